From an optimization exercise on the open Yosys and OpenROAD flow, aimed at small area; shortcuts taken in it are not production practice. At most, simulation tests tie the RTL to the original design; equivalence was not proved. The runs stand in the order in which they began. Some may have run side by side, so a run need not build on the results above it, and the first need not be the original design. Not every run is shown, and edits may drop behaviour that the tests do not exercise. Only the layout flow was run in runs 2, 3 and 21; the RTL was not checked for function there. The clock cells of runs 17 to 27 and 29 to 31 come from the design's own scripts or RTL, not from TritonCTS. The clock input has no modelled driver; a real chip could not lean on it and would need a root buffer or a full tree.

--- flow/design.v ---
module poly_fir_stage1 #(
    parameter int DECIMATION_FACTOR = 9,
    parameter int TAP_LEN          = 63,    
    parameter int DATA_WIDTH       = 16,
    parameter int COEF_WIDTH       = 16,
    parameter int BUF_LEN          = 64    
    )(
    input  logic                          clk,
    input  logic                          rst,
    input  logic                          din_valid,
    output logic                          dout_valid,
    input  logic signed [DATA_WIDTH-1:0]  din,
    output logic signed [DATA_WIDTH-1:0]  dout
    );
    function automatic logic signed [COEF_WIDTH-1:0] fir_coef(input logic [6:0] idx);
        case (idx)
            7'd0: fir_coef = 16'd2;
            7'd1: fir_coef = 16'd4;
            7'd2: fir_coef = 16'd8;
            7'd3: fir_coef = 16'd13;
            7'd4: fir_coef = 16'd21;
            7'd5: fir_coef = 16'd31;
            7'd6: fir_coef = 16'd44;
            7'd7: fir_coef = 16'd61;
            7'd8: fir_coef = 16'd82;
            7'd9: fir_coef = 16'd108;
            7'd10: fir_coef = 16'd139;
            7'd11: fir_coef = 16'd176;
            7'd12: fir_coef = 16'd218;
            7'd13: fir_coef = 16'd266;
            7'd14: fir_coef = 16'd320;
            7'd15: fir_coef = 16'd379;
            7'd16: fir_coef = 16'd444;
            7'd17: fir_coef = 16'd513;
            7'd18: fir_coef = 16'd585;
            7'd19: fir_coef = 16'd661;
            7'd20: fir_coef = 16'd738;
            7'd21: fir_coef = 16'd815;
            7'd22: fir_coef = 16'd891;
            7'd23: fir_coef = 16'd964;
            7'd24: fir_coef = 16'd1033;
            7'd25: fir_coef = 16'd1096;
            7'd26: fir_coef = 16'd1153;
            7'd27: fir_coef = 16'd1201;
            7'd28: fir_coef = 16'd1239;
            7'd29: fir_coef = 16'd1268;
            7'd30: fir_coef = 16'd1285;
            7'd31: fir_coef = 16'd1291;
            7'd32: fir_coef = 16'd1285;
            7'd33: fir_coef = 16'd1268;
            7'd34: fir_coef = 16'd1239;
            7'd35: fir_coef = 16'd1201;
            7'd36: fir_coef = 16'd1153;
            7'd37: fir_coef = 16'd1096;
            7'd38: fir_coef = 16'd1033;
            7'd39: fir_coef = 16'd964;
            7'd40: fir_coef = 16'd891;
            7'd41: fir_coef = 16'd815;
            7'd42: fir_coef = 16'd738;
            7'd43: fir_coef = 16'd661;
            7'd44: fir_coef = 16'd585;
            7'd45: fir_coef = 16'd513;
            7'd46: fir_coef = 16'd444;
            7'd47: fir_coef = 16'd379;
            7'd48: fir_coef = 16'd320;
            7'd49: fir_coef = 16'd266;
            7'd50: fir_coef = 16'd218;
            7'd51: fir_coef = 16'd176;
            7'd52: fir_coef = 16'd139;
            7'd53: fir_coef = 16'd108;
            7'd54: fir_coef = 16'd82;
            7'd55: fir_coef = 16'd61;
            7'd56: fir_coef = 16'd44;
            7'd57: fir_coef = 16'd31;
            7'd58: fir_coef = 16'd21;
            7'd59: fir_coef = 16'd13;
            7'd60: fir_coef = 16'd8;
            7'd61: fir_coef = 16'd4;
            7'd62: fir_coef = 16'd2;
            default: fir_coef = '0;
        endcase
    endfunction
    localparam int AW = $clog2(BUF_LEN);
    localparam int acc_width = (DATA_WIDTH + COEF_WIDTH) + $clog2(TAP_LEN);
    localparam signed [DATA_WIDTH-1:0] MAX_VAL = (1 <<< (DATA_WIDTH-1)) - 1;
    localparam signed [DATA_WIDTH-1:0] MIN_VAL = -(1 <<< (DATA_WIDTH-1));
    (* ramstyle = "M9K, no_rw_check" *)
    logic signed [DATA_WIDTH-1:0] sram [0:BUF_LEN-1];
    logic [AW-1:0] wr_ptr;   
    always_ff @(posedge clk) begin : WR_PORT
        if (rst) begin
            wr_ptr <= '0;
        end else if (din_valid) begin
            sram[wr_ptr] <= din;
            wr_ptr <= (wr_ptr == BUF_LEN-1) ? '0 : (wr_ptr + 1);
        end
    end
    logic [$clog2(DECIMATION_FACTOR)-1:0] phase_cnt;
    always_ff @(posedge clk) begin
        if (rst) phase_cnt <= '0;
        else if (din_valid) phase_cnt <= (phase_cnt == DECIMATION_FACTOR-1) ? '0 : (phase_cnt + 1);
    end
    wire base_trigger = (din_valid && (phase_cnt == DECIMATION_FACTOR-1));
    typedef enum logic [1:0] {IDLE, BUSY, DONE} st_t;
    st_t st;
    logic [AW-1:0] rd_addr;
    logic signed [DATA_WIDTH-1:0] sample_q;
    always_ff @(posedge clk) begin
        sample_q <= sram[rd_addr];  
    end
    logic [6:0]    tap_idx;            
    logic [6:0]    tap_done;           
    logic          have_prev;          
    logic signed [acc_width-1:0] acc_total;
    logic signed [DATA_WIDTH-1:0] dout_reg;
    assign dout = dout_reg;
    always_ff @(posedge clk) begin
        if (rst) begin
            st          <= IDLE;
            dout_valid  <= 1'b0;
            dout_reg    <= '0;
            rd_addr     <= '0;
            tap_idx     <= '0;
            tap_done    <= '0;
            have_prev   <= 1'b0;
            acc_total   <= '0;
        end else begin
            dout_valid <= 1'b0;  
            unique case (st)
                IDLE: begin
                    if (base_trigger) begin
                        rd_addr   <= wr_ptr;
                        tap_idx   <= 7'd0;    
                        tap_done  <= 7'd0;
                        have_prev <= 1'b0;    
                        acc_total <= '0;
                        st <= BUSY;
                    end
                end
                BUSY: begin
                    if (have_prev) begin
                        acc_total <= acc_total+(sample_q*(* multstyle = "dsp" *)fir_coef(tap_idx));
                        tap_idx  <= tap_idx + 1;
                        tap_done <= tap_done + 1;
                    end
                    rd_addr   <= (rd_addr == 0) ? (BUF_LEN-1) : (rd_addr - 1);
                    have_prev <= 1'b1;
                    if (have_prev && (tap_done == TAP_LEN-1)) begin
                        st       <= DONE;
                        have_prev<= 1'b0;  
                    end
                end
                DONE: begin
                    logic signed [acc_width-1:0] scaled;
                    logic signed [DATA_WIDTH-1:0] saturated;
                    scaled = acc_total >>> 15;
                    if      (scaled >  MAX_VAL) saturated = MAX_VAL;
                    else if (scaled <  MIN_VAL) saturated = MIN_VAL;
                    else                        saturated = scaled[DATA_WIDTH-1:0];
                    dout_reg   <= saturated;
                    dout_valid <= 1'b1;
                    st         <= IDLE;
                end
                default: st <= IDLE;
            endcase
        end
    end
endmodule
--- flow/run.sh ---
#!/bin/bash
# synth_recipe.tcl (not shown) runs the flow's synth.tcl, then flattens the netlist and writes it again
# the make line also repeats each setting of config.mk as NAME=value (left out here)
make -C /OpenROAD-flow-scripts/flow DESIGN_CONFIG=/design/flow/config.mk WORK_HOME=/design/flow/orfs CLKGATE_MAP_FILE= SYNTH_SCRIPT=/design/flow/synth_recipe.tcl finish
--- flow/config.mk ---
export PLATFORM = sky130hd
export DESIGN_NAME = poly_fir_stage1
export DESIGN_NICKNAME = poly_fir_stage1
export VERILOG_FILES = /design/flow/design.v
export SDC_FILE = /design/flow/constraint.sdc
export NUM_CORES = 8
export LEC_CHECK = 0
export CAP_MARGIN = 20
export CORE_MARGIN = 2
export CORE_UTILIZATION = 40
export SLEW_MARGIN = 20
--- flow/constraint.sdc ---
create_clock -name core_clock -period 10.0 [get_ports {clk}]
set_input_delay 2.0000 -clock core_clock [delete_from_list [all_inputs] [get_ports {clk}]]
set_output_delay 2.0000 -clock core_clock [all_outputs]
set_load 0.01 [all_outputs]
==> notes.md, run 1 <==
min-delay worst type=register to register; Area Overhead vs Synth=12.0%; Iteration-0 DRC Markers=~2,600; Worst path top cell family by delay=adder cells; crit-path max cell delay=840 ps; overall routing resource usage=18.6%; clock buffer depth=3; total negative slack=0 ps; CTS Buf Count=between 100 and 150; row count=roughly 140; Yosys top cell by area=edfxtp_1; top-area cell type share of the netlist area=approximately 57%; CP max FO=16; relative slew slack=roughly 25%; Worst Path Required=between 10,000 and 15,000 ps; die area=139,000 um2; Initial Util=40.2%; clock root buffer=clkbuf_16; main flop type after synthesis=edfxtp_1; CP Launch Type=register; synth top area cells=edfxtp_1 57%, mux4_2 12%, fa_1 8.3%; max-cap violation count=0; post-synthesis async set-or-reset flop share=0%; CTS clk-pin slew, worst paths=approximately 60 ps; top post-synthesis cells by count=1,024 x edfxtp_1, 394 x inv_1, 294 x mux4_2; Initial DRT Pass Iterations=6; WP buf/inv=5; largest net degree at the start of global routing=between 100 and 150; Yosys cell types=79; clock latency (worst-skew pair)=roughly 750 ps; post-synthesis register bit count=1,139; WL final=between 100,000 and 150,000 um; fmax=between 100 and 150 MHz; CTS tree=yes; cells resized by post-CTS repair=0; Worst EP arrival=approximately 8500 ps; Die Span X=372 um; Residual DRC=0; skew final=79.8 ps; Worst path slowest cell=nor2b_1; Top-Level Pins=36; GPL Wtd Cong=roughly 0.83; Regs by FF count=sram: 1024 flops, acc_total: 38 flops; first-pass GRT wire length=191,000 um; ordered cell list for the critical path=nor2b_1 > nand2_1 > fa_1 > inv_1 > fa_1 > inv_1 > fa_1 > inv_1 > ha_1 > inv_1 > fa_1 > fa_1 > inv_1 > ha_1 > a21oi_1 > nand2_1 > o21bai_1 > or4_1 > o21ai_1 > o311ai_1 > xnor2_1 > o21ai_1; Net Count, Synth=~3,800; Post-synth EDFFs=roughly 1,000; vias=between 20,000 and 30,000; Syn. warnings=1; grt ovf=0; top-count cell post-synth=edfxtp_1; H-tree depth=3; Avg Inst Size Synth=about 16 um2; Tcrit/Tclk final=79.1%; Slew @ Worst Pin=1130 ps; # hold bufs at CTS=0; final max-slew violation count=0; Top reg by flops=sram; initial antenna violation count=6; Tmin final=between 7000 and 8000 ps; Layout fillers=approximately 12,000; RSZ-0062 raised after global routing=no; post-CTS setup buffer count=0; # setup viols final=0; R2R Setup Slk=2090 ps; post-synthesis sequential area ratio=61.0%; drt wl/cell=around 24 um; DR vias/cell=roughly 5.4; vias in the first global route=29,200; Core ar.=135,000 um2; n_diodes=0; Detail Placement HPWL=around 79,000 um; final hold vios=0; mapped cell area=~54,000 um2; Die Ht=372 um; Synth Instances=between 3,000 and 4,000; Clock Sinks=1,139; max FFs per register=about 1,000; Antenna Violating Nets Remaining=0; IO buf count=35; status=finished clean; share of cells above drive strength 1=between 15 and 20%; CP Capture Type=register; crit path kind=register to register; Final nets=roughly 3,800
==> worst reg2reg max path, delay by kind of cell (launching register included) <==
family	cells	cell delay [ps]
AND/OR/NAND/NOR	4	1720
XOR/XNOR	1	170
AO/OA/AOI/OAI	5	980
flip-flops	1	460
adder cells (fa/ha/maj)	7	3910
buffers and inverters	5	560
==> metrics by stage <==
stage / utilization (%) / hold WS, ps / cells / instance area (um2) / worst slack, ps
after floorplan: - / 425 / 3413 / 54200 / 3210
after global placement: 42.0 / 439 / 5136 / 56700 / 2350
after detailed placement: 42.0 / 444 / 5136 / 56700 / 2100
after CTS: 45.0 / 453 / 5353 / 60700 / 2090
after global routing: 45.0 / 468 / 5355 / 60700 / 1400
final: 45.0 / 449 / 5355 / 60700 / 2090
==> layout by cell type, fill, tap and decap left out, types with 112 or more instances in the layout <==
cell,Yosys,layout
edfxtp_1,1024,1024
nand2_1,160,160
clkbuf_16,0,119
ha_1,117,117
inv_1,394,394
and2_1,123,123
a21oi_1,117,117
nor2_1,149,112
fa_1,224,224
mux4_2,294,294
==> layout make-up <==
| cell class | instances | area [um2] | share of cell area [%] |
|---|---|---|---|
| Tap cell | 1781 | 2230 | 3.67 |
| Multi-Input combinational cell | 1702 | 19000 | 31.4 |
| Clock inverter | 81 | 922 | 1.52 |
| Clock buffer | 136 | 3070 | 5.05 |
| Timing Repair Buffer | 117 | 918 | 1.51 |
| Sequential cell | 1139 | 33100 | 54.4 |
| Inverter | 399 | 1500 | 2.47 |
==> kinds of logic after synthesis <==
family,share of synthesized area [%]
flip-flops,61.0
multiplexers,13.4
AND/OR/NAND/NOR,5.32
buffers and inverters,4.15
adder cells (fa/ha/maj),11.0
AO/OA/AOI/OAI,4.28
XOR/XNOR,0.888
==> final timing paths <==
check                                  start            end  cells past startpoint
worst min-delay path            acc_total[3]   acc_total[3]                      2
worst max-delay path              tap_idx[6]  acc_total[35]                     22
worst min register to register  acc_total[3]   acc_total[3]                      2
worst max register to register    tap_idx[6]  acc_total[35]                     22
==> layer usage <==
layer / up-vias / GRT usage [%] / wire, um
li1: 12700 / - / -
met1: 15000 / 25.5 / 54800
met2: 732 / 30.6 / 61700
met3: 210 / 2.91 / 6210
met4: 10 / 5.62 / 3750
met5: - / 0 / 57
Power of run 1 is not shown: the default activity estimate is doubtful for this run.
==> run 2: changes to the inputs <==
==> flow/design.v (replaced) <==
module poly_fir_stage1 #(
    parameter int DECIMATION_FACTOR = 9,
    parameter int TAP_LEN          = 63,
    parameter int DATA_WIDTH       = 16,
    parameter int COEF_WIDTH       = 16,
    parameter int BUF_LEN          = 64
    )(
    input  logic                          clk,
    input  logic                          rst,
    input  logic                          din_valid,
    output logic                          dout_valid,
    input  logic signed [DATA_WIDTH-1:0]  din,
    output logic signed [DATA_WIDTH-1:0]  dout
    );
    localparam int W = 32;
    wire accept = din_valid & ~rst;
    logic [3:0] preg;
    always_ff @(posedge clk) begin
        if (rst) preg <= 4'd0;
        else if (accept) preg <= (preg == 4'd8) ? 4'd0 : preg + 4'd1;
    end
    logic       busy;
    logic [2:0] j;
    logic [1:0] r;
    wire last = busy & (j == 3'd6) & (r == 2'd3);
    always_ff @(posedge clk) begin
        if (rst) begin
            busy <= 1'b0;
        end else if (accept) begin
            busy <= 1'b1;
        end else if (last) begin
            busy <= 1'b0;
        end
        if (accept) begin
            j <= 3'd0;
            r <= 2'd0;
        end else if (j == 3'd6) begin
            j <= 3'd0;
            r <= r + 2'd1;
        end else begin
            j <= j + 3'd1;
        end
    end
    wire blk_end = last & (preg == 4'd0);
    logic [2:0] kc;
    always_ff @(posedge clk) begin
        if (rst) kc <= 3'd0;
        else if (!blk_end) kc <= (kc == 3'd6) ? 3'd0 : kc + 3'd1;
    end
    logic signed [15:0] x;
    always_ff @(posedge clk) begin
        if (accept) x <= din;
        else if (last) x <= '0;
    end
    wire signed [17:0] x3 = {{2{x[15]}}, x} + {x[15], x, 1'b0};
    logic [5:0] tc;
    always_comb begin
        case ({preg, kc, r})
            9'd0: tc = {1'b0, 4'd0, 1'b0};
            9'd1: tc = {1'b0, 4'd0, 1'b0};
            9'd2: tc = {1'b0, 4'd0, 1'b0};
            9'd3: tc = {1'b0, 4'd0, 1'b1};
            9'd4: tc = {1'b0, 4'd2, 1'b0};
            9'd5: tc = {1'b0, 4'd3, 1'b0};
            9'd6: tc = {1'b1, 4'd4, 1'b0};
            9'd7: tc = {1'b1, 4'd4, 1'b0};
            9'd8: tc = {1'b0, 4'd0, 1'b0};
            9'd9: tc = {1'b0, 4'd3, 1'b0};
            9'd10: tc = {1'b1, 4'd6, 1'b0};
            9'd11: tc = {1'b1, 4'd7, 1'b0};
            9'd12: tc = {1'b0, 4'd0, 1'b0};
            9'd13: tc = {1'b1, 4'd4, 1'b0};
            9'd14: tc = {1'b1, 4'd7, 1'b0};
            9'd15: tc = {1'b1, 4'd8, 1'b0};
            9'd16: tc = {1'b0, 4'd0, 1'b0};
            9'd17: tc = {1'b1, 4'd7, 1'b0};
            9'd18: tc = {1'b1, 4'd7, 1'b0};
            9'd19: tc = {1'b1, 4'd7, 1'b0};
            9'd20: tc = {1'b0, 4'd0, 1'b0};
            9'd21: tc = {1'b0, 4'd6, 1'b0};
            9'd22: tc = {1'b0, 4'd6, 1'b0};
            9'd23: tc = {1'b1, 4'd7, 1'b0};
            9'd24: tc = {1'b0, 4'd1, 1'b0};
            9'd25: tc = {1'b0, 4'd4, 1'b0};
            9'd26: tc = {1'b0, 4'd4, 1'b0};
            9'd27: tc = {1'b1, 4'd4, 1'b0};
            9'd32: tc = {1'b0, 4'd1, 1'b0};
            9'd33: tc = {1'b0, 4'd4, 1'b0};
            9'd34: tc = {1'b0, 4'd4, 1'b0};
            9'd35: tc = {1'b1, 4'd4, 1'b0};
            9'd36: tc = {1'b0, 4'd0, 1'b0};
            9'd37: tc = {1'b0, 4'd6, 1'b0};
            9'd38: tc = {1'b0, 4'd6, 1'b0};
            9'd39: tc = {1'b1, 4'd7, 1'b0};
            9'd40: tc = {1'b0, 4'd0, 1'b0};
            9'd41: tc = {1'b1, 4'd7, 1'b0};
            9'd42: tc = {1'b1, 4'd7, 1'b0};
            9'd43: tc = {1'b1, 4'd7, 1'b0};
            9'd44: tc = {1'b0, 4'd0, 1'b0};
            9'd45: tc = {1'b1, 4'd4, 1'b0};
            9'd46: tc = {1'b1, 4'd7, 1'b0};
            9'd47: tc = {1'b1, 4'd8, 1'b0};
            9'd48: tc = {1'b0, 4'd0, 1'b0};
            9'd49: tc = {1'b0, 4'd3, 1'b0};
            9'd50: tc = {1'b1, 4'd6, 1'b0};
            9'd51: tc = {1'b1, 4'd7, 1'b0};
            9'd52: tc = {1'b0, 4'd2, 1'b0};
            9'd53: tc = {1'b0, 4'd3, 1'b0};
            9'd54: tc = {1'b1, 4'd4, 1'b0};
            9'd55: tc = {1'b1, 4'd4, 1'b0};
            9'd56: tc = {1'b0, 4'd0, 1'b0};
            9'd57: tc = {1'b0, 4'd0, 1'b0};
            9'd58: tc = {1'b0, 4'd0, 1'b0};
            9'd59: tc = {1'b0, 4'd0, 1'b1};
            9'd64: tc = {1'b0, 4'd0, 1'b0};
            9'd65: tc = {1'b1, 4'd2, 1'b0};
            9'd66: tc = {1'b1, 4'd3, 1'b0};
            9'd67: tc = {1'b1, 4'd3, 1'b0};
            9'd68: tc = {1'b0, 4'd2, 1'b1};
            9'd69: tc = {1'b0, 4'd6, 1'b0};
            9'd70: tc = {1'b1, 4'd6, 1'b0};
            9'd71: tc = {1'b1, 4'd6, 1'b0};
            9'd72: tc = {1'b0, 4'd3, 1'b0};
            9'd73: tc = {1'b0, 4'd6, 1'b0};
            9'd74: tc = {1'b0, 4'd8, 1'b0};
            9'd75: tc = {1'b1, 4'd8, 1'b0};
            9'd76: tc = {1'b0, 4'd0, 1'b1};
            9'd77: tc = {1'b1, 4'd3, 1'b0};
            9'd78: tc = {1'b1, 4'd6, 1'b0};
            9'd79: tc = {1'b0, 4'd10, 1'b0};
            9'd80: tc = {1'b1, 4'd0, 1'b1};
            9'd81: tc = {1'b1, 4'd3, 1'b0};
            9'd82: tc = {1'b1, 4'd7, 1'b0};
            9'd83: tc = {1'b0, 4'd8, 1'b0};
            9'd84: tc = {1'b1, 4'd0, 1'b0};
            9'd85: tc = {1'b0, 4'd3, 1'b0};
            9'd86: tc = {1'b0, 4'd5, 1'b0};
            9'd87: tc = {1'b1, 4'd5, 1'b0};
            9'd88: tc = {1'b0, 4'd0, 1'b0};
            9'd89: tc = {1'b0, 4'd0, 1'b0};
            9'd90: tc = {1'b0, 4'd0, 1'b0};
            9'd91: tc = {1'b0, 4'd0, 1'b0};
            9'd96: tc = {1'b0, 4'd2, 1'b0};
            9'd97: tc = {1'b0, 4'd3, 1'b0};
            9'd98: tc = {1'b0, 4'd3, 1'b0};
            9'd99: tc = {1'b1, 4'd3, 1'b0};
            9'd100: tc = {1'b0, 4'd0, 1'b1};
            9'd101: tc = {1'b0, 4'd2, 1'b1};
            9'd102: tc = {1'b1, 4'd6, 1'b0};
            9'd103: tc = {1'b1, 4'd6, 1'b0};
            9'd104: tc = {1'b0, 4'd0, 1'b0};
            9'd105: tc = {1'b0, 4'd3, 1'b0};
            9'd106: tc = {1'b0, 4'd8, 1'b0};
            9'd107: tc = {1'b1, 4'd8, 1'b0};
            9'd108: tc = {1'b1, 4'd2, 1'b1};
            9'd109: tc = {1'b0, 4'd8, 1'b0};
            9'd110: tc = {1'b0, 4'd8, 1'b0};
            9'd111: tc = {1'b1, 4'd8, 1'b0};
            9'd112: tc = {1'b0, 4'd1, 1'b0};
            9'd113: tc = {1'b0, 4'd5, 1'b1};
            9'd114: tc = {1'b1, 4'd7, 1'b0};
            9'd115: tc = {1'b1, 4'd7, 1'b0};
            9'd116: tc = {1'b0, 4'd4, 1'b0};
            9'd117: tc = {1'b0, 4'd5, 1'b0};
            9'd118: tc = {1'b0, 4'd5, 1'b0};
            9'd119: tc = {1'b1, 4'd5, 1'b0};
            9'd120: tc = {1'b0, 4'd0, 1'b0};
            9'd121: tc = {1'b0, 4'd0, 1'b0};
            9'd122: tc = {1'b1, 4'd0, 1'b0};
            9'd123: tc = {1'b1, 4'd0, 1'b0};
            9'd128: tc = {1'b0, 4'd0, 1'b0};
            9'd129: tc = {1'b1, 4'd1, 1'b0};
            9'd130: tc = {1'b1, 4'd2, 1'b0};
            9'd131: tc = {1'b1, 4'd2, 1'b0};
            9'd132: tc = {1'b0, 4'd5, 1'b0};
            9'd133: tc = {1'b1, 4'd5, 1'b0};
            9'd134: tc = {1'b1, 4'd5, 1'b0};
            9'd135: tc = {1'b1, 4'd5, 1'b0};
            9'd136: tc = {1'b0, 4'd2, 1'b0};
            9'd137: tc = {1'b1, 4'd6, 1'b0};
            9'd138: tc = {1'b1, 4'd7, 1'b0};
            9'd139: tc = {1'b1, 4'd7, 1'b0};
            9'd140: tc = {1'b0, 4'd0, 1'b0};
            9'd141: tc = {1'b0, 4'd2, 1'b0};
            9'd142: tc = {1'b1, 4'd8, 1'b0};
            9'd143: tc = {1'b0, 4'd9, 1'b0};
            9'd144: tc = {1'b0, 4'd0, 1'b1};
            9'd145: tc = {1'b1, 4'd4, 1'b0};
            9'd146: tc = {1'b1, 4'd7, 1'b0};
            9'd147: tc = {1'b1, 4'd7, 1'b0};
            9'd148: tc = {1'b0, 4'd1, 1'b0};
            9'd149: tc = {1'b1, 4'd3, 1'b0};
            9'd150: tc = {1'b1, 4'd5, 1'b0};
            9'd151: tc = {1'b1, 4'd5, 1'b0};
            9'd152: tc = {1'b1, 4'd0, 1'b0};
            9'd153: tc = {1'b0, 4'd1, 1'b0};
            9'd154: tc = {1'b0, 4'd1, 1'b0};
            9'd155: tc = {1'b1, 4'd1, 1'b0};
            9'd160: tc = {1'b1, 4'd0, 1'b0};
            9'd161: tc = {1'b1, 4'd1, 1'b0};
            9'd162: tc = {1'b1, 4'd1, 1'b0};
            9'd163: tc = {1'b1, 4'd1, 1'b0};
            9'd164: tc = {1'b0, 4'd1, 1'b0};
            9'd165: tc = {1'b0, 4'd3, 1'b0};
            9'd166: tc = {1'b0, 4'd6, 1'b0};
            9'd167: tc = {1'b1, 4'd6, 1'b0};
            9'd168: tc = {1'b0, 4'd0, 1'b1};
            9'd169: tc = {1'b0, 4'd2, 1'b1};
            9'd170: tc = {1'b0, 4'd7, 1'b0};
            9'd171: tc = {1'b1, 4'd8, 1'b0};
            9'd172: tc = {1'b1, 4'd0, 1'b0};
            9'd173: tc = {1'b0, 4'd3, 1'b0};
            9'd174: tc = {1'b1, 4'd8, 1'b0};
            9'd175: tc = {1'b0, 4'd9, 1'b0};
            9'd176: tc = {1'b0, 4'd0, 1'b1};
            9'd177: tc = {1'b0, 4'd2, 1'b1};
            9'd178: tc = {1'b0, 4'd7, 1'b0};
            9'd179: tc = {1'b1, 4'd8, 1'b0};
            9'd180: tc = {1'b0, 4'd1, 1'b0};
            9'd181: tc = {1'b0, 4'd3, 1'b0};
            9'd182: tc = {1'b0, 4'd6, 1'b0};
            9'd183: tc = {1'b1, 4'd6, 1'b0};
            9'd184: tc = {1'b1, 4'd0, 1'b0};
            9'd185: tc = {1'b1, 4'd1, 1'b0};
            9'd186: tc = {1'b1, 4'd1, 1'b0};
            9'd187: tc = {1'b1, 4'd1, 1'b0};
            9'd192: tc = {1'b1, 4'd0, 1'b0};
            9'd193: tc = {1'b0, 4'd1, 1'b0};
            9'd194: tc = {1'b0, 4'd1, 1'b0};
            9'd195: tc = {1'b1, 4'd1, 1'b0};
            9'd196: tc = {1'b0, 4'd1, 1'b0};
            9'd197: tc = {1'b1, 4'd3, 1'b0};
            9'd198: tc = {1'b1, 4'd5, 1'b0};
            9'd199: tc = {1'b1, 4'd5, 1'b0};
            9'd200: tc = {1'b0, 4'd0, 1'b1};
            9'd201: tc = {1'b1, 4'd4, 1'b0};
            9'd202: tc = {1'b1, 4'd7, 1'b0};
            9'd203: tc = {1'b1, 4'd7, 1'b0};
            9'd204: tc = {1'b0, 4'd0, 1'b0};
            9'd205: tc = {1'b0, 4'd2, 1'b0};
            9'd206: tc = {1'b1, 4'd8, 1'b0};
            9'd207: tc = {1'b0, 4'd9, 1'b0};
            9'd208: tc = {1'b0, 4'd2, 1'b0};
            9'd209: tc = {1'b1, 4'd6, 1'b0};
            9'd210: tc = {1'b1, 4'd7, 1'b0};
            9'd211: tc = {1'b1, 4'd7, 1'b0};
            9'd212: tc = {1'b0, 4'd5, 1'b0};
            9'd213: tc = {1'b1, 4'd5, 1'b0};
            9'd214: tc = {1'b1, 4'd5, 1'b0};
            9'd215: tc = {1'b1, 4'd5, 1'b0};
            9'd216: tc = {1'b0, 4'd0, 1'b0};
            9'd217: tc = {1'b1, 4'd1, 1'b0};
            9'd218: tc = {1'b1, 4'd2, 1'b0};
            9'd219: tc = {1'b1, 4'd2, 1'b0};
            9'd224: tc = {1'b0, 4'd0, 1'b0};
            9'd225: tc = {1'b0, 4'd0, 1'b0};
            9'd226: tc = {1'b1, 4'd0, 1'b0};
            9'd227: tc = {1'b1, 4'd0, 1'b0};
            9'd228: tc = {1'b0, 4'd4, 1'b0};
            9'd229: tc = {1'b0, 4'd5, 1'b0};
            9'd230: tc = {1'b0, 4'd5, 1'b0};
            9'd231: tc = {1'b1, 4'd5, 1'b0};
            9'd232: tc = {1'b0, 4'd1, 1'b0};
            9'd233: tc = {1'b0, 4'd5, 1'b1};
            9'd234: tc = {1'b1, 4'd7, 1'b0};
            9'd235: tc = {1'b1, 4'd7, 1'b0};
            9'd236: tc = {1'b1, 4'd2, 1'b1};
            9'd237: tc = {1'b0, 4'd8, 1'b0};
            9'd238: tc = {1'b0, 4'd8, 1'b0};
            9'd239: tc = {1'b1, 4'd8, 1'b0};
            9'd240: tc = {1'b0, 4'd0, 1'b0};
            9'd241: tc = {1'b0, 4'd3, 1'b0};
            9'd242: tc = {1'b0, 4'd8, 1'b0};
            9'd243: tc = {1'b1, 4'd8, 1'b0};
            9'd244: tc = {1'b0, 4'd0, 1'b1};
            9'd245: tc = {1'b0, 4'd2, 1'b1};
            9'd246: tc = {1'b1, 4'd6, 1'b0};
            9'd247: tc = {1'b1, 4'd6, 1'b0};
            9'd248: tc = {1'b0, 4'd2, 1'b0};
            9'd249: tc = {1'b0, 4'd3, 1'b0};
            9'd250: tc = {1'b0, 4'd3, 1'b0};
            9'd251: tc = {1'b1, 4'd3, 1'b0};
            9'd256: tc = {1'b0, 4'd0, 1'b0};
            9'd257: tc = {1'b0, 4'd0, 1'b0};
            9'd258: tc = {1'b0, 4'd0, 1'b0};
            9'd259: tc = {1'b0, 4'd0, 1'b0};
            9'd260: tc = {1'b1, 4'd0, 1'b0};
            9'd261: tc = {1'b0, 4'd3, 1'b0};
            9'd262: tc = {1'b0, 4'd5, 1'b0};
            9'd263: tc = {1'b1, 4'd5, 1'b0};
            9'd264: tc = {1'b1, 4'd0, 1'b1};
            9'd265: tc = {1'b1, 4'd3, 1'b0};
            9'd266: tc = {1'b1, 4'd7, 1'b0};
            9'd267: tc = {1'b0, 4'd8, 1'b0};
            9'd268: tc = {1'b0, 4'd0, 1'b1};
            9'd269: tc = {1'b1, 4'd3, 1'b0};
            9'd270: tc = {1'b1, 4'd6, 1'b0};
            9'd271: tc = {1'b0, 4'd10, 1'b0};
            9'd272: tc = {1'b0, 4'd3, 1'b0};
            9'd273: tc = {1'b0, 4'd6, 1'b0};
            9'd274: tc = {1'b0, 4'd8, 1'b0};
            9'd275: tc = {1'b1, 4'd8, 1'b0};
            9'd276: tc = {1'b0, 4'd2, 1'b1};
            9'd277: tc = {1'b0, 4'd6, 1'b0};
            9'd278: tc = {1'b1, 4'd6, 1'b0};
            9'd279: tc = {1'b1, 4'd6, 1'b0};
            9'd280: tc = {1'b0, 4'd0, 1'b0};
            9'd281: tc = {1'b1, 4'd2, 1'b0};
            9'd282: tc = {1'b1, 4'd3, 1'b0};
            9'd283: tc = {1'b1, 4'd3, 1'b0};
            default: tc = 6'd0;
        endcase
    end
    wire        t_m3  = tc[5];
    wire [3:0]  t_sh  = tc[4:1];
    wire        t_neg = tc[0];
    wire signed [17:0] mx = t_m3 ? x3 : {{2{x[15]}}, x};
    wire signed [W-1:0] mxe = W'(mx);
    wire signed [W-1:0] term = (mxe <<< t_sh) ^ {W{t_neg}};
    logic signed [W-1:0] ring [0:6];
    wire clr = busy & (preg == 4'd1) & (r == 2'd0) & (kc == 3'd6);
    wire fin = busy & (preg == 4'd0) & (r == 2'd3) & (kc == 3'd0);
    wire signed [W-1:0] a = clr ? '0 : ring[6];
    wire signed [W-1:0] sum = a + term + W'(t_neg);
    always_ff @(posedge clk) begin
        ring[0] <= sum;
        for (int i = 1; i < 7; i++) ring[i] <= ring[i-1];
    end
    always_ff @(posedge clk) begin
        if (rst) dout_valid <= 1'b0;
        else dout_valid <= fin;
    end
    wire [1:0] top = ring[0][31:30];
    assign dout = (top == 2'b01) ? 16'sh7fff :
                  (top == 2'b10) ? 16'sh8000 : ring[0][30:15];
endmodule
==> run 2 against run 1 <==
Still clean on timing, DRC and antenna. Clock-buffer cell count shrank 106. Synthesized cell count shrank 64%. Critical path depth grew 2. Critical endpoint is now ring[0][30].
==> notes.md, run 2 <==
status=finished clean; Regs by FF count=ring: 224 flops, x: 16 flops, preg: 4 flops; overall routing resource usage=17.2% (-1.4 points); min-delay worst type=register to register; Final nets=1,292 (-66%); Slew @ Worst Pin=890 ps (-238 ps); Final Core Density=45.3% (+0.31 points); # setup viols final=0 (unchanged); CP Capture Type=register; Die Ht=177 um (-52%); clock root buffer=clkbuf_16; CTS tree=yes; mapped cell area=12,000 um2 (-78%); CP max FO=19 (+3); Syn. warnings=2 (+1); Residual DRC=0 (unchanged); max-cap violation count=0 (unchanged); Detail Placement HPWL=19,300 um (-75%); Top-Level Pins=36 (unchanged); WL final=27,000 um (-79%); fmax=130 MHz (+3.0%); Synth Instances=1,212 (-64%); largest net degree at the start of global routing=59 (-58%); commonest non-fill, non-tap cell in the layout=dfxtp_1; cells resized by post-CTS repair=0 (unchanged); H-tree depth=1 (-2); CTS Buf Count=24 (-79%); main flop type after synthesis=dfxtp_1; post-CTS setup buffer count=0 (unchanged); Met1 Wirelength=13,300 um (-76%); Tmin final=7680 ps (-231 ps); Die Span X=177 um (-52%); Yosys cell types=95 (+20%); CP Launch Type=register; IO buf count=35 (unchanged); n_diodes=0 (unchanged); RSZ-0062 raised after global routing=no; Worst Path Required=10,460 ps (-130 ps); Net Count, Synth=1,291 (-66%); Area Overhead vs Synth=11.7%; CTS clk-pin slew, worst paths=70 ps (about the same); clock buffer depth=3 (unchanged); relative slew slack=40.7% (+16 points); die area=31,500 um2 (-77%); commonest non-fill, non-tap cells in the layout=236 x dfxtp_1, 70 x a21oi_1, 66 x nor2_1; Avg Inst Size Synth=9.92 um2 (-38%); crit path kind=register to register; vias in the first global route=8,253 (-72%); Antenna Violating Nets Remaining=0 (unchanged); Yosys top cell by area=dfxtp_1; Core ar.=29,600 um2 (-78%); wire length on met2=11,600 um (-81%); first-pass GRT wire length=43,900 um (-77%); top-area cell type share of the netlist area=39.6% (-17 points); post-synthesis register bit count=254 (-78%); top post-synthesis cells by count=238 x dfxtp_1, 70 x a21oi_1, 66 x nor2_1; Top reg by flops=ring; initial antenna violation count=0 (-6); final hold vios=0 (unchanged); post-synthesis sequential area ratio=43.6% (-17 points); post-synthesis async set-or-reset flop share=0% (unchanged); Initial DRT Pass Iterations=5 (-1); GPL Wtd Cong=0.920 (+10%); met3 WL post-DR=1310 um (-79%); drt wl/cell=16.6 um (-30%); highest layer used for signal routing=met4; synth top area cells=dfxtp_1 40%, ha_1 6.0%, mux2i_1 4.3%; Iteration-0 DRC Markers=654 (-75%); vias=8,761 (-69%); top-count cell post-synth=dfxtp_1; Worst EP arrival=8140 ps (-360 ps); DR vias/cell=5.41 (+0.94%); final max-slew violation count=0 (unchanged); Clock Sinks=254 (-78%); share of cells above drive strength 1=8.86% (-9.4 points); row count=63 (-53%); # hold bufs at CTS=0 (unchanged); Initial Util=40.6% (+0.41 points); max FFs per register=224 (-78%); total negative slack=0 ps (unchanged); Post-synth EDFFs=16 (-98%); clock latency (worst-skew pair)=530 ps (-220 ps); grt ovf=0 (unchanged); skew final=18.0 ps (-61.8 ps); Tcrit/Tclk final=76.8% (-2.3 points)
[run 2: cell types whose count changed after synthesis, sizes merged, moves of 59 or more]
cell    change
edfxtp   -1008
inv       -363
mux4      -293
fa        -222
dfxtp     +123
and2      -102
nand2      -93
nor2       -83
clkbuf     -69
ha         -59
[run 2: worst max-delay path: stages (launching register included)]
cell,delay (ps)
dfxtp_1,620
inv_1,240
ha_1,510
nor2b_1,330
a211o_1,330
o21ai_1,230
a311oi_4,150
o31ai_4,740
mux2i_1,290
mux2_2,320
mux2i_1,320
nand2_1,100
a21oi_1,190
xnor2_1,90
ha_1,380
a2111oi_0,410
o21a_1,220
o31ai_1,120
o41a_1,400
a221o_1,360
o41ai_1,580
o211ai_1,230
o21a_1,210
nor2_1,110
xnor2_1,130
[run 2: worst paths after layout]
kind	from	to	slack, ps	depth (start not counted)
setup reg to reg	r[0]	ring[0][30]	2320	24
hold / removal	ring[4][26]	ring[5][26]	320	0
setup / recovery	r[0]	ring[0][30]	2320	24
hold reg to reg	ring[4][26]	ring[5][26]	320	0
[run 2: cell families (layout without fill, tap and decap cells)]
kind of cell,count (synthesis),count (layout),synth area share (%)
AOI/OAI and AO/OA,307,307,18.5
xor gates and xnor gates,67,67,4.88
adders and majority gates,75,75,7.61
buffers and inverters,107,125,4.44
DFF,254,254,43.6
muxes,75,75,6.71
and+or+nand+nor,327,327,14.3
[run 2: layout make-up]
| cell class | instances | area [um2] |
|---|---|---|
| Clock inverter | 13 | 170 |
| Clock buffer | 30 | 696 |
| Sequential cell | 254 | 5250 |
| Multi-Input combinational cell | 851 | 6260 |
| Inverter | 36 | 135 |
| Timing Repair Buffer | 46 | 433 |
| Fill cell | 2830 | 16200 |
| Tap cell | 390 | 488 |
[run 2: per-stage QoR]
step                hold slack, ps  instance area, um2  setup WS [ps]  cells
floorplan                      310               12000           3970   1212
global route                   329               13400           1710   1620
finish                         318               13400           2320   1620
CTS                            323               13400           2380   1620
global placement               310               12600           2700   1577
detailed placement             312               12600           2420   1577
[run 2: routing by layer]
layer,up-vias,track usage (%)
met5,-,0
met4,0,6.01
met3,51,2.55
met2,236,25.9
met1,4122,24.8
li1,4352,-
Power of run 2 is not shown: the default activity estimate is doubtful for this run.
==> run 3: changes to the inputs <==
==> flow/design.v (replaced) <==
module poly_fir_stage1 #(
    parameter int DECIMATION_FACTOR = 9,
    parameter int TAP_LEN          = 63,
    parameter int DATA_WIDTH       = 16,
    parameter int COEF_WIDTH       = 16,
    parameter int BUF_LEN          = 64
    )(
    input  logic                          clk,
    input  logic                          rst,
    input  logic                          din_valid,
    output logic                          dout_valid,
    input  logic signed [DATA_WIDTH-1:0]  din,
    output logic signed [DATA_WIDTH-1:0]  dout
    );
    localparam int W = 32;
    wire accept = din_valid & ~rst;
    logic       qs;
    logic [2:0] qm;
    always_ff @(posedge clk) begin
        if (rst) begin
            qs <= 1'b0;
            qm <= 3'd4;
        end else if (accept) begin
            if (qs) begin
                if (qm == 3'd1) begin
                    qs <= 1'b0;
                    qm <= 3'd0;
                end else begin
                    qm <= qm - 3'd1;
                end
            end else begin
                if (qm == 3'd4) qs <= 1'b1;
                else qm <= qm + 3'd1;
            end
        end
    end
    logic       busy;
    logic [1:0] r;
    logic [2:0] j;
    wire last = busy & (j == 3'd6) & (r == 2'd3);
    always_ff @(posedge clk) begin
        if (rst) busy <= 1'b0;
        else if (accept) busy <= 1'b1;
        else if (last) busy <= 1'b0;
        if (accept) begin
            r <= 2'd0;
            j <= 3'd0;
        end else if (j == 3'd6) begin
            r <= r + 2'd1;
            j <= 3'd0;
        end else begin
            j <= j + 3'd1;
        end
    end
    wire blk_end = last & ~qs & (qm == 3'd4);
    logic       ks;
    logic [1:0] km;
    always_ff @(posedge clk) begin
        if (!blk_end) begin
            if (ks) begin
                if (km == 2'd1) begin
                    ks <= 1'b0;
                    km <= 2'd0;
                end else begin
                    km <= km - 2'd1;
                end
            end else begin
                if (km == 2'd3) ks <= 1'b1;
                else km <= km + 2'd1;
            end
        end
    end
    logic [4:0] dg;
    always_comb begin
        case ({qm, ks ^ qs, km, r})
            8'd0: dg = 5'b00100;
            8'd1: dg = 5'b00001;
            8'd2: dg = 5'b11000;
            8'd3: dg = 5'b00100;
            8'd4: dg = 5'b00100;
            8'd5: dg = 5'b10001;
            8'd6: dg = 5'b10010;
            8'd7: dg = 5'b00010;
            8'd8: dg = 5'b00010;
            8'd9: dg = 5'b00001;
            8'd10: dg = 5'b11000;
            8'd11: dg = 5'b00001;
            8'd12: dg = 5'b10100;
            8'd13: dg = 5'b00100;
            8'd14: dg = 5'b00000;
            8'd15: dg = 5'b00000;
            8'd16: dg = 5'b00100;
            8'd17: dg = 5'b00001;
            8'd18: dg = 5'b11000;
            8'd19: dg = 5'b00100;
            8'd20: dg = 5'b00100;
            8'd21: dg = 5'b10001;
            8'd22: dg = 5'b10010;
            8'd23: dg = 5'b00010;
            8'd24: dg = 5'b00010;
            8'd25: dg = 5'b00001;
            8'd26: dg = 5'b11000;
            8'd27: dg = 5'b00001;
            8'd28: dg = 5'b10100;
            8'd29: dg = 5'b00100;
            8'd30: dg = 5'b00000;
            8'd31: dg = 5'b00000;
            8'd32: dg = 5'b10100;
            8'd33: dg = 5'b00001;
            8'd34: dg = 5'b11000;
            8'd35: dg = 5'b00100;
            8'd36: dg = 5'b11000;
            8'd37: dg = 5'b00001;
            8'd38: dg = 5'b10001;
            8'd39: dg = 5'b00010;
            8'd40: dg = 5'b00000;
            8'd41: dg = 5'b00000;
            8'd42: dg = 5'b10100;
            8'd43: dg = 5'b00001;
            8'd44: dg = 5'b10001;
            8'd45: dg = 5'b01000;
            8'd46: dg = 5'b00000;
            8'd47: dg = 5'b00000;
            8'd48: dg = 5'b10100;
            8'd49: dg = 5'b00001;
            8'd50: dg = 5'b11000;
            8'd51: dg = 5'b00100;
            8'd52: dg = 5'b10001;
            8'd53: dg = 5'b10010;
            8'd54: dg = 5'b10100;
            8'd55: dg = 5'b00010;
            8'd56: dg = 5'b00010;
            8'd57: dg = 5'b00100;
            8'd58: dg = 5'b00100;
            8'd59: dg = 5'b00000;
            8'd60: dg = 5'b10100;
            8'd61: dg = 5'b00010;
            8'd62: dg = 5'b00000;
            8'd63: dg = 5'b00000;
            8'd64: dg = 5'b11000;
            8'd65: dg = 5'b10001;
            8'd66: dg = 5'b01000;
            8'd67: dg = 5'b00010;
            8'd68: dg = 5'b00001;
            8'd69: dg = 5'b00001;
            8'd70: dg = 5'b00000;
            8'd71: dg = 5'b00010;
            8'd72: dg = 5'b00100;
            8'd73: dg = 5'b10001;
            8'd74: dg = 5'b10010;
            8'd75: dg = 5'b00001;
            8'd76: dg = 5'b11000;
            8'd77: dg = 5'b10010;
            8'd78: dg = 5'b00001;
            8'd79: dg = 5'b00000;
            8'd80: dg = 5'b11000;
            8'd81: dg = 5'b10001;
            8'd82: dg = 5'b01000;
            8'd83: dg = 5'b00010;
            8'd84: dg = 5'b00010;
            8'd85: dg = 5'b11000;
            8'd86: dg = 5'b01000;
            8'd87: dg = 5'b00001;
            8'd88: dg = 5'b00000;
            8'd89: dg = 5'b10010;
            8'd90: dg = 5'b00100;
            8'd91: dg = 5'b00000;
            8'd92: dg = 5'b00000;
            8'd93: dg = 5'b00001;
            8'd94: dg = 5'b00000;
            8'd95: dg = 5'b00000;
            8'd96: dg = 5'b10001;
            8'd97: dg = 5'b00100;
            8'd98: dg = 5'b00100;
            8'd99: dg = 5'b00010;
            8'd100: dg = 5'b00000;
            8'd101: dg = 5'b00001;
            8'd102: dg = 5'b00001;
            8'd103: dg = 5'b00010;
            8'd104: dg = 5'b11000;
            8'd105: dg = 5'b00000;
            8'd106: dg = 5'b10001;
            8'd107: dg = 5'b00001;
            8'd108: dg = 5'b10100;
            8'd109: dg = 5'b00000;
            8'd110: dg = 5'b00001;
            8'd111: dg = 5'b00000;
            8'd112: dg = 5'b10001;
            8'd113: dg = 5'b00100;
            8'd114: dg = 5'b00100;
            8'd115: dg = 5'b00010;
            8'd116: dg = 5'b10100;
            8'd117: dg = 5'b00100;
            8'd118: dg = 5'b00010;
            8'd119: dg = 5'b00001;
            8'd120: dg = 5'b00100;
            8'd121: dg = 5'b00001;
            8'd122: dg = 5'b00010;
            8'd123: dg = 5'b00000;
            8'd124: dg = 5'b11000;
            8'd125: dg = 5'b00001;
            8'd126: dg = 5'b00000;
            8'd127: dg = 5'b00000;
            8'd128: dg = 5'b00001;
            8'd129: dg = 5'b10010;
            8'd130: dg = 5'b00100;
            8'd131: dg = 5'b00010;
            8'd132: dg = 5'b00001;
            8'd133: dg = 5'b00000;
            8'd134: dg = 5'b00010;
            8'd135: dg = 5'b00010;
            8'd136: dg = 5'b00001;
            8'd137: dg = 5'b00000;
            8'd138: dg = 5'b00000;
            8'd139: dg = 5'b00001;
            8'd140: dg = 5'b00010;
            8'd141: dg = 5'b00010;
            8'd142: dg = 5'b00001;
            8'd143: dg = 5'b00000;
            8'd144: dg = 5'b00001;
            8'd145: dg = 5'b10010;
            8'd146: dg = 5'b00100;
            8'd147: dg = 5'b00010;
            8'd148: dg = 5'b00001;
            8'd149: dg = 5'b00001;
            8'd150: dg = 5'b00001;
            8'd151: dg = 5'b00001;
            8'd152: dg = 5'b11000;
            8'd153: dg = 5'b10010;
            8'd154: dg = 5'b00010;
            8'd155: dg = 5'b00000;
            8'd156: dg = 5'b00010;
            8'd157: dg = 5'b00000;
            8'd158: dg = 5'b00000;
            8'd159: dg = 5'b00000;
            default: dg = 5'd0;
        endcase
    end
    wire       neg = dg[4];
    wire [3:0] sel = dg[3:0] & {4{busy}};
    logic signed [15:0] x;
    always_ff @(posedge clk) begin
        if (accept) x <= din;
    end
    logic [17:0] x3;
    logic [16:0] c3;
    assign x3[0] = x[0];
    assign c3[0] = 1'b0;
    genvar gi;
    generate
        for (gi = 1; gi < 17; gi++) begin : g_x3
            wire aa = (gi < 16) ? x[gi] : x[15];
            wire bb = x[gi-1];
            assign x3[gi] = aa ^ bb ^ c3[gi-1];
            assign c3[gi] = (aa & bb) | (aa & c3[gi-1]) | (bb & c3[gi-1]);
        end
    endgenerate
    assign x3[17] = x[15] ^ x[15] ^ c3[16];
    wire [18:0] xe = {{3{x[15]}}, x};
    wire [18:0] mx = ({19{sel[0]}} & xe)
                   | ({19{sel[1]}} & {xe[17:0], 1'b0})
                   | ({19{sel[2]}} & {x3[17], x3})
                   | ({19{sel[3]}} & {xe[16:0], 2'b00});
    wire [18:0] mn = mx ^ {19{neg}};
    logic [W-1:0] term;
    always_comb begin
        case (r)
            2'd0: term = {{13{mn[18]}}, mn};
            2'd1: term = {{10{mn[18]}}, mn, {3{neg}}};
            2'd2: term = {{7{mn[18]}}, mn, {6{neg}}};
            default: term = {{4{mn[18]}}, mn, {9{neg}}};
        endcase
    end
    logic [W-1:0] ring [0:6];
    wire clr = busy & qs & (qm == 3'd4) & ~ks & (km == 2'd3) & (r == 2'd0);
    wire fin = busy & ~qs & (qm == 3'd4) & ks & (km == 2'd3) & (r == 2'd3);
    wire [W-1:0] a = ring[6] & {W{~clr}};
    logic [W-1:0] sum;
    logic [W:0] c;
    assign c[0] = neg;
    generate
        for (gi = 0; gi < W; gi++) begin : g_add
            assign sum[gi] = a[gi] ^ term[gi] ^ c[gi];
            assign c[gi+1] = (a[gi] & term[gi]) | (a[gi] & c[gi]) | (term[gi] & c[gi]);
        end
    endgenerate
    always_ff @(posedge clk) begin
        ring[0] <= sum;
        for (int i = 1; i < 7; i++) ring[i] <= ring[i-1];
    end
    always_ff @(posedge clk) begin
        if (rst) dout_valid <= 1'b0;
        else dout_valid <= fin;
    end
    wire [1:0] top = ring[0][31:30];
    assign dout = (top == 2'b01) ? 16'sh7fff :
                  (top == 2'b10) ? 16'sh8000 : ring[0][30:15];
endmodule
==> run 3 against run 2 <==
Via count is 29% lower. First-iteration DRC count decreased by 48%. Clock-buffer cell count grew 1. Sequential cell count did not move. Wire length decreased by 30%. Register-to-register slack got worse by 5800 ps. Core utilization increased by 6.3 points. The layout now fails its checks (setup timing). Highest routed layer unchanged. Sequential share of layout area rose by 4.8 points.
==> notes.md, run 3 <==
status=failed layout checks; Failed Checks=setup timing; Die Span X=158 um (-11%); Tcrit/Tclk final=135% (+58 points); reg2reg path depth=42 (+75%); Setup crit end=ring[0][31]; Tmin final=13,490 ps (+5810 ps); Post-synth EDFFs=19 (+3); Worst Path Required=10,370 ps (-90 ps); R2R Setup Slk=-3490 ps (-5810 ps); CP Capture Type=register; WL final=18,900 um (-30%); crit path kind=register to register; mapped cell area=9450 um2 (-21%); Core ar.=23,300 um2 (-21%); # hold bufs at CTS=0 (unchanged); Final Core Density=51.6% (+6.3 points); clock root buffer=clkbuf_16; drt wl/cell=14.4 um (-14%); worst reg2reg endpoint=ring[0][31]; Yosys cell types=69 (-27%); Initial Util=40.5% (-0.088 points); Detail Placement HPWL=13,900 um (-28%); CTS clk-pin slew, worst paths=70 ps (about the same); Initial DRT Pass Iterations=5 (unchanged); clock latency (worst-skew pair)=510 ps (-20 ps); overall routing resource usage=15.7% (-1.4 points); row count=56 (-11%); Yosys top cell by area=dfxtp_1; Top-Level Pins=36 (unchanged); vias in the first global route=6,032 (-27%); CP Launch Type=register; n_diodes=0 (unchanged); CTS Buf Count=24 (unchanged); commonest non-fill, non-tap cell in the layout=dfxtp_1; Synth Instances=820 (-32%); relative slew slack=36.2% (-4.5 points); CP Launch Point=r[0]; DR vias/cell=4.71 (-13%); Net Count, Synth=901 (-30%); initial antenna violation count=0 (unchanged); critical path's most frequent cell=fa_2; grt ovf=0 (unchanged); Reg-to-Reg Start=r[0]; top-count cell post-synth=dfxtp_1; share of cells above drive strength 1=26.6% (+18 points); Slew @ Worst Pin=955 ps (+65.7 ps); Avg Inst Size Synth=11.5 um2 (+16%); fmax=74.1 MHz (-43%); top post-synthesis cells by count=235 x dfxtp_1, 74 x nand2_1, 63 x inv_1; commonest non-fill, non-tap cells in the layout=233 x dfxtp_1, 150 x buf_4, 74 x nand2_1; post-synthesis async set-or-reset flop share=0% (unchanged); Worst EP arrival=13,860 ps (+5720 ps); final setup margin=-3490 ps (-5810 ps); Top reg by flops=ring; max FFs per register=224 (unchanged); Clock Sinks=254 (unchanged); IO buf count=35 (unchanged); main flop type after synthesis=dfxtp_1; post-synthesis sequential area ratio=55.8% (+12 points); crit-path max cell delay=450 ps (-290 ps); Final nets=1,065 (-18%); Area Overhead vs Synth=27.4%; Residual DRC=0 (unchanged); CTS tree=yes; top-area cell type share of the netlist area=49.8% (+10 points); H-tree depth=1 (unchanged); vias=6,206 (-29%); largest net degree at the start of global routing=32 (-46%); max-cap violation count=0 (unchanged); CP max FO=4 (-15); final hold vios=0 (unchanged); die area=24,900 um2 (-21%); Antenna Violating Nets Remaining=0 (unchanged); min-delay worst type=register to register; # setup viols final=11 (+11); clock buffer depth=3 (unchanged); Iteration-0 DRC Markers=342 (-48%); Regs by FF count=ring: 224 flops, x: 16 flops; synth top area cells=dfxtp_1 50%, fa_1 9.1%, edfxtp_1 6.0%; Die Ht=158 um (-11%); GPL Wtd Cong=0.857 (-6.8%); RSZ-0062 raised after global routing=yes; post-synthesis register bit count=254 (unchanged); skew final=20.3 ps (+2.25 ps); final max-slew violation count=0 (unchanged); first-pass GRT wire length=31,300 um (-29%); Worst path slowest cell=mux4_2; Syn. warnings=2 (unchanged)
[run 3: cell types whose count changed in the layout (fill, tap and decap cells not counted), moves of 33 or more]
cell     previous run  this run
mux2i_1            52        12
xor2_1             34         1
ha_1               58        17
nor2b_1            55         6
a21oi_1            70        25
buf_4              11       150
[run 3: cell type report]
| type | instances | area [um2] |
|---|---|---|
| Inverter | 65 | 251 |
| Sequential cell | 254 | 5280 |
| Multi-Input combinational cell | 452 | 3820 |
| Clock inverter | 11 | 128 |
| Timing Repair Buffer | 187 | 1520 |
| Fill cell | 2072 | 11300 |
| Tap cell | 319 | 399 |
| Clock buffer | 31 | 637 |
[run 3: how the worst min path moves through the flow]
stage                      startpoint           to  slack [ps]  cells past startpoint
after floorplan            ring[0][0]   ring[1][0]         310                      0
after CTS                 ring[4][23]  ring[5][23]         310                      0
final                     ring[4][23]  ring[5][23]         310                      0
after detailed placement   ring[1][0]   ring[2][0]         310                      0
after global placement    ring[4][10]  ring[5][10]         310                      0
after global routing      ring[4][23]  ring[5][23]         310                      0
[run 3: routing by layer]
metal | global-route usage, % | vias to the layer above | share of wire, %
met3 | 2.35 | 25 | 3.9
met5 | 0 | - | 0
met4 | 3.12 | 0 | 1.6
li1 | - | 3136 | -
met2 | 23.0 | 125 | 42
met1 | 24.6 | 2920 | 52
[run 3: cells by family after synthesis]
family / Yosys count / share of synthesized area [%]
mux: 20 / 2.46
simple gates: 169 / 7.89
compound gates: 174 / 14.3
buf+inv: 114 / 5.20
xor+xnor: 27 / 2.66
fa+ha+maj: 62 / 11.6
flops: 254 / 55.8
[run 3: per-stage QoR]
stage	cell area [um2]	TNS, ps	cells	setup WS, ps	hold WS, ps
4_1_cts	12000	-22060	1318	-3510	309
2_1_floorplan	9610	-22630	820	-3500	310
6_report	12000	-21870	1319	-3490	309
3_5_place_dp	11200	-21650	1274	-3470	312
3_3_place_gp	11200	-20660	1274	-3350	309
5_1_grt	12000	-25570	1319	-3840	310
[run 3: timing repair]
action	4_1_cts	5_1_grt
setup endpoints to repair	11	12
resized for setup	0	12
setup buffers	2	1
gates cloned	0	0
pin swaps	1	3
[run 3: critical path, delay by kind of cell (launching register included)]
family	cells	cell delay, ps
adder cells (fa/ha/maj)	31	10610
AO/OA/AOI/OAI	4	870
multiplexers	2	720
AND/OR/NAND/NOR	2	450
flip-flops	1	360
XOR/XNOR	2	270
buffers and inverters	1	40
Power of run 3 is not shown: the default activity estimate is doubtful for this run.
==> run 4: changes to the inputs <==
==> flow/design.v (replaced) <==
module poly_fir_stage1 #(
    parameter int DECIMATION_FACTOR = 9,
    parameter int TAP_LEN          = 63,
    parameter int DATA_WIDTH       = 16,
    parameter int COEF_WIDTH       = 16,
    parameter int BUF_LEN          = 64
    )(
    input  logic                          clk,
    input  logic                          rst,
    input  logic                          din_valid,
    output logic                          dout_valid,
    input  logic signed [DATA_WIDTH-1:0]  din,
    output logic signed [DATA_WIDTH-1:0]  dout
    );
    localparam int LW = 20;           
    localparam int HW = 32 - LW;      
    wire accept = din_valid & ~rst;
    logic       qs;
    logic [2:0] qm;
    always_ff @(posedge clk) begin
        if (rst) begin
            qs <= 1'b0;
            qm <= 3'd4;
        end else if (accept) begin
            if (qs) begin
                if (qm == 3'd1) begin
                    qs <= 1'b0;
                    qm <= 3'd0;
                end else begin
                    qm <= qm - 3'd1;
                end
            end else begin
                if (qm == 3'd4) qs <= 1'b1;
                else qm <= qm + 3'd1;
            end
        end
    end
    logic       go;
    logic       busy;
    logic [1:0] r;
    logic [2:0] j;
    wire last = busy & (j == 3'd6) & (r == 2'd3);
    wire       busy_n = rst ? 1'b0 : (go | (busy & ~last));
    wire [2:0] j_n = (go | (j == 3'd6)) ? 3'd0 : j + 3'd1;
    wire [1:0] r_n = go ? 2'd0 : ((j == 3'd6) ? r + 2'd1 : r);
    always_ff @(posedge clk) begin
        go   <= accept;
        busy <= busy_n;
        j    <= j_n;
        r    <= r_n;
    end
    wire blk_end = last & ~qs & (qm == 3'd4);
    logic       ks, ks_n;
    logic [1:0] km, km_n;
    always_comb begin
        ks_n = ks;
        km_n = km;
        if (!blk_end) begin
            if (ks) begin
                if (km == 2'd1) begin
                    ks_n = 1'b0;
                    km_n = 2'd0;
                end else begin
                    km_n = km - 2'd1;
                end
            end else begin
                if (km == 2'd3) ks_n = 1'b1;
                else km_n = km + 2'd1;
            end
        end
    end
    always_ff @(posedge clk) begin
        ks <= ks_n;
        km <= km_n;
    end
    logic [4:0] rom;
    always_comb begin
        case ({qm, ks_n ^ qs, km_n, r_n})
            8'd0: rom = 5'b00100;
            8'd1: rom = 5'b00001;
            8'd2: rom = 5'b11000;
            8'd3: rom = 5'b00100;
            8'd4: rom = 5'b00100;
            8'd5: rom = 5'b10001;
            8'd6: rom = 5'b10010;
            8'd7: rom = 5'b00010;
            8'd8: rom = 5'b00010;
            8'd9: rom = 5'b00001;
            8'd10: rom = 5'b11000;
            8'd11: rom = 5'b00001;
            8'd12: rom = 5'b10100;
            8'd13: rom = 5'b00100;
            8'd14: rom = 5'b00000;
            8'd15: rom = 5'b00000;
            8'd16: rom = 5'b00100;
            8'd17: rom = 5'b00001;
            8'd18: rom = 5'b11000;
            8'd19: rom = 5'b00100;
            8'd20: rom = 5'b00100;
            8'd21: rom = 5'b10001;
            8'd22: rom = 5'b10010;
            8'd23: rom = 5'b00010;
            8'd24: rom = 5'b00010;
            8'd25: rom = 5'b00001;
            8'd26: rom = 5'b11000;
            8'd27: rom = 5'b00001;
            8'd28: rom = 5'b10100;
            8'd29: rom = 5'b00100;
            8'd30: rom = 5'b00000;
            8'd31: rom = 5'b00000;
            8'd32: rom = 5'b10100;
            8'd33: rom = 5'b00001;
            8'd34: rom = 5'b11000;
            8'd35: rom = 5'b00100;
            8'd36: rom = 5'b11000;
            8'd37: rom = 5'b00001;
            8'd38: rom = 5'b10001;
            8'd39: rom = 5'b00010;
            8'd40: rom = 5'b00000;
            8'd41: rom = 5'b00000;
            8'd42: rom = 5'b10100;
            8'd43: rom = 5'b00001;
            8'd44: rom = 5'b10001;
            8'd45: rom = 5'b01000;
            8'd46: rom = 5'b00000;
            8'd47: rom = 5'b00000;
            8'd48: rom = 5'b10100;
            8'd49: rom = 5'b00001;
            8'd50: rom = 5'b11000;
            8'd51: rom = 5'b00100;
            8'd52: rom = 5'b10001;
            8'd53: rom = 5'b10010;
            8'd54: rom = 5'b10100;
            8'd55: rom = 5'b00010;
            8'd56: rom = 5'b00010;
            8'd57: rom = 5'b00100;
            8'd58: rom = 5'b00100;
            8'd59: rom = 5'b00000;
            8'd60: rom = 5'b10100;
            8'd61: rom = 5'b00010;
            8'd62: rom = 5'b00000;
            8'd63: rom = 5'b00000;
            8'd64: rom = 5'b11000;
            8'd65: rom = 5'b10001;
            8'd66: rom = 5'b01000;
            8'd67: rom = 5'b00010;
            8'd68: rom = 5'b00001;
            8'd69: rom = 5'b00001;
            8'd70: rom = 5'b00000;
            8'd71: rom = 5'b00010;
            8'd72: rom = 5'b00100;
            8'd73: rom = 5'b10001;
            8'd74: rom = 5'b10010;
            8'd75: rom = 5'b00001;
            8'd76: rom = 5'b11000;
            8'd77: rom = 5'b10010;
            8'd78: rom = 5'b00001;
            8'd79: rom = 5'b00000;
            8'd80: rom = 5'b11000;
            8'd81: rom = 5'b10001;
            8'd82: rom = 5'b01000;
            8'd83: rom = 5'b00010;
            8'd84: rom = 5'b00010;
            8'd85: rom = 5'b11000;
            8'd86: rom = 5'b01000;
            8'd87: rom = 5'b00001;
            8'd88: rom = 5'b00000;
            8'd89: rom = 5'b10010;
            8'd90: rom = 5'b00100;
            8'd91: rom = 5'b00000;
            8'd92: rom = 5'b00000;
            8'd93: rom = 5'b00001;
            8'd94: rom = 5'b00000;
            8'd95: rom = 5'b00000;
            8'd96: rom = 5'b10001;
            8'd97: rom = 5'b00100;
            8'd98: rom = 5'b00100;
            8'd99: rom = 5'b00010;
            8'd100: rom = 5'b00000;
            8'd101: rom = 5'b00001;
            8'd102: rom = 5'b00001;
            8'd103: rom = 5'b00010;
            8'd104: rom = 5'b11000;
            8'd105: rom = 5'b00000;
            8'd106: rom = 5'b10001;
            8'd107: rom = 5'b00001;
            8'd108: rom = 5'b10100;
            8'd109: rom = 5'b00000;
            8'd110: rom = 5'b00001;
            8'd111: rom = 5'b00000;
            8'd112: rom = 5'b10001;
            8'd113: rom = 5'b00100;
            8'd114: rom = 5'b00100;
            8'd115: rom = 5'b00010;
            8'd116: rom = 5'b10100;
            8'd117: rom = 5'b00100;
            8'd118: rom = 5'b00010;
            8'd119: rom = 5'b00001;
            8'd120: rom = 5'b00100;
            8'd121: rom = 5'b00001;
            8'd122: rom = 5'b00010;
            8'd123: rom = 5'b00000;
            8'd124: rom = 5'b11000;
            8'd125: rom = 5'b00001;
            8'd126: rom = 5'b00000;
            8'd127: rom = 5'b00000;
            8'd128: rom = 5'b00001;
            8'd129: rom = 5'b10010;
            8'd130: rom = 5'b00100;
            8'd131: rom = 5'b00010;
            8'd132: rom = 5'b00001;
            8'd133: rom = 5'b00000;
            8'd134: rom = 5'b00010;
            8'd135: rom = 5'b00010;
            8'd136: rom = 5'b00001;
            8'd137: rom = 5'b00000;
            8'd138: rom = 5'b00000;
            8'd139: rom = 5'b00001;
            8'd140: rom = 5'b00010;
            8'd141: rom = 5'b00010;
            8'd142: rom = 5'b00001;
            8'd143: rom = 5'b00000;
            8'd144: rom = 5'b00001;
            8'd145: rom = 5'b10010;
            8'd146: rom = 5'b00100;
            8'd147: rom = 5'b00010;
            8'd148: rom = 5'b00001;
            8'd149: rom = 5'b00001;
            8'd150: rom = 5'b00001;
            8'd151: rom = 5'b00001;
            8'd152: rom = 5'b11000;
            8'd153: rom = 5'b10010;
            8'd154: rom = 5'b00010;
            8'd155: rom = 5'b00000;
            8'd156: rom = 5'b00010;
            8'd157: rom = 5'b00000;
            8'd158: rom = 5'b00000;
            8'd159: rom = 5'b00000;
            default: rom = 5'd0;
        endcase
    end
    logic [4:0] dg;
    always_ff @(posedge clk) begin
        dg <= rom & {5{busy_n}};
    end
    wire       neg = dg[4];
    wire [3:0] sel = dg[3:0];
    logic signed [15:0] x;
    always_ff @(posedge clk) begin
        if (accept) x <= din;
    end
    logic [17:0] x3;
    logic [17:0] c3;
    logic        c9;
    assign x3[0] = x[0];
    assign c3[1] = 1'b0;
    genvar gi;
    generate
        for (gi = 1; gi < 17; gi++) begin : g_x3
            wire aa = (gi < 16) ? x[gi] : x[15];
            wire bb = x[gi-1];
            wire ci = (gi == 9) ? c9 : c3[gi];
            assign x3[gi] = aa ^ bb ^ ci;
            assign c3[gi+1] = (aa & bb) | (aa & ci) | (bb & ci);
        end
    endgenerate
    assign x3[17] = x[15];
    always_ff @(posedge clk) begin
        c9 <= c3[9];
    end
    wire [18:0] xe = {{3{x[15]}}, x};
    wire [18:0] mx = ({19{sel[0]}} & xe)
                   | ({19{sel[1]}} & {xe[17:0], 1'b0})
                   | ({19{sel[2]}} & {x3[17], x3})
                   | ({19{sel[3]}} & {xe[16:0], 2'b00});
    wire [18:0] mn = mx ^ {19{neg}};
    logic [31:0] term;
    always_comb begin
        case (r)
            2'd0: term = {{13{mn[18]}}, mn};
            2'd1: term = {{10{mn[18]}}, mn, {3{neg}}};
            2'd2: term = {{7{mn[18]}}, mn, {6{neg}}};
            default: term = {{4{mn[18]}}, mn, {9{neg}}};
        endcase
    end
    logic [32:0] ring [0:6];
    wire clr = busy & qs & (qm == 3'd4) & ~ks & (km == 2'd3) & (r == 2'd0);
    wire fin = busy & ~qs & (qm == 3'd4) & ks & (km == 2'd3) & (r == 2'd1);
    wire [32:0] a = ring[6] & {33{~clr}};
    logic [LW-1:0] lsum;
    logic [LW:0]   lc;
    logic [HW-1:0] hsum;
    logic [HW:0]   hc;
    assign lc[0] = neg;
    assign hc[0] = a[LW];
    generate
        for (gi = 0; gi < LW; gi++) begin : g_lo
            assign lsum[gi] = a[gi] ^ term[gi] ^ lc[gi];
            assign lc[gi+1] = (a[gi] & term[gi]) | (a[gi] & lc[gi]) | (term[gi] & lc[gi]);
        end
        for (gi = 0; gi < HW; gi++) begin : g_hi
            wire aa = a[LW+1+gi];
            wire tt = term[LW+gi];
            assign hsum[gi] = aa ^ tt ^ hc[gi];
            assign hc[gi+1] = (aa & tt) | (aa & hc[gi]) | (tt & hc[gi]);
        end
    endgenerate
    always_ff @(posedge clk) begin
        ring[0] <= {hsum, lc[LW], lsum};
        for (int i = 1; i < 7; i++) ring[i] <= ring[i-1];
    end
    always_ff @(posedge clk) begin
        if (rst) dout_valid <= 1'b0;
        else dout_valid <= fin;
    end
    wire [31:0] acc = {ring[0][32:LW+1], ring[0][LW-1:0]};
    wire [1:0] top = acc[31:30];
    assign dout = (top == 2'b01) ? 16'sh7fff :
                  (top == 2'b10) ? 16'sh8000 : acc[30:15];
endmodule
==> run 4 against run 3 <==
Now clean on timing, DRC and antenna. Synthesized area increased by 1.8%. Die area increased by 1.8%. Synthesized cell count increased by 3.9%. Global-route usage decreased by 1.5 points. Wire length decreased by 4.7%. Register-to-register slack improved by 4100 ps. Core utilization decreased by 4.3 points. Critical path depth decreased by 14. Clock skew decreased by 13 ps. Non-clock buffer count decreased by 135. Critical endpoint is now ring[0][19]. Largest cell class unchanged.
==> notes.md, run 4 <==
status=finished clean; Top reg by flops=ring; initial antenna violation count=0 (unchanged); GPL Wtd Cong=0.868 (+1.2%); Top-Level Pins=36 (unchanged); Slew @ Worst Pin=846 ps (-110 ps); final hold vios=0 (unchanged); Initial Util=40.9% (+0.38 points); CTS tree=yes; Layout fillers=2,210 (+6.7%); Yosys cell types=76 (+10%); commonest non-fill, non-tap cell in the layout=dfxtp_1; Worst path slowest cell=fa_1; overall routing resource usage=14.2% (-1.5 points); Detail Placement HPWL=12,400 um (-11%); post-CTS setup buffer count=0 (-2); total negative slack=0 ps (+21,870 ps); CTS Buf Count=26 (+8.3%); Avg Inst Size Synth=11.3 um2 (-2.0%); fmax=106 MHz (+44%); # setup viols final=0 (-11); row count=56 (unchanged); max-cap violation count=0 (unchanged); Tmin final=9400 ps (-4090 ps); Antenna Violating Nets Remaining=0 (unchanged); first-pass GRT wire length=29,700 um (-5.2%); Syn. warnings=2 (unchanged); RSZ-0062 raised after global routing=no; vias in the first global route=5,600 (-7.2%); Core ar.=23,500 um2 (+0.90%); commonest non-fill, non-tap cells in the layout=252 x dfxtp_1, 90 x nand2_1, 64 x inv_1; grt ovf=0 (unchanged); main flop type after synthesis=dfxtp_1; min-delay worst type=register to register; max FFs per register=231 (+3.1%); Die Span X=159 um (+0.89%); Die Ht=159 um (+0.89%); CP max FO=9 (+5); synth top area cells=dfxtp_1 52%, fa_1 8.9%, edfxtp_1 5.0%; Iteration-0 DRC Markers=510 (+49%); footprint of the multi-input gates=3620 um2 (-5.4%); Initial DRT Pass Iterations=5 (unchanged); Residual DRC=0 (unchanged); post-synthesis register bit count=268 (+5.5%); WL final=18,100 um (-4.7%); Post-synth EDFFs=16 (-3); Reg area=5530 um2 (+4.6%); clock latency (worst-skew pair)=530 ps (+20 ps); mapped cell area=9620 um2 (+1.8%); Net Count, Synth=937 (+4.0%); clock root buffer=clkbuf_16; Worst EP arrival=9800 ps (-4060 ps); Synth Instances=852 (+3.9%); Clock Sinks=268 (+5.5%); IO buf count=35 (unchanged); Tcrit/Tclk final=94.0% (-41 points); final max-slew violation count=0 (unchanged); # hold bufs at CTS=0 (unchanged); H-tree depth=1 (unchanged); n_diodes=0 (unchanged); Area Overhead vs Synth=15.7%; crit-path max cell delay=430 ps (-20 ps); largest net degree at the start of global routing=32 (unchanged); critical path's most frequent cell=fa_1; cells resized by post-CTS repair=0 (unchanged); share of cells above drive strength 1=8.74% (-18 points); Final nets=971 (-8.8%); clock buffer depth=3 (unchanged); top post-synthesis cells by count=252 x dfxtp_1, 90 x nand2_1, 64 x inv_1; relative slew slack=43.6% (+7.4 points); vias=6,009 (-3.2%); CP Launch Type=register; CTS clk-pin slew, worst paths=70 ps (about the same); top-area cell type share of the netlist area=52.4% (+2.6 points); skew final=7.50 ps (-12.8 ps); drt wl/cell=14.8 um (+2.8%); top-count cell post-synth=dfxtp_1; die area=25,300 um2 (+1.8%); post-synthesis async set-or-reset flop share=0% (unchanged); Worst Path Required=10,400 ps (+30 ps); post-synthesis sequential area ratio=57.4% (+1.6 points); CP Capture Type=register; DR vias/cell=4.91 (+4.4%); Regs by FF count=ring: 231 flops, x: 16 flops, dg: 5 flops; crit path kind=register to register; Yosys top cell by area=dfxtp_1
==> run 4: worst max-delay path: cells and delay by family (launching register included) <==
family                   cells  cell delay, ps
AO/OA/AOI/OAI                2             380
adder cells (fa/ha/maj)     21            8080
buffers and inverters        4             320
flip-flops                   1             420
AND/OR/NAND/NOR              1              60
==> run 4: area by class of cell <==
| class | instances | area share (%) |
|---|---|---|
| Sequential cell | 268 | 49.6 |
| Multi-Input combinational cell | 470 | 32.5 |
| Clock buffer | 35 | 6.51 |
| Timing Repair Buffer | 52 | 4.29 |
| Tap cell | 319 | 3.59 |
| Inverter | 68 | 2.29 |
| Clock inverter | 11 | 1.21 |
==> run 4: worst paths after layout <==
check,startpoint,endpoint,slack (ps),cells past startpoint
worst min register to register,ring[3][2],ring[4][2],320,0
worst min-delay path,ring[3][2],ring[4][2],320,0
worst max register to register,r[0],ring[0][19],600,28
worst max-delay path,r[0],ring[0][19],600,28
==> run 4: through the flow <==
stage          utilization [%]  hold WS (ps)  worst slack [ps]  cells  instance area (um2)
6_report                  47.3           321               602   1223                11100
4_1_cts                   47.3           322               616   1223                11100
3_3_place_gp              43.6           310               733   1177                10300
3_5_place_dp              43.6           312               674   1177                10300
5_1_grt                   47.3           328               204   1223                11100
2_1_floorplan                -           310               562    852                 9620
==> run 4: cells by family after synthesis <==
group	count (synthesis)	synth area share [%]
AO/OA/AOI/OAI	167	12.5
XOR/XNOR	25	2.28
adder cells (fa/ha/maj)	66	11.9
buffers and inverters	114	5.03
flip-flops	268	57.4
multiplexers	9	1.11
AND/OR/NAND/NOR	203	9.78
==> run 4: metal layers <==
layer  track usage, %  up-vias  wire length [um]
met4             3.43        0               412
met1             22.0     2835              9180
met2             20.3      190              7460
li1                 -     2946                 -
met5                0        -                 0
met3             2.76       38              1000
Power of run 4 is not shown: the default activity estimate is doubtful for this run.
==> run 5: changes to the inputs <==
--- a/flow/config.mk
+++ b/flow/config.mk
@@ -7,5 +7,6 @@
 export LEC_CHECK = 0
 export CAP_MARGIN = 20
 export CORE_MARGIN = 2
-export CORE_UTILIZATION = 40
+export CORE_UTILIZATION = 60
+export CTS_BUF_LIST = sky130_fd_sc_hd__clkbuf_4
 export SLEW_MARGIN = 20
==> run 5 against run 4 <==
Fmax shrank 1.8%. Critical path depth up 1. Wire length up 7.7%. Die area down 33%. Synthesized cell count unchanged. Cell count down 4.1%. Core utilization is 22 points higher. Register-to-register slack worse by 170 ps. Sequential share of layout area increased by 1.3 points. Global-route usage rose by 9.1 points. Largest cell class unchanged.
==> notes.md, run 5 <==
commonest non-fill, non-tap cell in the layout=dfxtp_1; Net Count, Synth=937 (unchanged); clock latency (worst-skew pair)=650 ps (+120 ps); CP Launch Point=qm[0]; commonest non-fill, non-tap cells in the layout=251 x dfxtp_1, 91 x clkbuf_4, 90 x nand2_1; Die Ht=131 um (-18%); Worst path slowest cell=fa_1; mapped cell area=9620 um2 (unchanged); CP Capture Type=register; Die Span X=131 um (-18%); Top-Level Pins=36 (unchanged); Synth Instances=852 (unchanged); CTS Buf Count=61 (+130%); WL final=19,400 um (+7.7%); crit path kind=register to register; total negative slack=0 ps (unchanged); CTS clk-pin slew, worst paths=70 ps (about the same); Area Overhead vs Synth=12.8%; vias=6,394 (+6.4%); post-CTS setup buffer count=0 (unchanged); Final Core Density=68.8% (+22 points); Slew @ Worst Pin=1070 ps (+229 ps); Top reg by flops=ring; CTS tree=yes; grt ovf=0 (unchanged); Residual DRC=0 (unchanged); top post-synthesis cells by count=252 x dfxtp_1, 90 x nand2_1, 64 x inv_1; fmax=105 MHz (-1.8%); footprint of the multi-input gates=3610 um2 (about the same); Antenna Violating Nets Remaining=0 (unchanged); skew final=33.8 ps (+26.3 ps); Yosys cell types=76 (unchanged); min-delay worst type=register to register; crit-path max cell delay=440 ps (about the same); top-area cell type share of the netlist area=52.4% (unchanged); Initial Util=61.0% (+20 points); Reg-to-Reg Start=qm[0]; CP Launch Type=register; Detail Placement HPWL=13,500 um (+8.4%); Post-synth EDFFs=16 (unchanged); Worst EP arrival=10,070 ps (+270 ps); main flop type after synthesis=dfxtp_1; row count=46 (-18%); post-synthesis register bit count=268 (unchanged); R2R Setup Slk=430 ps (-170 ps); max FFs per register=231 (unchanged); # hold bufs at CTS=0 (unchanged); relative slew slack=28.2% (-15 points); largest net degree at the start of global routing=33 (+3.1%); Initial DRT Pass Iterations=8 (+3); synth top area cells=dfxtp_1 52%, fa_1 8.9%, edfxtp_1 5.0%; Hold Path Origin=ring[5][20]; WP buf/inv=4 (unchanged); # setup viols final=0 (unchanged); post-synthesis sequential area ratio=57.4% (unchanged); die area=17,100 um2 (-33%); vias in the first global route=6,363 (+14%); clock buffer depth=3 (unchanged); Core ar.=15,800 um2 (-33%); max-cap violation count=0 (unchanged); Final nets=999 (+2.9%); DR vias/cell=5.45 (+11%); CP max FO=10 (+1); drt wl/cell=16.6 um (+12%); final hold vios=0 (unchanged); Clock Sinks=268 (unchanged); Worst Path Required=10,510 ps (+110 ps); RSZ-0062 raised after global routing=no; Syn. warnings=2 (unchanged); worst reg2reg endpoint=ring[0][19]; overall routing resource usage=23.3% (+9.1 points); Tmin final=9570 ps (+168 ps); Tcrit/Tclk final=95.7% (+1.7 points); status=finished clean; reg2reg path depth=29 (+3.6%); Layout fillers=1,194 (-46%); initial antenna violation count=1 (+1); final max-slew violation count=0 (unchanged); Regs by FF count=ring: 231 flops, x: 16 flops, dg: 5 flops; Iteration-0 DRC Markers=426 (-16%); Yosys top cell by area=dfxtp_1; Worst path top cell family by delay=adder cells; post-synthesis async set-or-reset flop share=0% (unchanged); critical path's most frequent cell=fa_1; clock root buffer=clkbuf_4; Reg area=5530 um2 (about the same); GPL Wtd Cong=0.904 (+4.1%); first-pass GRT wire length=31,000 um (+4.3%); Hold Path Cell Cnt=0 (unchanged); Worst Hold Path EP=ring[6][20]; H-tree depth=2 (+1); IO buf count=35 (unchanged); share of cells above drive strength 1=13.5% (+4.8 points); top-count cell post-synth=dfxtp_1; Avg Inst Size Synth=11.3 um2 (unchanged)
-- run 5: cell counts after synthesis --
No cell type changed its count.
-- run 5: layout make-up --
type | count | area share (%)
flip-flops and latches | 268 | 50.9
multi-input cells | 470 | 33.3
clock buffers | 91 | 6.30
repair buffers | 45 | 3.95
well taps | 216 | 2.49
inverters | 68 | 2.39
clock inverters | 14 | 0.623
diodes | 1 | 0.0231
-- run 5: logic make-up (layout without fill, tap and decap cells) --
logic type	after synthesis	count (layout)	synth area share, %
buffers and inverters	114	218	5.03
XOR/XNOR	25	25	2.28
adder cells (fa/ha/maj)	66	66	11.9
AO/OA/AOI/OAI	167	167	12.5
other	0	1	0
AND/OR/NAND/NOR	203	203	9.78
flip-flops	268	268	57.4
multiplexers	9	9	1.11
-- run 5: metal layers --
metal  track usage, %  vias up  wire length [um]
met3             5.21       36              1260
met1             30.6     3055              8550
met4             10.3        0               526
li1                 -     3032                 -
met2             37.4      271              9110
met5                0        -                 0
-- run 5: stage by stage --
step                std cells  hold WS [ps]  setup WS (ps)  cell area, um2
floorplan                 852           310            562            9620
global placement         1067           310            548           10100
detailed placement       1067           312            427           10100
CTS                      1172           303            349           10800
global route             1173           301           71.8           10900
finish                   1173           298            434           10900
-- run 5: how the worst max path moves through the flow --
| stage | end | cells after the start |
|---|---|---|
| after global routing | ring[0][19] | 29 |
| after detailed placement | ring[0][19] | 28 |
| after CTS | ring[0][19] | 28 |
| after global placement | ring[0][19] | 28 |
| after floorplan | ring[0][19] | 30 |
| final | ring[0][19] | 29 |
-- run 5: timing repair --
action,in CTS,in global routing
setup endpoints to repair,0,1
hold endpoints to repair,0,0
gates resized for setup,0,3
Power of run 5 is not shown: the default activity estimate is doubtful for this run.
==> run 6: changes to the inputs <==
==> flow/flow/run.sh (new file) <==
#!/bin/bash
set -euo pipefail
export BUFFER_PORTS_ARGS="-buffer_cell sky130_fd_sc_hd__buf_1"
export CTS_ARGS="-sink_clustering_enable -repair_clock_nets -sink_clustering_size ${CTS_SIZE:-24} -sink_clustering_max_diameter ${CTS_DIAM:-60} -buf_list sky130_fd_sc_hd__clkbuf_16 -dont_use_dummy_load"
bash standard.sh finish > make_flow.log 2>&1
==> flow/standard.sh (new file) <==
#!/bin/bash
# synth_recipe.tcl (not shown) runs the flow's synth.tcl, then flattens the netlist and writes it again
# the make line also repeats each setting of config.mk as NAME=value (left out here)
make -C /OpenROAD-flow-scripts/flow DESIGN_CONFIG=/design/flow/config.mk WORK_HOME=/design/flow/orfs CLKGATE_MAP_FILE= SYNTH_SCRIPT=/design/flow/synth_recipe.tcl "${@:-finish}"
--- a/flow/config.mk
+++ b/flow/config.mk
@@ -8,5 +8,4 @@
 export CAP_MARGIN = 20
 export CORE_MARGIN = 2
 export CORE_UTILIZATION = 60
-export CTS_BUF_LIST = sky130_fd_sc_hd__clkbuf_4
 export SLEW_MARGIN = 20
removed: flow/run.sh
==> run 6 against run 5 <==
Register-to-register slack got worse by 70 ps. Via count is 5.9% lower. Largest cell class unchanged. Core utilization fell by 3.6 points. Sequential share of layout area up 2.8 points. Wire length fell by 5.8%. First-iteration DRC count grew 18%. Highest routed layer unchanged.
==> notes.md, run 6 <==
grt ovf=0 (unchanged); Clock Sinks=268 (unchanged); Reg-to-Reg Start=dg[0]; WL final=18,300 um (-5.8%); Top reg by flops=ring; clock root buffer=clkbuf_16; skew final=57.5 ps (+23.7 ps); fmax=104 MHz (-0.69%); Final Cell Area=10,300 um2 (-5.2%); top post-synthesis cells by count=252 x dfxtp_1, 90 x nand2_1, 64 x inv_1; Core ar.=15,800 um2 (unchanged); H-tree depth=1 (-1); drt wl/cell=16.9 um (+2.1%); post-synthesis register bit count=268 (unchanged); n_diodes=0 (-1); Residual DRC=0 (unchanged); vias=6,015 (-5.9%); Hold Path Origin=ring[4][32]; top-count cell post-synth=dfxtp_1; post-synthesis sequential area ratio=57.4% (unchanged); share of cells above drive strength 1=5.42% (-8.1 points); Syn. warnings=2 (unchanged); Iteration-0 DRC Markers=503 (+18%); crit path kind=register to register; CTS clk-pin slew, worst paths=90 ps (+20 ps); Die Ht=131 um (unchanged); top-area cell type share of the netlist area=52.4% (unchanged); Tcrit/Tclk final=96.3% (+0.67 points); # hold bufs at CTS=0 (unchanged); Synth Instances=852 (unchanged); GPL Wtd Cong=0.953 (+5.4%); Worst Hold Path EP=ring[5][32]; Final Core Density=65.2% (-3.6 points); Area Overhead vs Synth=6.93%; mapped cell area=9620 um2 (unchanged); die area=17,100 um2 (unchanged); status=finished clean; vias in the first global route=5,946 (-6.6%); # setup viols final=0 (unchanged); CP max FO=18 (+8); Detail Placement HPWL=12,800 um (-4.6%); Worst EP arrival=10,020 ps (-50 ps); Slew @ Worst Pin=1090 ps (+14.8 ps); max-cap violation count=0 (unchanged); first-pass GRT wire length=30,100 um (-2.9%); Finished Layout Cells=1,083 (-7.7%); CTS tree=yes; CTS Buf Count=17 (-72%); dpl cells=1,066 (-0.094%); Yosys top cell by area=dfxtp_1; relative slew slack=27.2% (-0.99 points); Hold Path Cell Cnt=0 (unchanged); worst reg2reg endpoint=ring[0][19]; row count=46 (unchanged); largest net degree at the start of global routing=32 (-3.0%); cells resized by post-CTS repair=0 (unchanged); Net Count, Synth=937 (unchanged); clock latency (worst-skew pair)=500 ps (-150 ps); commonest non-fill, non-tap cell in the layout=dfxtp_1; Initial Util=61.0% (unchanged); synth top area cells=dfxtp_1 52%, fa_1 8.9%, edfxtp_1 5.0%; Final nets=954 (-4.5%); commonest non-fill, non-tap cells in the layout=251 x dfxtp_1, 90 x nand2_1, 64 x inv_1; Post-synth EDFFs=16 (unchanged); Initial DRT Pass Iterations=7 (-1); final max-slew violation count=0 (unchanged); R2R Setup Slk=370 ps (-70 ps); Regs by FF count=ring: 231 flops, x: 16 flops, dg: 5 flops; Area after DPL=9860 um2 (-2.2%); Yosys cell types=76 (unchanged); Tmin final=9630 ps (+66.6 ps); CP Capture Type=register; DR vias/cell=5.55 (+1.9%); Layout fillers=1,272 (+6.5%); CP Launch Type=register; Antenna Violating Nets Remaining=0 (unchanged); max FFs per register=231 (unchanged); post-synthesis async set-or-reset flop share=0% (unchanged); CP Launch Point=dg[0]; initial antenna violation count=0 (-1); reg2reg path depth=27 (-6.9%); Top-Level Pins=36 (unchanged); post-CTS setup buffer count=0 (unchanged); main flop type after synthesis=dfxtp_1; min-delay worst type=register to register; Avg Inst Size Synth=11.3 um2 (unchanged); clock buffer depth=3 (unchanged); overall routing resource usage=22.1% (-1.2 points); IO buf count=35 (unchanged); Die Span X=131 um (unchanged); final hold vios=0 (unchanged); Worst Path Required=10,380 ps (-130 ps)
## run 6: cell counts after synthesis
No cell type changed its count.
## run 6: logic make-up after synthesis
kind of cell	synth area share, %
flip-flops	57.4
AND/OR/NAND/NOR	9.78
multiplexers	1.11
adder cells (fa/ha/maj)	11.9
buffers and inverters	5.03
XOR/XNOR	2.28
AO/OA/AOI/OAI	12.5
## run 6: through the flow
stage	setup WS, ps	TNS (ps)	hold slack, ps
floorplan	562	0	310
global placement	540	0	310
detailed placement	378	0	312
CTS	365	0	290
global route	-7.60	-7.60	301
finish	367	0	289
## run 6: worst max-delay path by stage
stage                              to  depth (start not counted)
final                     ring[0][19]                         27
after global routing      ring[0][19]                         29
after CTS                 ring[0][19]                         29
after detailed placement  ring[0][19]                         29
after global placement    ring[0][19]                         29
after floorplan           ring[0][19]                         30
## run 6: critical path, cell delays in order (launching register included)
cell	delay, ps
dfxtp_1	660
o21ai_0	230
xnor2_1	370
a221o_1	210
nand2_1	70
fa_1	380
inv_1	80
fa_1	170
inv_1	60
fa_1	390
fa_1	410
fa_1	430
fa_1	410
fa_1	410
fa_1	400
fa_1	390
fa_1	390
fa_1	400
fa_1	400
fa_1	390
fa_1	390
fa_1	390
fa_1	390
fa_1	400
fa_1	430
fa_1	420
inv_1	80
fa_1	390
## run 6: cell type report
class | count | area [um2] | share of cell area, %
inverters | 68 | 255 | 2.48
repair buffers | 44 | 199 | 1.93
clock buffers | 17 | 425 | 4.13
flip-flops and latches | 268 | 5530 | 53.7
multi-input cells | 470 | 3610 | 35.1
well taps | 216 | 270 | 2.63
## run 6: per-layer routing
metal	GRT usage (%)	vias up	part of all wire [%]
li1	-	2897	-
met1	31.4	2859	46
met2	35.5	226	46
met3	3.62	33	6.3
met4	5.94	0	2.0
met5	0	-	0
Power of run 6 is not shown: the default activity estimate is doubtful for this run.
==> run 7: changes to the inputs <==
==> flow/flow/run.sh (replaced) <==
#!/bin/bash
set -euo pipefail
export BUFFER_PORTS_ARGS="-buffer_cell sky130_fd_sc_hd__buf_1"
export CTS_ARGS="-sink_clustering_enable -repair_clock_nets -sink_clustering_size ${CTS_SIZE:-28} -sink_clustering_max_diameter ${CTS_DIAM:-100} -buf_list sky130_fd_sc_hd__clkbuf_16 -dont_use_dummy_load"
bash standard.sh finish > make_flow.log 2>&1
--- a/flow/config.mk
+++ b/flow/config.mk
@@ -7,5 +7,6 @@
 export LEC_CHECK = 0
 export CAP_MARGIN = 20
 export CORE_MARGIN = 2
-export CORE_UTILIZATION = 60
+export CORE_UTILIZATION = 75
+export PLACE_DENSITY = 0.85
 export SLEW_MARGIN = 20
==> run 7 against run 6 <==
Cell count down 4.1%. Synthesized cell count unchanged. Clock skew down 23 ps. Fmax down 1.2%. Sequential cell count unchanged. Die area down 19%. Critical path type unchanged. Critical endpoint unchanged.
==> notes.md, run 7 <==
relative slew slack=43.2% (+16 points); max-cap violation count=0 (unchanged); min-delay worst type=register to register; max FFs per register=231 (unchanged); row count=41 (-11%); synth top area cells=dfxtp_1 52%, fa_1 8.9%, edfxtp_1 5.0%; top-count cell post-synth=dfxtp_1; RSZ-0062 raised after global routing=no; dpl cells=1,024 (-3.9%); Antenna Violating Nets Remaining=0 (unchanged); Post-synth EDFFs=16 (unchanged); vias in the first global route=6,563 (+10%); XOR/XNOR Fraction of Synth Area=2.28% (unchanged); Final nets=954 (unchanged); critical path's most frequent cell=fa_1; Post-Synth Simple-Gate Area=9.78% (unchanged); CP max FO=10 (-8); Worst Hold Path EP=ring[6][27]; R2R Setup Slk=250 ps (-120 ps); WL final=21,500 um (+17%); largest family of logic cells by synthesized area=compound AO/OA/AOI/OAI gates; worst reg2reg endpoint=ring[0][19]; Iteration-0 DRC Markers=722 (+44%); Hold Path Cell Cnt=0 (unchanged); Reg-to-Reg Start=qm[1]; mapped cell area=9620 um2 (unchanged); Yosys top cell by area=dfxtp_1; Hold Path Origin=ring[5][27]; Adder-Cell Fraction of Synth Area=11.9% (unchanged); clock latency (worst-skew pair)=470 ps (-30 ps); crit path kind=register to register; Initial Util=76.6% (+16 points); IO buf count=35 (unchanged); Die Span X=117 um (-10%); skew final=34.7 ps (-22.8 ps); Synth Instances=852 (unchanged); first-pass GRT wire length=34,200 um (+14%); Finished Layout Cells=1,039 (-4.1%); Area Overhead vs Synth=5.89%; n_diodes=0 (unchanged); CTS Buf Count=13 (-4); final max-slew violation count=0 (unchanged); grt ovf=0 (unchanged); CP Launch Point=qm[1]; Residual DRC=0 (unchanged); CP Capture Type=register; commonest non-fill, non-tap cell in the layout=dfxtp_1; H-tree depth=1 (unchanged); top-area cell type share of the netlist area=52.4% (unchanged); Net Count, Synth=937 (unchanged); DR vias/cell=6.21 (+12%); Regs by FF count=ring: 231 flops, x: 16 flops, dg: 5 flops; Tcrit/Tclk final=97.5% (+1.2 points); final hold vios=0 (unchanged); post-synthesis async set-or-reset flop share=0% (unchanged); total negative slack=0 ps (unchanged); overall routing resource usage=32.5% (+10 points); CTS clk-pin slew, worst paths=100 ps (about the same); drt wl/cell=20.7 um (+22%); Layout fillers=661 (-48%); top post-synthesis cells by count=252 x dfxtp_1, 90 x nand2_1, 64 x inv_1; clock buffer depth=3 (unchanged); clock root buffer=clkbuf_16; Synth Area in Compound Gates=12.5% (unchanged); status=finished clean; Yosys cell types=76 (unchanged); Core ar.=12,600 um2 (-20%); Worst Path Required=10,350 ps (-30 ps); post-synthesis register bit count=268 (unchanged); largest net degree at the start of global routing=33 (+3.1%); Worst EP arrival=10,100 ps (+80 ps); Clock Sinks=268 (unchanged); initial antenna violation count=0 (unchanged); Top reg by flops=ring; mux contribution to synthesized area=1.11% (unchanged); commonest non-fill, non-tap cells in the layout=251 x dfxtp_1, 90 x nand2_1, 64 x inv_1; Tmin final=9750 ps (+122 ps); Initial DRT Pass Iterations=7 (unchanged); die area=13,800 um2 (-19%); Top-Level Pins=36 (unchanged); GPL Wtd Cong=0.924 (-3.0%); # hold bufs at CTS=0 (unchanged); CTS tree=yes; main flop type after synthesis=dfxtp_1; Detail Placement HPWL=14,200 um (+10%); Syn. warnings=2 (unchanged); reg2reg path depth=29 (+7.4%); Die Ht=117 um (-10%); # setup viols final=0 (unchanged); Avg Inst Size Synth=11.3 um2 (unchanged); share of cells above drive strength 1=6.11% (+0.69 points); Worst path slowest cell=fa_1; post-synthesis sequential area ratio=57.4% (unchanged); vias=6,448 (+7.2%); CP Launch Type=register; Hold Slack=292 ps (+3.21 ps); Slew @ Worst Pin=853 ps (-237 ps); fmax=103 MHz (-1.2%); crit-path max cell delay=460 ps (-200 ps)
==> run 7: cell counts after synthesis <==
Identical to the previous run, type by type.
==> run 7: stage by stage <==
stage	setup slack [ps]	area (um2)	util, %
after global placement	701	9820	78.2
after floorplan	562	9620	-
after global routing	24.3	10200	81.1
final	246	10200	81.1
after CTS	149	10100	80.7
after detailed placement	372	9820	78.2
==> run 7: cells by family after synthesis <==
kind of cell | count (synthesis)
AO/OA/AOI/OAI | 167
XOR/XNOR | 25
adder cells (fa/ha/maj) | 66
buffers and inverters | 114
flip-flops | 268
multiplexers | 9
AND/OR/NAND/NOR | 203
==> run 7: metal layers <==
metal | routed length (um) | up-vias | GRT usage, %
li1 | - | 2891 | -
met1 | 8280 | 3055 | 41.6
met2 | 10700 | 392 | 55.8
met3 | 1470 | 110 | 4.38
met4 | 1050 | 0 | 13.7
met5 | 0 | - | 0
==> run 7: worst max path at each step <==
stage | end | slack [ps] | cells after the start
after global placement | ring[0][19] | 700 | 29
after global routing | ring[0][19] | 20 | 29
after detailed placement | ring[0][19] | 370 | 28
final | ring[0][19] | 250 | 29
after CTS | ring[0][19] | 150 | 28
after floorplan | ring[0][19] | 560 | 30
==> run 7: repair_timing <==
item | in CTS | in global routing
endpoints found under the setup margin | 0 | 1
gates resized for setup | 0 | 7
buffers inserted | 0 | 2
==> run 7: layout make-up <==
cell class / count / area [um2] / area share [%]
clock buffer: 13 / 325 / 3.19
sequential: 268 / 5530 / 54.2
timing repair buffer: 48 / 233 / 2.28
inverter: 68 / 259 / 2.54
multi-input combinational: 470 / 3630 / 35.6
tap: 172 / 215 / 2.11
==> run 7: worst max-delay path: cells and delay by family (launching register included) <==
family	cells	cell delay, ps
adders and majority gates	21	8210
and+or+nand+nor	4	550
DFF	1	440
buffers and inverters	4	420
Power of run 7 is not shown: the default activity estimate is doubtful for this run.
==> run 8: changes to the inputs <==
==> flow/flow/run.sh (replaced) <==
#!/bin/bash
# Own layout flow: the standard flow (standard.sh) with changes that only affect how the
# layout is built:
#  - synthesis: flow/synth.tcl (the standard flow's synthesis script with an area-oriented ABC mapping;
#    same registers, names and cell types),
#  - port buffers use the smallest buffer cell,
#  - clock tree synthesis builds one level of large clock buffers without dummy loads,
set -euo pipefail
here=$(pwd)
export OWN_ABC_SCRIPT="$here/flow/area.abc"
export BUFFER_PORTS_ARGS="-buffer_cell sky130_fd_sc_hd__buf_1"
export CTS_ARGS="-sink_clustering_enable -repair_clock_nets -sink_clustering_size 24 -sink_clustering_max_diameter 60 -buf_list sky130_fd_sc_hd__clkbuf_16 -dont_use_dummy_load"
sed "s#SYNTH_SCRIPT=[^ ]*#SYNTH_SCRIPT=$here/flow/synth.tcl#" standard.sh > own_standard.sh
bash own_standard.sh finish > make_flow.log 2>&1
==> flow/flow/area.abc (new file) <==
strash
 &get -n
 &fraig -x
 &put
 scorr
 dc2
 strash
 &get -n
 &dch -f
 &nf -a
 &put
==> flow/flow/synth.tcl (new file) <==
# The standard synthesis (synth_recipe.tcl) with two changes to the combinational mapping only:
# Yosys's synth runs without its internal quick ABC pass (so full adders are extracted from the
# RTL's own adder structure), and the final ABC mapping uses flow/area.abc. Register inference,
# flip-flop mapping, flattening and renaming are unchanged.
proc synth {args} { yosys synth -nofsm -noshare -noabc {*}$args }
proc abc {args} {
  set i [lsearch -exact $args -script]
  if {$i >= 0} { lset args [expr {$i+1}] $::env(OWN_ABC_SCRIPT) }
  yosys abc {*}$args
}
source $::env(SCRIPTS_DIR)/synth.tcl
# left out here: clear keep_hierarchy, flatten, clean up, hide names made inside functions, write 1_2_yosys.v
--- a/flow/config.mk
+++ b/flow/config.mk
@@ -7,6 +7,5 @@
 export LEC_CHECK = 0
 export CAP_MARGIN = 20
 export CORE_MARGIN = 2
-export CORE_UTILIZATION = 75
-export PLACE_DENSITY = 0.85
+export CORE_UTILIZATION = 60
 export SLEW_MARGIN = 20
==> run 8 against run 7 <==
Critical path type unchanged. Global-route usage shrank 11 points. Wire length shrank 22%. Register-to-register slack gained 320 ps. Worst setup slack gained 320 ps. Still clean. Synthesized area shrank 7.6%. Non-clock buffer count shrank 2. Critical path depth shrank 4. Die area grew 15%. Design area shrank 4.6%. Highest routed layer unchanged. Worst hold slack is essentially flat.
==> notes.md, run 8 <==
Regs by FF count=ring: 231 flops, x: 16 flops, dg: 5 flops; cells resized by post-CTS repair=0 (unchanged); Yosys top cell by area=dfxtp_1; final hold vios=0 (unchanged); max-cap violation count=0 (unchanged); skew final=40.4 ps (+5.70 ps); die area=15,800 um2 (+15%); CP max FO=13 (+3); CP Capture Type=register; post-synthesis register bit count=268 (unchanged); top-area cell type share of the netlist area=56.7% (+4.3 points); Detail Placement HPWL=11,400 um (-19%); row count=44 (+7.3%); worst reg2reg endpoint=ring[0][19]; Synth Instances=715 (-16%); Worst EP arrival=9790 ps (-310 ps); clock buffer depth=3 (unchanged); Reg-to-Reg Start=qm[1]; synth top area cells=dfxtp_1 57%, fa_1 10%, edfxtp_1 5.4%; Post-synth EDFFs=16 (unchanged); XOR/XNOR Fraction of Synth Area=2.56% (+0.28 points); Syn. warnings=2 (unchanged); mux contribution to synthesized area=0.338% (-0.77 points); Iteration-0 DRC Markers=518 (-28%); Top reg by flops=ring; Slew @ Worst Pin=664 ps (-188 ps); main flop type after synthesis=dfxtp_1; status=finished clean; Die Span X=126 um (+7.2%); CP Launch Point=qm[1]; Adder-Cell Fraction of Synth Area=12.0% (+0.019 points); IO buf count=35 (unchanged); Layout fillers=1,090 (+65%); commonest non-fill, non-tap cells in the layout=252 x dfxtp_1, 87 x nand2_1, 45 x fa_1; CP Launch Type=register; Reg area=5530 um2 (about the same); CTS clk-pin slew, worst paths=80 ps (-20 ps); relative slew slack=55.4% (+12 points); H-tree depth=1 (unchanged); reg2reg path depth=25 (-14%); Worst Path Required=10,360 ps (about the same); drt wl/cell=17.5 um (-15%); CTS tree=yes; clock latency (worst-skew pair)=470 ps (about the same); clock root buffer=clkbuf_16; Tmin final=9430 ps (-325 ps); Residual DRC=0 (unchanged); post-synthesis async set-or-reset flop share=0% (unchanged); RSZ-0062 raised after global routing=no; post-CTS setup buffer count=0 (unchanged); Post-Synth Simple-Gate Area=10.5% (+0.74 points); CTS Buf Count=15 (+2); footprint of the multi-input gates=3310 um2 (-8.9%); min-delay worst type=register to register; top post-synthesis cells by count=252 x dfxtp_1, 87 x nand2_1, 45 x fa_1; grt ovf=0 (unchanged); post-synthesis sequential area ratio=62.1% (+4.7 points); # setup viols final=0 (unchanged); vias in the first global route=5,395 (-18%); DR vias/cell=5.70 (-8.1%); top-count cell post-synth=dfxtp_1; Synth Area in Compound Gates=11.7% (-0.78 points); Initial DRT Pass Iterations=7 (unchanged); initial antenna violation count=0 (unchanged); max FFs per register=231 (unchanged); R2R Setup Slk=570 ps (+320 ps); mapped cell area=8900 um2 (-7.6%); Area Overhead vs Synth=9.30%; Core ar.=14,500 um2 (+16%); share of cells above drive strength 1=3.48% (-2.6 points); n_diodes=0 (unchanged); first-pass GRT wire length=28,000 um (-18%); Die Ht=126 um (+7.2%); Net Count, Synth=792 (-15%); Avg Inst Size Synth=12.4 um2 (+10%); Final nets=854 (-10%); commonest non-fill, non-tap cell in the layout=dfxtp_1; final max-slew violation count=0 (unchanged); total negative slack=0 ps (unchanged); Antenna Violating Nets Remaining=0 (unchanged); overall routing resource usage=22.0% (-11 points); Yosys cell types=46 (-39%); crit path kind=register to register; # hold bufs at CTS=0 (unchanged); WL final=16,800 um (-22%); vias=5,471 (-15%); Top-Level Pins=36 (unchanged); Initial Util=61.2% (-15 points); fmax=106 MHz (+3.4%); GPL Wtd Cong=0.852 (-7.8%); largest net degree at the start of global routing=37 (+12%); Clock Sinks=268 (unchanged); Tcrit/Tclk final=94.3% (-3.2 points); largest family of logic cells by synthesized area=adder cells; Setup crit end=ring[0][19]
[run 8: per-stage QoR]
stage                     std cells  worst slack (ps)  instance area, um2  utilization (%)  hold slack [ps]
after floorplan                 715              18.1                8900                -              310
after global placement          944               678                9350             64.3              310
after detailed placement        944               525                9350             64.3              312
after CTS                       959               577                9720             66.9              289
after global routing            959               152                9720             66.9              303
final                           959               570                9720             66.9              293
[run 8: kinds of logic (layout without fill, tap and decap cells)]
group	after synthesis	in the layout
and+or+nand+nor	195	195
AOI/OAI and AO/OA	145	145
muxes	3	3
DFF	268	268
buffers and inverters	20	80
xor gates and xnor gates	26	26
adders and majority gates	58	58
[run 8: cell type report]
class                           instances  area share, %
Timing Repair Buffer                   46           2.20
Tap cell                              184           2.37
Inverter                               19          0.733
Multi-Input combinational cell        427           34.0
Sequential cell                       268           56.8
Clock buffer                           15           3.86
[run 8: worst max-delay path, cell delays in order (launching register included)]
cell and delay, ps:
dfxtp_1 450, clkinv_1 260, ha_1 250, nand2_1 130, nor3_4 260, nor2b_1 90
fa_1 450, fa_1 390, fa_1 390, fa_1 390, fa_1 390, fa_1 390
fa_1 390, fa_1 400, fa_1 390, fa_1 390, fa_1 390, fa_1 390
fa_1 380, fa_1 390, fa_1 390, fa_1 390, fa_1 380, fa_1 380
fa_1 380, fa_1 430
[run 8: metal layers]
layer	vias up	GRT usage, %	share of wire [%]
met1	2613	32.7	47
met3	25	2.89	4.8
li1	2643	-	-
met2	190	35.3	47
met5	-	0	0
met4	0	4.14	1.7
[run 8: how the worst min path moves through the flow]
stage / cells after the start / startpoint / slack, ps / end
floorplan: 0 / ring[0][0] / 310 / ring[1][0]
global placement: 0 / ring[3][17] / 310 / ring[4][17]
detailed placement: 0 / ring[2][17] / 310 / ring[3][17]
CTS: 0 / ring[3][19] / 290 / ring[4][19]
global route: 0 / ring[3][19] / 300 / ring[4][19]
finish: 0 / ring[3][19] / 290 / ring[4][19]
Power of run 8 is not shown: the default activity estimate is doubtful for this run.
==> run 9: changes to the inputs <==
--- a/flow/design.v
+++ b/flow/design.v
@@ -283,14 +283,19 @@
             default: term = {{4{mn[18]}}, mn, {9{neg}}};
         endcase
     end
-    logic [32:0] ring [0:6];
-    wire clr = busy & qs & (qm == 3'd4) & ~ks & (km == 2'd3) & (r == 2'd0);
-    wire fin = busy & ~qs & (qm == 3'd4) & ks & (km == 2'd3) & (r == 2'd1);
-    wire [32:0] a = ring[6] & {33{~clr}};
+    localparam int UW = HW - 1;       
+    logic [LW+UW:0] ring [0:6];
+    wire clr  = busy & qs & (qm == 3'd4) & ~ks & (km == 2'd3) & (r == 2'd0);
+    wire fin  = busy & ~qs & (qm == 3'd4) & ks & (km == 2'd3) & (r == 2'd1);
+    wire role0 = ks & (km == 2'd3);
+    wire [LW+UW:0] a = ring[6] & {(LW+UW+1){~clr}};
+    logic e31, e31v;
+    wire  a31 = e31v ? e31 : a[LW+UW];
     logic [LW-1:0] lsum;
     logic [LW:0]   lc;
     logic [HW-1:0] hsum;
     logic [HW:0]   hc;
+    wire  [HW-1:0] ah = {a31, a[LW+UW:LW+1]};
     assign lc[0] = neg;
     assign hc[0] = a[LW];
     generate
@@ -299,22 +304,23 @@
             assign lc[gi+1] = (a[gi] & term[gi]) | (a[gi] & lc[gi]) | (term[gi] & lc[gi]);
         end
         for (gi = 0; gi < HW; gi++) begin : g_hi
-            wire aa = a[LW+1+gi];
-            wire tt = term[LW+gi];
-            assign hsum[gi] = aa ^ tt ^ hc[gi];
-            assign hc[gi+1] = (aa & tt) | (aa & hc[gi]) | (tt & hc[gi]);
+            assign hsum[gi] = ah[gi] ^ term[LW+gi] ^ hc[gi];
+            assign hc[gi+1] = (ah[gi] & term[LW+gi]) | (ah[gi] & hc[gi]) | (term[LW+gi] & hc[gi]);
         end
     endgenerate
     always_ff @(posedge clk) begin
-        ring[0] <= {hsum, lc[LW], lsum};
+        ring[0] <= {hsum[UW-1:0], lc[LW], lsum};
         for (int i = 1; i < 7; i++) ring[i] <= ring[i-1];
+        if (role0) e31 <= hsum[HW-1];
+        if (blk_end) e31v <= 1'b0;
+        else if (role0) e31v <= 1'b1;
     end
     always_ff @(posedge clk) begin
         if (rst) dout_valid <= 1'b0;
         else dout_valid <= fin;
     end
-    wire [31:0] acc = {ring[0][32:LW+1], ring[0][LW-1:0]};
-    wire [1:0] top = acc[31:30];
+    wire [30:0] acc = {ring[0][LW+UW:LW+1], ring[0][LW-1:0]};
+    wire [1:0] top = {e31, acc[30]};
     assign dout = (top == 2'b01) ? 16'sh7fff :
                   (top == 2'b10) ? 16'sh8000 : acc[30:15];
 endmodule
==> run 9 against run 8 <==
Sequential cell count down 5. First-iteration DRC count up 11%. Non-clock buffer count up 4. Wire length up 2.7%. Worst hold slack worse by 12 ps. Sequential share of layout area down 0.81 points. Highest routed layer unchanged.
==> notes.md, run 9 <==
synth top area cells=dfxtp_1 56%, fa_1 10%, edfxtp_1 5.8%; CP Capture Type=register; Core ar.=14,400 um2 (-0.76%); share of cells above drive strength 1=4.38% (+0.90 points); Tcrit/Tclk final=94.4% (+0.11 points); Final nets=855 (+0.12%); die area=15,600 um2 (-1.2%); first-pass GRT wire length=28,500 um (+1.7%); skew final=63.9 ps (+23.5 ps); Worst Path Required=10,380 ps (+20 ps); status=finished clean; CP max FO=5 (-8); Hold Slack=281 ps (-11.8 ps); dpl cells=943 (-0.11%); Finished Layout Cells=960 (+0.10%); post-CTS setup buffer count=0 (unchanged); Slew @ Worst Pin=1010 ps (+349 ps); worst reg2reg endpoint=ring[0][19]; Syn. warnings=2 (unchanged); Setup crit end=ring[0][19]; Regs by FF count=ring: 224 flops, x: 16 flops, dg: 5 flops; CTS Buf Count=17 (+2); grt ovf=0 (unchanged); DR vias/cell=5.87 (+2.9%); CTS tree=yes; R2R Setup Slk=560 ps (about the same); row count=44 (unchanged); post-synthesis async set-or-reset flop share=0% (unchanged); Synth Instances=710 (-0.70%); Clock Sinks=263 (-1.9%); GPL Wtd Cong=0.882 (+3.4%); Initial DRT Pass Iterations=8 (+1); Die Ht=125 um (-0.59%); top-count cell post-synth=dfxtp_1; Worst EP arrival=9820 ps (+30 ps); Antenna Violating Nets Remaining=0 (unchanged); # hold bufs at CTS=0 (unchanged); largest net degree at the start of global routing=41 (+11%); max FFs per register=224 (-3.0%); IO buf count=35 (unchanged); main flop type after synthesis=dfxtp_1; post-synthesis register bit count=263 (-1.9%); top-area cell type share of the netlist area=56.0% (-0.67 points); Net Count, Synth=787 (-0.63%); mapped cell area=8790 um2 (-1.2%); relative slew slack=32.1% (-23 points); vias in the first global route=5,591 (+3.6%); Yosys top cell by area=dfxtp_1; drt wl/cell=18.0 um (+2.6%); clock latency (worst-skew pair)=500 ps (+30 ps); commonest non-fill, non-tap cells in the layout=246 x dfxtp_1, 91 x nand2_1, 45 x fa_1; Avg Inst Size Synth=12.4 um2 (-0.51%); Layout fillers=1,085 (-0.46%); initial antenna violation count=0 (unchanged); CTS clk-pin slew, worst paths=90 ps (about the same); final max-slew violation count=0 (unchanged); Reg-to-Reg Start=x[1]; Initial Util=60.9% (-0.28 points); n_diodes=0 (unchanged); H-tree depth=1 (unchanged); reg2reg path depth=25 (unchanged); Residual DRC=0 (unchanged); top post-synthesis cells by count=246 x dfxtp_1, 91 x nand2_1, 45 x fa_1; Die Span X=125 um (-0.59%); clock root buffer=clkbuf_16; Post-synth EDFFs=17 (+1); Tmin final=9440 ps (+11.0 ps); commonest non-fill, non-tap cell in the layout=dfxtp_1; crit path kind=register to register; cells resized by post-CTS repair=0 (unchanged); CP Launch Point=x[1]; Top-Level Pins=36 (unchanged); post-synthesis sequential area ratio=61.8% (-0.26 points); clock buffer depth=3 (unchanged); max-cap violation count=0 (unchanged); total negative slack=0 ps (unchanged); Iteration-0 DRC Markers=576 (+11%); fmax=106 MHz (-0.12%); # setup viols final=0 (unchanged); vias=5,636 (+3.0%); final hold vios=0 (unchanged); overall routing resource usage=22.5% (+0.52 points); Area Overhead vs Synth=10.4%; Top reg by flops=ring; WL final=17,300 um (+2.7%); RSZ-0062 raised after global routing=no; Detail Placement HPWL=12,100 um (+5.6%); CP Launch Type=register; Yosys cell types=50 (+8.7%); min-delay worst type=register to register
run 9: cell type report:
| cell class | count | area (um2) | share of cell area [%] |
|---|---|---|---|
| sequential | 263 | 5440 | 56.0 |
| clock buffer | 17 | 425 | 4.38 |
| inverter | 20 | 75.1 | 0.774 |
| tap | 184 | 230 | 2.37 |
| timing repair buffer | 50 | 244 | 2.51 |
| multi-input combinational | 426 | 3290 | 33.9 |
run 9: cells by family (layout without fill, tap and decap cells):
group | count (synthesis) | after routing | share of synthesized area [%]
flip-flops | 263 | 263 | 61.8
AND/OR/NAND/NOR | 195 | 195 | 10.5
AO/OA/AOI/OAI | 147 | 147 | 12.0
adder cells (fa/ha/maj) | 58 | 58 | 12.1
XOR/XNOR | 23 | 23 | 2.29
buffers and inverters | 21 | 87 | 0.897
multiplexers | 3 | 3 | 0.342
run 9: critical path, stage by stage (launching register included):
cell and delay, ps:
edfxtp_1 480, ha_1 270, fa_1 390, fa_1 400, fa_1 390, fa_1 390
fa_1 400, fa_1 400, fa_1 450, nand2_1 80, nand2_1 60, xor2_1 210
a222oi_1 360, o21ai_0 180, fa_1 500, fa_1 410, fa_1 400, fa_1 390
fa_1 400, fa_1 400, fa_1 390, fa_1 400, fa_1 410, fa_1 390
fa_1 380, fa_1 440
run 9: how the worst min path moves through the flow:
stage	slack, ps	from	to	cells after the start
6_report	280	ring[1][8]	ring[2][8]	0
5_1_grt	290	ring[1][8]	ring[2][8]	0
4_1_cts	290	ring[1][8]	ring[2][8]	0
3_5_place_dp	310	ring[0][11]	ring[1][11]	0
3_3_place_gp	310	ring[4][28]	ring[5][28]	0
2_1_floorplan	310	ring[0][0]	ring[1][0]	0
run 9: through the flow:
stage               setup WS [ps]  util, %  instance area (um2)
floorplan                    38.6        -                 8790
global placement              815     64.3                 9280
detailed placement            613     64.3                 9280
CTS                           584     67.3                 9700
global route                  223     67.3                 9700
finish                        559     67.3                 9700
run 9: per-layer routing:
metal	track usage, %	part of all wire, %
met1	32.5	45
met3	5.09	7.2
met2	35.2	46
met5	0	0
met4	5.03	2.2
Power of run 9 is not shown: the default activity estimate is doubtful for this run.
==> run 10: changes to the inputs <==
--- a/flow/flow/run.sh
+++ b/flow/flow/run.sh
@@ -9,6 +9,6 @@
 here=$(pwd)
 export OWN_ABC_SCRIPT="$here/flow/area.abc"
 export BUFFER_PORTS_ARGS="-buffer_cell sky130_fd_sc_hd__buf_1"
-export CTS_ARGS="-sink_clustering_enable -repair_clock_nets -sink_clustering_size 24 -sink_clustering_max_diameter 60 -buf_list sky130_fd_sc_hd__clkbuf_16 -dont_use_dummy_load"
+export CTS_ARGS="-sink_clustering_enable -repair_clock_nets -sink_clustering_size 32 -sink_clustering_max_diameter 100 -buf_list sky130_fd_sc_hd__clkbuf_16 -dont_use_dummy_load"
 sed "s#SYNTH_SCRIPT=[^ ]*#SYNTH_SCRIPT=$here/flow/synth.tcl#" standard.sh > own_standard.sh
 bash own_standard.sh finish > make_flow.log 2>&1
--- a/flow/config.mk
+++ b/flow/config.mk
@@ -7,5 +7,5 @@
 export LEC_CHECK = 0
 export CAP_MARGIN = 20
 export CORE_MARGIN = 2
-export CORE_UTILIZATION = 60
+export CORE_UTILIZATION = 65
 export SLEW_MARGIN = 20
==> run 10 against run 9 <==
Core utilization grew 4.8 points. Clock skew decreased by 11 ps. Cell count shrank 1.8%. Register-to-register slack got worse by 280 ps. Still clean. Highest routed layer unchanged.
==> notes.md, run 10 <==
mapped cell area=8790 um2 (unchanged); post-synthesis sequential area ratio=61.8% (unchanged); Tmin final=9720 ps (+279 ps); Layout fillers=838 (-23%); Tcrit/Tclk final=97.2% (+2.8 points); worst reg2reg endpoint=ring[0][19]; Area Overhead vs Synth=8.57%; crit path kind=register to register; synth top area cells=dfxtp_1 56%, fa_1 10%, edfxtp_1 5.8%; CP Capture Type=register; RSZ-0062 raised after global routing=no; Residual DRC=0 (unchanged); Iteration-0 DRC Markers=672 (+17%); Net Count, Synth=787 (unchanged); grt ovf=0 (unchanged); main flop type after synthesis=dfxtp_1; CTS tree=yes; Synth Instances=710 (unchanged); largest net degree at the start of global routing=41 (unchanged); relative slew slack=31.6% (-0.53 points); CP max FO=31 (+26); top-count cell post-synth=dfxtp_1; post-synthesis async set-or-reset flop share=0% (unchanged); DR vias/cell=6.13 (+4.4%); CTS Buf Count=12 (-5); Detail Placement HPWL=12,800 um (+6.0%); clock root buffer=clkbuf_16; Avg Inst Size Synth=12.4 um2 (unchanged); Clock Sinks=263 (unchanged); first-pass GRT wire length=31,200 um (+9.4%); status=finished clean; post-synthesis register bit count=263 (unchanged); Syn. warnings=2 (unchanged); CP Launch Point=qm[1]; Slew @ Worst Pin=1020 ps (+7.92 ps); final hold vios=0 (unchanged); reg2reg path depth=25 (unchanged); top post-synthesis cells by count=246 x dfxtp_1, 91 x nand2_1, 45 x fa_1; min-delay worst type=register to register; Yosys cell types=50 (unchanged); GPL Wtd Cong=0.833 (-5.5%); share of cells above drive strength 1=3.39% (-0.99 points); Worst Path Required=10,360 ps (-20 ps); Worst EP arrival=10,080 ps (+260 ps); Top reg by flops=ring; WL final=19,300 um (+12%); # setup viols final=0 (unchanged); final max-slew violation count=0 (unchanged); post-CTS setup buffer count=0 (unchanged); cells resized by post-CTS repair=0 (unchanged); fmax=103 MHz (-2.9%); R2R Setup Slk=280 ps (-280 ps); # hold bufs at CTS=0 (unchanged); clock latency (worst-skew pair)=480 ps (-20 ps); vias in the first global route=5,853 (+4.7%); Antenna Violating Nets Remaining=0 (unchanged); max FFs per register=224 (unchanged); Hold Slack=329 ps (+48.3 ps); Die Span X=120 um (-3.8%); Top-Level Pins=36 (unchanged); Regs by FF count=ring: 224 flops, x: 16 flops, dg: 5 flops; overall routing resource usage=27.6% (+5.1 points); CP Launch Type=register; die area=14,500 um2 (-7.4%); clock buffer depth=3 (unchanged); total negative slack=0 ps (unchanged); H-tree depth=1 (unchanged); initial antenna violation count=0 (unchanged); Setup crit end=ring[0][19]; Initial Util=66.4% (+5.4 points); Die Ht=120 um (-3.8%); max-cap violation count=0 (unchanged); Post-synth EDFFs=17 (unchanged); vias=5,778 (+2.5%); commonest non-fill, non-tap cells in the layout=246 x dfxtp_1, 91 x nand2_1, 45 x fa_1; row count=42 (-4.5%); Core ar.=13,200 um2 (-8.2%); Initial DRT Pass Iterations=7 (-1); CTS clk-pin slew, worst paths=120 ps (+30 ps); Reg-to-Reg Start=qm[1]; drt wl/cell=20.4 um (+14%); commonest non-fill, non-tap cell in the layout=dfxtp_1; Final nets=846 (-1.1%); Yosys top cell by area=dfxtp_1; IO buf count=35 (unchanged); skew final=53.0 ps (-10.9 ps); n_diodes=0 (unchanged); top-area cell type share of the netlist area=56.0% (unchanged)
-- run 10: cell counts after synthesis --
Identical to the previous run, type by type.
-- run 10: logic make-up (layout without fill, tap and decap cells) --
group,Yosys count,in the layout,share of synthesized area [%]
DFF,263,263,61.8
and+or+nand+nor,195,195,10.5
AOI/OAI and AO/OA,147,147,12.0
adders and majority gates,58,58,12.1
xor gates and xnor gates,23,23,2.29
buffers and inverters,21,78,0.897
muxes,3,3,0.342
-- run 10: routing by layer --
metal / up-vias / routed length, um / GRT usage, % / share of wire, %
met5: - / 0 / 0 / 0
met4: 0 / 743 / 8.36 / 3.9
met3: 64 / 1090 / 3.30 / 5.6
met2: 276 / 9460 / 46.9 / 49
met1: 2808 / 7980 / 37.5 / 41
li1: 2630 / - / - / -
-- run 10: through the flow --
stage | util (%) | instances | cell area, um2 | setup slack (ps)
finish | 72.1 | 943 | 9540 | 281
global route | 72.1 | 943 | 9540 | 74.0
CTS | 72.1 | 943 | 9540 | 439
detailed placement | 69.8 | 931 | 9240 | 560
global placement | 69.8 | 931 | 9240 | 731
floorplan | - | 710 | 8790 | 38.6
-- run 10: area by class of cell --
| type | instances | area (um2) | area share, % |
|---|---|---|---|
| clock buffer | 12 | 300 | 3.15 |
| inverter | 20 | 75.1 | 0.787 |
| multi-input combinational | 426 | 3300 | 34.6 |
| sequential | 263 | 5440 | 57.0 |
| tap | 176 | 220 | 2.31 |
| timing repair buffer | 46 | 214 | 2.24 |
-- run 10: worst max-delay path, cell delays in order (launching register included) --
cell and delay (ps):
dfxtp_1 500, clkinv_1 190, ha_1 240, nand2_1 140, nor3_4 250, buf_4 360, nor2b_1 150, fa_1 470
fa_1 400, fa_1 410, fa_1 410, fa_1 400, fa_1 400, fa_1 400, fa_1 400, fa_1 410
fa_1 400, fa_1 390, fa_1 430, fa_1 420, fa_1 400, fa_1 400, fa_1 390, fa_1 400
fa_1 410, fa_1 460
-- run 10: worst min path at each step --
| stage | from | end | slack [ps] | cells after the start |
|---|---|---|---|---|
| 2_1_floorplan | ring[0][0] | ring[1][0] | 310 | 0 |
| 3_3_place_gp | ring[1][22] | ring[2][22] | 310 | 0 |
| 3_5_place_dp | ring[3][22] | ring[4][22] | 310 | 0 |
| 4_1_cts | ring[1][16] | ring[2][16] | 330 | 0 |
| 5_1_grt | ring[4][20] | ring[5][20] | 340 | 0 |
| 6_report | ring[2][18] | ring[3][18] | 330 | 0 |
Power of run 10 is not shown: the default activity estimate is doubtful for this run.
==> run 11: changes to the inputs <==
--- a/flow/flow/run.sh
+++ b/flow/flow/run.sh
@@ -9,6 +9,6 @@
 here=$(pwd)
 export OWN_ABC_SCRIPT="$here/flow/area.abc"
 export BUFFER_PORTS_ARGS="-buffer_cell sky130_fd_sc_hd__buf_1"
-export CTS_ARGS="-sink_clustering_enable -repair_clock_nets -sink_clustering_size 32 -sink_clustering_max_diameter 100 -buf_list sky130_fd_sc_hd__clkbuf_16 -dont_use_dummy_load"
+export CTS_ARGS="-sink_clustering_enable -repair_clock_nets -sink_clustering_size 36 -sink_clustering_max_diameter 120 -buf_list sky130_fd_sc_hd__clkbuf_16 -dont_use_dummy_load"
 sed "s#SYNTH_SCRIPT=[^ ]*#SYNTH_SCRIPT=$here/flow/synth.tcl#" standard.sh > own_standard.sh
 bash own_standard.sh finish > make_flow.log 2>&1
==> run 11 against run 10 <==
Still clean. Core utilization is 0.19 points lower. Die area unchanged. Sequential cell count unchanged. Cell count is 0.11% lower. Sequential share of layout area up 0.15 points. Synthesized cell count unchanged. Worst setup slack improved by 63 ps. Clock skew is 16 ps lower. Via count fell by 0.31%. Fmax increased by 0.65%. Critical endpoint unchanged. Largest cell class unchanged.
==> notes.md, run 11 <==
status=finished clean; worst reg2reg endpoint=ring[0][19]; footprint of the multi-input gates=3300 um2 (unchanged); min-delay worst type=register to register; IO buf count=35 (unchanged); max FFs per register=224 (unchanged); Area Overhead vs Synth=8.29%; commonest non-fill, non-tap cells in the layout=246 x dfxtp_1, 91 x nand2_1, 45 x fa_1; CP max FO=31 (unchanged); initial antenna violation count=0 (unchanged); clock buffer depth=3 (unchanged); Core ar.=13,200 um2 (unchanged); Hold Path Origin=ring[5][31]; # setup viols final=0 (unchanged); Hold Slack=307 ps (-22.7 ps); Net Count, Synth=787 (unchanged); WP buf/inv=2 (unchanged); crit-path max cell delay=510 ps (about the same); reg2reg path depth=25 (unchanged); Antenna Violating Nets Remaining=0 (unchanged); clock latency (worst-skew pair)=480 ps (about the same); clock root buffer=clkbuf_16; Yosys top cell by area=dfxtp_1; Final nets=845 (-0.12%); share of cells above drive strength 1=3.26% (-0.13 points); main flop type after synthesis=dfxtp_1; final max-slew violation count=0 (unchanged); DR vias/cell=6.11 (-0.21%); Worst Hold Path EP=ring[6][31]; synth top area cells=dfxtp_1 56%, fa_1 10%, edfxtp_1 5.8%; row count=42 (unchanged); post-synthesis async set-or-reset flop share=0% (unchanged); vias=5,760 (-0.31%); top-count cell post-synth=dfxtp_1; Iteration-0 DRC Markers=629 (-6.4%); Tcrit/Tclk final=96.6% (-0.63 points); die area=14,500 um2 (unchanged); total negative slack=0 ps (unchanged); Post-synth EDFFs=17 (unchanged); R2R Setup Slk=340 ps (+60 ps); Worst EP arrival=10,010 ps (-70 ps); CP Capture Type=register; top post-synthesis cells by count=246 x dfxtp_1, 91 x nand2_1, 45 x fa_1; Clock Sinks=263 (unchanged); Reg-to-Reg Start=qm[1]; Top reg by flops=ring; CTS clk-pin slew, worst paths=120 ps (about the same); Syn. warnings=2 (unchanged); cells resized by post-CTS repair=0 (unchanged); drt wl/cell=20.6 um (+0.73%); vias in the first global route=5,796 (-0.97%); H-tree depth=1 (unchanged); first-pass GRT wire length=31,100 um (-0.15%); overall routing resource usage=27.5% (about the same); Worst path slowest cell=dfxtp_1; CTS tree=yes; post-synthesis register bit count=263 (unchanged); post-CTS setup buffer count=0 (unchanged); Tmin final=9660 ps (-62.9 ps); Layout fillers=847 (+1.1%); Reg area=5440 um2 (unchanged); GPL Wtd Cong=0.833 (unchanged); Detail Placement HPWL=12,800 um (unchanged); skew final=36.5 ps (-16.4 ps); Worst Path Required=10,360 ps (about the same); relative slew slack=31.0% (-0.51 points); CP Launch Type=register; Die Ht=120 um (unchanged); largest net degree at the start of global routing=41 (unchanged); final hold vios=0 (unchanged); n_diodes=0 (unchanged); Top-Level Pins=36 (unchanged); commonest non-fill, non-tap cell in the layout=dfxtp_1; CTS Buf Count=11 (-1); critical path's most frequent cell=fa_1; post-synthesis sequential area ratio=61.8% (unchanged); RSZ-0062 raised after global routing=no; Synth Instances=710 (unchanged); Regs by FF count=ring: 224 flops, x: 16 flops, dg: 5 flops; Yosys cell types=50 (unchanged); Slew @ Worst Pin=1030 ps (+7.67 ps); # hold bufs at CTS=0 (unchanged); Initial Util=66.4% (unchanged); Die Span X=120 um (unchanged); Initial DRT Pass Iterations=8 (+1); Hold Path Cell Cnt=0 (unchanged); max-cap violation count=0 (unchanged); Residual DRC=0 (unchanged); top-area cell type share of the netlist area=56.0% (unchanged); Worst path top cell family by delay=adder cells; grt ovf=0 (unchanged); Avg Inst Size Synth=12.4 um2 (unchanged); crit path kind=register to register; fmax=104 MHz (+0.65%); mapped cell area=8790 um2 (unchanged); WL final=19,400 um (+0.63%)
run 11: how the worst max path moves through the flow:
stage | start | to | cells past startpoint
finish | qm[1] | ring[0][19] | 25
global route | qm[1] | ring[0][19] | 25
CTS | qm[1] | ring[0][19] | 25
detailed placement | qm[1] | ring[0][19] | 25
global placement | qm[1] | ring[0][19] | 25
floorplan | r[0] | ring[0][19] | 25
run 11: per-layer routing:
| metal | routed length (um) | GRT usage, % | part of all wire [%] | vias up |
|---|---|---|---|---|
| li1 | - | - | - | 2625 |
| met1 | 8060 | 37.5 | 42 | 2800 |
| met2 | 9580 | 46.9 | 49 | 287 |
| met3 | 1160 | 2.97 | 6.0 | 48 |
| met4 | 587 | 8.72 | 3.0 | 0 |
| met5 | 0 | 0 | 0 | - |
run 11: worst reg2reg max path, stage by stage (launching register included):
cell      delay [ps]
dfxtp_1          510
clkinv_1         190
ha_1             240
nand2_1          140
nor3_4           240
buf_4            360
nor2b_1          140
fa_1             460
fa_1             390
fa_1             410
fa_1             400
fa_1             420
fa_1             400
fa_1             390
fa_1             420
fa_1             390
fa_1             390
fa_1             400
fa_1             400
fa_1             410
fa_1             410
fa_1             400
fa_1             400
fa_1             410
fa_1             390
fa_1             450
run 11: cell type report:
type                            instances  area share, %
Clock buffer                           11           2.89
Inverter                               20          0.789
Multi-Input combinational cell        426           34.6
Sequential cell                       263           57.1
Tap cell                              176           2.31
Timing Repair Buffer                   46           2.25
run 11: cell families after synthesis:
group / Yosys count / synth area share [%]
flops: 263 / 61.8
mux: 3 / 0.342
compound gates: 147 / 12.0
xor+xnor: 23 / 2.29
simple gates: 195 / 10.5
buf+inv: 21 / 0.897
fa+ha+maj: 58 / 12.1
run 11: through the flow:
| step | utilization, % | cell area [um2] | worst slack [ps] | instances |
|---|---|---|---|---|
| 6_report | 71.9 | 9520 | 344 | 942 |
| 2_1_floorplan | - | 8790 | 38.6 | 710 |
| 4_1_cts | 71.9 | 9520 | 435 | 942 |
| 3_5_place_dp | 69.8 | 9240 | 560 | 931 |
| 5_1_grt | 71.9 | 9520 | 139 | 942 |
| 3_3_place_gp | 69.8 | 9240 | 731 | 931 |
Power of run 11 is not shown: the default activity estimate is doubtful for this run.
==> run 12: changes to the inputs <==
--- a/flow/flow/run.sh
+++ b/flow/flow/run.sh
@@ -9,6 +9,6 @@
 here=$(pwd)
 export OWN_ABC_SCRIPT="$here/flow/area.abc"
 export BUFFER_PORTS_ARGS="-buffer_cell sky130_fd_sc_hd__buf_1"
-export CTS_ARGS="-sink_clustering_enable -repair_clock_nets -sink_clustering_size 36 -sink_clustering_max_diameter 120 -buf_list sky130_fd_sc_hd__clkbuf_16 -dont_use_dummy_load"
+export CTS_ARGS="-sink_clustering_enable -repair_clock_nets -sink_clustering_size 32 -sink_clustering_max_diameter 100 -buf_list sky130_fd_sc_hd__clkbuf_16 -dont_use_dummy_load -distance_between_buffers 1000 -branching_point_buffers_distance 1000"
 sed "s#SYNTH_SCRIPT=[^ ]*#SYNTH_SCRIPT=$here/flow/synth.tcl#" standard.sh > own_standard.sh
 bash own_standard.sh finish > make_flow.log 2>&1
==> run 12 against run 11 <==
Fmax shrank 0.65%. Cell count grew 0.11%. Non-clock buffer count is the same. Largest cell class unchanged. Highest routed layer unchanged.
==> notes.md, run 12 <==
Tcrit/Tclk final=97.2% (+0.63 points); XOR/XNOR Fraction of Synth Area=2.29% (unchanged); share of cells above drive strength 1=3.39% (+0.13 points); Detail Placement HPWL=12,800 um (unchanged); Top-Level Pins=36 (unchanged); RSZ-0062 raised after global routing=no; first-pass GRT wire length=31,200 um (+0.15%); mux contribution to synthesized area=0.342% (unchanged); fmax=103 MHz (-0.65%); mapped cell area=8790 um2 (unchanged); Layout fillers=838 (-1.1%); initial antenna violation count=0 (unchanged); dpl cells=931 (unchanged); top-count cell post-synth=dfxtp_1; H-tree depth=1 (unchanged); worst setup slack after placement=560 ps (unchanged); commonest non-fill, non-tap cell in the layout=dfxtp_1; CTS tree=yes; row count=42 (unchanged); drt wl/cell=20.4 um (-0.73%); vias=5,778 (+0.31%); clock buffer depth=3 (unchanged); final hold vios=0 (unchanged); crit path kind=register to register; DR vias/cell=6.13 (+0.21%); CP Capture Type=register; clock root buffer=clkbuf_16; Tmin final=9720 ps (+62.9 ps); Hold Slack=329 ps (+22.7 ps); post-CTS setup buffer count=0 (unchanged); top post-synthesis cells by count=246 x dfxtp_1, 91 x nand2_1, 45 x fa_1; final setup margin=281 ps (-62.9 ps); main flop type after synthesis=dfxtp_1; Post-Synth Simple-Gate Area=10.5% (unchanged); CTS Buf Count=12 (+1); crit-path max cell delay=500 ps (about the same); cells resized by post-CTS repair=0 (unchanged); die area=14,500 um2 (unchanged); Die Ht=120 um (unchanged); CP Launch Type=register; max FFs per register=224 (unchanged); Avg Inst Size Synth=12.4 um2 (unchanged); n_diodes=0 (unchanged); # hold bufs at CTS=0 (unchanged); Worst path slowest cell=dfxtp_1; # setup viols final=0 (unchanged); Area Overhead vs Synth=8.57%; Residual DRC=0 (unchanged); Worst Path Required=10,360 ps (about the same); Final nets=846 (+0.12%); max-cap violation count=0 (unchanged); Iteration-0 DRC Markers=672 (+6.8%); Antenna Violating Nets Remaining=0 (unchanged); Adder-Cell Fraction of Synth Area=12.1% (unchanged); clock latency (worst-skew pair)=480 ps (about the same); vias in the first global route=5,853 (+0.98%); Net Count, Synth=787 (unchanged); Yosys cell types=50 (unchanged); CP max FO=31 (unchanged); Syn. warnings=2 (unchanged); final max-slew violation count=0 (unchanged); synth top area cells=dfxtp_1 56%, fa_1 10%, edfxtp_1 5.8%; Die Span X=120 um (unchanged); critical path's most frequent cell=fa_1; relative slew slack=31.6% (+0.51 points); Synth Area in Compound Gates=12.0% (unchanged); post-synthesis register bit count=263 (unchanged); status=finished clean; Core ar.=13,200 um2 (unchanged); largest family of logic cells by synthesized area=adder cells; Post-synth EDFFs=17 (unchanged); Yosys top cell by area=dfxtp_1; top-area cell type share of the netlist area=56.0% (unchanged); Clock Sinks=263 (unchanged); WL final=19,300 um (-0.62%); post-synthesis async set-or-reset flop share=0% (unchanged); Regs by FF count=ring: 224 flops, x: 16 flops, dg: 5 flops; skew final=53.0 ps (+16.4 ps); total negative slack=0 ps (unchanged); overall routing resource usage=27.6% (about the same); Top reg by flops=ring; Initial DRT Pass Iterations=7 (-1); Synth Instances=710 (unchanged); grt ovf=0 (unchanged); Worst EP arrival=10,080 ps (+70 ps); Slew @ Worst Pin=1020 ps (-7.67 ps); IO buf count=35 (unchanged); CTS clk-pin slew, worst paths=120 ps (about the same); commonest non-fill, non-tap cells in the layout=246 x dfxtp_1, 91 x nand2_1, 45 x fa_1; GPL Wtd Cong=0.833 (unchanged); Finished Layout Cells=943 (+0.11%); post-synthesis sequential area ratio=61.8% (unchanged); Initial Util=66.4% (unchanged); largest net degree at the start of global routing=41 (unchanged); min-delay worst type=register to register
## run 12: metrics by stage
step,cell area [um2],utilization [%]
6_report,9540,72.1
3_3_place_gp,9240,69.8
3_5_place_dp,9240,69.8
2_1_floorplan,8790,-
4_1_cts,9540,72.1
5_1_grt,9540,72.1
## run 12: logic make-up (layout without fill, tap and decap cells)
kind of cell / count (synthesis) / after routing
flip-flops: 263 / 263
AND/OR/NAND/NOR: 195 / 195
AO/OA/AOI/OAI: 147 / 147
adder cells (fa/ha/maj): 58 / 58
XOR/XNOR: 23 / 23
buffers and inverters: 21 / 78
multiplexers: 3 / 3
## run 12: area by class of cell
cell class | instances | area [um2] | share of cell area [%]
Clock buffer | 12 | 300 | 3.15
Inverter | 20 | 75.1 | 0.787
Tap cell | 176 | 220 | 2.31
Timing Repair Buffer | 46 | 214 | 2.24
Sequential cell | 263 | 5440 | 57.0
Multi-Input combinational cell | 426 | 3300 | 34.6
## run 12: critical path: cells and delay by family, from the launching register on
family,cells,cell delay [ps]
flip-flops,1,500
buffers and inverters,2,550
AND/OR/NAND/NOR,3,540
adder cells (fa/ha/maj),20,8040
## run 12: final timing paths
kind                            slack (ps)           to         from  cells after the start
worst max-delay path                   280  ring[0][19]        qm[1]                     25
worst min-delay path                   330  ring[3][18]  ring[2][18]                      0
worst max register to register         280  ring[0][19]        qm[1]                     25
worst min register to register         330  ring[3][18]  ring[2][18]                      0
## run 12: routing by layer
| metal | up-vias | track usage (%) | wire (um) |
|---|---|---|---|
| met5 | - | 0 | 0 |
| met4 | 0 | 8.36 | 743 |
| met3 | 64 | 3.30 | 1090 |
| met2 | 276 | 46.9 | 9460 |
| met1 | 2808 | 37.5 | 7980 |
| li1 | 2630 | - | - |
Power of run 12 is not shown: the default activity estimate is doubtful for this run.
==> run 13: changes to the inputs <==
--- a/flow/flow/run.sh
+++ b/flow/flow/run.sh
@@ -9,6 +9,6 @@
 here=$(pwd)
 export OWN_ABC_SCRIPT="$here/flow/area.abc"
 export BUFFER_PORTS_ARGS="-buffer_cell sky130_fd_sc_hd__buf_1"
-export CTS_ARGS="-sink_clustering_enable -repair_clock_nets -sink_clustering_size 32 -sink_clustering_max_diameter 100 -buf_list sky130_fd_sc_hd__clkbuf_16 -dont_use_dummy_load -distance_between_buffers 1000 -branching_point_buffers_distance 1000"
+export CTS_ARGS="-sink_clustering_enable -repair_clock_nets -sink_clustering_size 32 -sink_clustering_max_diameter 100 -buf_list sky130_fd_sc_hd__clkbuf_16 -dont_use_dummy_load -root_buf sky130_fd_sc_hd__clkbuf_8 -tree_buf sky130_fd_sc_hd__clkbuf_8"
 sed "s#SYNTH_SCRIPT=[^ ]*#SYNTH_SCRIPT=$here/flow/synth.tcl#" standard.sh > own_standard.sh
 bash own_standard.sh finish > make_flow.log 2>&1
==> run 13 against run 12 <==
Cell count unchanged. Still clean on timing, DRC and antenna. Worst hold slack got worse by 11 ps. Largest cell class unchanged. Wire length up 0.26%.
==> notes.md, run 13 <==
status=finished clean; DR vias/cell=6.08 (-0.81%); H-tree depth=1 (unchanged); IO buf count=35 (unchanged); Worst EP arrival=10,090 ps (about the same); Final nets=846 (unchanged); Tcrit/Tclk final=97.1% (about the same); clock latency (worst-skew pair)=520 ps (+40 ps); # setup viols final=0 (unchanged); largest net degree at the start of global routing=41 (unchanged); CTS tree=yes; Area Overhead vs Synth=8.19%; Top-Level Pins=36 (unchanged); max FFs per register=224 (unchanged); CTS clk-pin slew, worst paths=110 ps (about the same); Reg area=5440 um2 (unchanged); relative slew slack=31.9% (+0.35 points); post-CTS setup buffer count=0 (unchanged); cells resized by post-CTS repair=0 (unchanged); Slew @ Worst Pin=1020 ps (-5.18 ps); first-pass GRT wire length=31,200 um (about the same); Clock Sinks=263 (unchanged); Residual DRC=0 (unchanged); R2R Setup Slk=290 ps (about the same); Layout fillers=843 (+0.60%); skew final=64.7 ps (+11.7 ps); row count=42 (unchanged); Core ar.=13,200 um2 (unchanged); top-area cell type share of the netlist area=56.0% (unchanged); Regs by FF count=ring: 224 flops, x: 16 flops, dg: 5 flops; share of cells above drive strength 1=3.39% (unchanged); max-cap violation count=0 (unchanged); Synth Instances=710 (unchanged); post-synthesis async set-or-reset flop share=0% (unchanged); clock buffer depth=3 (unchanged); RSZ-0062 raised after global routing=no; CP Launch Type=register; synth top area cells=dfxtp_1 56%, fa_1 10%, edfxtp_1 5.8%; Yosys cell types=50 (unchanged); total negative slack=0 ps (unchanged); crit path kind=register to register; CP Capture Type=register; vias in the first global route=5,819 (-0.58%); post-synthesis sequential area ratio=61.8% (unchanged); Die Span X=120 um (unchanged); Die Ht=120 um (unchanged); Tmin final=9710 ps (-8.62 ps); fmax=103 MHz (about the same); Initial Util=66.4% (unchanged); Iteration-0 DRC Markers=698 (+3.9%); post-synthesis register bit count=263 (unchanged); Syn. warnings=2 (unchanged); # hold bufs at CTS=0 (unchanged); initial antenna violation count=0 (unchanged); top-count cell post-synth=dfxtp_1; overall routing resource usage=27.7% (+0.11 points); CP max FO=5 (-84%); top post-synthesis cells by count=246 x dfxtp_1, 91 x nand2_1, 45 x fa_1; Post-synth EDFFs=17 (unchanged); min-delay worst type=register to register; mapped cell area=8790 um2 (unchanged); clock root buffer=clkbuf_8; Detail Placement HPWL=12,800 um (unchanged); final hold vios=0 (unchanged); Antenna Violating Nets Remaining=0 (unchanged); n_diodes=0 (unchanged); grt ovf=0 (unchanged); die area=14,500 um2 (unchanged); Worst Path Required=10,380 ps (+20 ps); Final Core Density=71.8% (-0.26 points); Initial DRT Pass Iterations=9 (+2); final max-slew violation count=0 (unchanged); vias=5,731 (-0.81%); footprint of the multi-input gates=3300 um2 (unchanged); Net Count, Synth=787 (unchanged); Final Cell Area=9510 um2 (-0.35%); commonest non-fill, non-tap cell in the layout=dfxtp_1; Top reg by flops=ring; main flop type after synthesis=dfxtp_1; WL final=19,300 um (+0.26%); drt wl/cell=20.5 um (+0.26%); Yosys top cell by area=dfxtp_1; Avg Inst Size Synth=12.4 um2 (unchanged); CTS Buf Count=12 (unchanged); GPL Wtd Cong=0.833 (unchanged); commonest non-fill, non-tap cells in the layout=246 x dfxtp_1, 91 x nand2_1, 45 x fa_1; Area after DPL=9240 um2 (unchanged)
run 13: worst paths after layout:
kind	to	startpoint	cells past startpoint
setup / recovery	ring[0][19]	x[1]	25
hold reg to reg	ring[2][24]	ring[1][24]	0
hold / removal	ring[2][24]	ring[1][24]	0
setup reg to reg	ring[0][19]	x[1]	25
run 13: critical path: stages, from the launching register on:
cell	delay, ps
edfxtp_1	480
ha_1	250
fa_1	380
fa_1	390
fa_1	390
fa_1	400
fa_1	400
fa_1	390
fa_1	460
nand2_1	100
nand2_1	80
xor2_1	230
a222oi_1	470
o21ai_0	220
fa_1	480
fa_1	400
fa_1	390
fa_1	400
fa_1	400
fa_1	420
fa_1	400
fa_1	410
fa_1	390
fa_1	410
fa_1	410
fa_1	450
run 13: kinds of logic (layout without fill, tap and decap cells):
logic type	Yosys count	in the layout	share of synthesized area [%]
mux	3	3	0.342
buf+inv	21	78	0.897
flops	263	263	61.8
xor+xnor	23	23	2.29
fa+ha+maj	58	58	12.1
simple gates	195	195	10.5
compound gates	147	147	12.0
run 13: layer usage:
layer	share of wire, %	vias up	track usage (%)
met5	0	-	0
met4	3.8	0	8.72
met3	6.1	61	3.25
met2	48	287	47.0
met1	42	2755	37.6
li1	-	2628	-
run 13: through the flow:
step,std cells,hold slack [ps],setup slack (ps)
floorplan,710,310,38.6
global placement,931,310,731
detailed placement,931,312,560
CTS,943,324,391
global route,943,332,33.7
finish,943,318,289
run 13: layout make-up:
type | count | share of cell area (%)
sequential | 263 | 57.2
multi-input combinational | 426 | 34.7
clock buffer | 12 | 2.80
tap | 176 | 2.32
timing repair buffer | 46 | 2.25
inverter | 20 | 0.790
Power of run 13 is not shown: the default activity estimate is doubtful for this run.
==> run 14: changes to the inputs <==
==> flow/flow/area.abc (replaced) <==
strash
 &get -n
 &fraig -x
 &put
 scorr
 dc2
 strash
 &get -n
 &deepsyn -J 300
 &synch2
 &dch -f
 &nf -a -R 1000
 &put
==> run 14 against run 13 <==
Still clean. Clock-buffer cell count did not move. Design area fell by 1.1%. Die area fell by 1.2%. Critical path depth fell by 1. First-iteration DRC count fell by 10%. Clock skew fell by 12 ps. Core utilization fell by 0.24 points. Critical path type unchanged. Largest cell class unchanged. Highest routed layer unchanged.
==> notes.md, run 14 <==
status=finished clean; total negative slack=0 ps (unchanged); WL final=17,200 um (-11%); initial antenna violation count=0 (unchanged); top-count cell post-synth=dfxtp_1; Regs by FF count=ring: 224 flops, x: 16 flops, dg: 5 flops; Net Count, Synth=781 (-0.76%); post-synthesis register bit count=263 (unchanged); relative slew slack=24.5% (-7.4 points); die area=14,300 um2 (-1.2%); grt met3 use=2.76% (-0.50 points); vias=5,376 (-6.2%); global route hottest layer=met2; # setup viols final=0 (unchanged); Residual DRC=0 (unchanged); cells resized by post-CTS repair=0 (unchanged); Antenna Violating Nets Remaining=0 (unchanged); max FFs per register=224 (unchanged); Worst Path Required=10,390 ps (about the same); Iteration-0 DRC Markers=625 (-10%); Top reg by flops=ring; synth top area cells=dfxtp_1 57%, fa_1 10%, edfxtp_1 5.9%; n_diodes=0 (unchanged); Slew @ Worst Pin=1120 ps (+108 ps); share of cells above drive strength 1=3.54% (+0.15 points); top-area cell type share of the netlist area=56.7% (+0.69 points); post-CTS setup buffer count=0 (unchanged); grt met1 use=35.6% (-1.9 points); H-tree depth=1 (unchanged); Reg-to-Reg Start=x[1]; overall routing resource usage=24.9% (-2.7 points); Syn. warnings=2 (unchanged); Tmin final=9640 ps (-74.8 ps); Die Span X=120 um (-0.59%); grt ovf=0 (unchanged); Post-synth EDFFs=17 (unchanged); main flop type after synthesis=dfxtp_1; commonest non-fill, non-tap cell in the layout=dfxtp_1; Top-Level Pins=36 (unchanged); Yosys cell types=42 (-16%); post-synthesis sequential area ratio=62.6% (+0.77 points); reg2reg path depth=24 (-4.0%); CP max FO=5 (unchanged); Final Core Density=71.6% (-0.24 points); Initial DRT Pass Iterations=6 (-3); Tcrit/Tclk final=96.4% (-0.75 points); top post-synthesis cells by count=246 x dfxtp_1, 73 x nand2_1, 50 x nor2_1; clock buffer depth=3 (unchanged); largest net degree at the start of global routing=33 (-20%); Die Ht=120 um (-0.59%); max-cap violation count=0 (unchanged); Clock Sinks=263 (unchanged); fmax=104 MHz (+0.78%); # hold bufs at CTS=0 (unchanged); vias in the first global route=5,335 (-8.3%); mapped cell area=8680 um2 (-1.2%); R2R Setup Slk=360 ps (+70 ps); commonest non-fill, non-tap cells in the layout=246 x dfxtp_1, 73 x nand2_1, 50 x nor2_1; min-delay worst type=register to register; Yosys top cell by area=dfxtp_1; Detail Placement HPWL=11,500 um (-10%); CTS clk-pin slew, worst paths=110 ps (about the same); skew final=52.9 ps (-11.8 ps); Area Overhead vs Synth=8.30%; Worst EP arrival=10,030 ps (-60 ps); Avg Inst Size Synth=12.3 um2 (-0.38%); Final nets=841 (-0.59%); worst reg2reg endpoint=ring[0][19]; CP Launch Type=register; drt wl/cell=18.4 um (-10%); clock latency (worst-skew pair)=520 ps (about the same); IO buf count=35 (unchanged); Hold Path Origin=ring[2][25]; RSZ-0062 raised after global routing=no; met2 Track Usage GR=42.0% (-5.0 points); row count=42 (unchanged); post-synthesis async set-or-reset flop share=0% (unchanged); crit path kind=register to register; Worst Hold Path EP=ring[3][25]; Synth Instances=704 (-0.85%); clock root buffer=clkbuf_8; first-pass GRT wire length=28,200 um (-9.6%); GPL Wtd Cong=0.887 (+6.5%); Hold Path Cell Cnt=0 (unchanged); DR vias/cell=5.73 (-5.7%); final max-slew violation count=0 (unchanged); CTS tree=yes; CP Capture Type=register; Layout fillers=875 (+3.8%); Initial Util=66.1% (-0.29 points); Core ar.=13,100 um2 (-0.79%); final hold vios=0 (unchanged); CTS Buf Count=12 (unchanged)
## run 14: cell types whose count changed in the layout (fill, tap and decap cells not counted), moves of 5 or more
cell,delta
a21oi_1,-6
a222oi_1,-14
a22oi_1,+17
nand2_1,-18
nor2_1,+34
nor3_1,-8
o211ai_1,+5
o21ai_0,-5
xnor2_1,+6
## run 14: through the flow
stage               cell area [um2]  instances  hold slack (ps)  setup slack (ps)
finish                         9400        938              299               364
global route                   9400        938              307              62.9
CTS                            9400        938              300               416
detailed placement             9130        926              312               476
global placement               9130        926              309               774
floorplan                      8690        704              310               103
## run 14: cell type report
type	instances	area, um2	area share (%)
Sequential cell	263	5440	57.8
Timing Repair Buffer	47	221	2.36
Multi-Input combinational cell	422	3190	33.9
Clock buffer	12	267	2.83
Inverter	18	67.6	0.719
Tap cell	176	220	2.34
## run 14: how the worst max path moves through the flow
stage	slack, ps	depth (start not counted)	to	startpoint
after global routing	60	25	ring[0][19]	x[1]
after detailed placement	480	24	ring[0][19]	r[0]
final	360	24	ring[0][19]	x[1]
after global placement	770	25	ring[0][19]	x[1]
after floorplan	100	25	ring[0][19]	qm[0]
after CTS	420	25	ring[0][19]	x[1]
## run 14: per-layer routing
layer	part of all wire (%)	vias up
li1	-	2540
met3	4.4	25
met5	0	-
met2	49	194
met1	45	2617
met4	1.8	0
## run 14: cells by family after synthesis
kind of cell,count (synthesis),synth area share (%)
muxes,4,0.461
and+or+nand+nor,202,10.8
AOI/OAI and AO/OA,132,10.5
DFF,263,62.6
xor gates and xnor gates,26,2.62
buffers and inverters,19,0.821
adders and majority gates,58,12.3
## run 14: worst max-delay path, cell delays in order (launching register included)
cell and delay (ps):
edfxtp_1 490, ha_1 330, a222oi_1 460, xnor2_1 240, clkinv_1 70, o21ai_0 150
fa_1 500, fa_1 400, fa_1 410, fa_1 400, fa_1 400, fa_1 390
fa_1 380, fa_1 420, fa_1 400, fa_1 430, fa_1 420, fa_1 390
fa_1 410, fa_1 390, fa_1 390, fa_1 390, fa_1 400, fa_1 420
fa_1 450
Power of run 14 is not shown: the default activity estimate is doubtful for this run.
==> run 15: changes to the inputs <==
--- a/flow/flow/area.abc
+++ b/flow/flow/area.abc
@@ -11,3 +11,9 @@
  &dch -f
  &nf -a -R 1000
  &put
+ mfs3 -a
+ strash
+ &get -n
+ &dch -f
+ &nf -a -R 1000
+ &put
--- a/flow/config.mk
+++ b/flow/config.mk
@@ -8,4 +8,5 @@
 export CAP_MARGIN = 20
 export CORE_MARGIN = 2
 export CORE_UTILIZATION = 65
+export GPL_TIMING_DRIVEN = 0
 export SLEW_MARGIN = 20
==> run 15 against run 14 <==
Clock-buffer cell count unchanged. Critical path depth rose by 1. Core utilization down 0.52 points. Design area down 0.73%.
==> notes.md, run 15 <==
final hold vios=0 (unchanged); Core ar.=13,100 um2 (unchanged); Layout fillers=856 (-2.2%); vias=5,285 (-1.7%); Iteration-0 DRC Markers=670 (+7.2%); largest net degree at the start of global routing=33 (unchanged); top-area cell type share of the netlist area=56.9% (+0.19 points); crit path kind=register to register; Yosys top cell by area=dfxtp_1; Final nets=828 (-1.5%); Avg Inst Size Synth=12.4 um2 (+0.38%); Hold Path Cell Cnt=0 (unchanged); DR vias/cell=5.71 (-0.31%); top-count cell post-synth=dfxtp_1; Antenna Violating Nets Remaining=0 (unchanged); n_diodes=0 (unchanged); skew final=62.3 ps (+9.41 ps); main flop type after synthesis=dfxtp_1; CP Capture Type=register; post-synthesis sequential area ratio=62.8% (+0.21 points); overall routing resource usage=24.0% (-0.91 points); GPL Wtd Cong=0.883 (-0.48%); Worst Path Required=10,370 ps (-20 ps); Residual DRC=0 (unchanged); share of cells above drive strength 1=3.07% (-0.47 points); IO buf count=35 (unchanged); Initial Util=65.9% (-0.22 points); die area=14,200 um2 (-0.33%); commonest non-fill, non-tap cell in the layout=dfxtp_1; Area Overhead vs Synth=7.87%; CP max FO=17 (+12); Yosys cell types=42 (unchanged); Slew @ Worst Pin=1120 ps (-5.34 ps); Regs by FF count=ring: 224 flops, x: 16 flops, dg: 5 flops; clock latency (worst-skew pair)=500 ps (-20 ps); H-tree depth=1 (unchanged); max-cap violation count=0 (unchanged); RSZ-0062 raised after global routing=no; min-delay worst type=register to register; synth top area cells=dfxtp_1 57%, fa_1 10%, edfxtp_1 5.9%; drt wl/cell=18.1 um (-1.6%); Final Core Density=71.0% (-0.52 points); Top reg by flops=ring; status=finished clean; WL final=16,700 um (-3.0%); Tmin final=9590 ps (-43.6 ps); top post-synthesis cells by count=246 x dfxtp_1, 80 x nand2_1, 49 x nor2_1; vias in the first global route=5,216 (-2.2%); first-pass GRT wire length=26,800 um (-4.9%); Die Ht=119 um (-0.16%); final setup margin=408 ps (+43.6 ps); CTS clk-pin slew, worst paths=110 ps (about the same); Die Span X=119 um (-0.16%); relative slew slack=25.1% (+0.62 points); # setup viols final=0 (unchanged); clock root buffer=clkbuf_8; Initial DRT Pass Iterations=9 (+3); post-synthesis async set-or-reset flop share=0% (unchanged); CTS Buf Count=12 (unchanged); clock buffer depth=3 (unchanged); Hold Slack=331 ps (+32.3 ps); Net Count, Synth=776 (-0.64%); CP Launch Type=register; Syn. warnings=2 (unchanged); row count=42 (unchanged); final max-slew violation count=0 (unchanged); Tcrit/Tclk final=95.9% (-0.44 points); Clock Sinks=263 (unchanged); Worst EP arrival=9960 ps (-70 ps); grt ovf=0 (unchanged); mapped cell area=8650 um2 (-0.33%); fmax=104 MHz (+0.45%); commonest non-fill, non-tap cells in the layout=245 x dfxtp_1, 80 x nand2_1, 49 x nor2_1; max FFs per register=224 (unchanged); Detail Placement HPWL=11,500 um (-0.50%); Top-Level Pins=36 (unchanged); initial antenna violation count=0 (unchanged); CTS tree=yes; Post-synth EDFFs=17 (unchanged); post-synthesis register bit count=263 (unchanged); Synth Instances=699 (-0.71%); reg2reg path depth=25 (+4.2%); worst setup slack after placement=-31.7 ps (-508 ps); total negative slack=0 ps (unchanged)
## run 15: cell types whose count changed in the layout (fill, tap and decap cells not counted), sizes merged, moves of 2 or more
| cell | change |
|---|---|
| a211oi | +2 |
| a21oi | -5 |
| a31oi | -5 |
| buf | -8 |
| clkinv | -3 |
| nand2 | +7 |
| o211ai | -3 |
| o21a | +2 |
| o22ai | -3 |
| o31ai | +2 |
| or3 | +2 |
| xnor2 | -2 |
| xor2 | +2 |
## run 15: worst paths after layout
check                                 start           to  slack [ps]
worst max register to register        qm[0]  ring[0][19]         410
worst max-delay path                  qm[0]  ring[0][19]         410
worst min register to register  ring[3][19]  ring[4][19]         330
worst min-delay path            ring[3][19]  ring[4][19]         330
## run 15: metal layers
metal | vias to the layer above | track usage [%] | routed length (um)
met3 | 31 | 3.45 | 1120
met2 | 221 | 39.3 | 7730
met1 | 2530 | 34.1 | 7450
met4 | 0 | 6.25 | 416
met5 | - | 0 | 0
li1 | 2503 | - | -
## run 15: cell type report
class | count | area, um2 | area share (%)
Sequential cell | 263 | 5440 | 58.3
Tap cell | 176 | 220 | 2.36
Inverter | 15 | 56.3 | 0.603
Multi-Input combinational cell | 420 | 3190 | 34.2
Clock buffer | 12 | 267 | 2.86
Timing Repair Buffer | 38 | 161 | 1.73
Buffer | 1 | 3.75 | 0.0402
## run 15: worst max-delay path: stages, from the launching register on
cell      delay (ps)
dfxtp_1          520
clkinv_1         210
ha_1             230
nand2_1          180
nor3_4           200
nor2b_1          100
fa_1             470
fa_1             430
fa_1             400
fa_1             410
fa_1             420
fa_1             400
fa_1             400
fa_1             400
fa_1             390
fa_1             390
fa_1             380
fa_1             390
fa_1             390
fa_1             380
fa_1             380
fa_1             390
fa_1             380
fa_1             400
fa_1             390
fa_1             430
## run 15: timing repair
item	in CTS	in global routing
pin swaps	1	0
setup buffers	2	0
endpoints found under the setup margin	2	2
hold buffers	0	0
resized for setup	0	1
gates cloned	0	0
## run 15: cell families (layout without fill, tap and decap cells)
kind of cell	count (synthesis)	count (layout)	share of synthesized area, %
flip-flops	263	263	62.8
XOR/XNOR	26	26	2.63
AO/OA/AOI/OAI	122	122	9.89
adder cells (fa/ha/maj)	58	58	12.3
buffers and inverters	16	66	0.694
AND/OR/NAND/NOR	209	209	11.1
multiplexers	5	5	0.578
## run 15: metrics by stage
stage | instances | cell area (um2)
floorplan | 699 | 8660
global placement | 910 | 9010
detailed placement | 911 | 9040
CTS | 925 | 9330
global route | 925 | 9330
finish | 925 | 9330
Power of run 15 is not shown: the default activity estimate is doubtful for this run.
==> run 16: changes to the inputs <==
--- a/flow/config.mk
+++ b/flow/config.mk
@@ -8,5 +8,4 @@
 export CAP_MARGIN = 20
 export CORE_MARGIN = 2
 export CORE_UTILIZATION = 65
-export GPL_TIMING_DRIVEN = 0
 export SLEW_MARGIN = 20
==> run 16 against run 15 <==
Clock-buffer cell count unchanged. Fmax decreased by 0.55%. Design area up 0.38%. Critical path depth unchanged. Via count up 3.9%. Core utilization increased by 0.27 points. Highest routed layer unchanged. Synthesized cell count stayed put. Critical path type unchanged. Synthesized area unchanged. Sequential cell count unchanged. Clock skew increased by 3.9 ps. Die area is the same. Non-clock buffer count rose by 8. Critical endpoint unchanged.
==> notes.md, run 16 <==
status=finished clean; CTS clk-pin slew, worst paths=110 ps (about the same); WP buf/inv=2 (+1); die area=14,200 um2 (unchanged); Clock Sinks=263 (unchanged); # setup viols final=0 (unchanged); Avg Inst Size Synth=12.4 um2 (unchanged); Antenna Violating Nets Remaining=0 (unchanged); Worst EP arrival=10,040 ps (+80 ps); Worst path top cell family by delay=adder cells; Top reg by flops=ring; GPL Wtd Cong=0.875 (-0.95%); Top-Level Pins=36 (unchanged); Tmin final=9650 ps (+53.3 ps); Detail Placement HPWL=12,400 um (+7.8%); commonest non-fill, non-tap cell in the layout=dfxtp_1; clock root buffer=clkbuf_8; Post-Synth Simple-Gate Area=11.1% (unchanged); initial antenna violation count=0 (unchanged); largest net degree at the start of global routing=33 (unchanged); Post-synth EDFFs=17 (unchanged); final hold vios=0 (unchanged); Yosys top cell by area=dfxtp_1; fmax=104 MHz (-0.55%); CTS Buf Count=12 (unchanged); relative slew slack=38.8% (+14 points); crit-path max cell delay=500 ps (-20 ps); share of cells above drive strength 1=3.30% (+0.23 points); n_diodes=0 (unchanged); post-synthesis sequential area ratio=62.8% (unchanged); Slew @ Worst Pin=916 ps (-203 ps); overall routing resource usage=26.9% (+2.9 points); Residual DRC=0 (unchanged); Die Span X=119 um (unchanged); dpl cells=920 (+0.99%); Syn. warnings=2 (unchanged); clock buffer depth=3 (unchanged); Area Overhead vs Synth=8.27%; CP Launch Type=register; Final Core Density=71.3% (+0.27 points); worst setup slack after placement=440 ps (+472 ps); row count=42 (unchanged); max-cap violation count=0 (unchanged); # hold bufs at CTS=0 (unchanged); vias in the first global route=5,434 (+4.2%); Synth Area in Compound Gates=9.89% (unchanged); CTS tree=yes; post-synthesis register bit count=263 (unchanged); critical path's most frequent cell=fa_1; DR vias/cell=5.89 (+3.0%); Layout fillers=889 (+3.9%); top-area cell type share of the netlist area=56.9% (unchanged); post-CTS setup buffer count=0 (-2); XOR/XNOR Fraction of Synth Area=2.63% (unchanged); Core ar.=13,100 um2 (unchanged); WL final=18,700 um (+12%); post-synthesis async set-or-reset flop share=0% (unchanged); Worst path slowest cell=dfxtp_1; mapped cell area=8650 um2 (unchanged); Finished Layout Cells=933 (+0.86%); Tcrit/Tclk final=96.5% (+0.53 points); drt wl/cell=20.0 um (+11%); mux contribution to synthesized area=0.578% (unchanged); clock latency (worst-skew pair)=520 ps (+20 ps); min-delay worst type=register to register; CP max FO=31 (+14); largest family of logic cells by synthesized area=adder cells; Die Ht=119 um (unchanged); top post-synthesis cells by count=246 x dfxtp_1, 80 x nand2_1, 49 x nor2_1; Worst Path Required=10,390 ps (+20 ps); Initial DRT Pass Iterations=6 (-3); cells resized by post-CTS repair=0 (unchanged); CP Capture Type=register; Adder-Cell Fraction of Synth Area=12.3% (unchanged); Iteration-0 DRC Markers=644 (-3.9%); main flop type after synthesis=dfxtp_1; Net Count, Synth=776 (unchanged); commonest non-fill, non-tap cells in the layout=246 x dfxtp_1, 80 x nand2_1, 49 x nor2_1; RSZ-0062 raised after global routing=no; H-tree depth=1 (unchanged); synth top area cells=dfxtp_1 57%, fa_1 10%, edfxtp_1 5.9%; skew final=66.2 ps (+3.92 ps); crit path kind=register to register; top-count cell post-synth=dfxtp_1; first-pass GRT wire length=29,500 um (+10%); final setup margin=354 ps (-53.3 ps); total negative slack=0 ps (unchanged); max FFs per register=224 (unchanged); Regs by FF count=ring: 224 flops, x: 16 flops, dg: 5 flops; grt ovf=0 (unchanged); vias=5,492 (+3.9%); footprint of the multi-input gates=3170 um2 (-0.63%); Yosys cell types=42 (unchanged); Reg area=5440 um2 (about the same); final max-slew violation count=0 (unchanged); Synth Instances=699 (unchanged); IO buf count=35 (unchanged); Initial Util=65.9% (unchanged); Final nets=836 (+0.97%)
## run 16: worst paths after layout
check,cells past startpoint,slack [ps],start,to
worst min-delay path,0,330,ring[1][7],ring[2][7]
worst min register to register,0,330,ring[1][7],ring[2][7]
worst max-delay path,25,350,qm[0],ring[0][19]
worst max register to register,25,350,qm[0],ring[0][19]
## run 16: cell type report
cell class,count,share of cell area [%]
Clock buffer,12,2.84
Sequential cell,263,58.0
Multi-Input combinational cell,420,33.8
Inverter,15,0.601
Tap cell,176,2.35
Timing Repair Buffer,47,2.36
## run 16: through the flow
step	hold slack, ps	area, um2
after floorplan	310	8660
after global placement	310	9090
after detailed placement	312	9090
after CTS	325	9360
after global routing	330	9370
final	328	9370
## run 16: logic make-up after synthesis
kind of cell             count (synthesis)
flip-flops                             263
adder cells (fa/ha/maj)                 58
buffers and inverters                   16
multiplexers                             5
AO/OA/AOI/OAI                          122
AND/OR/NAND/NOR                        209
XOR/XNOR                                26
## run 16: layer usage
layer  share of wire, %  GRT usage (%)  routed length [um]
met4                2.6           6.18                 484
met3                5.8           3.59                1080
met5                  0              0                   0
met2                 48           45.3                9070
met1                 43           37.5                8070
Power of run 16 is not shown: the default activity estimate is doubtful for this run.
==> run 17: changes to the inputs <==
--- a/flow/flow/run.sh
+++ b/flow/flow/run.sh
@@ -9,6 +9,9 @@
 here=$(pwd)
 export OWN_ABC_SCRIPT="$here/flow/area.abc"
 export BUFFER_PORTS_ARGS="-buffer_cell sky130_fd_sc_hd__buf_1"
+export PRE_CTS_TCL="$here/flow/cts_manual.tcl"
+export OWN_CTS_LEAVES=9 OWN_CTS_COLS=3 OWN_CTS_CLOCK_PORT=clk
+export OWN_CTS_LEAF_BUF=sky130_fd_sc_hd__clkbuf_16 OWN_CTS_ROOT_BUF=sky130_fd_sc_hd__clkbuf_8
 export CTS_ARGS="-sink_clustering_enable -repair_clock_nets -sink_clustering_size 32 -sink_clustering_max_diameter 100 -buf_list sky130_fd_sc_hd__clkbuf_16 -dont_use_dummy_load -root_buf sky130_fd_sc_hd__clkbuf_8 -tree_buf sky130_fd_sc_hd__clkbuf_8"
 sed "s#SYNTH_SCRIPT=[^ ]*#SYNTH_SCRIPT=$here/flow/synth.tcl#" standard.sh > own_standard.sh
 bash own_standard.sh finish > make_flow.log 2>&1
==> flow/flow/area.abc (replaced) <==
strash
 &get -n
 &fraig -x
 &put
 scorr
 dc2
 strash
 &get -n
 &deepsyn -J 300
 &synch2
 &dch -f
 &nf -a -R 1000
 &put
==> flow/flow/cts_manual.tcl (new file) <==
# Clock tree for this design, built in place of clock_tree_synthesis (sourced by ORFS cts.tcl
# through PRE_CTS_TCL). One root buffer drives OWN_CTS_LEAVES leaf buffers; the flip-flops are
# split into that many groups of equal size (columns by x, then rows by y) and each leaf buffer
# sits at the centre of its group. Detailed placement in cts.tcl then legalizes the buffers.
rename clock_tree_synthesis ::orfs_clock_tree_synthesis
proc clock_tree_synthesis {args} {
  set block [ord::get_db_block]
  set db [ord::get_db]
  set nleaf $::env(OWN_CTS_LEAVES)
  set ncol $::env(OWN_CTS_COLS)
  set leaf_master [$db findMaster $::env(OWN_CTS_LEAF_BUF)]
  set root_master [$db findMaster $::env(OWN_CTS_ROOT_BUF)]
  set clk_net [[$block findBTerm $::env(OWN_CTS_CLOCK_PORT)] getNet]
  set sinks {}
  foreach it [$clk_net getITerms] {
    set bb [[$it getInst] getBBox]
    lappend sinks [list $it [expr {([$bb xMin] + [$bb xMax]) / 2}] [expr {([$bb yMin] + [$bb yMax]) / 2}]]
  }
  set n [llength $sinks]
  puts "manual CTS: $n sinks, $nleaf leaves in $ncol columns"
  set sinks [lsort -integer -index 1 $sinks]
  # split into columns with leaf counts as even as possible, sinks per leaf as even as possible
  set groups {}
  set pos 0
  set leaves_left $nleaf
  for {set c 0} {$c < $ncol} {incr c} {
    set lc [expr {int(ceil(double($leaves_left) / ($ncol - $c)))}]
    set cnt [expr {int(round(double($n - $pos) * $lc / $leaves_left))}]
    set col [lsort -integer -index 2 [lrange $sinks $pos [expr {$pos + $cnt - 1}]]]
    set p2 0
    for {set l 0} {$l < $lc} {incr l} {
      set c2 [expr {int(round(double($cnt - $p2) / ($lc - $l)))}]
      lappend groups [lrange $col $p2 [expr {$p2 + $c2 - 1}]]
      incr p2 $c2
    }
    incr pos $cnt
    incr leaves_left -$lc
  }
  set root [odb::dbInst_create $block $root_master "clkbuf_root_own"]
  set root_net [odb::dbNet_create $block "clknet_root_own"]
  $root_net setSigType CLOCK
  set lx 0; set ly 0
  set i 0
  foreach g $groups {
    set sx 0; set sy 0
    foreach s $g { incr sx [lindex $s 1]; incr sy [lindex $s 2] }
    set cx [expr {$sx / [llength $g]}]
    set cy [expr {$sy / [llength $g]}]
    set buf [odb::dbInst_create $block $leaf_master "clkbuf_leaf_own_$i"]
    set net [odb::dbNet_create $block "clknet_leaf_own_$i"]
    $net setSigType CLOCK
    $buf setLocation $cx $cy
    $buf setPlacementStatus PLACED
    [$buf findITerm A] connect $root_net
    [$buf findITerm X] connect $net
    foreach s $g {
      set it [lindex $s 0]
      $it disconnect
      $it connect $net
    }
    puts "manual CTS: leaf $i at ($cx, $cy) drives [llength $g] sinks"
    incr lx $cx; incr ly $cy
    incr i
  }
  $root setLocation [expr {$lx / $nleaf}] [expr {$ly / $nleaf}]
  $root setPlacementStatus PLACED
  [$root findITerm A] connect $clk_net
  [$root findITerm X] connect $root_net
  set_propagated_clock [all_clocks]
}
==> run 17 against run 16 <==
Worst hold slack lost 2.2 ps. Wire length fell by 8.4%. Still clean. Design area barely moved. Core utilization about the same. Synthesized cell count is 0.72% higher. Fmax hardly changed. Clock skew decreased by 50 ps. First-iteration DRC count grew 1.2%. Synthesized area rose by 0.33%. Sequential cell count did not move.
==> notes.md, run 17 <==
status=finished clean; CTS clk-pin slew, worst paths=110 ps (about the same); top-area cell type share of the netlist area=56.7% (-0.19 points); reg2reg path depth=24 (-4.0%); top-count cell post-synth=dfxtp_1; Top reg by flops=ring; share of cells above drive strength 1=3.29% (-0.013 points); skew final=15.7 ps (-50.5 ps); final max-slew violation count=0 (unchanged); post-synthesis async set-or-reset flop share=0% (unchanged); CP Capture Type=register; Worst Hold Path EP=ring[6][6]; Top-Level Pins=36 (unchanged); Tcrit/Tclk final=96.5% (about the same); Regs by FF count=ring: 224 flops, x: 16 flops, dg: 5 flops; overall routing resource usage=24.4% (-2.5 points); post-synthesis sequential area ratio=62.6% (-0.21 points); cells resized by post-CTS repair=0 (unchanged); IO buf count=35 (unchanged); first-pass GRT wire length=28,000 um (-5.2%); main flop type after synthesis=dfxtp_1; Avg Inst Size Synth=12.3 um2 (-0.38%); Syn. warnings=2 (unchanged); row count=42 (unchanged); die area=14,300 um2 (+0.33%); Net Count, Synth=781 (+0.64%); # hold bufs at CTS=0 (unchanged); final hold vios=0 (unchanged); Tmin final=9650 ps (+6.90 ps); Residual DRC=0 (unchanged); relative slew slack=25.2% (-14 points); worst reg2reg endpoint=ring[0][19]; Slew @ Worst Pin=1110 ps (+199 ps); total negative slack=0 ps (unchanged); Die Span X=120 um (+0.16%); post-CTS setup buffer count=0 (unchanged); vias in the first global route=5,318 (-2.1%); CP Launch Type=register; commonest non-fill, non-tap cells in the layout=246 x dfxtp_1, 73 x nand2_1, 50 x nor2_1; grt ovf=0 (unchanged); Reg-to-Reg Start=x[1]; CP max FO=5 (-84%); crit path kind=register to register; Die Ht=120 um (+0.16%); fmax=104 MHz (about the same); DR vias/cell=5.73 (-2.7%); Core ar.=13,100 um2 (unchanged); GPL Wtd Cong=0.887 (+1.5%); Area Overhead vs Synth=7.99%; drt wl/cell=18.3 um (-8.7%); Hold Path Origin=ring[5][6]; Initial Util=66.1% (+0.22 points); max FFs per register=224 (unchanged); Initial DRT Pass Iterations=9 (+3); n_diodes=0 (unchanged); min-delay worst type=register to register; Post-synth EDFFs=17 (unchanged); synth top area cells=dfxtp_1 57%, fa_1 10%, edfxtp_1 5.9%; Yosys top cell by area=dfxtp_1; top post-synthesis cells by count=246 x dfxtp_1, 73 x nand2_1, 50 x nor2_1; R2R Setup Slk=350 ps (about the same); Synth Instances=704 (+0.72%); largest net degree at the start of global routing=31 (-6.1%); Worst Path Required=10,360 ps (-30 ps); Yosys cell types=42 (unchanged); clock latency (worst-skew pair)=480 ps (-40 ps); RSZ-0062 raised after global routing=no; post-synthesis register bit count=263 (unchanged); WL final=17,100 um (-8.4%); Final nets=839 (+0.36%); vias=5,362 (-2.4%); initial antenna violation count=0 (unchanged); max-cap violation count=0 (unchanged); # setup viols final=0 (unchanged); Detail Placement HPWL=11,500 um (-6.7%); commonest non-fill, non-tap cell in the layout=dfxtp_1; Worst EP arrival=10,010 ps (-30 ps); Hold Path Cell Cnt=0 (unchanged); Antenna Violating Nets Remaining=0 (unchanged); Iteration-0 DRC Markers=652 (+1.2%); mapped cell area=8680 um2 (+0.33%)
==> run 17: cell types whose count changed after synthesis, sizes merged, moves of 2 or more <==
cell / previous run / this run
a211oi: 5 / 3
a21oi: 18 / 23
a31oi: 4 / 9
clkinv: 15 / 18
nand2: 80 / 73
o211ai: 4 / 7
o21a: 5 / 3
o22ai: 1 / 4
o31ai: 6 / 4
or3: 4 / 2
xnor2: 9 / 11
xor2: 17 / 15
==> run 17: final cells by class <==
type                            instances  area (um2)
Sequential cell                       263        5440
Fill cell                             873        3760
Multi-Input combinational cell        422        3190
Buffer                                 10         239
Timing Repair Buffer                   47         221
Tap cell                              176         220
Inverter                               18        67.6
==> run 17: how the worst max path moves through the flow <==
stage           from     endpoint  slack, ps  depth (start not counted)
5_1_grt         x[1]  ring[0][19]         90                         24
3_5_place_dp    r[0]  ring[0][19]        480                         24
2_1_floorplan  qm[0]  ring[0][19]        100                         25
4_1_cts         r[0]  ring[0][19]        420                         24
3_3_place_gp    x[1]  ring[0][19]        770                         25
6_report        x[1]  ring[0][19]        350                         24
==> run 17: metrics by stage <==
stage | hold WS, ps | cell area (um2) | worst slack [ps] | utilization, % | cells
6_report | 326 | 9370 | 347 | 71.4 | 936
5_1_grt | 335 | 9370 | 86.9 | 71.4 | 936
4_1_cts | 328 | 9370 | 416 | 71.3 | 936
3_5_place_dp | 312 | 9130 | 476 | 69.5 | 926
3_3_place_gp | 309 | 9130 | 774 | 69.5 | 926
2_1_floorplan | 310 | 8690 | 103 | - | 704
==> run 17: layer usage <==
| layer | vias up | GRT usage (%) | routed length (um) |
|---|---|---|---|
| li1 | 2532 | - | - |
| met1 | 2635 | 35.9 | 7850 |
| met2 | 179 | 41.8 | 8340 |
| met3 | 16 | 1.76 | 747 |
| met4 | 0 | 2.13 | 195 |
| met5 | - | 0 | 0 |
==> run 17: cell families (layout without fill, tap and decap cells) <==
family | after synthesis | count (layout) | share of synthesized area (%)
multiplexers | 4 | 4 | 0.461
adder cells (fa/ha/maj) | 58 | 58 | 12.3
XOR/XNOR | 26 | 26 | 2.62
AND/OR/NAND/NOR | 202 | 202 | 10.8
flip-flops | 263 | 263 | 62.6
buffers and inverters | 19 | 75 | 0.821
AO/OA/AOI/OAI | 132 | 132 | 10.5
==> run 17: critical path, cell delays in order, from the launching register on <==
cell      delay (ps)
edfxtp_1         490
ha_1             330
a222oi_1         460
xnor2_1          230
clkinv_1          70
o21ai_0          140
fa_1             490
fa_1             400
fa_1             410
fa_1             410
fa_1             410
fa_1             390
fa_1             390
fa_1             410
fa_1             420
fa_1             410
fa_1             400
fa_1             400
fa_1             420
fa_1             390
fa_1             390
fa_1             390
fa_1             400
fa_1             420
fa_1             440
Power of run 17 is not shown: the default activity estimate is doubtful for this run.
==> run 18: changes to the inputs <==
==> flow/flow/run.sh (replaced) <==
#!/bin/bash
# Own layout flow: the standard flow (standard.sh) with changes that only affect how the
# layout is built:
#  - synthesis: flow/synth.tcl (the standard flow's synthesis script with an area-oriented ABC mapping;
#    same registers, names and cell types),
#  - port buffers use the smallest buffer cell,
#  - the clock tree is built by flow/cts_manual.tcl (one root buffer, nine leaf buffers over
#    equal groups of flip-flops) in place of clock_tree_synthesis,
set -euo pipefail
here=$(pwd)
export OWN_ABC_SCRIPT="$here/flow/area.abc"
export BUFFER_PORTS_ARGS="-buffer_cell sky130_fd_sc_hd__buf_1"
export PRE_CTS_TCL="$here/flow/cts_manual.tcl"
export OWN_CTS_LEAVES=9 OWN_CTS_COLS=3 OWN_CTS_CLOCK_PORT=clk
export OWN_CTS_LEAF_BUF=sky130_fd_sc_hd__clkbuf_16 OWN_CTS_ROOT_BUF=sky130_fd_sc_hd__clkbuf_8
sed "s#SYNTH_SCRIPT=[^ ]*#SYNTH_SCRIPT=$here/flow/synth.tcl#" standard.sh > own_standard.sh
bash own_standard.sh finish > make_flow.log 2>&1
--- a/flow/flow/area.abc
+++ b/flow/flow/area.abc
@@ -11,3 +11,9 @@
  &dch -f
  &nf -a -R 1000
  &put
+ mfs3 -a
+ strash
+ &get -n
+ &dch -f
+ &nf -a -R 1000
+ &put
--- a/flow/config.mk
+++ b/flow/config.mk
@@ -8,4 +8,5 @@
 export CAP_MARGIN = 20
 export CORE_MARGIN = 2
 export CORE_UTILIZATION = 65
+export GPL_TIMING_DRIVEN = 0
 export SLEW_MARGIN = 20
==> run 18 against run 17 <==
Still clean on timing, DRC and antenna. Cell count shrank 1.4%. First-iteration DRC count shrank 1.8%. Design area shrank 0.72%. Sequential share of layout area grew 0.45 points. Die area shrank 0.33%. Largest cell class unchanged.
==> notes.md, run 18 <==
Worst EP arrival=9960 ps (-50 ps); critical path's most frequent cell=fa_1; top-count cell post-synth=dfxtp_1; R2R Setup Slk=390 ps (+50 ps); Core ar.=13,100 um2 (unchanged); # setup viols final=0 (unchanged); Tcrit/Tclk final=96.1% (-0.47 points); IO buf count=35 (unchanged); CTS clk-pin slew, worst paths=110 ps (about the same); n_diodes=0 (unchanged); Avg Inst Size Synth=12.4 um2 (+0.38%); CP Capture Type=register; Hold Slack=335 ps (+8.96 ps); vias in the first global route=5,135 (-3.4%); initial antenna violation count=0 (unchanged); Worst Path Required=10,350 ps (about the same); Regs by FF count=ring: 224 flops, x: 16 flops, dg: 5 flops; Yosys top cell by area=dfxtp_1; grt ovf=0 (unchanged); main flop type after synthesis=dfxtp_1; final max-slew violation count=0 (unchanged); CP max FO=17 (+12); overall routing resource usage=23.6% (-0.75 points); drt wl/cell=18.1 um (-0.88%); footprint of the multi-input gates=3190 um2 (about the same); die area=14,200 um2 (-0.33%); crit path kind=register to register; Die Span X=119 um (-0.16%); RSZ-0062 raised after global routing=no; relative slew slack=27.5% (+2.3 points); CP Launch Type=register; Hold Path Origin=ring[3][11]; final hold vios=0 (unchanged); largest net degree at the start of global routing=31 (unchanged); top post-synthesis cells by count=246 x dfxtp_1, 80 x nand2_1, 49 x nor2_1; Finished Layout Cells=923 (-1.4%); mapped cell area=8650 um2 (-0.33%); max FFs per register=224 (unchanged); # hold bufs at CTS=0 (unchanged); Final Core Density=70.8% (-0.51 points); Post-synth EDFFs=17 (unchanged); min-delay worst type=register to register; Synth Instances=699 (-0.71%); Slew @ Worst Pin=1060 ps (-57.4 ps); Initial Util=65.9% (-0.22 points); commonest non-fill, non-tap cell in the layout=dfxtp_1; Reg-to-Reg Start=qm[0]; Reg area=5440 um2 (about the same); Detail Placement HPWL=11,500 um (-0.50%); GPL Wtd Cong=0.883 (-0.48%); max-cap violation count=0 (unchanged); Top reg by flops=ring; crit-path max cell delay=520 ps (+30 ps); row count=42 (unchanged); Top-Level Pins=36 (unchanged); Area Overhead vs Synth=7.56%; top-area cell type share of the netlist area=56.9% (+0.19 points); CP Launch Point=qm[0]; Yosys cell types=42 (unchanged); Residual DRC=0 (unchanged); Syn. warnings=2 (unchanged); synth top area cells=dfxtp_1 57%, fa_1 10%, edfxtp_1 5.9%; status=finished clean; Net Count, Synth=776 (-0.64%); Worst path slowest cell=dfxtp_1; WP buf/inv=1 (unchanged); vias=5,295 (-1.2%); WL final=16,700 um (-2.3%); DR vias/cell=5.74 (+0.14%); first-pass GRT wire length=26,500 um (-5.2%); post-synthesis register bit count=263 (unchanged); Die Ht=119 um (-0.16%); Tmin final=9610 ps (-46.7 ps); fmax=104 MHz (+0.49%); share of cells above drive strength 1=2.95% (-0.34 points); clock latency (worst-skew pair)=470 ps (about the same); skew final=11.9 ps (-3.77 ps); Iteration-0 DRC Markers=640 (-1.8%); Initial DRT Pass Iterations=8 (-1); Layout fillers=857 (-1.8%); Antenna Violating Nets Remaining=0 (unchanged); Final nets=826 (-1.5%); commonest non-fill, non-tap cells in the layout=244 x dfxtp_1, 80 x nand2_1, 49 x nor2_1; Worst path top cell family by delay=adder cells; post-synthesis async set-or-reset flop share=0% (unchanged); dpl cells=911 (-1.6%); post-synthesis sequential area ratio=62.8% (+0.21 points)
-- run 18: repair_timing --
action | 4_1_cts | 5_1_grt
gates resized for setup | 1 | 1
pin swaps | 1 | 0
setup buffers | 2 | 0
setup endpoints to repair | 2 | 1
-- run 18: path summary, 6_finish.rpt --
kind                  to  depth (start not counted)
max reg2reg  ring[0][19]                         25
max          ring[0][19]                         25
min reg2reg  ring[4][11]                          0
min          ring[4][11]                          0
-- run 18: area by class of cell --
class	instances	area share, %
inverter	15	0.605
sequential	263	58.4
multi-input combinational	420	34.3
buffer	11	2.61
tap	176	2.37
timing repair buffer	38	1.73
-- run 18: layer usage --
layer / GRT usage (%) / vias to the layer above / wire, um / part of all wire (%)
met1: 34.2 / 2526 / 7440 / 44
met2: 39.7 / 234 / 7850 / 47
met4: 3.97 / 0 / 354 / 2.1
li1: - / 2498 / - / -
met3: 2.25 / 37 / 1100 / 6.6
met5: 0 / - / 0 / 0
-- run 18: kinds of logic (layout without fill, tap and decap cells) --
| family | count (synthesis) | after routing | share of synthesized area, % |
|---|---|---|---|
| compound gates | 122 | 122 | 9.89 |
| xor+xnor | 26 | 26 | 2.63 |
| fa+ha+maj | 58 | 58 | 12.3 |
| buf+inv | 16 | 64 | 0.694 |
| flops | 263 | 263 | 62.8 |
| mux | 5 | 5 | 0.578 |
| simple gates | 209 | 209 | 11.1 |
-- run 18: metrics by stage --
| step | instance area (um2) | TNS [ps] | setup WS, ps |
|---|---|---|---|
| after floorplan | 8660 | 0 | 132 |
| after global placement | 9010 | -3500 | -1180 |
| after detailed placement | 9040 | -31.7 | -31.7 |
| after CTS | 9300 | 0 | 201 |
| after global routing | 9310 | 0 | 5.11 |
| final | 9310 | 0 | 394 |
-- run 18: worst reg2reg max path, cell delays in order (launching register included) --
cell      delay (ps)
dfxtp_1          520
clkinv_1         210
ha_1             230
nand2_1          180
nor3_4           210
nor2b_1          100
fa_1             450
fa_1             390
fa_1             400
fa_1             390
fa_1             380
fa_1             390
fa_1             410
fa_1             430
fa_1             400
fa_1             390
fa_1             380
fa_1             390
fa_1             390
fa_1             380
fa_1             380
fa_1             390
fa_1             390
fa_1             390
fa_1             430
fa_1             480
Power of run 18 is not shown: the default activity estimate is doubtful for this run.
==> run 19: changes to the inputs <==
--- a/flow/flow/run.sh
+++ b/flow/flow/run.sh
@@ -11,7 +11,7 @@
 export OWN_ABC_SCRIPT="$here/flow/area.abc"
 export BUFFER_PORTS_ARGS="-buffer_cell sky130_fd_sc_hd__buf_1"
 export PRE_CTS_TCL="$here/flow/cts_manual.tcl"
-export OWN_CTS_LEAVES=9 OWN_CTS_COLS=3 OWN_CTS_CLOCK_PORT=clk
+export OWN_CTS_LEAVES=8 OWN_CTS_COLS=3 OWN_CTS_CLOCK_PORT=clk
 export OWN_CTS_LEAF_BUF=sky130_fd_sc_hd__clkbuf_16 OWN_CTS_ROOT_BUF=sky130_fd_sc_hd__clkbuf_8
 sed "s#SYNTH_SCRIPT=[^ ]*#SYNTH_SCRIPT=$here/flow/synth.tcl#" standard.sh > own_standard.sh
 bash own_standard.sh finish > make_flow.log 2>&1
==> run 19 against run 18 <==
Wire length down 0.93%. Register-to-register slack improved by 90 ps. Via count is 0.47% lower. Design area down 0.28%. Critical path depth unchanged. Fmax increased by 0.94%. Cell count shrank 0.11%. Critical endpoint unchanged. Synthesized area is the same. Die area stayed put.
==> notes.md, run 19 <==
Yosys top cell by area=dfxtp_1; Worst EP arrival=9870 ps (-90 ps); XOR/XNOR Fraction of Synth Area=2.63% (unchanged); vias in the first global route=5,197 (+1.2%); Core ar.=13,100 um2 (unchanged); dpl cells=911 (unchanged); post-synthesis sequential area ratio=62.8% (unchanged); CP Capture Type=register; Area Overhead vs Synth=7.26%; total negative slack=0 ps (unchanged); Die Ht=119 um (unchanged); max-cap violation count=0 (unchanged); worst setup slack after placement=-31.7 ps (unchanged); clock latency (worst-skew pair)=460 ps (about the same); row count=42 (unchanged); Area after DPL=9040 um2 (unchanged); Slew @ Worst Pin=1080 ps (+21.5 ps); Tmin final=9520 ps (-89.8 ps); commonest non-fill, non-tap cells in the layout=245 x dfxtp_1, 80 x nand2_1, 49 x nor2_1; Worst Path Required=10,360 ps (about the same); Net Count, Synth=776 (unchanged); final max-slew violation count=0 (unchanged); # setup viols final=0 (unchanged); status=finished clean; Residual DRC=0 (unchanged); Top-Level Pins=36 (unchanged); DR vias/cell=5.72 (-0.36%); Finished Layout Cells=922 (-0.11%); n_diodes=0 (unchanged); CP max FO=15 (-2); top-area cell type share of the netlist area=56.9% (unchanged); largest family of logic cells by synthesized area=adder cells; main flop type after synthesis=dfxtp_1; Detail Placement HPWL=11,500 um (unchanged); Syn. warnings=2 (unchanged); relative slew slack=26.0% (-1.5 points); first-pass GRT wire length=26,700 um (+0.49%); skew final=15.0 ps (+3.11 ps); Top reg by flops=ring; final hold vios=0 (unchanged); min-delay worst type=register to register; Yosys cell types=42 (unchanged); Avg Inst Size Synth=12.4 um2 (unchanged); CTS clk-pin slew, worst paths=120 ps (about the same); top post-synthesis cells by count=246 x dfxtp_1, 80 x nand2_1, 49 x nor2_1; WL final=16,600 um (-0.93%); Iteration-0 DRC Markers=593 (-7.3%); grt ovf=0 (unchanged); RSZ-0062 raised after global routing=no; overall routing resource usage=23.6% (about the same); Antenna Violating Nets Remaining=0 (unchanged); R2R Setup Slk=480 ps (+90 ps); Synth Area in Compound Gates=9.89% (unchanged); crit-path max cell delay=500 ps (-20 ps); Tcrit/Tclk final=95.2% (-0.90 points); share of cells above drive strength 1=2.68% (-0.26 points); critical path's most frequent cell=fa_1; Worst path slowest cell=dfxtp_1; die area=14,200 um2 (unchanged); mapped cell area=8650 um2 (unchanged); commonest non-fill, non-tap cell in the layout=dfxtp_1; fmax=105 MHz (+0.94%); synth top area cells=dfxtp_1 57%, fa_1 10%, edfxtp_1 5.9%; IO buf count=35 (unchanged); Synth Instances=699 (unchanged); Regs by FF count=ring: 224 flops, x: 16 flops, dg: 5 flops; Post-synth EDFFs=17 (unchanged); post-synthesis register bit count=263 (unchanged); Die Span X=119 um (unchanged); WP buf/inv=1 (unchanged); mux contribution to synthesized area=0.578% (unchanged); largest net degree at the start of global routing=34 (+9.7%); Initial Util=65.9% (unchanged); Post-Synth Simple-Gate Area=11.1% (unchanged); crit path kind=register to register; max FFs per register=224 (unchanged); Worst path top cell family by delay=adder cells; GPL Wtd Cong=0.883 (unchanged); top-count cell post-synth=dfxtp_1; drt wl/cell=18.0 um (-0.82%); Initial DRT Pass Iterations=10 (+2); CP Launch Type=register; final setup margin=484 ps (+89.8 ps); initial antenna violation count=0 (unchanged); Final Cell Area=9280 um2 (-0.28%); post-synthesis async set-or-reset flop share=0% (unchanged); Final nets=825 (-0.12%); vias=5,270 (-0.47%); Adder-Cell Fraction of Synth Area=12.3% (unchanged)
==> run 19: cell counts after synthesis <==
Identical to the previous run, type by type.
==> run 19: worst paths after layout <==
| check | to | cells past startpoint | start |
|---|---|---|---|
| max | ring[0][19] | 25 | qm[1] |
| min reg2reg | ring[4][9] | 0 | ring[3][9] |
| min | ring[4][9] | 0 | ring[3][9] |
| max reg2reg | ring[0][19] | 25 | qm[1] |
==> run 19: layout make-up <==
type,instances,area (um2)
inverter,15,56.3
timing repair buffer,38,161
tap,176,220
sequential,263,5440
fill,873,3860
buffer,10,218
multi-input combinational,420,3190
==> run 19: repair_timing <==
action,CTS,global route
buffers inserted,2,0
hold buffers,0,0
pin swaps,1,0
setup endpoints to repair,2,2
endpoints found under the hold margin,0,0
resized for setup,0,1
==> run 19: cells by family after synthesis <==
family                   count (synthesis)
multiplexers                             5
AND/OR/NAND/NOR                        209
AO/OA/AOI/OAI                          122
adder cells (fa/ha/maj)                 58
flip-flops                             263
buffers and inverters                   16
XOR/XNOR                                26
==> run 19: through the flow <==
step	utilization [%]	hold slack, ps
finish	70.6	337
CTS	70.6	331
global route	70.6	337
global placement	68.6	309
floorplan	-	310
detailed placement	68.8	312
==> run 19: metal layers <==
layer	part of all wire [%]	GRT usage, %	vias up
met5	0	0	-
met4	2.3	4.12	0
met3	6.1	1.58	30
met2	47	40.0	212
met1	45	34.4	2526
li1	-	-	2502
Power of run 19 is not shown: the default activity estimate is doubtful for this run.
==> run 20: changes to the inputs <==
==> flow/design.v (replaced) <==
module poly_fir_stage1 #(
    parameter int DECIMATION_FACTOR = 9,
    parameter int TAP_LEN          = 63,
    parameter int DATA_WIDTH       = 16,
    parameter int COEF_WIDTH       = 16,
    parameter int BUF_LEN          = 64
    )(
    input  logic                          clk,
    input  logic                          rst,
    input  logic                          din_valid,
    output logic                          dout_valid,
    input  logic signed [DATA_WIDTH-1:0]  din,
    output logic signed [DATA_WIDTH-1:0]  dout
    );
    localparam int LW = 20;           
    localparam int HW = 32 - LW;      
    wire accept = din_valid & ~rst;
    logic       qs;
    logic [2:0] qm;
    always_ff @(posedge clk) begin
        if (rst) begin
            qs <= 1'b0;
            qm <= 3'd4;
        end else if (accept) begin
            if (qs) begin
                if (qm == 3'd1) begin
                    qs <= 1'b0;
                    qm <= 3'd0;
                end else begin
                    qm <= qm - 3'd1;
                end
            end else begin
                if (qm == 3'd4) qs <= 1'b1;
                else qm <= qm + 3'd1;
            end
        end
    end
    logic [1:0] r, r_n;
    logic [2:0] j, j_n;
    wire busy = (j != 3'd7);
    wire last = (j == 3'd6) & (r == 2'd3);
    always_comb begin
        if (rst) begin
            j_n = 3'd7;
            r_n = 2'd0;
        end else if (accept) begin
            j_n = 3'd7;
            r_n = 2'd3;
        end else if (j == 3'd7) begin
            j_n = (r == 2'd3) ? 3'd0 : 3'd7;
            r_n = 2'd0;
        end else if (j == 3'd6) begin
            j_n = (r == 2'd3) ? 3'd7 : 3'd0;
            r_n = r + 2'd1;
        end else begin
            j_n = j + 3'd1;
            r_n = r;
        end
    end
    wire busy_n = (j_n != 3'd7);
    always_ff @(posedge clk) begin
        j <= j_n;
        r <= r_n;
    end
    wire blk_end = last & ~qs & (qm == 3'd4);
    logic       ks, ks_n;
    logic [1:0] km, km_n;
    always_comb begin
        ks_n = ks;
        km_n = km;
        if (!blk_end) begin
            if (ks) begin
                if (km == 2'd1) begin
                    ks_n = 1'b0;
                    km_n = 2'd0;
                end else begin
                    km_n = km - 2'd1;
                end
            end else begin
                if (km == 2'd3) ks_n = 1'b1;
                else km_n = km + 2'd1;
            end
        end
    end
    always_ff @(posedge clk) begin
        ks <= ks_n;
        km <= km_n;
    end
    logic [3:0] rom;
    always_comb begin
        case ({qm, ks_n ^ qs, km_n, r_n})
            8'd0: rom = 4'b0011;
            8'd1: rom = 4'b0001;
            8'd2: rom = 4'b1100;
            8'd3: rom = 4'b0011;
            8'd4: rom = 4'b0011;
            8'd5: rom = 4'b1001;
            8'd6: rom = 4'b1010;
            8'd7: rom = 4'b0010;
            8'd8: rom = 4'b0010;
            8'd9: rom = 4'b0001;
            8'd10: rom = 4'b1100;
            8'd11: rom = 4'b0001;
            8'd12: rom = 4'b1011;
            8'd13: rom = 4'b0011;
            8'd14: rom = 4'b0000;
            8'd15: rom = 4'b0000;
            8'd16: rom = 4'b0011;
            8'd17: rom = 4'b0001;
            8'd18: rom = 4'b1100;
            8'd19: rom = 4'b0011;
            8'd20: rom = 4'b0011;
            8'd21: rom = 4'b1001;
            8'd22: rom = 4'b1010;
            8'd23: rom = 4'b0010;
            8'd24: rom = 4'b0010;
            8'd25: rom = 4'b0001;
            8'd26: rom = 4'b1100;
            8'd27: rom = 4'b0001;
            8'd28: rom = 4'b1011;
            8'd29: rom = 4'b0011;
            8'd30: rom = 4'b0000;
            8'd31: rom = 4'b0000;
            8'd32: rom = 4'b1011;
            8'd33: rom = 4'b0001;
            8'd34: rom = 4'b1100;
            8'd35: rom = 4'b0011;
            8'd36: rom = 4'b1100;
            8'd37: rom = 4'b0001;
            8'd38: rom = 4'b1001;
            8'd39: rom = 4'b0010;
            8'd40: rom = 4'b0000;
            8'd41: rom = 4'b0000;
            8'd42: rom = 4'b1011;
            8'd43: rom = 4'b0001;
            8'd44: rom = 4'b1001;
            8'd45: rom = 4'b0100;
            8'd46: rom = 4'b0000;
            8'd47: rom = 4'b0000;
            8'd48: rom = 4'b1011;
            8'd49: rom = 4'b0001;
            8'd50: rom = 4'b1100;
            8'd51: rom = 4'b0011;
            8'd52: rom = 4'b1001;
            8'd53: rom = 4'b1010;
            8'd54: rom = 4'b1011;
            8'd55: rom = 4'b0010;
            8'd56: rom = 4'b0010;
            8'd57: rom = 4'b0011;
            8'd58: rom = 4'b0011;
            8'd59: rom = 4'b0000;
            8'd60: rom = 4'b1011;
            8'd61: rom = 4'b0010;
            8'd62: rom = 4'b0000;
            8'd63: rom = 4'b0000;
            8'd64: rom = 4'b1100;
            8'd65: rom = 4'b1001;
            8'd66: rom = 4'b0100;
            8'd67: rom = 4'b0010;
            8'd68: rom = 4'b0001;
            8'd69: rom = 4'b0001;
            8'd70: rom = 4'b0000;
            8'd71: rom = 4'b0010;
            8'd72: rom = 4'b0011;
            8'd73: rom = 4'b1001;
            8'd74: rom = 4'b1010;
            8'd75: rom = 4'b0001;
            8'd76: rom = 4'b1100;
            8'd77: rom = 4'b1010;
            8'd78: rom = 4'b0001;
            8'd79: rom = 4'b0000;
            8'd80: rom = 4'b1100;
            8'd81: rom = 4'b1001;
            8'd82: rom = 4'b0100;
            8'd83: rom = 4'b0010;
            8'd84: rom = 4'b0010;
            8'd85: rom = 4'b1100;
            8'd86: rom = 4'b0100;
            8'd87: rom = 4'b0001;
            8'd88: rom = 4'b0000;
            8'd89: rom = 4'b1010;
            8'd90: rom = 4'b0011;
            8'd91: rom = 4'b0000;
            8'd92: rom = 4'b0000;
            8'd93: rom = 4'b0001;
            8'd94: rom = 4'b0000;
            8'd95: rom = 4'b0000;
            8'd96: rom = 4'b1001;
            8'd97: rom = 4'b0011;
            8'd98: rom = 4'b0011;
            8'd99: rom = 4'b0010;
            8'd100: rom = 4'b0000;
            8'd101: rom = 4'b0001;
            8'd102: rom = 4'b0001;
            8'd103: rom = 4'b0010;
            8'd104: rom = 4'b1100;
            8'd105: rom = 4'b0000;
            8'd106: rom = 4'b1001;
            8'd107: rom = 4'b0001;
            8'd108: rom = 4'b1011;
            8'd109: rom = 4'b0000;
            8'd110: rom = 4'b0001;
            8'd111: rom = 4'b0000;
            8'd112: rom = 4'b1001;
            8'd113: rom = 4'b0011;
            8'd114: rom = 4'b0011;
            8'd115: rom = 4'b0010;
            8'd116: rom = 4'b1011;
            8'd117: rom = 4'b0011;
            8'd118: rom = 4'b0010;
            8'd119: rom = 4'b0001;
            8'd120: rom = 4'b0011;
            8'd121: rom = 4'b0001;
            8'd122: rom = 4'b0010;
            8'd123: rom = 4'b0000;
            8'd124: rom = 4'b1100;
            8'd125: rom = 4'b0001;
            8'd126: rom = 4'b0000;
            8'd127: rom = 4'b0000;
            8'd128: rom = 4'b0001;
            8'd129: rom = 4'b1010;
            8'd130: rom = 4'b0011;
            8'd131: rom = 4'b0010;
            8'd132: rom = 4'b0001;
            8'd133: rom = 4'b0000;
            8'd134: rom = 4'b0010;
            8'd135: rom = 4'b0010;
            8'd136: rom = 4'b0001;
            8'd137: rom = 4'b0000;
            8'd138: rom = 4'b0000;
            8'd139: rom = 4'b0001;
            8'd140: rom = 4'b0010;
            8'd141: rom = 4'b0010;
            8'd142: rom = 4'b0001;
            8'd143: rom = 4'b0000;
            8'd144: rom = 4'b0001;
            8'd145: rom = 4'b1010;
            8'd146: rom = 4'b0011;
            8'd147: rom = 4'b0010;
            8'd148: rom = 4'b0001;
            8'd149: rom = 4'b0001;
            8'd150: rom = 4'b0001;
            8'd151: rom = 4'b0001;
            8'd152: rom = 4'b1100;
            8'd153: rom = 4'b1010;
            8'd154: rom = 4'b0010;
            8'd155: rom = 4'b0000;
            8'd156: rom = 4'b0010;
            8'd157: rom = 4'b0000;
            8'd158: rom = 4'b0000;
            8'd159: rom = 4'b0000;
            default: rom = 4'd0;
        endcase
    end
    logic [3:0] dg;
    always_ff @(posedge clk) begin
        dg <= rom & {4{busy_n}};
    end
    wire       neg = dg[3];
    wire [3:0] sel = {dg[2], dg[1] & dg[0], dg[1] & ~dg[0], ~dg[1] & dg[0]};
    logic signed [15:0] x;
    always_ff @(posedge clk) begin
        if (accept) x <= din;
    end
    logic [17:0] x3;
    logic [17:0] c3;
    logic        c9;
    assign x3[0] = x[0];
    assign c3[1] = 1'b0;
    genvar gi;
    generate
        for (gi = 1; gi < 17; gi++) begin : g_x3
            wire aa = (gi < 16) ? x[gi] : x[15];
            wire bb = x[gi-1];
            wire ci = (gi == 9) ? c9 : c3[gi];
            assign x3[gi] = aa ^ bb ^ ci;
            assign c3[gi+1] = (aa & bb) | (aa & ci) | (bb & ci);
        end
    endgenerate
    assign x3[17] = x[15];
    always_ff @(posedge clk) begin
        c9 <= c3[9];
    end
    wire [18:0] xe = {{3{x[15]}}, x};
    wire [18:0] mx = ({19{sel[0]}} & xe)
                   | ({19{sel[1]}} & {xe[17:0], 1'b0})
                   | ({19{sel[2]}} & {x3[17], x3})
                   | ({19{sel[3]}} & {xe[16:0], 2'b00});
    wire [18:0] mn = mx ^ {19{neg}};
    logic [31:0] term;
    always_comb begin
        case (r)
            2'd0: term = {{13{mn[18]}}, mn};
            2'd1: term = {{10{mn[18]}}, mn, {3{neg}}};
            2'd2: term = {{7{mn[18]}}, mn, {6{neg}}};
            default: term = {{4{mn[18]}}, mn, {9{neg}}};
        endcase
    end
    localparam int UW = HW - 1;       
    logic [LW+UW:0] ring [0:6];
    wire clr  = busy & qs & (qm == 3'd4) & ~ks & (km == 2'd3) & (r == 2'd0);
    wire fin  = busy & ~qs & (qm == 3'd4) & ks & (km == 2'd3) & (r == 2'd1);
    wire role0 = ks & (km == 2'd3);
    wire [LW+UW:0] a = ring[6] & {(LW+UW+1){~clr}};
    logic e31, e31v;
    wire  a31 = e31v ? e31 : a[LW+UW];
    logic [LW-1:0] lsum;
    logic [LW:0]   lc;
    logic [HW-1:0] hsum;
    logic [HW:0]   hc;
    wire  [HW-1:0] ah = {a31, a[LW+UW:LW+1]};
    assign lc[0] = neg;
    assign hc[0] = a[LW];
    generate
        for (gi = 0; gi < LW; gi++) begin : g_lo
            assign lsum[gi] = a[gi] ^ term[gi] ^ lc[gi];
            assign lc[gi+1] = (a[gi] & term[gi]) | (a[gi] & lc[gi]) | (term[gi] & lc[gi]);
        end
        for (gi = 0; gi < HW; gi++) begin : g_hi
            assign hsum[gi] = ah[gi] ^ term[LW+gi] ^ hc[gi];
            assign hc[gi+1] = (ah[gi] & term[LW+gi]) | (ah[gi] & hc[gi]) | (term[LW+gi] & hc[gi]);
        end
    endgenerate
    always_ff @(posedge clk) begin
        ring[0] <= {hsum[UW-1:0], lc[LW], lsum};
        for (int i = 1; i < 7; i++) ring[i] <= ring[i-1];
        if (role0) e31 <= hsum[HW-1];
        if (blk_end) e31v <= 1'b0;
        else if (role0) e31v <= 1'b1;
    end
    always_ff @(posedge clk) begin
        if (rst) dout_valid <= 1'b0;
        else dout_valid <= fin;
    end
    wire [30:0] acc = {ring[0][LW+UW:LW+1], ring[0][LW-1:0]};
    wire [1:0] top = {e31, acc[30]};
    assign dout = (top == 2'b01) ? 16'sh7fff :
                  (top == 2'b10) ? 16'sh8000 : acc[30:15];
endmodule
--- a/flow/flow/run.sh
+++ b/flow/flow/run.sh
@@ -11,7 +11,7 @@
 export OWN_ABC_SCRIPT="$here/flow/area.abc"
 export BUFFER_PORTS_ARGS="-buffer_cell sky130_fd_sc_hd__buf_1"
 export PRE_CTS_TCL="$here/flow/cts_manual.tcl"
-export OWN_CTS_LEAVES=8 OWN_CTS_COLS=3 OWN_CTS_CLOCK_PORT=clk
+export OWN_CTS_LEAVES=9 OWN_CTS_COLS=3 OWN_CTS_CLOCK_PORT=clk
 export OWN_CTS_LEAF_BUF=sky130_fd_sc_hd__clkbuf_16 OWN_CTS_ROOT_BUF=sky130_fd_sc_hd__clkbuf_8
 sed "s#SYNTH_SCRIPT=[^ ]*#SYNTH_SCRIPT=$here/flow/synth.tcl#" standard.sh > own_standard.sh
 bash own_standard.sh finish > make_flow.log 2>&1
==> run 20 against run 19 <==
Still clean. Critical path depth shrank 1. Core utilization grew 1.8 points. Die area down 1.2%. Cell count down 2.6%. Sequential share of layout area shrank 0.21 points. Worst hold slack lost 4.9 ps. Fmax down 1.1%. Highest routed layer unchanged.
==> notes.md, run 20 <==
CP max FO=20 (+5); CTS clk-pin slew, worst paths=100 ps (-20 ps); Top-Level Pins=36 (unchanged); status=finished clean; Reg area=5380 um2 (-1.1%); Avg Inst Size Synth=12.6 um2 (+1.9%); vias in the first global route=4,733 (-8.9%); GPL Wtd Cong=0.942 (+6.7%); post-synthesis async set-or-reset flop share=0% (unchanged); relative slew slack=31.0% (+5.0 points); Core ar.=12,700 um2 (-3.2%); Layout fillers=908 (+4.0%); Yosys top cell by area=dfxtp_1; Regs by FF count=ring: 224 flops, x: 16 flops, dg: 4 flops; skew final=17.1 ps (+2.06 ps); Post-synth EDFFs=17 (unchanged); drt wl/cell=15.9 um (-12%); Initial DRT Pass Iterations=10 (unchanged); Tcrit/Tclk final=96.3% (+1.1 points); Slew @ Worst Pin=1030 ps (-46.2 ps); first-pass GRT wire length=23,400 um (-12%); max FFs per register=224 (unchanged); Syn. warnings=2 (unchanged); Residual DRC=0 (unchanged); mapped cell area=8540 um2 (-1.3%); top-count cell post-synth=dfxtp_1; Yosys cell types=41 (-2.4%); n_diodes=0 (unchanged); final max-slew violation count=0 (unchanged); # hold bufs at CTS=0 (unchanged); synth top area cells=dfxtp_1 57%, fa_1 11%, edfxtp_1 6.0%; Tmin final=9630 ps (+111 ps); Hold Slack=332 ps (-4.89 ps); clock latency (worst-skew pair)=470 ps (about the same); Synth Instances=677 (-3.1%); CP Launch Type=register; Die Ht=119 um (-0.62%); commonest non-fill, non-tap cell in the layout=dfxtp_1; min-delay worst type=register to register; final hold vios=0 (unchanged); Area Overhead vs Synth=7.87%; Die Span X=119 um (-0.62%); Top reg by flops=ring; final setup margin=373 ps (-111 ps); post-synthesis sequential area ratio=62.9% (+0.12 points); Antenna Violating Nets Remaining=0 (unchanged); grt ovf=0 (unchanged); WL final=14,300 um (-14%); fmax=104 MHz (-1.1%); overall routing resource usage=20.1% (-3.5 points); Detail Placement HPWL=9870 um (-14%); post-synthesis register bit count=260 (-1.1%); vias=5,016 (-4.8%); Net Count, Synth=755 (-2.7%); Initial Util=67.1% (+1.3 points); main flop type after synthesis=dfxtp_1; # setup viols final=0 (unchanged); top-area cell type share of the netlist area=57.0% (about the same); footprint of the multi-input gates=3130 um2 (-1.7%); Worst EP arrival=9980 ps (+110 ps); Worst Path Required=10,350 ps (about the same); max-cap violation count=0 (unchanged); RSZ-0062 raised after global routing=no; CP Capture Type=register; Iteration-0 DRC Markers=595 (+0.34%); crit path kind=register to register; die area=14,100 um2 (-1.2%); initial antenna violation count=0 (unchanged); largest net degree at the start of global routing=38 (+12%); commonest non-fill, non-tap cells in the layout=241 x dfxtp_1, 63 x nand2_1, 50 x nor2_1; Final nets=806 (-2.3%); row count=41 (-2.4%); top post-synthesis cells by count=243 x dfxtp_1, 63 x nand2_1, 50 x nor2_1; IO buf count=35 (unchanged); share of cells above drive strength 1=3.31% (+0.62 points); worst setup slack after placement=-377 ps (-345 ps); DR vias/cell=5.59 (-2.3%)
## run 20: cell types whose count changed in the layout (fill, tap and decap cells not counted), sizes merged, moves of 5 or more
cell    change
nand2      -17
a22oi      -11
a222oi      +9
nand3       -9
a21oi       +6
clkinv      +5
nor3        -5
o21ai       +5
xnor2       -5
xor2        +5
## run 20: worst paths after layout
check | depth (start not counted) | startpoint | slack [ps] | endpoint
max | 24 | r[1] | 370 | ring[0][19]
min reg2reg | 0 | ring[3][20] | 330 | ring[4][20]
max reg2reg | 24 | r[1] | 370 | ring[0][19]
min | 0 | ring[3][20] | 330 | ring[4][20]
## run 20: per-stage QoR
step	cells	area, um2	TNS [ps]	util, %
after floorplan	677	8550	0	-
after global placement	884	8890	-4340	69.9
after detailed placement	885	8920	-664	70.1
after CTS	896	9170	0	72.1
after global routing	898	9210	0	72.4
final	898	9210	0	72.4
## run 20: area by class of cell
cell class                      instances  area share (%)
Inverter                               20           0.815
Sequential cell                       260            58.4
Multi-Input combinational cell        396            34.0
Timing Repair Buffer                   39            1.83
Tap cell                              172            2.34
Buffer                                 11            2.63
## run 20: layer usage
metal	wire [um]	share of wire [%]	global-route usage, %	up-vias
li1	-	-	-	2432
met1	6910	48	30.7	2367
met2	6310	44	32.2	192
met3	823	5.8	1.98	25
met4	246	1.7	2.60	0
met5	0	0	0	-
## run 20: repair_timing
item / 4_1_cts / 5_1_grt
setup buffers: 1 / 2
endpoints found under the setup margin: 2 / 2
pin swaps: 1 / 2
resized for setup: 0 / 6
## run 20: worst max-delay path: stages, from the launching register on
cell and delay, ps:
dfxtp_1 400, clkinv_1 170, ha_1 470, o31ai_2 360, o21ai_0 170, fa_1 400
fa_1 400, fa_1 400, fa_1 400, fa_1 390, fa_1 380, fa_1 380
fa_1 380, fa_1 380, fa_1 390, fa_2 380, fa_1 390, fa_1 400
fa_1 410, fa_1 400, fa_1 400, fa_1 390, fa_1 410, fa_1 390
fa_1 440
## run 20: cells by family (layout without fill, tap and decap cells)
kind of cell | after synthesis | in the layout | synth area share [%]
AO/OA/AOI/OAI | 128 | 128 | 10.5
XOR/XNOR | 26 | 26 | 2.67
adder cells (fa/ha/maj) | 59 | 59 | 12.6
buffers and inverters | 21 | 70 | 0.923
flip-flops | 260 | 260 | 62.9
multiplexers | 6 | 6 | 0.718
AND/OR/NAND/NOR | 177 | 177 | 9.63
Power of run 20 is not shown: the default activity estimate is doubtful for this run.
==> run 21: changes to the inputs <==
--- a/flow/design.v
+++ b/flow/design.v
@@ -302,8 +302,8 @@
     wire fin  = busy & ~qs & (qm == 3'd4) & ks & (km == 2'd3) & (r == 2'd1);
     wire role0 = ks & (km == 2'd3);
     wire [LW+UW:0] a = ring[6] & {(LW+UW+1){~clr}};
-    logic e31, e31v;
-    wire  a31 = e31v ? e31 : a[LW+UW];
+    logic ov;
+    wire  a31 = a[LW+UW] ^ ov;
     logic [LW-1:0] lsum;
     logic [LW:0]   lc;
     logic [HW-1:0] hsum;
@@ -324,16 +324,13 @@
     always_ff @(posedge clk) begin
         ring[0] <= {hsum[UW-1:0], lc[LW], lsum};
         for (int i = 1; i < 7; i++) ring[i] <= ring[i-1];
-        if (role0) e31 <= hsum[HW-1];
-        if (blk_end) e31v <= 1'b0;
-        else if (role0) e31v <= 1'b1;
+        if (blk_end) ov <= 1'b0;
+        else if (role0) ov <= hsum[HW-1] ^ hsum[HW-2];
     end
     always_ff @(posedge clk) begin
         if (rst) dout_valid <= 1'b0;
         else dout_valid <= fin;
     end
     wire [30:0] acc = {ring[0][LW+UW:LW+1], ring[0][LW-1:0]};
-    wire [1:0] top = {e31, acc[30]};
-    assign dout = (top == 2'b01) ? 16'sh7fff :
-                  (top == 2'b10) ? 16'sh8000 : acc[30:15];
+    assign dout = ov ? {~acc[30], {15{acc[30]}}} : acc[30:15];
 endmodule
==> run 21 against run 20 <==
Still clean on timing, DRC and antenna. Via count increased by 2.4%. Wire length is 0.84% higher. Worst setup slack got worse by 15 ps. Synthesized cell count increased by 4.4%. Register-to-register slack barely moved. Cell count is 4.0% higher. Design area grew 1.2%. Clock skew fell by 5.2 ps. Die area increased by 1.0%. First-iteration DRC count is 17% lower. Worst hold slack about the same. Critical path type unchanged. Largest cell class unchanged.
==> notes.md, run 21 <==
status=finished clean; WL final=14,400 um (+0.84%); commonest non-fill, non-tap cells in the layout=240 x dfxtp_1, 62 x o21ai_0, 54 x nand2_1; Die Span X=119 um (+0.50%); skew final=11.9 ps (-5.17 ps); Yosys top cell by area=dfxtp_1; reg2reg path depth=25 (+4.2%); overall routing resource usage=20.4% (+0.35 points); vias in the first global route=4,758 (+0.53%); crit path kind=register to register; final hold vios=0 (unchanged); R2R Setup Slk=360 ps (about the same); drt wl/cell=15.4 um (-3.0%); Post-synth EDFFs=16 (-1); Avg Inst Size Synth=12.2 um2 (-3.2%); CP Launch Type=register; DR vias/cell=5.50 (-1.5%); Detail Placement HPWL=10,000 um (+1.6%); crit-path max cell delay=440 ps (-30 ps); Syn. warnings=2 (unchanged); Die Ht=119 um (+0.50%); Layout fillers=968 (+6.6%); Reg-to-Reg Start=x[1]; # setup viols final=0 (unchanged); max FFs per register=224 (unchanged); Yosys cell types=40 (-2.4%); first-pass GRT wire length=23,800 um (+1.6%); top-count cell post-synth=dfxtp_1; min-delay worst type=register to register; max-cap violation count=0 (unchanged); Tcrit/Tclk final=96.4% (+0.15 points); Area Overhead vs Synth=8.05%; Net Count, Synth=785 (+4.0%); Hold Path Origin=ring[4][23]; Tmin final=9640 ps (+14.8 ps); post-synthesis register bit count=259 (-0.38%); grt ovf=0 (unchanged); Worst Hold Path EP=ring[5][23]; CTS clk-pin slew, worst paths=100 ps (about the same); initial antenna violation count=0 (unchanged); Worst path slowest cell=edfxtp_1; Worst EP arrival=10,010 ps (+30 ps); Residual DRC=0 (unchanged); synth top area cells=dfxtp_1 56%, fa_1 10%, edfxtp_1 5.6%; largest net degree at the start of global routing=42 (+11%); Initial Util=65.9% (-1.2 points); RSZ-0062 raised after global routing=no; post-synthesis sequential area ratio=61.9% (-1.0 points); main flop type after synthesis=dfxtp_1; Initial DRT Pass Iterations=8 (-2); post-synthesis async set-or-reset flop share=0% (unchanged); top post-synthesis cells by count=243 x dfxtp_1, 64 x o21ai_0, 54 x nand2_1; top-area cell type share of the netlist area=56.4% (-0.59 points); Final nets=838 (+4.0%); total negative slack=0 ps (unchanged); worst reg2reg endpoint=ring[0][19]; Hold Path Cell Cnt=0 (unchanged); mapped cell area=8630 um2 (+1.0%); commonest non-fill, non-tap cell in the layout=dfxtp_1; IO buf count=35 (unchanged); Core ar.=13,100 um2 (+2.9%); GPL Wtd Cong=0.891 (-5.4%); share of cells above drive strength 1=3.43% (+0.12 points); Top reg by flops=ring; Iteration-0 DRC Markers=491 (-17%); Slew @ Worst Pin=953 ps (-79.2 ps); n_diodes=0 (unchanged); CP max FO=4 (-80%); CP Capture Type=register; Hold Slack=332 ps (+0.458 ps); Synth Instances=707 (+4.4%); Antenna Violating Nets Remaining=0 (unchanged); WP buf/inv=0 (-1); relative slew slack=36.4% (+5.4 points); # hold bufs at CTS=0 (unchanged); critical path's most frequent cell=fa_1; clock latency (worst-skew pair)=480 ps (about the same); Top-Level Pins=36 (unchanged); vias=5,137 (+2.4%); die area=14,200 um2 (+1.0%); Worst Path Required=10,370 ps (+20 ps); Regs by FF count=ring: 224 flops, x: 16 flops, dg: 4 flops; final max-slew violation count=0 (unchanged); row count=42 (+2.4%); Worst path top cell family by delay=adder cells; fmax=104 MHz (-0.15%)
run 21: changes by cell type after synthesis, sizes merged, moves of 15 or more:
cell | previous run | this run
o21ai | 31 | 64
clkinv | 20 | 48
nor2 | 50 | 22
xnor2 | 4 | 21
a21oi | 24 | 39
xor2 | 22 | 7
run 21: worst max-delay path by stage:
stage | from | end | slack [ps] | cells after the start
after floorplan | r[0] | ring[0][19] | 50 | 25
after global placement | r[0] | ring[0][19] | -1370 | 25
after detailed placement | r[0] | ring[0][19] | -400 | 26
after CTS | r[0] | ring[0][19] | 60 | 26
after global routing | x[1] | ring[0][19] | 10 | 25
final | x[1] | ring[0][19] | 360 | 25
run 21: what timing repair did:
item | in CTS | in global routing
setup endpoints to repair | 2 | 2
pin swaps | 1 | 2
setup buffers | 1 | 4
resized for setup | 0 | 8
run 21: through the flow:
step / utilization, % / instances / cell area, um2 / setup slack (ps)
3_5_place_dp: 68.9 / 919 / 9010 / -402
6_report: 71.3 / 934 / 9320 / 358
5_1_grt: 71.3 / 934 / 9320 / 13.9
4_1_cts: 70.8 / 930 / 9260 / 62.7
3_3_place_gp: 68.7 / 918 / 8990 / -1370
2_1_floorplan: - / 707 / 8630 / 53.5
run 21: final cells by class:
class                           count  area [um2]  area share, %
Multi-Input combinational cell    400        3150           33.8
Timing Repair Buffer               41         184           1.97
Tap cell                          176         220           2.36
Inverter                           48         180           1.93
Sequential cell                   259        5350           57.4
Buffer                             10         239           2.56
run 21: logic make-up after synthesis:
kind of cell | synth area share, %
muxes | 0.594
xor gates and xnor gates | 2.84
buffers and inverters | 2.09
adders and majority gates | 12.5
and+or+nand+nor | 7.55
AOI/OAI and AO/OA | 12.5
DFF | 61.9
run 21: metal layers:
metal	part of all wire [%]	vias to the layer above	track usage (%)
met2	44	153	32.0
met1	49	2423	32.0
li1	-	2535	-
met4	1.4	0	2.01
met3	5.3	26	2.35
met5	0	-	0
Power of run 21 is not shown: the default activity estimate is doubtful for this run.
==> run 22: changes to the inputs <==
--- a/flow/design.v
+++ b/flow/design.v
@@ -302,8 +302,8 @@
     wire fin  = busy & ~qs & (qm == 3'd4) & ks & (km == 2'd3) & (r == 2'd1);
     wire role0 = ks & (km == 2'd3);
     wire [LW+UW:0] a = ring[6] & {(LW+UW+1){~clr}};
-    logic ov;
-    wire  a31 = a[LW+UW] ^ ov;
+    logic e31, e31v;
+    wire  a31 = e31v ? e31 : a[LW+UW];
     logic [LW-1:0] lsum;
     logic [LW:0]   lc;
     logic [HW-1:0] hsum;
@@ -324,13 +324,16 @@
     always_ff @(posedge clk) begin
         ring[0] <= {hsum[UW-1:0], lc[LW], lsum};
         for (int i = 1; i < 7; i++) ring[i] <= ring[i-1];
-        if (blk_end) ov <= 1'b0;
-        else if (role0) ov <= hsum[HW-1] ^ hsum[HW-2];
+        if (role0) e31 <= hsum[HW-1];
+        if (blk_end) e31v <= 1'b0;
+        else if (role0) e31v <= 1'b1;
     end
     always_ff @(posedge clk) begin
         if (rst) dout_valid <= 1'b0;
         else dout_valid <= fin;
     end
     wire [30:0] acc = {ring[0][LW+UW:LW+1], ring[0][LW-1:0]};
-    assign dout = ov ? {~acc[30], {15{acc[30]}}} : acc[30:15];
+    wire [1:0] top = {e31, acc[30]};
+    assign dout = (top == 2'b01) ? 16'sh7fff :
+                  (top == 2'b10) ? 16'sh8000 : acc[30:15];
 endmodule
--- a/flow/flow/run.sh
+++ b/flow/flow/run.sh
@@ -12,6 +12,6 @@
 export BUFFER_PORTS_ARGS="-buffer_cell sky130_fd_sc_hd__buf_1"
 export PRE_CTS_TCL="$here/flow/cts_manual.tcl"
 export OWN_CTS_LEAVES=9 OWN_CTS_COLS=3 OWN_CTS_CLOCK_PORT=clk
-export OWN_CTS_LEAF_BUF=sky130_fd_sc_hd__clkbuf_16 OWN_CTS_ROOT_BUF=sky130_fd_sc_hd__clkbuf_8
+export OWN_CTS_LEAF_BUF=sky130_fd_sc_hd__clkbuf_16 OWN_CTS_ROOT_BUF=sky130_fd_sc_hd__clkbuf_4
 sed "s#SYNTH_SCRIPT=[^ ]*#SYNTH_SCRIPT=$here/flow/synth.tcl#" standard.sh > own_standard.sh
 bash own_standard.sh finish > make_flow.log 2>&1
==> run 22 against run 21 <==
Fmax is 0.15% higher. Design area is 1.2% lower. Critical path depth is 1 lower. Via count is 2.3% lower. Synthesized area is 1.0% lower. Worst hold slack hardly changed. Clock skew is 5.6 ps higher. Sequential cell count is 1 higher. First-iteration DRC count is 21% higher. Sequential share of layout area is 1.0 points higher. Core utilization is 1.1 points higher. Synthesized cell count is 4.2% lower.
==> notes.md, run 22 <==
WP buf/inv=1 (+1); Top reg by flops=ring; post-synthesis sequential area ratio=62.9% (+1.0 points); top post-synthesis cells by count=243 x dfxtp_1, 63 x nand2_1, 50 x nor2_1; Final nets=806 (-3.8%); CP Capture Type=register; Post-synth EDFFs=17 (+1); max-cap violation count=0 (unchanged); clock latency (worst-skew pair)=610 ps (+130 ps); R2R Setup Slk=370 ps (about the same); Detail Placement HPWL=9870 um (-1.6%); CP Launch Point=r[1]; Crit path depth=24 (-4.0%); Finished Layout Cells=899 (-3.7%); Initial Util=67.1% (+1.2 points); Yosys cell types=41 (+2.5%); drt wl/cell=16.0 um (+3.5%); Slew @ Worst Pin=1030 ps (+76.8 ps); vias in the first global route=4,731 (-0.57%); share of cells above drive strength 1=3.31% (-0.12 points); Worst Path Required=10,490 ps (+120 ps); row count=41 (-2.4%); skew final=17.6 ps (+5.64 ps); Worst path slowest cell=ha_1; initial antenna violation count=1 (+1); mapped cell area=8540 um2 (-1.0%); Avg Inst Size Synth=12.6 um2 (+3.4%); Setup crit end=ring[0][19]; Net Count, Synth=755 (-3.8%); main flop type after synthesis=dfxtp_1; GPL Wtd Cong=0.942 (+5.7%); vias=5,018 (-2.3%); fmax=104 MHz (+0.15%); crit-path max cell delay=470 ps (+30 ps); min-delay worst type=register to register; Synth Instances=677 (-4.2%); ordered cell list for the critical path=clkinv_1 > ha_1 > o31ai_2 > o21ai_0 > fa_1 > fa_1 > fa_1 > fa_1 > fa_1 > fa_1 > fa_1 > fa_1 > fa_1 > fa_1 > fa_2 > fa_1 > fa_1 > fa_1 > fa_1 > fa_1 > fa_1 > fa_1 > fa_1 > fa_1; post-synthesis async set-or-reset flop share=0% (unchanged); critical path's most frequent cell=fa_1; commonest non-fill, non-tap cell in the layout=dfxtp_1; Die Span X=119 um (-0.50%); Core ar.=12,700 um2 (-2.8%); Tmin final=9630 ps (-14.0 ps); final hold vios=0 (unchanged); dpl cells=885 (-3.7%); first-pass GRT wire length=23,500 um (-1.4%); Yosys top cell by area=dfxtp_1; commonest non-fill, non-tap cells in the layout=241 x dfxtp_1, 63 x nand2_1, 50 x nor2_1; IO buf count=35 (unchanged); Syn. warnings=2 (unchanged); synth top area cells=dfxtp_1 57%, fa_1 11%, edfxtp_1 6.0%; reg2reg path depth=24 (-4.0%); CTS clk-pin slew, worst paths=100 ps (about the same); Tcrit/Tclk final=96.3% (-0.14 points); Reg-to-Reg Start=r[1]; Die Ht=119 um (-0.50%); status=finished clean; WL final=14,400 um (-0.37%); max FFs per register=224 (unchanged); relative slew slack=30.6% (-5.8 points); Top-Level Pins=36 (unchanged); Layout fillers=910 (-6.0%); post-synthesis register bit count=260 (+0.39%); grt ovf=0 (unchanged); top-area cell type share of the netlist area=57.0% (+0.59 points); CP Launch Type=register; Worst path top cell family by delay=adder cells; largest net degree at the start of global routing=38 (-9.5%); Antenna Violating Nets Remaining=0 (unchanged); # hold bufs at CTS=0 (unchanged); die area=14,100 um2 (-1.0%); RSZ-0062 raised after global routing=no; Area Overhead vs Synth=7.82%; Iteration-0 DRC Markers=592 (+21%); Worst EP arrival=10,120 ps (+110 ps); overall routing resource usage=20.1% (-0.33 points); # setup viols final=0 (unchanged); crit path kind=register to register; top-count cell post-synth=dfxtp_1; Regs by FF count=ring: 224 flops, x: 16 flops, dg: 4 flops; Residual DRC=0 (unchanged); worst reg2reg endpoint=ring[0][19]; DR vias/cell=5.58 (+1.5%); final max-slew violation count=0 (unchanged); Initial DRT Pass Iterations=7 (-1); CP max FO=20 (+16)
## run 22: area by class of cell
type,instances,area (um2),share of cell area (%)
Tap cell,172,215,2.34
Multi-Input combinational cell,396,3130,34.0
Buffer,11,236,2.57
Sequential cell,260,5380,58.4
Timing Repair Buffer,39,169,1.83
Inverter,20,75.1,0.815
Antenna cell,1,2.50,0.0272
## run 22: worst register-to-register path, stage by stage, from the launching register on
cell      delay, ps
dfxtp_1         400
clkinv_1        170
ha_1            470
o31ai_2         360
o21ai_0         170
fa_1            400
fa_1            400
fa_1            400
fa_1            400
fa_1            390
fa_1            380
fa_1            380
fa_1            380
fa_1            390
fa_1            390
fa_2            380
fa_1            390
fa_1            400
fa_1            410
fa_1            400
fa_1            400
fa_1            390
fa_1            410
fa_1            400
fa_1            440
## run 22: cell families after synthesis
kind of cell | Yosys count | synth area share (%)
compound gates | 128 | 10.5
xor+xnor | 26 | 2.67
fa+ha+maj | 59 | 12.6
buf+inv | 21 | 0.923
flops | 260 | 62.9
mux | 6 | 0.718
simple gates | 177 | 9.63
## run 22: worst min-delay path by stage
stage           startpoint          end  slack [ps]  depth (start not counted)
3_3_place_gp    ring[4][2]   ring[5][2]         310                          0
2_1_floorplan   ring[0][0]   ring[1][0]         310                          0
4_1_cts        ring[4][29]  ring[5][29]         340                          0
3_5_place_dp    ring[2][2]   ring[3][2]         310                          0
5_1_grt         ring[2][5]   ring[3][5]         340                          0
6_report       ring[3][20]  ring[4][20]         330                          0
## run 22: metrics by stage
step	TNS [ps]	setup slack, ps	util (%)	area [um2]	hold slack, ps
2_1_floorplan	0	40.4	-	8550	310
3_3_place_gp	-4340	-1360	69.9	8890	310
3_5_place_dp	-664	-377	70.1	8920	312
4_1_cts	0	55.2	72.0	9160	335
5_1_grt	0	19.6	72.4	9210	339
6_report	0	373	72.4	9210	332
## run 22: what timing repair did
action	CTS	global route
setup buffers	1	2
gates cloned	0	0
pin swaps	1	2
resized for setup	0	6
endpoints found under the setup margin	2	2
## run 22: per-layer routing
layer  global-route usage, %  vias up  share of wire, %
met3                    2.03       28               5.9
met1                    30.7     2369                48
met2                    32.2      191                44
met4                    2.68        0               1.8
met5                       0        -                 0
li1                        -     2430                 -
Power of run 22 is not shown: the default activity estimate is doubtful for this run.
==> run 23: changes to the inputs <==
--- a/flow/design.v
+++ b/flow/design.v
@@ -83,8 +83,13 @@
         end
     end
     always_ff @(posedge clk) begin
-        ks <= ks_n;
-        km <= km_n;
+        if (rst) begin
+            ks <= 1'b1;
+            km <= 2'd3;
+        end else begin
+            ks <= ks_n;
+            km <= km_n;
+        end
     end
     logic [3:0] rom;
     always_comb begin
--- a/flow/flow/run.sh
+++ b/flow/flow/run.sh
@@ -12,6 +12,6 @@
 export BUFFER_PORTS_ARGS="-buffer_cell sky130_fd_sc_hd__buf_1"
 export PRE_CTS_TCL="$here/flow/cts_manual.tcl"
 export OWN_CTS_LEAVES=9 OWN_CTS_COLS=3 OWN_CTS_CLOCK_PORT=clk
-export OWN_CTS_LEAF_BUF=sky130_fd_sc_hd__clkbuf_16 OWN_CTS_ROOT_BUF=sky130_fd_sc_hd__clkbuf_4
+export OWN_CTS_LEAF_BUF=sky130_fd_sc_hd__clkbuf_16 OWN_CTS_ROOT_BUF=sky130_fd_sc_hd__clkbuf_8
 sed "s#SYNTH_SCRIPT=[^ ]*#SYNTH_SCRIPT=$here/flow/synth.tcl#" standard.sh > own_standard.sh
 bash own_standard.sh finish > make_flow.log 2>&1
==> run 23 against run 22 <==
Register-to-register slack got worse by 60 ps. Fmax decreased by 0.64%. Critical path type unchanged. Sequential share of layout area decreased by 0.84 points. Cell count increased by 3.2%.
==> notes.md, run 23 <==
crit path kind=register to register; Final nets=832 (+3.2%); Net Count, Synth=778 (+3.0%); post-synthesis async set-or-reset flop share=0% (unchanged); CP Capture Type=register; critical path's most frequent cell=fa_1; footprint of the multi-input gates=3250 um2 (+3.8%); fmax=103 MHz (-0.64%); n_diodes=0 (-1); Die Span X=119 um (+0.54%); first-pass GRT wire length=25,900 um (+11%); IO buf count=35 (unchanged); status=finished clean; largest net degree at the start of global routing=39 (+2.6%); CP max FO=4 (-80%); top post-synthesis cells by count=243 x dfxtp_1, 71 x nand2_1, 51 x nor2_1; vias=5,278 (+5.2%); Tcrit/Tclk final=96.9% (+0.62 points); R2R Setup Slk=310 ps (-60 ps); final max-slew violation count=0 (unchanged); crit-path max cell delay=470 ps (about the same); WP buf/inv=0 (-1); Crit path depth=25 (+4.2%); total negative slack=0 ps (unchanged); top-area cell type share of the netlist area=56.3% (-0.63 points); clock latency (worst-skew pair)=470 ps (-140 ps); Top-Level Pins=36 (unchanged); Area Overhead vs Synth=8.24%; final hold vios=0 (unchanged); share of cells above drive strength 1=3.72% (+0.42 points); min-delay worst type=register to register; Post-synth EDFFs=17 (unchanged); Die Ht=119 um (+0.54%); CTS clk-pin slew, worst paths=110 ps (about the same); Reg-to-Reg Start=x[1]; Top reg by flops=ring; max-cap violation count=0 (unchanged); mapped cell area=8640 um2 (+1.1%); synth top area cells=dfxtp_1 56%, fa_1 10%, edfxtp_1 5.9%; # setup viols final=0 (unchanged); overall routing resource usage=22.8% (+2.7 points); Layout fillers=881 (-3.2%); Regs by FF count=ring: 224 flops, x: 16 flops, dg: 4 flops; Worst path top cell family by delay=adder cells; Synth Instances=700 (+3.4%); WL final=16,000 um (+11%); GPL Wtd Cong=0.873 (-7.4%); vias in the first global route=5,063 (+7.0%); relative slew slack=36.1% (+5.5 points); skew final=14.8 ps (-2.76 ps); worst reg2reg endpoint=ring[0][19]; Avg Inst Size Synth=12.3 um2 (-2.2%); Detail Placement HPWL=11,200 um (+14%); post-synthesis sequential area ratio=62.2% (-0.69 points); Hold Slack=323 ps (-9.10 ps); commonest non-fill, non-tap cells in the layout=241 x dfxtp_1, 71 x nand2_1, 51 x nor2_1; commonest non-fill, non-tap cell in the layout=dfxtp_1; Iteration-0 DRC Markers=428 (-28%); Core ar.=13,100 um2 (+2.9%); Setup crit end=ring[0][19]; Worst Path Required=10,330 ps (-160 ps); row count=42 (+2.4%); drt wl/cell=17.2 um (+7.8%); reg2reg path depth=25 (+4.2%); Slew @ Worst Pin=956 ps (-74.2 ps); Yosys top cell by area=dfxtp_1; Reg area=5380 um2 (about the same); grt ovf=0 (unchanged); Final Cell Area=9350 um2 (+1.5%); die area=14,200 um2 (+1.1%); Tmin final=9690 ps (+61.6 ps); Worst EP arrival=10,020 ps (-100 ps); Hold Path Cell Cnt=0 (unchanged); CP Launch Point=x[1]; Initial DRT Pass Iterations=6 (-1); top-count cell post-synth=dfxtp_1; post-synthesis register bit count=260 (unchanged); main flop type after synthesis=dfxtp_1; Syn. warnings=2 (unchanged); # hold bufs at CTS=0 (unchanged); DR vias/cell=5.69 (+1.9%); Antenna Violating Nets Remaining=0 (unchanged); Yosys cell types=41 (unchanged); Initial Util=66.0% (-1.1 points); initial antenna violation count=0 (-1); CP Launch Type=register; max FFs per register=224 (unchanged); Worst path slowest cell=fa_1; Area after DPL=9030 um2 (+1.2%); Residual DRC=0 (unchanged)
==> run 23: cell count changes after synthesis, moves of 4 or more <==
cell	delta
o21ai_0	+16
nand2_1	+8
nor3_1	+4
clkinv_1	-6
==> run 23: per-layer routing <==
layer	global-route usage, %	up-vias	wire length, um
li1	-	2530	-
met1	34.3	2559	7240
met2	37.9	173	7670
met3	1.63	16	815
met4	2.98	0	257
met5	0	-	0
==> run 23: worst min-delay path by stage <==
| stage | slack, ps | to | from |
|---|---|---|---|
| after floorplan | 310 | ring[1][0] | ring[0][0] |
| after global placement | 310 | ring[4][24] | ring[3][24] |
| after detailed placement | 310 | ring[6][3] | ring[5][3] |
| after CTS | 330 | ring[2][20] | ring[1][20] |
| after global routing | 340 | ring[5][31] | ring[4][31] |
| final | 320 | ring[5][31] | ring[4][31] |
==> run 23: repair_timing <==
item / CTS / global route
setup buffers: 1 / 3
gates cloned: 0 / 0
pin swaps: 1 / 1
gates resized for setup: 0 / 9
endpoints found under the setup margin: 2 / 2
==> run 23: cell families after synthesis <==
| group | count (synthesis) | share of synthesized area, % |
|---|---|---|
| buffers and inverters | 15 | 0.652 |
| adders and majority gates | 59 | 12.5 |
| DFF | 260 | 62.2 |
| and+or+nand+nor | 197 | 10.6 |
| xor gates and xnor gates | 26 | 2.64 |
| AOI/OAI and AO/OA | 137 | 10.7 |
| muxes | 6 | 0.695 |
==> run 23: cell type report <==
cell class	instances	area share, %
Sequential cell	260	57.6
Multi-Input combinational cell	425	34.8
Buffer	11	2.60
Tap cell	176	2.36
Timing Repair Buffer	42	2.10
Inverter	14	0.602
==> run 23: per-stage QoR <==
step	setup WS [ps]	util [%]	instances
2_1_floorplan	38.7	-	700
5_1_grt	-11.0	71.4	928
6_report	311	71.4	928
4_1_cts	84.0	70.9	924
3_3_place_gp	-1280	68.7	911
3_5_place_dp	-340	69.0	913
Power of run 23 is not shown: the default activity estimate is doubtful for this run.
==> run 24: changes to the inputs <==
--- a/flow/flow/run.sh
+++ b/flow/flow/run.sh
@@ -12,6 +12,6 @@
 export BUFFER_PORTS_ARGS="-buffer_cell sky130_fd_sc_hd__buf_1"
 export PRE_CTS_TCL="$here/flow/cts_manual.tcl"
 export OWN_CTS_LEAVES=9 OWN_CTS_COLS=3 OWN_CTS_CLOCK_PORT=clk
-export OWN_CTS_LEAF_BUF=sky130_fd_sc_hd__clkbuf_16 OWN_CTS_ROOT_BUF=sky130_fd_sc_hd__clkbuf_8
+export OWN_CTS_LEAF_BUF=sky130_fd_sc_hd__clkbuf_16 OWN_CTS_ROOT_BUF=sky130_fd_sc_hd__clkbuf_4
 sed "s#SYNTH_SCRIPT=[^ ]*#SYNTH_SCRIPT=$here/flow/synth.tcl#" standard.sh > own_standard.sh
 bash own_standard.sh finish > make_flow.log 2>&1
==> run 24 against run 23 <==
Die area unchanged. Synthesized cell count unchanged. Highest routed layer is now met5. Critical path type unchanged. Critical endpoint unchanged. Global-route usage about the same. Sequential share of layout area about the same. Design area about the same. Still clean on timing, DRC and antenna. Critical path depth decreased by 1.
==> notes.md, run 24 <==
Initial Util=66.0% (unchanged); commonest non-fill, non-tap cell in the layout=dfxtp_1; share of cells above drive strength 1=3.72% (unchanged); Initial DRT Pass Iterations=9 (+3); top post-synthesis cells by count=243 x dfxtp_1, 71 x nand2_1, 51 x nor2_1; Tcrit/Tclk final=96.6% (-0.32 points); Tmin final=9660 ps (-31.9 ps); skew final=14.8 ps (-0.00170 ps); Worst Path Required=10,470 ps (+140 ps); Regs by FF count=ring: 224 flops, x: 16 flops, dg: 4 flops; Residual DRC=0 (unchanged); CP Capture Type=register; vias in the first global route=5,061 (-0.040%); crit path kind=register to register; drt wl/cell=17.2 um (-0.39%); final max-slew violation count=0 (unchanged); clock latency (worst-skew pair)=610 ps (+140 ps); Worst EP arrival=10,130 ps (+110 ps); grt ovf=0 (unchanged); final hold vios=0 (unchanged); Post-synth EDFFs=17 (unchanged); ordered cell list for the critical path=clkinv_1 > ha_1 > o31ai_2 > nand2_1 > fa_1 > fa_1 > fa_1 > fa_1 > fa_1 > fa_1 > fa_1 > fa_1 > fa_1 > fa_1 > fa_1 > fa_1 > fa_1 > fa_1 > fa_1 > fa_1 > fa_1 > fa_1 > fa_1 > fa_1; fmax=104 MHz (+0.33%); top-count cell post-synth=dfxtp_1; Die Ht=119 um (unchanged); synth top area cells=dfxtp_1 56%, fa_1 10%, edfxtp_1 5.9%; initial antenna violation count=1 (+1); die area=14,200 um2 (unchanged); Net Count, Synth=778 (unchanged); Yosys cell types=41 (unchanged); Synth Instances=700 (unchanged); WL final=15,900 um (-0.39%); critical path's most frequent cell=fa_1; max-cap violation count=0 (unchanged); post-synthesis async set-or-reset flop share=0% (unchanged); Yosys top cell by area=dfxtp_1; IO buf count=35 (unchanged); row count=42 (unchanged); post-synthesis sequential area ratio=62.2% (unchanged); top-area cell type share of the netlist area=56.3% (unchanged); commonest non-fill, non-tap cells in the layout=241 x dfxtp_1, 71 x nand2_1, 51 x nor2_1; Worst path slowest cell=ha_1; CP max FO=20 (+16); CTS clk-pin slew, worst paths=110 ps (about the same); CP Launch Type=register; DR vias/cell=5.70 (+0.21%); crit-path max cell delay=470 ps (about the same); Area Overhead vs Synth=8.17% (about the same); Core ar.=13,100 um2 (unchanged); status=finished clean; overall routing resource usage=22.8% (about the same); max FFs per register=224 (unchanged); Slew @ Worst Pin=957 ps (+1.25 ps); min-delay worst type=register to register; vias=5,289 (+0.21%); Detail Placement HPWL=11,200 um (unchanged); first-pass GRT wire length=25,900 um (about the same); Final Core Density=71.4% (about the same); n_diodes=0 (unchanged); Final nets=832 (unchanged); relative slew slack=36.1% (-0.084 points); Top-Level Pins=36 (unchanged); Iteration-0 DRC Markers=421 (-1.6%); GPL Wtd Cong=0.873 (unchanged); main flop type after synthesis=dfxtp_1; mapped cell area=8640 um2 (unchanged); Avg Inst Size Synth=12.3 um2 (unchanged); Die Span X=119 um (unchanged); Syn. warnings=2 (unchanged); Top reg by flops=ring; largest net degree at the start of global routing=39 (unchanged); Antenna Violating Nets Remaining=0 (unchanged); # setup viols final=0 (unchanged); post-synthesis register bit count=260 (unchanged)
## run 24: cell count changes in the layout (fill, tap and decap cells not counted)
cell      previous run  this run
clkbuf_4             0         1
clkbuf_8             1         0
## run 24: cells by family after synthesis
group	after synthesis	share of synthesized area, %
buffers and inverters	15	0.652
flip-flops	260	62.2
multiplexers	6	0.695
adder cells (fa/ha/maj)	59	12.5
XOR/XNOR	26	2.64
AO/OA/AOI/OAI	137	10.7
AND/OR/NAND/NOR	197	10.6
## run 24: metrics by stage
step	TNS (ps)	setup WS, ps	instance area [um2]	std cells	hold WS (ps)
after floorplan	0	38.7	8640	700	310
after global placement	-3960	-1280	8990	911	310
after detailed placement	-599	-340	9030	913	312
after CTS	0	83.7	9270	924	332
after global routing	-11.4	-11.4	9340	928	336
final	0	343	9340	928	323
## run 24: path summary, 6_finish.rpt
| path | startpoint | end | slack (ps) | cells past startpoint |
|---|---|---|---|---|
| worst min register to register | ring[4][31] | ring[5][31] | 320 | 0 |
| worst max-delay path | r[1] | ring[0][19] | 340 | 24 |
| worst min-delay path | ring[4][31] | ring[5][31] | 320 | 0 |
| worst max register to register | r[1] | ring[0][19] | 340 | 24 |
## run 24: layer usage
layer	GRT usage (%)	part of all wire, %
met1	34.2	45
met3	1.63	4.8
met4	2.98	1.8
met5	0	0.12
met2	37.9	48
## run 24: timing repair
action | 4_1_cts | 5_1_grt
endpoints found under the hold margin | 0 | 0
pin swaps | 1 | 1
setup buffers | 1 | 3
hold buffers | 0 | 0
setup endpoints to repair | 2 | 2
resized for setup | 0 | 9
## run 24: worst max-delay path: cells and delay by family (launching register included)
family | cells | cell delay [ps]
AO/OA/AOI/OAI | 1 | 360
adder cells (fa/ha/maj) | 21 | 8460
buffers and inverters | 1 | 170
flip-flops | 1 | 400
AND/OR/NAND/NOR | 1 | 110
## run 24: area by class of cell
cell class                      count  area (um2)
Buffer                             11         236
Tap cell                          176         220
Timing Repair Buffer               42         196
Sequential cell                   260        5380
Fill cell                         882        3740
Inverter                           14        56.3
Multi-Input combinational cell    425        3250
Power of run 24 is not shown: the default activity estimate is doubtful for this run.
==> run 25: changes to the inputs <==
--- a/flow/design.v
+++ b/flow/design.v
@@ -307,8 +307,8 @@
     wire fin  = busy & ~qs & (qm == 3'd4) & ks & (km == 2'd3) & (r == 2'd1);
     wire role0 = ks & (km == 2'd3);
     wire [LW+UW:0] a = ring[6] & {(LW+UW+1){~clr}};
-    logic e31, e31v;
-    wire  a31 = e31v ? e31 : a[LW+UW];
+    logic ov;
+    wire  a31 = a[LW+UW] ^ ov;
     logic [LW-1:0] lsum;
     logic [LW:0]   lc;
     logic [HW-1:0] hsum;
@@ -329,16 +329,13 @@
     always_ff @(posedge clk) begin
         ring[0] <= {hsum[UW-1:0], lc[LW], lsum};
         for (int i = 1; i < 7; i++) ring[i] <= ring[i-1];
-        if (role0) e31 <= hsum[HW-1];
-        if (blk_end) e31v <= 1'b0;
-        else if (role0) e31v <= 1'b1;
+        if (blk_end) ov <= 1'b0;
+        else if (role0) ov <= hsum[HW-1] ^ hsum[HW-2];
     end
     always_ff @(posedge clk) begin
         if (rst) dout_valid <= 1'b0;
         else dout_valid <= fin;
     end
     wire [30:0] acc = {ring[0][LW+UW:LW+1], ring[0][LW-1:0]};
-    wire [1:0] top = {e31, acc[30]};
-    assign dout = (top == 2'b01) ? 16'sh7fff :
-                  (top == 2'b10) ? 16'sh8000 : acc[30:15];
+    assign dout = ov ? {~acc[30], {15{acc[30]}}} : acc[30:15];
 endmodule
==> run 25 against run 24 <==
Wire length decreased by 4.7%. Still clean on timing, DRC and antenna. Design area decreased by 0.28%. Synthesized area about the same. Fmax about the same. Die area about the same. Via count decreased by 1.5%. Highest routed layer is now met4. Worst hold slack improved by 10 ps. Register-to-register slack about the same.
==> notes.md, run 25 <==
# hold bufs at CTS=0 (unchanged); fmax=104 MHz (about the same); min-delay worst type=register to register; max FFs per register=224 (unchanged); GPL Wtd Cong=1.06 (+21%); Synth Instances=700 (unchanged); Net Count, Synth=778 (unchanged); Iteration-0 DRC Markers=551 (+31%); crit path kind=register to register; Die Span X=119 um (about the same); max-cap violation count=0 (unchanged); first-pass GRT wire length=24,900 um (-4.2%); post-synthesis async set-or-reset flop share=0% (unchanged); vias in the first global route=5,017 (-0.87%); critical path's most frequent cell=fa_1; post-synthesis sequential area ratio=61.9% (-0.32 points); Area after DPL=9030 um2 (about the same); Adder-Cell Fraction of Synth Area=12.5% (about the same); top-area cell type share of the netlist area=56.4% (about the same); main flop type after synthesis=dfxtp_1; CP Launch Type=register; Synth Area in Compound Gates=11.4% (+0.67 points); Layout fillers=901 (+2.2%); top post-synthesis cells by count=243 x dfxtp_1, 73 x nand2_1, 53 x o21ai_0; largest net degree at the start of global routing=38 (-2.6%); Detail Placement HPWL=10,800 um (-4.4%); crit-path max cell delay=470 ps (about the same); mux contribution to synthesized area=0.696% (about the same); skew final=15.5 ps (+0.666 ps); XOR/XNOR Fraction of Synth Area=2.94% (+0.31 points); RSZ-0062 raised after global routing=no; # setup viols final=0 (unchanged); grt ovf=0 (unchanged); Top reg by flops=ring; Final nets=829 (-0.36%); CP Capture Type=register; Avg Inst Size Synth=12.3 um2 (about the same); grt met1 use=32.8% (-1.4 points); die area=14,200 um2 (about the same); drt wl/cell=16.4 um (-4.4%); post-synthesis register bit count=259 (-0.38%); relative slew slack=25.3% (-11 points); Regs by FF count=ring: 224 flops, x: 16 flops, dg: 4 flops; met2 Track Usage GR=34.5% (-3.4 points); Residual DRC=0 (unchanged); DR vias/cell=5.63 (-1.2%); mapped cell area=8630 um2 (about the same); Worst path top cell family by delay=adder cells; Tcrit/Tclk final=96.5% (about the same); initial antenna violation count=0 (-1); largest family of logic cells by synthesized area=adder cells; Post-synth EDFFs=16 (-1); final hold vios=0 (unchanged); WL final=15,200 um (-4.7%); synth top area cells=dfxtp_1 56%, fa_1 10%, edfxtp_1 5.6%; commonest non-fill, non-tap cell in the layout=dfxtp_1; share of cells above drive strength 1=3.34% (-0.39 points); IO buf count=35 (unchanged); Final Cell Area=9320 um2 (-0.28%); Die Ht=119 um (about the same); n_diodes=0 (unchanged); CTS clk-pin slew, worst paths=110 ps (about the same); Core ar.=13,100 um2 (unchanged); Worst Path Required=10,500 ps (+30 ps); Initial Util=66.0% (about the same); commonest non-fill, non-tap cells in the layout=241 x dfxtp_1, 73 x nand2_1, 52 x o21ai_0; global route hottest layer=met2; Tmin final=9650 ps (-4.96 ps); row count=42 (unchanged); CP max FO=4 (-80%); overall routing resource usage=21.6% (-1.2 points); Yosys top cell by area=dfxtp_1; Yosys cell types=39 (-4.9%); Antenna Violating Nets Remaining=0 (unchanged); top-count cell post-synth=dfxtp_1; vias=5,210 (-1.5%); Syn. warnings=2 (unchanged); Initial DRT Pass Iterations=7 (-2); clock latency (worst-skew pair)=620 ps (about the same); Area Overhead vs Synth=7.91%; Worst EP arrival=10,150 ps (+20 ps); final max-slew violation count=0 (unchanged); grt met3 use=1.48% (-0.14 points); WP buf/inv=0 (-1); Slew @ Worst Pin=1120 ps (+163 ps); Top-Level Pins=36 (unchanged); status=finished clean; Worst path slowest cell=edfxtp_1; Post-Synth Simple-Gate Area=9.29% (-1.3 points)
-- run 25: worst paths after layout --
check,endpoint,startpoint,slack (ps),cells after the start
max,ring[0][19],x[1],350,25
min,ring[3][6],ring[2][6],330,0
max reg2reg,ring[0][19],x[1],350,25
min reg2reg,ring[3][6],ring[2][6],330,0
-- run 25: final cells by class --
class	count	area [um2]	share of cell area, %
buffer	10	233	2.50
inverter	30	113	1.21
multi-input combinational	411	3220	34.6
sequential	259	5350	57.4
tap	176	220	2.36
timing repair buffer	39	181	1.95
-- run 25: metrics by stage --
| step | setup WS [ps] | setup TNS, ps | hold WS [ps] | utilization, % | cells |
|---|---|---|---|---|---|
| finish | 348 | 0 | 334 | 71.2 | 925 |
| global route | 22.7 | 0 | 340 | 71.2 | 925 |
| CTS | 33.1 | 0 | 335 | 70.8 | 923 |
| detailed placement | -369 | -686 | 312 | 69.0 | 912 |
| global placement | -1290 | -4030 | 310 | 68.7 | 911 |
| floorplan | 37.8 | 0 | 310 | - | 700 |
-- run 25: cell families after synthesis --
logic type / Yosys count
flip-flops: 259
AND/OR/NAND/NOR: 170
multiplexers: 6
buffers and inverters: 30
XOR/XNOR: 29
adder cells (fa/ha/maj): 59
AO/OA/AOI/OAI: 147
-- run 25: what timing repair did --
item	CTS	global route
endpoints found under the setup margin	3	2
buffers inserted	1	2
pin swaps	1	1
gates resized for setup	0	8
-- run 25: metal layers --
| layer | part of all wire, % | wire [um] |
|---|---|---|
| met5 | 0 | 0 |
| met4 | 3.0 | 453 |
| met3 | 5.0 | 765 |
| met2 | 46 | 6940 |
| met1 | 46 | 7010 |
Power of run 25 is not shown: the default activity estimate is doubtful for this run.
==> run 26: changes to the inputs <==
--- a/flow/config.mk
+++ b/flow/config.mk
@@ -5,8 +5,8 @@
 export SDC_FILE = /design/flow/constraint.sdc
 export NUM_CORES = 8
 export LEC_CHECK = 0
-export CAP_MARGIN = 20
+export CAP_MARGIN = 0
 export CORE_MARGIN = 2
-export CORE_UTILIZATION = 65
+export CORE_UTILIZATION = 50
 export GPL_TIMING_DRIVEN = 0
-export SLEW_MARGIN = 20
+export SLEW_MARGIN = 0
==> run 26 against run 25 <==
Still clean on timing, DRC and antenna. Critical path depth up 1. Synthesized cell count stayed put. First-iteration DRC count shrank 16%. Wire length up 6.2%. Global-route usage is 4.0 points lower. Design area grew 0.82%. Core utilization shrank 16 points. Cell count grew 5.5%. Highest routed layer unchanged.
==> notes.md, run 26 <==
vias in the first global route=5,088 (+1.4%); relative slew slack=16.4% (-8.9 points); top-count cell post-synth=dfxtp_1; crit-path max cell delay=450 ps (-20 ps); Antenna Violating Nets Remaining=0 (unchanged); final max-slew violation count=0 (unchanged); # hold bufs at CTS=0 (unchanged); Area Overhead vs Synth=8.80%; Slew @ Worst Pin=1240 ps (+120 ps); max FFs per register=224 (unchanged); Yosys cell types=39 (unchanged); drt wl/cell=16.5 um (+0.61%); post-synthesis sequential area ratio=61.9% (unchanged); Tcrit/Tclk final=95.8% (-0.70 points); post-synthesis register bit count=259 (unchanged); Area after DPL=9080 um2 (+0.60%); Worst EP arrival=10,070 ps (-80 ps); Iteration-0 DRC Markers=462 (-16%); Top reg by flops=ring; min-delay worst type=register to register; first-pass GRT wire length=26,100 um (+5.1%); die area=18,300 um2 (+29%); Die Ht=135 um (+14%); CP Launch Type=register; Final Cell Area=9390 um2 (+0.82%); commonest non-fill, non-tap cells in the layout=240 x dfxtp_1, 72 x nand2_1, 53 x o21ai_0; top-area cell type share of the netlist area=56.4% (unchanged); WP buf/inv=2 (+2); vias=5,163 (-0.90%); post-synthesis async set-or-reset flop share=0% (unchanged); Final nets=830 (+0.12%); Residual DRC=0 (unchanged); Worst path top cell family by delay=adder cells; max-cap violation count=0 (unchanged); RSZ-0062 raised after global routing=no; IO buf count=35 (unchanged); grt ovf=0 (unchanged); top post-synthesis cells by count=243 x dfxtp_1, 73 x nand2_1, 53 x o21ai_0; Regs by FF count=ring: 224 flops, x: 16 flops, dg: 4 flops; # setup viols final=0 (unchanged); Syn. warnings=2 (unchanged); skew final=14.3 ps (-1.15 ps); GPL Wtd Cong=0.855 (-19%); Final Core Density=55.1% (-16 points); DR vias/cell=5.29 (-6.1%); initial antenna violation count=1 (+1); status=finished clean; commonest non-fill, non-tap cell in the layout=dfxtp_1; CP Capture Type=register; Synth Instances=700 (unchanged); fmax=104 MHz (+0.73%); overall routing resource usage=17.5% (-4.0 points); main flop type after synthesis=dfxtp_1; CP max FO=17 (+13); Net Count, Synth=778 (unchanged); Tmin final=9580 ps (-70.3 ps); mapped cell area=8630 um2 (unchanged); Post-synth EDFFs=16 (unchanged); Detail Placement HPWL=11,300 um (+5.3%); crit path kind=register to register; Worst path slowest cell=fa_1; Yosys top cell by area=dfxtp_1; row count=48 (+14%); Worst Path Required=10,490 ps (about the same); CTS clk-pin slew, worst paths=110 ps (about the same); critical path's most frequent cell=fa_1; synth top area cells=dfxtp_1 56%, fa_1 10%, edfxtp_1 5.6%; Top-Level Pins=36 (unchanged); Core ar.=17,100 um2 (+30%); share of cells above drive strength 1=3.73% (+0.40 points); final hold vios=0 (unchanged); Initial DRT Pass Iterations=6 (-1); Initial Util=50.6% (-15 points); Avg Inst Size Synth=12.3 um2 (unchanged); largest net degree at the start of global routing=38 (unchanged); WL final=16,100 um (+6.2%); Die Span X=135 um (+14%); clock latency (worst-skew pair)=610 ps (about the same)
==> run 26: cell count changes in the layout (fill, tap and decap cells not counted), sizes merged <==
cell / before / now
clkbuf: 10 / 11
diode: 0 / 1
==> run 26: final timing paths <==
check / start / to / slack (ps) / cells past startpoint
setup reg to reg: r[0] / ring[0][19] / 420 / 26
hold / removal: ring[4][11] / ring[5][11] / 330 / 0
setup / recovery: r[0] / ring[0][19] / 420 / 26
hold reg to reg: ring[4][11] / ring[5][11] / 330 / 0
==> run 26: per-layer routing <==
layer | wire length [um] | track usage, % | vias up
met2 | 6920 | 26.4 | 145
met3 | 717 | 1.61 | 26
li1 | - | - | 2515
met5 | 0 | 0 | -
met1 | 7850 | 26.6 | 2477
met4 | 607 | 6.19 | 0
==> run 26: repair_timing <==
action | in CTS | in global routing
gates resized for setup | 1 | 14
gates cloned | 0 | 1
setup buffers | 1 | 2
setup endpoints to repair | 2 | 2
pin swaps | 1 | 1
==> run 26: cells by family (layout without fill, tap and decap cells) <==
kind of cell | after synthesis | count (layout) | synth area share [%]
compound gates | 147 | 147 | 11.4
xor+xnor | 29 | 29 | 2.94
fa+ha+maj | 59 | 59 | 12.5
buf+inv | 30 | 80 | 1.30
flops | 259 | 259 | 61.9
mux | 6 | 6 | 0.696
other cells | 0 | 1 | 0
simple gates | 170 | 170 | 9.29
==> run 26: area by class of cell <==
type	count	area (um2)
Sequential cell	259	5350
Tap cell	225	282
Inverter	30	113
Timing Repair Buffer	40	190
Antenna cell	1	2.50
Buffer	10	233
Multi-Input combinational cell	411	3220
Fill cell	1470	7660
==> run 26: metrics by stage <==
step | setup TNS, ps | worst slack [ps] | hold slack (ps) | instances
2_1_floorplan | 0 | 37.8 | 310 | 700
3_3_place_gp | -4290 | -1350 | 310 | 960
3_5_place_dp | -387 | -222 | 312 | 961
4_1_cts | 0 | 179 | 336 | 972
5_1_grt | 0 | 11.8 | 339 | 975
6_report | 0 | 418 | 334 | 976
Power of run 26 is not shown: the default activity estimate is doubtful for this run.
==> run 27: changes to the inputs <==
--- a/flow/config.mk
+++ b/flow/config.mk
@@ -7,6 +7,6 @@
 export LEC_CHECK = 0
 export CAP_MARGIN = 0
 export CORE_MARGIN = 2
-export CORE_UTILIZATION = 50
+export CORE_UTILIZATION = 65
 export GPL_TIMING_DRIVEN = 0
 export SLEW_MARGIN = 0
==> run 27 against run 26 <==
Synthesized cell count did not move. Cell count shrank 5.2%. Core utilization rose by 16 points. Fmax is 1.2% lower. Largest cell class unchanged. Still clean on timing, DRC and antenna. Worst setup slack got worse by 110 ps.
==> notes.md, run 27 <==
Post-Synth Simple-Gate Area=9.29% (unchanged); WL final=15,300 um (-5.1%); Core ar.=13,100 um2 (-23%); CTS clk-pin slew, worst paths=110 ps (about the same); CP Capture Type=register; Die Span X=119 um (-12%); # setup viols final=0 (unchanged); first-pass GRT wire length=25,200 um (-3.7%); Initial Util=66.0% (+15 points); Final nets=829 (-0.12%); Hold Path Cell Cnt=0 (unchanged); Worst Path Required=10,490 ps (about the same); Top-Level Pins=36 (unchanged); synth top area cells=dfxtp_1 56%, fa_1 10%, edfxtp_1 5.6%; largest net degree at the start of global routing=38 (unchanged); IO buf count=35 (unchanged); Slew @ Worst Pin=1270 ps (+29.8 ps); Synth Instances=700 (unchanged); top post-synthesis cells by count=243 x dfxtp_1, 73 x nand2_1, 53 x o21ai_0; Tmin final=9700 ps (+114 ps); Worst EP arrival=10,190 ps (+120 ps); DR vias/cell=5.66 (+6.9%); Tcrit/Tclk final=97.0% (+1.1 points); Worst Hold Path EP=ring[2][11]; GPL Wtd Cong=1.06 (+23%); Hold Path Origin=ring[1][11]; Yosys top cell by area=dfxtp_1; post-synthesis register bit count=259 (unchanged); final max-slew violation count=0 (unchanged); worst setup slack after placement=-365 ps (-143 ps); Initial DRT Pass Iterations=8 (+2); Net Count, Synth=778 (unchanged); CP Launch Type=register; vias=5,232 (+1.3%); # hold bufs at CTS=0 (unchanged); post-synthesis async set-or-reset flop share=0% (unchanged); final hold vios=0 (unchanged); initial antenna violation count=0 (-1); top-area cell type share of the netlist area=56.4% (unchanged); Reg-to-Reg Start=x[1]; drt wl/cell=16.5 um (+0.11%); RSZ-0062 raised after global routing=no; Yosys cell types=39 (unchanged); relative slew slack=14.7% (-1.7 points); main flop type after synthesis=dfxtp_1; Hold Slack=332 ps (-2.53 ps); grt ovf=0 (unchanged); crit path kind=register to register; skew final=12.2 ps (-2.09 ps); Final Core Density=71.1% (+16 points); max-cap violation count=0 (unchanged); die area=14,200 um2 (-22%); Detail Placement HPWL=10,800 um (-4.5%); R2R Setup Slk=300 ps (-110 ps); CP max FO=4 (-13); min-delay worst type=register to register; final setup margin=304 ps (-114 ps); Area Overhead vs Synth=7.81%; Avg Inst Size Synth=12.3 um2 (unchanged); Syn. warnings=2 (unchanged); n_diodes=0 (-1); status=finished clean; Antenna Violating Nets Remaining=0 (unchanged); commonest non-fill, non-tap cell in the layout=dfxtp_1; mapped cell area=8630 um2 (unchanged); largest family of logic cells by synthesized area=adder cells; post-synthesis sequential area ratio=61.9% (unchanged); Top reg by flops=ring; clock latency (worst-skew pair)=600 ps (about the same); commonest non-fill, non-tap cells in the layout=242 x dfxtp_1, 73 x nand2_1, 52 x o21ai_0; top-count cell post-synth=dfxtp_1; max FFs per register=224 (unchanged); Residual DRC=0 (unchanged); Post-synth EDFFs=16 (unchanged); share of cells above drive strength 1=3.07% (-0.66 points); Die Ht=119 um (-12%); Synth Area in Compound Gates=11.4% (unchanged); XOR/XNOR Fraction of Synth Area=2.94% (unchanged); fmax=103 MHz (-1.2%); Layout fillers=924 (-37%); worst reg2reg endpoint=ring[0][19]; Regs by FF count=ring: 224 flops, x: 16 flops, dg: 4 flops; row count=42 (-13%); overall routing resource usage=21.8% (+4.3 points); mux contribution to synthesized area=0.696% (unchanged); vias in the first global route=5,047 (-0.81%); Adder-Cell Fraction of Synth Area=12.5% (unchanged); reg2reg path depth=25 (-3.8%); Iteration-0 DRC Markers=532 (+15%)
## run 27: how the worst max path moves through the flow
| stage | startpoint | to | slack, ps |
|---|---|---|---|
| final | x[1] | ring[0][19] | 300 |
| after global routing | x[1] | ring[0][19] | 4 |
| after CTS | r[0] | ring[0][19] | 30 |
| after detailed placement | r[0] | ring[0][19] | -370 |
| after global placement | r[0] | ring[0][19] | -1290 |
| after floorplan | r[0] | ring[0][19] | 40 |
## run 27: timing repair
action	4_1_cts	5_1_grt
pin swaps	1	2
setup endpoints to repair	3	2
buffers inserted	1	2
gates resized for setup	0	10
## run 27: cells by family (layout without fill, tap and decap cells)
family	Yosys count	after routing
mux	6	6
fa+ha+maj	59	59
flops	259	259
xor+xnor	29	29
simple gates	170	170
compound gates	147	147
buf+inv	30	79
## run 27: worst max-delay path: stages (launching register included)
cell      delay, ps
edfxtp_1        460
ha_1            250
fa_1            380
fa_1            390
fa_1            390
fa_1            390
fa_1            400
fa_1            440
a222oi_1        330
nand2_1         120
xor2_1          200
a222oi_1        450
o21ai_0         180
fa_1            450
fa_2            380
fa_1            390
fa_1            400
fa_1            390
fa_1            390
fa_1            390
fa_1            390
fa_1            380
fa_1            400
fa_1            390
fa_1            390
fa_1            440
## run 27: metrics by stage
step	cells	instance area [um2]	TNS, ps
floorplan	700	8640	0
global placement	911	8990	-4030
detailed placement	912	9020	-679
CTS	923	9260	0
global route	925	9310	0
finish	925	9310	0
## run 27: area by class of cell
| class | instances | area (um2) | area share [%] |
|---|---|---|---|
| repair buffers | 39 | 181 | 1.95 |
| well taps | 176 | 220 | 2.37 |
| multi-input cells | 411 | 3210 | 34.5 |
| inverters | 30 | 113 | 1.21 |
| plain buffers | 10 | 233 | 2.50 |
| flip-flops and latches | 259 | 5350 | 57.4 |
## run 27: per-layer routing
layer  up-vias  track usage [%]  share of wire, %
met5         -                0                 0
met2       201             35.0                45
met4         0             4.54               2.6
met3        41             2.11               5.6
met1      2475             32.8                46
li1       2515                -                 -
Power of run 27 is not shown: the default activity estimate is doubtful for this run.
==> run 28: changes to the inputs <==
==> flow/flow/area.abc (replaced) <==
strash
 &get -n
 &fraig -x
 &put
 scorr
 dc2
 strash
 &get -n
 &deepsyn -J 300
 &synch2
 &dch -f
 &nf -a -R 1000
 &put
 mfs3 -ae
 strash
 &get -n
 &dch -f
 &nf -a -R 1000
 &put
 mfs3 -ae
==> run 28 against run 27 <==
The flow now stops in synthesis (1_2_yosys).
==> notes.md, run 28 <==
Halt Reason=ERROR: ABC failed with status 6; Syn. warnings=2 (unchanged); Halt Stage=synthesis (1_2_yosys); status=stopped before the end
==> run 29: changes to the inputs <==
--- a/flow/design.v
+++ b/flow/design.v
@@ -254,6 +254,102 @@
             8'd157: rom = 4'b0000;
             8'd158: rom = 4'b0000;
             8'd159: rom = 4'b0000;
+            8'd160: rom = 4'b0001;
+            8'd161: rom = 4'b1010;
+            8'd162: rom = 4'b0011;
+            8'd163: rom = 4'b0010;
+            8'd164: rom = 4'b0001;
+            8'd165: rom = 4'b0000;
+            8'd166: rom = 4'b0010;
+            8'd167: rom = 4'b0010;
+            8'd168: rom = 4'b0001;
+            8'd169: rom = 4'b0000;
+            8'd170: rom = 4'b0000;
+            8'd171: rom = 4'b0001;
+            8'd172: rom = 4'b0010;
+            8'd173: rom = 4'b0010;
+            8'd174: rom = 4'b0001;
+            8'd175: rom = 4'b0000;
+            8'd176: rom = 4'b0001;
+            8'd177: rom = 4'b1010;
+            8'd178: rom = 4'b0011;
+            8'd179: rom = 4'b0010;
+            8'd180: rom = 4'b0001;
+            8'd181: rom = 4'b0001;
+            8'd182: rom = 4'b0001;
+            8'd183: rom = 4'b0001;
+            8'd184: rom = 4'b1100;
+            8'd185: rom = 4'b1010;
+            8'd186: rom = 4'b0010;
+            8'd187: rom = 4'b0000;
+            8'd188: rom = 4'b0010;
+            8'd189: rom = 4'b0000;
+            8'd190: rom = 4'b0000;
+            8'd191: rom = 4'b0000;
+            8'd192: rom = 4'b0001;
+            8'd193: rom = 4'b1010;
+            8'd194: rom = 4'b0011;
+            8'd195: rom = 4'b0010;
+            8'd196: rom = 4'b0001;
+            8'd197: rom = 4'b0000;
+            8'd198: rom = 4'b0010;
+            8'd199: rom = 4'b0010;
+            8'd200: rom = 4'b0001;
+            8'd201: rom = 4'b0000;
+            8'd202: rom = 4'b0000;
+            8'd203: rom = 4'b0001;
+            8'd204: rom = 4'b0010;
+            8'd205: rom = 4'b0010;
+            8'd206: rom = 4'b0001;
+            8'd207: rom = 4'b0000;
+            8'd208: rom = 4'b0001;
+            8'd209: rom = 4'b1010;
+            8'd210: rom = 4'b0011;
+            8'd211: rom = 4'b0010;
+            8'd212: rom = 4'b0001;
+            8'd213: rom = 4'b0001;
+            8'd214: rom = 4'b0001;
+            8'd215: rom = 4'b0001;
+            8'd216: rom = 4'b1100;
+            8'd217: rom = 4'b1010;
+            8'd218: rom = 4'b0010;
+            8'd219: rom = 4'b0000;
+            8'd220: rom = 4'b0010;
+            8'd221: rom = 4'b0000;
+            8'd222: rom = 4'b0000;
+            8'd223: rom = 4'b0000;
+            8'd224: rom = 4'b0001;
+            8'd225: rom = 4'b1010;
+            8'd226: rom = 4'b0011;
+            8'd227: rom = 4'b0010;
+            8'd228: rom = 4'b0001;
+            8'd229: rom = 4'b0000;
+            8'd230: rom = 4'b0010;
+            8'd231: rom = 4'b0010;
+            8'd232: rom = 4'b0001;
+            8'd233: rom = 4'b0000;
+            8'd234: rom = 4'b0000;
+            8'd235: rom = 4'b0001;
+            8'd236: rom = 4'b0010;
+            8'd237: rom = 4'b0010;
+            8'd238: rom = 4'b0001;
+            8'd239: rom = 4'b0000;
+            8'd240: rom = 4'b0001;
+            8'd241: rom = 4'b1010;
+            8'd242: rom = 4'b0011;
+            8'd243: rom = 4'b0010;
+            8'd244: rom = 4'b0001;
+            8'd245: rom = 4'b0001;
+            8'd246: rom = 4'b0001;
+            8'd247: rom = 4'b0001;
+            8'd248: rom = 4'b1100;
+            8'd249: rom = 4'b1010;
+            8'd250: rom = 4'b0010;
+            8'd251: rom = 4'b0000;
+            8'd252: rom = 4'b0010;
+            8'd253: rom = 4'b0000;
+            8'd254: rom = 4'b0000;
+            8'd255: rom = 4'b0000;
             default: rom = 4'd0;
         endcase
     end
==> flow/flow/area.abc (replaced) <==
strash
 &get -n
 &fraig -x
 &put
 scorr
 dc2
 strash
 &get -n
 &deepsyn -J 300
 &synch2
 &dch -f
 &nf -a -R 1000
 &put
 mfs3 -a
 strash
 &get -n
 &dch -f
 &nf -a -R 1000
 &put
==> run 29 against run 28 <==
Now clean on timing, DRC and antenna.
==> notes.md, run 29 <==
commonest non-fill, non-tap cells in the layout=241 x dfxtp_1, 82 x nand2_1, 47 x o21ai_0; Slew @ Worst Pin=between 1000 and 1500 ps; # setup viols final=0; initial antenna violation count=1; CTS clk-pin slew, worst paths=about 100 ps; Top reg by flops=ring; drt wl/cell=roughly 16 um; RSZ-0062 raised after global routing=no; WL final=about 15,000 um; post-synthesis async set-or-reset flop share=0%; IO buf count=35; fmax=104 MHz; Die Span X=about 120 um; Antenna Violating Nets Remaining=0; Avg Inst Size Synth=between 10 and 15 um2; Worst EP arrival=between 10,000 and 15,000 ps; status=finished clean; vias=roughly 5,300; DR vias/cell=between 5 and 6; largest net degree at the start of global routing=40; die area=approximately 14,000 um2; vias in the first global route=around 5,100; CP Capture Type=register; max-cap violation count=0; Worst Path Required=between 10,000 and 15,000 ps; Initial DRT Pass Iterations=7; top-area cell type share of the netlist area=between 50% and 60%; Final nets=838; grt ovf=0; Iteration-0 DRC Markers=519; relative slew slack=between 10% and 20%; Yosys top cell by area=dfxtp_1; Core ar.=~13,000 um2; min-delay worst type=register to register; top-count cell post-synth=dfxtp_1; Finished Layout Cells=around 930; max FFs per register=224; Net Count, Synth=about 790; CP Launch Type=register; Tmin final=about 9700 ps; Residual DRC=0; skew final=approximately 9.6 ps; Synth Instances=just over 700; final hold vios=0; Die Ht=approximately 120 um; Initial Util=between 60% and 70%; clock latency (worst-skew pair)=a little over 600 ps; share of cells above drive strength 1=roughly 2.9%; Final Core Density=~71%; row count=42; main flop type after synthesis=dfxtp_1; Tcrit/Tclk final=between 90% and 100%; post-synthesis sequential area ratio=61.8%; # hold bufs at CTS=0; synth top area cells=dfxtp_1 56%, fa_1 10%, edfxtp_1 5.6%; mapped cell area=just under 9000 um2; Yosys cell types=40; top post-synthesis cells by count=243 x dfxtp_1, 83 x nand2_1, 47 x o21ai_0; dpl cells=about 920; final max-slew violation count=0; Top-Level Pins=36; crit path kind=register to register; GPL Wtd Cong=0.859; commonest non-fill, non-tap cell in the layout=dfxtp_1; Post-synth EDFFs=16; Area Overhead vs Synth=7.49%; Regs by FF count=ring: 224 flops, x: 16 flops, dg: 4 flops; Detail Placement HPWL=roughly 11,000 um; first-pass GRT wire length=25,400 um; CP max FO=20; n_diodes=0; overall routing resource usage=a little over a fifth; post-synthesis register bit count=between 200 and 300; Syn. warnings=2 (unchanged)
[run 29: metrics by stage]
stage	hold slack, ps	setup slack, ps	instance area [um2]	TNS [ps]
4_1_cts	332	124	9270	0
6_report	333	348	9300	0
2_1_floorplan	310	64.3	8660	0
5_1_grt	340	42.5	9300	0
3_3_place_gp	310	-1310	9010	-4070
3_5_place_dp	312	-466	9030	-910
[run 29: routing by layer]
layer / vias up / GRT usage [%] / share of wire [%]
met5: - / 0 / 0.085
met4: 2 / 3.38 / 1.7
met3: 29 / 2.30 / 5.2
met2: 190 / 34.7 / 46
met1: 2540 / 33.4 / 47
li1: 2544 / - / -
[run 29: worst paths after layout]
| path | endpoint | from | cells past startpoint | slack [ps] |
|---|---|---|---|---|
| setup / recovery | ring[0][19] | qm[0] | 26 | 350 |
| hold / removal | ring[4][1] | ring[3][1] | 0 | 330 |
| setup reg to reg | ring[0][19] | qm[0] | 26 | 350 |
| hold reg to reg | ring[4][1] | ring[3][1] | 0 | 330 |
[run 29: cell families (layout without fill, tap and decap cells)]
group           Yosys count  count (layout)  synth area share, %
fa+ha+maj                59              59                 12.4
simple gates            187             187                 10.2
mux                       1               1                0.116
xor+xnor                 29              29                 2.94
compound gates          144             144                 11.1
buf+inv                  32              79                 1.39
flops                   259             259                 61.8
[run 29: area by class of cell]
cell class	count	area (um2)
inverter	32	120
timing repair buffer	37	154
tap	176	220
sequential	259	5350
fill	906	3840
multi-input combinational	420	3220
buffer	10	233
[run 29: critical path: stages (launching register included)]
cell and delay (ps):
dfxtp_2 460, clkinv_1 160, ha_1 200, nand2_1 130, nor3_4 240, buf_8 190
nor2b_1 90, fa_1 450, fa_1 390, fa_1 380, fa_1 380, fa_1 390
fa_1 380, fa_1 380, fa_1 380, fa_1 390, fa_1 400, fa_1 410
fa_1 420, fa_1 400, fa_1 430, fa_1 430, fa_1 400, fa_1 390
fa_1 390, fa_1 390, fa_1 450
[run 29: timing repair]
| action | CTS | global route |
|---|---|---|
| endpoints found under the setup margin | 3 | 2 |
| pin swaps | 1 | 1 |
| buffers inserted | 1 | 0 |
| gates resized for setup | 0 | 10 |
Power of run 29 is not shown: the default activity estimate is doubtful for this run.
==> run 30: changes to the inputs <==
==> flow/flow/run.sh (replaced) <==
#!/bin/bash
# Own layout flow: the standard flow (standard.sh) with changes that only affect how the
# layout is built:
#  - synthesis: flow/synth.tcl (the standard flow's synthesis script with an area-oriented ABC mapping,
#    flow/area.abc; same registers, names and cell types),
#  - port buffers use the smallest buffer cell,
#  - the clock tree is built by flow/cts_manual.tcl (one root buffer, nine leaf buffers over
#    equal groups of flip-flops) in place of clock_tree_synthesis,
set -euo pipefail
here=$(pwd)
export OWN_ABC_SCRIPT="$here/flow/area.abc"
export BUFFER_PORTS_ARGS="-buffer_cell sky130_fd_sc_hd__buf_1"
export PRE_CTS_TCL="$here/flow/cts_manual.tcl"
export OWN_CTS_LEAVES=9 OWN_CTS_COLS=3 OWN_CTS_CLOCK_PORT=clk
export OWN_CTS_LEAF_BUF=sky130_fd_sc_hd__clkbuf_16 OWN_CTS_ROOT_BUF=sky130_fd_sc_hd__clkbuf_4
sed "s#SYNTH_SCRIPT=[^ ]*#SYNTH_SCRIPT=$here/flow/synth.tcl#" standard.sh > own_standard.sh
# synthesis first; should ABC fail on flow/area.abc, synthesize again with the plainer
# flow/area_fallback.abc (same registers either way)
if ! bash own_standard.sh synth > make_synth.log 2>&1; then
  export OWN_ABC_SCRIPT="$here/flow/area_fallback.abc"
  bash own_standard.sh synth > make_synth_fallback.log 2>&1
fi
bash own_standard.sh finish > make_flow.log 2>&1
==> flow/flow/area_fallback.abc (new file) <==
strash
 &get -n
 &fraig -x
 &put
 scorr
 dc2
 strash
 &get -n
 &dch -f
 &nf -a
 &put
==> run 30 against run 29 <==
Global-route usage unchanged. Sequential share of layout area unchanged. Cell count is the same. Clock skew did not move. Fmax unchanged. Design area did not move. Critical endpoint unchanged. Largest cell class unchanged.
==> notes.md, run 30 <==
reg2reg path depth=26 (unchanged); Net Count, Synth=789 (unchanged); overall routing resource usage=21.8% (unchanged); Avg Inst Size Synth=12.2 um2 (unchanged); crit path kind=register to register; WL final=15,300 um (unchanged); CP Capture Type=register; # setup viols final=0 (unchanged); Post-synth EDFFs=16 (unchanged); Residual DRC=0 (unchanged); Initial Util=65.8% (unchanged); Area after DPL=9030 um2 (unchanged); row count=42 (unchanged); CP Launch Type=register; skew final=9.62 ps (unchanged); Worst path slowest cell=dfxtp_2; Antenna Violating Nets Remaining=0 (unchanged); status=finished clean; share of cells above drive strength 1=2.90% (unchanged); dpl cells=923 (unchanged); final max-slew violation count=0 (unchanged); worst reg2reg endpoint=ring[0][19]; grt ovf=0 (unchanged); # hold bufs at CTS=0 (unchanged); fmax=104 MHz (unchanged); Worst Path Required=10,490 ps (about the same); R2R Setup Slk=350 ps (about the same); top post-synthesis cells by count=243 x dfxtp_1, 83 x nand2_1, 47 x o21ai_0; Top reg by flops=ring; clock latency (worst-skew pair)=610 ps (about the same); Setup crit end=ring[0][19]; Core ar.=13,100 um2 (unchanged); Final Cell Area=9300 um2 (unchanged); synth top area cells=dfxtp_1 56%, fa_1 10%, edfxtp_1 5.6%; largest net degree at the start of global routing=40 (unchanged); CP Launch Point=qm[0]; commonest non-fill, non-tap cells in the layout=241 x dfxtp_1, 82 x nand2_1, 47 x o21ai_0; worst setup slack after placement=-466 ps (unchanged); Iteration-0 DRC Markers=519 (unchanged); crit-path max cell delay=460 ps (about the same); Top-Level Pins=36 (unchanged); Tmin final=9650 ps (unchanged); final hold vios=0 (unchanged); RSZ-0062 raised after global routing=no; top-area cell type share of the netlist area=56.2% (unchanged); relative slew slack=15.5% (unchanged); Finished Layout Cells=934 (unchanged); Area Overhead vs Synth=7.49% (unchanged); post-synthesis async set-or-reset flop share=0% (unchanged); Tcrit/Tclk final=96.5% (unchanged); vias in the first global route=5,094 (unchanged); total negative slack=0 ps (unchanged); min-delay worst type=register to register; Die Ht=119 um (unchanged); Syn. warnings=2 (unchanged); final setup margin=348 ps (unchanged); mapped cell area=8650 um2 (unchanged); Detail Placement HPWL=10,800 um (unchanged); CTS clk-pin slew, worst paths=100 ps (about the same); Reg-to-Reg Start=qm[0]; Yosys cell types=40 (unchanged); critical path's most frequent cell=fa_1; Worst EP arrival=10,140 ps (about the same); first-pass GRT wire length=25,400 um (unchanged); max FFs per register=224 (unchanged); n_diodes=0 (unchanged); Initial DRT Pass Iterations=7 (unchanged); Synth Instances=711 (unchanged); Regs by FF count=ring: 224 flops, x: 16 flops, dg: 4 flops; IO buf count=35 (unchanged); Yosys top cell by area=dfxtp_1; Die Span X=119 um (unchanged); top-count cell post-synth=dfxtp_1; CP max FO=20 (unchanged); vias=5,305 (unchanged); Layout fillers=906 (unchanged); post-synthesis register bit count=259 (unchanged); initial antenna violation count=1 (unchanged); Slew @ Worst Pin=1260 ps (unchanged); drt wl/cell=16.4 um (unchanged); die area=14,200 um2 (unchanged); max-cap violation count=0 (unchanged); DR vias/cell=5.68 (unchanged); main flop type after synthesis=dfxtp_1; GPL Wtd Cong=0.859 (unchanged); Final nets=838 (unchanged); commonest non-fill, non-tap cell in the layout=dfxtp_1; post-synthesis sequential area ratio=61.8% (unchanged)
==> run 30: cell families after synthesis <==
| logic type | after synthesis | synth area share, % |
|---|---|---|
| xor+xnor | 29 | 2.94 |
| buf+inv | 32 | 1.39 |
| compound gates | 144 | 11.1 |
| simple gates | 187 | 10.2 |
| mux | 1 | 0.116 |
| flops | 259 | 61.8 |
| fa+ha+maj | 59 | 12.4 |
==> run 30: cell type report <==
| cell class | count | area [um2] | area share [%] |
|---|---|---|---|
| tap | 176 | 220 | 2.37 |
| timing repair buffer | 37 | 154 | 1.66 |
| buffer | 10 | 233 | 2.50 |
| multi-input combinational | 420 | 3220 | 34.7 |
| sequential | 259 | 5350 | 57.5 |
| inverter | 32 | 120 | 1.29 |
==> run 30: repair_timing <==
action	CTS	global route
setup buffers	1	0
hold endpoints to repair	0	0
pin swaps	1	1
gates cloned	0	0
gates resized for setup	0	10
endpoints found under the setup margin	3	2
==> run 30: worst min path at each step <==
stage                      startpoint          end  slack [ps]  depth (start not counted)
after floorplan            ring[0][0]   ring[1][0]         310                          0
after global placement     ring[3][4]   ring[4][4]         310                          0
after detailed placement  ring[3][19]  ring[4][19]         310                          0
after CTS                  ring[5][9]   ring[6][9]         330                          0
after global routing      ring[3][29]  ring[4][29]         340                          0
final                      ring[3][1]   ring[4][1]         330                          0
==> run 30: per-layer routing <==
| layer | vias to the layer above | wire length (um) | track usage, % |
|---|---|---|---|
| met5 | - | 13 | 0 |
| met3 | 29 | 804 | 2.30 |
| met2 | 190 | 6990 | 34.7 |
| met4 | 2 | 260 | 3.38 |
| li1 | 2544 | - | - |
| met1 | 2540 | 7270 | 33.4 |
==> run 30: through the flow <==
step	utilization (%)	hold slack [ps]
global route	70.8	340
detailed placement	68.7	312
finish	70.8	333
floorplan	-	310
CTS	70.6	332
global placement	68.6	310
==> run 30: worst max-delay path, delay by kind of cell, from the launching register on <==
family / cells / cell delay, ps
buffers and inverters: 2 / 350
AND/OR/NAND/NOR: 3 / 460
adder cells (fa/ha/maj): 21 / 8230
flip-flops: 1 / 460
Power of run 30 is not shown: the default activity estimate is doubtful for this run.
==> run 31: changes to the inputs <==
==> flow/flow/area.abc (replaced) <==
strash
 bogus_command
==> run 31 against run 30 <==
Design area is 3.0% higher. Core utilization is 1.3 points higher. Global-route usage is 3.1 points higher. Sequential share of layout area is 1.7 points lower. Die area is 2.8% higher. Synthesized cell count is 5.1% higher. First-iteration DRC count is 13% higher. Via count is 9.3% higher. Clock skew is 3.6 ps higher. Largest cell class unchanged.
==> notes.md, run 31 <==
status=finished clean; CP max FO=5 (-75%); # setup viols final=0 (unchanged); Die Span X=121 um (+1.4%); post-synthesis sequential area ratio=60.0% (-1.7 points); largest net degree at the start of global routing=43 (+7.5%); IO buf count=35 (unchanged); initial antenna violation count=1 (unchanged); Net Count, Synth=825 (+4.6%); synth top area cells=dfxtp_1 55%, fa_1 10%, edfxtp_1 5.4%; Residual DRC=0 (unchanged); share of cells above drive strength 1=3.51% (+0.61 points); fmax=104 MHz (+0.83%); Synth Instances=747 (+5.1%); Top-Level Pins=36 (unchanged); post-synthesis register bit count=259 (unchanged); Syn. warnings=2 (unchanged); top-count cell post-synth=dfxtp_1; GPL Wtd Cong=0.871 (+1.4%); Post-synth EDFFs=16 (unchanged); crit path kind=register to register; Tcrit/Tclk final=95.7% (-0.80 points); relative slew slack=14.1% (-1.4 points); top post-synthesis cells by count=243 x dfxtp_1, 85 x nand2_1, 46 x o21ai_0; commonest non-fill, non-tap cells in the layout=241 x dfxtp_1, 85 x nand2_1, 45 x o21ai_0; CTS clk-pin slew, worst paths=110 ps (about the same); Top reg by flops=ring; final max-slew violation count=0 (unchanged); vias=5,798 (+9.3%); clock latency (worst-skew pair)=620 ps (about the same); min-delay worst type=register to register; Die Ht=121 um (+1.4%); Layout fillers=901 (-0.55%); Slew @ Worst Pin=1280 ps (+23.0 ps); die area=14,600 um2 (+2.8%); Yosys cell types=53 (+33%); Detail Placement HPWL=11,900 um (+11%); Initial Util=67.0% (+1.1 points); Tmin final=9570 ps (-79.9 ps); skew final=13.2 ps (+3.58 ps); CP Capture Type=register; Core ar.=13,300 um2 (+1.2%); n_diodes=0 (unchanged); CP Launch Type=register; Initial DRT Pass Iterations=6 (-1); Worst EP arrival=10,070 ps (-70 ps); overall routing resource usage=24.9% (+3.1 points); Final Core Density=72.1% (+1.3 points); main flop type after synthesis=dfxtp_1; Area Overhead vs Synth=7.62%; # hold bufs at CTS=0 (unchanged); Regs by FF count=ring: 224 flops, x: 16 flops, dg: 4 flops; drt wl/cell=18.6 um (+13%); DR vias/cell=5.96 (+4.9%); WL final=18,100 um (+18%); max-cap violation count=0 (unchanged); grt ovf=0 (unchanged); mapped cell area=8900 um2 (+2.9%); final hold vios=0 (unchanged); first-pass GRT wire length=29,000 um (+14%); Worst Path Required=10,500 ps (about the same); Iteration-0 DRC Markers=587 (+13%); commonest non-fill, non-tap cell in the layout=dfxtp_1; post-synthesis async set-or-reset flop share=0% (unchanged); max FFs per register=224 (unchanged); top-area cell type share of the netlist area=54.6% (-1.6 points); vias in the first global route=5,485 (+7.7%); row count=42 (unchanged); Antenna Violating Nets Remaining=0 (unchanged); total negative slack=0 ps (unchanged); Final nets=877 (+4.7%); Avg Inst Size Synth=11.9 um2 (-2.1%); Yosys top cell by area=dfxtp_1
-- run 31: cell types whose count changed after synthesis, sizes merged, moves of 4 or more --
| cell | delta |
|---|---|
| a21oi | +13 |
| a31oi | +7 |
| o211ai | +7 |
| nand2b | -4 |
| or3 | +4 |
-- run 31: final timing paths --
path,start,endpoint,slack [ps],depth (start not counted)
max,x[1],ring[0][19],430,25
min,ring[3][23],ring[4][23],330,0
max reg2reg,x[1],ring[0][19],430,25
min reg2reg,ring[3][23],ring[4][23],330,0
-- run 31: worst max-delay path, stage by stage, from the launching register on --
cell and delay, ps:
edfxtp_1 490, ha_1 260, fa_1 380, fa_1 390, fa_1 390, fa_1 390
fa_1 390, fa_1 430, a222oi_1 300, nand2_1 120, xor2_1 210, a222oi_1 380
o21ai_1 160, fa_2 390, fa_1 380, fa_1 400, fa_1 390, fa_1 400
fa_2 370, fa_1 390, fa_2 380, fa_1 400, fa_1 400, fa_1 410
fa_1 400, fa_1 440
-- run 31: repair_timing --
item,4_1_cts,5_1_grt
pin swaps,1,4
cloned,1,0
setup buffers,1,3
setup endpoints to repair,4,2
endpoints found under the hold margin,0,0
resized for setup,1,11
-- run 31: area by class of cell --
cell class              count  area (um2)  area share, %
flip-flops and latches    259        5350           55.8
multi-input cells         455        3490           36.4
plain buffers              10         233           2.43
well taps                 176         220           2.30
repair buffers             39         161           1.68
inverters                  34         128           1.33
-- run 31: logic make-up after synthesis --
logic type,share of synthesized area [%]
XOR/XNOR,2.46
buffers and inverters,1.43
AND/OR/NAND/NOR,10.1
flip-flops,60.0
AO/OA/AOI/OAI,13.4
multiplexers,0.450
adder cells (fa/ha/maj),12.1
-- run 31: layer usage --
layer,track usage [%],part of all wire [%]
met5,0,0.072
met4,3.71,1.8
met3,1.83,5.9
met2,40.2,46
met1,38.0,46
-- run 31: per-stage QoR --
| step | hold WS [ps] | instances | area, um2 | setup WS, ps |
|---|---|---|---|---|
| floorplan | 310 | 747 | 8910 | 260 |
| global placement | 310 | 958 | 9270 | -727 |
| detailed placement | 312 | 958 | 9270 | -892 |
| CTS | 334 | 970 | 9520 | 83.7 |
| global route | 334 | 973 | 9580 | -7.60 |
| finish | 334 | 973 | 9580 | 428 |
Power of run 31 is not shown: the default activity estimate is doubtful for this run.

-- port drivers added, routing unchanged --
The flow's constraints put no driver on any port. The routed layouts listed below were extracted and timed again, unchanged, in two steps. Step 1 assumes that a clkbuf_16 drives the clock port and a buf_2 every other input. Step 2, shift: input delay + t, output delay - t, t = (earliest + latest rising clock arrival at the registers) / 2. This alone moves slack from input paths to output paths. a / b / c = ideal ports / drivers / drivers and shift; a / b = the first two.
| run | t, ns | setup slack, ns | worst setup path after step 2 | slew at the worst register clock pin (ns) | worst slew at a driven data input, ns |
|---|---|---|---|---|---|
| run 1 | 0.784 | 2.088 / 2.088 / 2.088 | register to register | 0.08 / 0.08 | 0.10 |
| run 2 | 0.569 | 2.319 / 2.319 / 2.319 | register to register | 0.07 / 0.07 | 0.05 |
| run 3 | 0.547 | -3.488 / -3.488 / -3.488 | register to register | 0.07 / 0.07 | 0.03 |
| run 4 | 0.568 | 0.602 / 0.602 / 0.602 | register to register | 0.07 / 0.07 | 0.04 |
| run 5 | 0.671 | 0.434 / 0.434 / 0.434 | register to register | 0.08 / 0.08 | 0.04 |
| run 6 | 0.502 | 0.367 / 0.367 / 0.367 | register to register | 0.09 / 0.09 | 0.04 |
| run 7 | 0.494 | 0.246 / 0.246 / 0.246 | register to register | 0.10 / 0.10 | 0.05 |
| run 8 | 0.495 | 0.570 / 0.570 / 0.570 | register to register | 0.09 / 0.09 | 0.03 |
| run 9 | 0.506 | 0.559 / 0.559 / 0.559 | register to register | 0.09 / 0.09 | 0.05 |
| run 10 | 0.497 | 0.281 / 0.281 / 0.281 | register to register | 0.12 / 0.12 | 0.03 |
| run 11 | 0.501 | 0.344 / 0.344 / 0.344 | register to register | 0.12 / 0.12 | 0.04 |
| run 12 | 0.497 | 0.281 / 0.281 / 0.281 | register to register | 0.12 / 0.12 | 0.03 |
| run 13 | 0.526 | 0.289 / 0.289 / 0.289 | register to register | 0.11 / 0.11 | 0.03 |
| run 14 | 0.528 | 0.364 / 0.364 / 0.364 | register to register | 0.11 / 0.11 | 0.03 |
| run 15 | 0.506 | 0.408 / 0.408 / 0.408 | register to register | 0.11 / 0.11 | 0.04 |
| run 16 | 0.528 | 0.354 / 0.354 / 0.354 | register to register | 0.12 / 0.12 | 0.04 |
| run 17 | 0.510 | 0.347 / 0.347 / 0.347 | register to register | 0.11 / 0.11 | 0.03 |
| run 18 | 0.499 | 0.394 / 0.394 / 0.394 | register to register | 0.11 / 0.11 | 0.04 |
| run 19 | 0.491 | 0.484 / 0.484 / 0.484 | register to register | 0.12 / 0.12 | 0.04 |
| run 20 | 0.500 | 0.373 / 0.373 / 0.373 | register to register | 0.11 / 0.11 | 0.03 |
| run 21 | 0.516 | 0.358 / 0.358 / 0.358 | register to register | 0.10 / 0.10 | 0.03 |
| run 22 | 0.637 | 0.373 / 0.373 / 0.373 | register to register | 0.11 / 0.11 | 0.03 |
| run 23 | 0.495 | 0.311 / 0.311 / 0.311 | register to register | 0.11 / 0.11 | 0.03 |
| run 24 | 0.631 | 0.343 / 0.343 / 0.343 | register to register | 0.11 / 0.11 | 0.03 |
| run 25 | 0.655 | 0.348 / 0.348 / 0.348 | register to register | 0.11 / 0.11 | 0.03 |
| run 26 | 0.643 | 0.418 / 0.418 / 0.418 | register to register | 0.11 / 0.11 | 0.03 |
| run 27 | 0.635 | 0.304 / 0.304 / 0.304 | register to register | 0.11 / 0.11 | 0.03 |
| run 29 | 0.642 | 0.348 / 0.348 / 0.348 | register to register | 0.11 / 0.11 | 0.03 |
| run 30 | 0.642 | 0.348 / 0.348 / 0.348 | register to register | 0.11 / 0.11 | 0.03 |
| run 31 | 0.651 | 0.428 / 0.428 / 0.428 | register to register | 0.11 / 0.11 | 0.03 |
